Context: an optimization exercise on an open-source flow, tuned for small area and a short achievable clock period. The choices shown serve that exercise and are no tape-out recipe. At most, simulation tests tie the RTL to the original design; equivalence was not proved. The runs stand in the order in which they began. Some may have run side by side, so a run need not build on the results above it, and the first need not be the original design. Some runs may be left out. An edit can pass the tests and still lose a function that they never use. The RTL of run 2 was laid out without a check of its function. Power and IR drop assume default switching activity.

==> design/flow/design.v <==
`timescale 1ns / 1ps
module ProgCount(
    input PC_CLK,
    input PC_RST,
    input PC_LD,
    input logic [31:0] PC_DIN,
    output logic [31:0] PC_COUNT
    );
    always_ff @(posedge PC_CLK)
    begin
        if (PC_RST == 1'b1)
            PC_COUNT <= '0;
        else if (PC_LD == 1'b1)
            PC_COUNT <= PC_DIN;
    end
endmodule
`timescale 1ns / 1ps
module Mult7to1(In1, In2, In3, In4, In5, In6, In7, Sel, Out);
    input [31:0] In1, In2, In3, In4, In5, In6, In7;  
    input [3:0] Sel;  
    output logic [31:0] Out;  
    always_comb
        case (Sel)  
            0: Out <= In1; 
            1: Out <= In2; 
            2: Out <= In3;
            3: Out <= In4;
            4: Out <= In5;
            5: Out <= In6;
            6: Out <= In7;
            default: Out <= In1; 
        endcase
endmodule
module Mult6to1(In1, In2, In3, In4, In5, In6, Sel, Out);
    input [31:0] In1, In2, In3, In4, In5, In6;  
    input [3:0] Sel;  
    output logic [31:0] Out;  
    always_comb
        case (Sel)  
            0: Out <= In1; 
            1: Out <= In2; 
            2: Out <= In3;
            3: Out <= In4;
            4: Out <= In5;
            5: Out <= In6;
            default: Out <= In1; 
        endcase
endmodule
module Mult5to1(In1, In2, In3, In4, In5, Sel, Out);
    input [31:0] In1, In2, In3, In4, In5;  
    input [2:0] Sel;  
    output logic [31:0] Out;  
    always_comb
        case (Sel)  
            0: Out <= In1; 
            1: Out <= In2; 
            2: Out <= In3;
            3: Out <= In4;
            4: Out <= In5;
            default: Out <= In1; 
        endcase
endmodule
module Mult4to1(In1, In2, In3, In4, Sel, Out);
    input [31:0] In1, In2, In3, In4;  
    input [1:0] Sel;  
    output logic [31:0] Out;  
    always_comb
        case (Sel)  
            0: Out <= In1; 
            1: Out <= In2; 
            2: Out <= In3;
            default: Out <= In4; 
        endcase
endmodule
module Mult2to1(In1, In2, Sel, Out);
    input [31:0] In1, In2;  
    input Sel;  
    output logic [31:0] Out;  
    always_comb
        case (Sel)  
            0: Out <= In1;            
            default: Out <= In2; 
        endcase
endmodule
`timescale 1ns / 1ps
module OTTER_ALU(ALU_fun, A, B, ALUOut);
        input [3:0] ALU_fun;   
        input [31:0] A,B;
        output logic [31:0] ALUOut; 
        always_comb
        begin  
            case(ALU_fun)
                0:  ALUOut = A + B;      
                8:  ALUOut = A - B;      
                6:  ALUOut = A | B;      
                7:  ALUOut = A & B;      
                4:  ALUOut = A ^ B;      
                5:  ALUOut =  A >> B[4:0];     
                1:  ALUOut =  A << B[4:0];     
               13:  ALUOut =  $signed(A) >>> B[4:0];     
                2:  ALUOut = $signed(A) < $signed(B) ? 1: 0;        
                3:  ALUOut = A < B ? 1: 0;       
                9:  ALUOut = A;  
                10: ALUOut = A * B;
                default: ALUOut = 0; 
            endcase
        end
    endmodule
`timescale 1ns / 1ps
module OTTER_registerFile(Read1,Read2,WriteReg,WriteData,RegWrite,Data1,Data2,clock,
                          Read1_2,Read2_2,WriteReg_2,WriteData_2,RegWrite_2,Data1_2,Data2_2
                          );
    input [4:0] Read1,Read2,WriteReg;  
    input [4:0] Read1_2, Read2_2, WriteReg_2;
    input [31:0] WriteData;  
    input [31:0] WriteData_2;
    input RegWrite,  
          RegWrite_2,
          clock;   
    output logic [31:0] Data1, Data2;  
    output logic [31:0] Data1_2, Data2_2;
    logic [31:0] RF [31:0];  
    always_comb
    begin
        if(Read1==0) Data1 =0;
        else Data1 = RF[Read1];
        if(Read1_2==0) Data1_2 =0;
        else Data1_2 = RF[Read1_2];
    end
    always_comb
    begin
        if(Read2==0) Data2 =0;
        else Data2 = RF[Read2];
        if(Read2_2==0) Data2_2 =0;
        else Data2_2 = RF[Read2_2];
    end
    always@(negedge clock) begin  
        if(RegWrite && WriteReg!=0) RF[WriteReg] <= WriteData;
        if(RegWrite_2 && WriteReg_2 !=0) RF[WriteReg_2] <= WriteData_2;
    end
 endmodule
`timescale 1ns / 1ps
module OTTER_CU_DECODER_PIPE(
        input [6:0] CU_OPCODE,
        input [2:0] CU_FUNC3,
        input [6:0] CU_FUNC7,
        input CU_BR_EQ,
        input CU_BR_LT,
        input CU_BR_LTU,
        input intTaken,
        output logic CU_ALU_SRCA,
        output logic [1:0] CU_ALU_SRCB,
        output logic [3:0] CU_ALU_FUN,
        output logic [1:0] CU_RF_WR_SEL,   
        output logic [3:0] CU_PCSOURCE,
        output logic CU_PCWRITE,
        output logic CU_REGWRITE,    
        output logic CU_MEMWRITE,
        output logic CU_MEMREAD1,
        output logic CU_MEMREAD2
    );
    typedef enum logic [6:0] {
               LUI      = 7'b0110111,
               AUIPC    = 7'b0010111,
               JAL      = 7'b1101111,
               JALR     = 7'b1100111,
               BRANCH   = 7'b1100011,
               LOAD     = 7'b0000011,
               STORE    = 7'b0100011,
               OP_IMM   = 7'b0010011,
               OP       = 7'b0110011,
               SYSTEM   = 7'b1110011
    } opcode_t;
    typedef enum logic [2:0] {
            Func3_CSRRW  = 3'b001,
            Func3_CSRRS  = 3'b010,
            Func3_CSRRC  = 3'b011,
            Func3_CSRRWI = 3'b101,
            Func3_CSRRSI = 3'b110,
            Func3_CSRRCI = 3'b111,
            Func3_PRIV   = 3'b000        
    } funct3_system_t;
     logic brn_cond;
     always_comb
         case(CU_OPCODE)
             AUIPC: begin
                     CU_ALU_FUN = 4'b0;
                     CU_ALU_SRCA = 1;
                     CU_ALU_SRCB = 3;
                     CU_MEMREAD2 = 0;  
                     CU_MEMWRITE = 0;
                     CU_PCSOURCE=3'b000;
                     CU_REGWRITE = 1;  
                     CU_RF_WR_SEL = 0;
                    end
             BRANCH: begin
                     CU_ALU_FUN = 4'b0;
                     CU_ALU_SRCA = 0;
                     CU_ALU_SRCB = 0;
                     CU_PCSOURCE=(brn_cond)?3'b010:2'b000;
                     CU_REGWRITE=0;
                     CU_MEMREAD2 = 0;  
                     CU_MEMWRITE = 0;  
                     CU_RF_WR_SEL = 3;
                     end
             OP_IMM: begin
                     CU_ALU_FUN= (CU_FUNC3==3'b101)?{CU_FUNC7[5],CU_FUNC3}:{1'b0,CU_FUNC3};
                     CU_ALU_SRCA = 0;
                     CU_ALU_SRCB = 1;
                     CU_MEMREAD2 = 0;  
                     CU_MEMWRITE = 0;  
                     CU_PCSOURCE=3'b000;
                     CU_REGWRITE = 1;  
                     CU_RF_WR_SEL = 3;
                     end
             OP: begin
                  CU_ALU_FUN = {CU_FUNC7[5],CU_FUNC3};
                  CU_ALU_SRCA = 0;
                  CU_ALU_SRCB = 0;
                  CU_MEMREAD2 = 0;  
                  CU_MEMWRITE = 0; 
                  CU_PCSOURCE=3'b000; 
                  CU_REGWRITE = 1;  
                  CU_RF_WR_SEL = 3;
                 end
             LUI: begin
                  CU_ALU_FUN = 4'b1001;
                  CU_ALU_SRCA = 1;
                  CU_ALU_SRCB = 1;
                  CU_MEMREAD2 = 0;  
                  CU_MEMWRITE = 0;  
                  CU_REGWRITE = 1;
                  CU_PCSOURCE=3'b000;
                  CU_RF_WR_SEL = 3;  
                  end
             JAL: begin
                  CU_ALU_FUN = 4'b0;
                  CU_ALU_SRCA = 0;
                  CU_ALU_SRCB = 1;
                  CU_RF_WR_SEL=0;
                  CU_PCSOURCE =3'b011;
                  CU_MEMREAD2 = 0;  
                  CU_MEMWRITE = 0;  
                  CU_REGWRITE = 1;  
                  end
             JALR: begin
                   CU_ALU_FUN = 4'b0;
                   CU_ALU_SRCA = 0;
                   CU_ALU_SRCB = 0;
                   CU_RF_WR_SEL = 0;
                   CU_PCSOURCE=3'b001;
                   CU_MEMREAD2 = 0;  
                   CU_MEMWRITE = 0; 
                   CU_REGWRITE = 1;  
                   end
             LOAD: begin
                   CU_ALU_FUN = 4'b0;
                   CU_ALU_SRCA = 0;
                   CU_ALU_SRCB = 1;
                   CU_RF_WR_SEL = 2;
                   CU_MEMREAD2 = 1;
                   CU_MEMWRITE = 0;  
                   CU_PCSOURCE=3'b000;
                   CU_REGWRITE = 1;  
                   end
             STORE: begin 
                    CU_ALU_SRCA = 0;
                    CU_ALU_SRCB = 2; 
                    CU_MEMWRITE = 1;
                    CU_ALU_FUN = 4'b0;
                    CU_REGWRITE = 0;
                    CU_MEMREAD2 = 0;  
                    CU_PCSOURCE=3'b000;
                    CU_RF_WR_SEL = 3;
                    end
             SYSTEM: begin
                     CU_ALU_FUN = 4'b1001;
                     CU_ALU_SRCA = 0;
                     CU_ALU_SRCB = 0;
                     CU_RF_WR_SEL=1;
                     CU_PCSOURCE = (CU_FUNC3==Func3_PRIV)? 3'b101:3'b000;
                     CU_MEMREAD2 = 0;  
                     CU_MEMWRITE = 0;  
                     CU_REGWRITE = 1;  
                     end
             default: begin
                      CU_ALU_FUN = 4'b0;
                      CU_RF_WR_SEL=3;
                      CU_ALU_SRCA = 0;
                      CU_ALU_SRCB=0; 
                      CU_PCSOURCE=3'b000; 
                      CU_MEMREAD2 = 0;  
                      CU_MEMWRITE = 0;  
                      CU_REGWRITE = 1;  
                      end
         endcase
         always_comb begin
         case(CU_FUNC3)
                     3'b000: brn_cond = CU_BR_EQ;      
                     3'b001: brn_cond = ~CU_BR_EQ;     
                     3'b100: brn_cond = CU_BR_LT;      
                     3'b101: brn_cond = ~CU_BR_LT;     
                     3'b110: brn_cond = CU_BR_LTU;     
                     3'b111: brn_cond = ~CU_BR_LTU;    
                     default: brn_cond =0;
         endcase
         end
    assign CU_MEMREAD1 = 1'b1;
    assign CU_PCWRITE = 1'b1;
endmodule
`timescale 1ns / 1ps
 module OTTER_mem_byte(MEM_ADDR2, MEM_ADDR2_2, MEM_DIN2, MEM_DIN2_2, MEM_WRITE2, MEM_WRITE2_2,
                               MEM_RDATA2, MEM_RDATA2_2, MEM_DOUT2, MEM_DOUT2_2,
                               MEM_BE2, MEM_BE2_2, MEM_WDATA2, MEM_WDATA2_2,
                               IO_WR, IO_WR_2,MEM_SIZE, MEM_SIZE_2, MEM_SIGN, MEM_SIGN_2);
    parameter NUM_COL = 4;
    parameter COL_WIDTH = 8;
    input [31:0] MEM_ADDR2, MEM_ADDR2_2;      
    input [31:0] MEM_DIN2, MEM_DIN2_2;
    input MEM_WRITE2, MEM_WRITE2_2;
    input [31:0] MEM_RDATA2, MEM_RDATA2_2;
    input [1:0] MEM_SIZE, MEM_SIZE_2;
    input MEM_SIGN, MEM_SIGN_2;
    output logic [31:0] MEM_DOUT2, MEM_DOUT2_2;
    output logic [NUM_COL-1:0] MEM_BE2, MEM_BE2_2;
    output logic [31:0] MEM_WDATA2, MEM_WDATA2_2;
    output logic IO_WR, IO_WR_2;
    logic memWrite2, memWrite2_2;  
    logic [31:0] memOut2, memOut2_2;
    logic [NUM_COL-1:0] weA, weA_2;
    assign memOut2 = MEM_RDATA2;
    assign memOut2_2 = MEM_RDATA2_2;
    always_comb
    begin
        case(MEM_SIZE)
                0:  weA = 4'b1 << MEM_ADDR2[1:0];    
                1:  weA =4'b0011 << MEM_ADDR2[1:0];   
                2:  weA=4'b1111;                     
                default: weA=4'b0000;
        endcase
    end
    always_comb
    begin
        case(MEM_SIZE_2)
                0:  weA_2 = 4'b1 << MEM_ADDR2_2[1:0];    
                1:  weA_2 =4'b0011 << MEM_ADDR2_2[1:0];   
                2:  weA_2 =4'b1111;                     
                default: weA_2 =4'b0000;
        endcase
    end
    assign MEM_BE2 = memWrite2 ? weA : 4'b0000;
    assign MEM_BE2_2 = memWrite2_2 ? weA_2 : 4'b0000;
    assign MEM_WDATA2 = (MEM_SIZE == 2) ? MEM_DIN2 : (MEM_DIN2 << {MEM_ADDR2[1:0], 3'b000});
    assign MEM_WDATA2_2 = (MEM_SIZE_2 == 2) ? MEM_DIN2_2 : (MEM_DIN2_2 << {MEM_ADDR2_2[1:0], 3'b000});
    logic [31:0] memOut2_sliced;
    logic [31:0] memOut2_2_sliced;
    always_comb
    begin
            memOut2_sliced=32'b0;
            case({MEM_SIGN,MEM_SIZE})
                0: case(MEM_ADDR2[1:0])
                        3:  memOut2_sliced = {{24{memOut2[31]}},memOut2[31:24]};       
                        2:  memOut2_sliced = {{24{memOut2[23]}},memOut2[23:16]};
                        1:  memOut2_sliced = {{24{memOut2[15]}},memOut2[15:8]};
                        0:  memOut2_sliced = {{24{memOut2[7]}},memOut2[7:0]};
                   endcase
                1: case(MEM_ADDR2[1:0])
                        3: memOut2_sliced = {{16{memOut2[31]}},memOut2[31:24]};       
                        2: memOut2_sliced = {{16{memOut2[31]}},memOut2[31:16]};
                        1: memOut2_sliced = {{16{memOut2[23]}},memOut2[23:8]};
                        0: memOut2_sliced = {{16{memOut2[15]}},memOut2[15:0]};
                   endcase
                2: case(MEM_ADDR2[1:0])
                        1: memOut2_sliced = memOut2[31:8];    
                        0: memOut2_sliced = memOut2;       
                   endcase
                4: case(MEM_ADDR2[1:0])
                        3:  memOut2_sliced = {24'd0,memOut2[31:24]};       
                        2:  memOut2_sliced = {24'd0,memOut2[23:16]};
                        1:  memOut2_sliced = {24'd0,memOut2[15:8]};
                        0:  memOut2_sliced = {24'd0,memOut2[7:0]};
                   endcase
                5: case(MEM_ADDR2[1:0])
                        3: memOut2_sliced = {16'd0,memOut2};       
                        2: memOut2_sliced = {16'd0,memOut2[31:16]};
                        1: memOut2_sliced = {16'd0,memOut2[23:8]};
                        0: memOut2_sliced = {16'd0,memOut2[15:0]};
                   endcase
            endcase
    end
     always_comb
     begin
               memOut2_2_sliced=32'b0;
               case({MEM_SIGN_2,MEM_SIZE_2})
                   0: case(MEM_ADDR2_2[1:0])
                           3:  memOut2_2_sliced = {{24{memOut2_2[31]}},memOut2_2[31:24]};       
                           2:  memOut2_2_sliced = {{24{memOut2_2[23]}},memOut2_2[23:16]};
                           1:  memOut2_2_sliced = {{24{memOut2_2[15]}},memOut2_2[15:8]};
                           0:  memOut2_2_sliced = {{24{memOut2_2[7]}},memOut2_2[7:0]};
                      endcase
                   1: case(MEM_ADDR2_2[1:0])
                           3: memOut2_2_sliced = {{16{memOut2_2[31]}},memOut2_2[31:24]};       
                           2: memOut2_2_sliced = {{16{memOut2_2[31]}},memOut2_2[31:16]};
                           1: memOut2_2_sliced = {{16{memOut2_2[23]}},memOut2_2[23:8]};
                           0: memOut2_2_sliced = {{16{memOut2_2[15]}},memOut2_2[15:0]};
                      endcase
                   2: case(MEM_ADDR2_2[1:0])
                           1: memOut2_2_sliced = memOut2_2[31:8];    
                           0: memOut2_2_sliced = memOut2_2;          
                      endcase
                   4: case(MEM_ADDR2_2[1:0])
                           3:  memOut2_2_sliced = {24'd0,memOut2_2[31:24]};       
                           2:  memOut2_2_sliced = {24'd0,memOut2_2[23:16]};
                           1:  memOut2_2_sliced = {24'd0,memOut2_2[15:8]};
                           0:  memOut2_2_sliced = {24'd0,memOut2_2[7:0]};
                      endcase
                   5: case(MEM_ADDR2_2[1:0])
                           3: memOut2_2_sliced = {16'd0,memOut2_2};       
                           2: memOut2_2_sliced = {16'd0,memOut2_2[31:16]};
                           1: memOut2_2_sliced = {16'd0,memOut2_2[23:8]};
                           0: memOut2_2_sliced = {16'd0,memOut2_2[15:0]};
                      endcase
               endcase
       end
    always_comb
    begin
        IO_WR=0;
        IO_WR_2=0;
        if(MEM_ADDR2 >= 32'h11000000)
        begin       
            if(MEM_WRITE2) IO_WR = 1;
            memWrite2=0;
            MEM_DOUT2 = 0;  
        end
        else begin 
            memWrite2=MEM_WRITE2;
            MEM_DOUT2 = memOut2_sliced;
        end    
        if(MEM_ADDR2_2 >= 32'h11000000)
        begin       
            if(MEM_WRITE2_2) IO_WR_2 = 1;
            memWrite2_2=0;
            MEM_DOUT2_2 = 0;  
        end
        else begin 
            memWrite2_2 = MEM_WRITE2_2;
            MEM_DOUT2_2 = memOut2_2_sliced;
        end
    end 
 endmodule
`timescale 1ns / 1ps
  typedef enum logic [6:0] {
           LUI      = 7'b0110111,
           AUIPC    = 7'b0010111,
           JAL      = 7'b1101111,
           JALR     = 7'b1100111,
           BRANCH   = 7'b1100011,
           LOAD     = 7'b0000011,
           STORE    = 7'b0100011,
           OP_IMM   = 7'b0010011,
           OP       = 7'b0110011,
           SYSTEM   = 7'b1110011
 } opcode_t;
typedef struct packed{
    opcode_t opcode, opcode_2;
    logic [4:0] rs1_addr, rs1_addr_2;
    logic [4:0] rs2_addr, rs2_addr_2;
    logic [4:0] rd_addr, rd_addr_2;
    logic rs1_used;
    logic rs2_used;
    logic rd_used;
    logic [3:0] alu_fun, alu_fun_2;
    logic memWrite, memWrite_2;
    logic memRead1, memRead1_2;
    logic memRead2, memRead2_2;
    logic regWrite, regWrite_2;
    logic [1:0] rf_wr_sel, rf_wr_sel_2;
    logic [2:0] mem_type;   
    logic [31:0] pc;
    logic [31:0] pc_2;
    logic [31:0] next_pc, next_pc_2;
    logic pcWrite;
    logic [3:0]  pc_sel, pc_sel_2;
    logic [31:0] rs1, rs1_2;
    logic [31:0] rs2, rs2_2;
    logic [31:0] aluRes, aluRes_2;
    logic [31:0] IR, IR_2;
    logic [31:0] I_immed, I_immed_2;
} instr_t;
module OTTER_MCU(input CLK,
                input RESET,
                output [31:0] IMEM_ADDR,
                input [31:0] IMEM_RDATA1,
                input [31:0] IMEM_RDATA2,
                output [31:0] DMEM_ADDR1,
                output [31:0] DMEM_WDATA1,
                output [3:0] DMEM_BE1,
                input [31:0] DMEM_RDATA1,
                output [31:0] DMEM_ADDR2,
                output [31:0] DMEM_WDATA2,
                output [3:0] DMEM_BE2,
                input [31:0] DMEM_RDATA2,
                output [31:0] IOBUS_OUT,
                output [31:0] IOBUS_ADDR,
                output logic IOBUS_WR 
);           
    wire [6:0] opcode;
    wire [31:0] pc, pc_2, pc_value, next_pc, jalr_pc, branch_pc, jump_pc, int_pc,A,B, A_2, B_2,
        I_immed,S_immed,U_immed, I_immed_2,S_immed_2,U_immed_2, aluBin,aluAin,aluResult, aluBin_2,aluAin_2,aluResult_2,
        rfIn, rfIn_2, csr_reg, mem_data, mem_data_2;
    wire [31:0] IR, IR_2;
    assign IR = IMEM_RDATA1;
    assign IR_2 = IMEM_RDATA2;
    assign IMEM_ADDR = pc;
    wire memRead1,memRead2, memRead1_2,memRead2_2;
    wire pcWrite,regWrite,memWrite, op1_sel,mem_op,IorD,pcWriteCond,memRead;
    wire regWrite_2, memWrite_2;
    wire [1:0] opB_sel, opB_sel_2, rf_wr_sel, rf_wr_sel_2, wb_sel, mSize;
    logic [3:0] pc_sel, ex_pc_sel, pc_sel_2;
    wire [3:0]alu_fun, alu_fun_2;
    wire opA_sel, opA_sel_2;
    wire mepcWrite, csrWrite,intCLR, mie, intTaken;
    wire [31:0] mepc, mtvec;
    logic br_lt, br_eq, br_ltu;
    logic br_lt_2, br_eq_2, br_ltu_2;
    logic [31:0] ex_jalr_pc, ex_branch_pc, ex_jump_pc, ex_next_pc;
    logic [31:0] ex_jalr_pc_2, ex_branch_pc_2, ex_jump_pc_2, ex_next_pc_2;
    logic  [31:0] wb_rfIn, wb_rfIn_2;
    logic wb_regWrite, wb_regWrite_2;
    logic [4:0] wb_rd_addr, wb_rd_addr_2;
     instr_t if_de_inst;
     assign next_pc = pc + 8;
     always_ff @(posedge CLK) begin
               if_de_inst.pc <= pc;
               if_de_inst.pc_2 <= pc + 4;
               if_de_inst.next_pc <= next_pc;
               if_de_inst.next_pc_2 <= next_pc + 4;
     end
     Mult7to1 PCdatasrc (next_pc, ex_jalr_pc, ex_branch_pc, ex_jump_pc, ex_jalr_pc_2, ex_branch_pc_2, ex_jump_pc_2, ex_pc_sel, pc_value);    
    ProgCount PC (.PC_CLK(CLK), .PC_RST(RESET), .PC_LD(de_ex_inst.pcWrite),
             .PC_DIN(pc_value), .PC_COUNT(pc)); 
    logic de_br_lt, de_br_eq, de_br_ltu;
    logic [31:0] de_ex_opA, de_ex_opB;
    logic [31:0] de_ex_opA_2, de_ex_opB_2;
    logic [31:0] de_ex_I_immed;
    logic [31:0] de_ex_I_immed_2;
    instr_t de_ex_inst, de_inst;
    opcode_t OPCODE, OPCODE_2;
    assign OPCODE = opcode_t'(IR[6:0]);
    assign OPCODE_2 = opcode_t'(IR_2[6:0]);
    assign de_inst.pc = if_de_inst.pc;
    assign de_inst.next_pc = if_de_inst.next_pc;
    assign de_inst.pc_2 = if_de_inst.pc_2;
    assign de_inst.next_pc_2 = if_de_inst.next_pc_2;
    assign de_inst.IR = IR;
    assign de_inst.rs1_addr = IR[19:15];
    assign de_inst.rs2_addr = IR[24:20];
    assign de_inst.rd_addr  = IR[11:7];
    assign de_inst.opcode   = OPCODE;
    assign de_inst.IR_2 = IR_2;
    assign de_inst.rs1_addr_2 = IR_2[19:15];
    assign de_inst.rs2_addr_2 = IR_2[24:20];
    assign de_inst.rd_addr_2  = IR_2[11:7];
    assign de_inst.opcode_2   = OPCODE_2;
    assign de_inst.rs1_used=    de_inst.rs1 != 0
                                && de_inst.opcode != LUI
                                && de_inst.opcode != AUIPC
                                && de_inst.opcode != JAL;
    always_ff @(posedge CLK)
    begin
        de_ex_inst    <= de_inst;
        de_ex_inst.pcWrite <= pcWrite;
        de_ex_inst.memRead1 <= memRead1;
        de_ex_opA <= aluAin;
        de_ex_opB <= aluBin;
        de_ex_inst.rs1 <= A;
        de_ex_inst.rs2 <= B;
        de_ex_opA_2 <= aluAin_2;
        de_ex_opB_2 <= aluBin_2;
        de_ex_inst.rs1_2 <= A_2;
        de_ex_inst.rs2_2 <= B_2;
        de_ex_inst.I_immed <= I_immed;
        de_ex_inst.I_immed_2 <= I_immed_2;
        de_ex_inst.regWrite  <= regWrite;
        de_ex_inst.memWrite  <= memWrite;
        de_ex_inst.memRead2  <= memRead2;
        de_ex_inst.alu_fun   <= alu_fun;
        de_ex_inst.rf_wr_sel <= rf_wr_sel;
        de_ex_inst.pc_sel    <= pc_sel;
        de_ex_inst.pc_sel_2    <= pc_sel_2;
        de_ex_inst.regWrite_2  <= regWrite_2;
        de_ex_inst.memWrite_2  <= memWrite_2;
        de_ex_inst.memRead2_2  <= memRead2_2;
        de_ex_inst.alu_fun_2   <= alu_fun_2;
        de_ex_inst.rf_wr_sel_2 <= rf_wr_sel_2;
    end
     always_comb
     begin
         br_lt = 0; br_eq = 0; br_ltu = 0;
         if($signed(A) < $signed(B)) br_lt=1;
         if(A == B) br_eq=1;
         if(A < B) br_ltu=1;
     end
      always_comb
      begin
          br_lt_2 = 0; br_eq_2 = 0; br_ltu_2 = 0;
          if($signed(A_2) < $signed(B_2)) br_lt_2=1;
          if(A_2 == B_2) br_eq_2=1;
          if(A_2 < B_2) br_ltu_2=1;
      end
     assign S_immed = {{20{de_inst.IR[31]}},de_inst.IR[31:25],de_inst.IR[11:7]};
     assign I_immed = {{20{de_inst.IR[31]}},de_inst.IR[31:20]};
     assign U_immed = {de_inst.IR[31:12],{12{1'b0}}};
     assign S_immed_2 = {{20{de_inst.IR_2[31]}},de_inst.IR_2[31:25],de_inst.IR_2[11:7]};
     assign I_immed_2 = {{20{de_inst.IR_2[31]}},de_inst.IR_2[31:20]};
     assign U_immed_2 = {de_inst.IR_2[31:12],{12{1'b0}}};
     OTTER_CU_DECODER_PIPE CU_DECODER_PIPE(.CU_OPCODE(de_inst.opcode), .CU_FUNC3(de_inst.IR[14:12]),.CU_FUNC7(de_inst.IR[31:25]), 
                 .CU_BR_EQ(br_eq),.CU_BR_LT(br_lt),.CU_BR_LTU(br_ltu),.CU_PCSOURCE(pc_sel),
                 .CU_ALU_SRCA(opA_sel),.CU_ALU_SRCB(opB_sel),.CU_ALU_FUN(alu_fun),.CU_RF_WR_SEL(rf_wr_sel),.intTaken(intTaken),
                 .CU_PCWRITE(pcWrite), .CU_REGWRITE(regWrite), .CU_MEMWRITE(memWrite), .CU_MEMREAD1(memRead1), .CU_MEMREAD2(memRead2));
     OTTER_CU_DECODER_PIPE CU_DECODER_PIPE_2(.CU_OPCODE(de_inst.opcode_2), .CU_FUNC3(de_inst.IR_2[14:12]),.CU_FUNC7(de_inst.IR_2[31:25]), 
                                 .CU_BR_EQ(br_lt_2),.CU_BR_LT(br_lt_2),.CU_BR_LTU(br_ltu_2),.CU_PCSOURCE(pc_sel_2),
                                 .CU_ALU_SRCA(opA_sel_2),.CU_ALU_SRCB(opB_sel_2),.CU_ALU_FUN(alu_fun_2),.CU_RF_WR_SEL(rf_wr_sel_2),.intTaken(intTaken),
                                 .CU_PCWRITE(), .CU_REGWRITE(regWrite_2), .CU_MEMWRITE(memWrite_2), .CU_MEMREAD1(memRead1_2), .CU_MEMREAD2(memRead2_2));
     OTTER_registerFile RF (.Read1(de_inst.rs1_addr), .Read2(de_inst.rs2_addr), 
                            .WriteReg(wb_rd_addr), .WriteData(wb_rfIn), .RegWrite(wb_regWrite), 
                            .Data1(A), .Data2(B), .clock(CLK),
                            .Read1_2(de_inst.rs1_addr_2) , .Read2_2(de_inst.rs2_addr_2), 
                            .WriteReg_2(wb_rd_addr_2), .WriteData_2(wb_rfIn_2), .RegWrite_2(wb_regWrite_2),
                            .Data1_2(A_2), .Data2_2(B_2) );  
     Mult2to1 ALUAinput (A, U_immed, opA_sel, aluAin);
     Mult4to1 ALUBinput (B, I_immed, S_immed, de_inst.pc, opB_sel, aluBin);
     Mult2to1 ALUAinput_2 (A_2, U_immed_2, opA_sel_2, aluAin_2);
     Mult4to1 ALUBinput_2 (B_2, I_immed_2, S_immed_2, de_inst.pc_2, opB_sel_2, aluBin_2);
     logic [31:0] ex_opA_forwarded;
     logic [31:0] ex_opB_forwarded;
     logic [31:0] ex_opA, ex_opB, ex_opA_2, ex_opB_2;
     logic [31:0] ex_I_immed, ex_I_immed_2; 
     instr_t ex_mem_inst, ex_inst;
     assign ex_inst = de_ex_inst;
     assign ex_I_immed = de_ex_inst.I_immed;
     assign ex_I_immed_2 = de_ex_inst.I_immed_2;
     assign ex_opA = de_ex_opA;
     assign ex_opB = de_ex_opB;
     assign ex_opA_2 = de_ex_opA_2;
     assign ex_opB_2 = de_ex_opB_2;
     always_comb
     begin
     if(de_ex_inst.pc_sel_2 == 0)
       ex_pc_sel = de_ex_inst.pc_sel;
     else if((de_ex_inst.pc_sel == 0) && (de_ex_inst.pc_sel_2 != 0))
        ex_pc_sel = 3 + de_ex_inst.pc_sel_2;
     else
        ex_pc_sel = 0;
     end
     always_ff @(posedge CLK)
     begin       
        ex_mem_inst <= ex_inst;
        ex_mem_inst.aluRes <= aluResult;
        ex_mem_inst.aluRes_2 <= aluResult_2;
     end
    assign ex_jalr_pc = ex_I_immed + ex_inst.rs1;
    assign ex_branch_pc = ex_inst.pc + {{20{ex_inst.IR[31]}},ex_inst.IR[7],ex_inst.IR[30:25],ex_inst.IR[11:8],1'b0};    
    assign ex_jump_pc = de_inst.pc + {{12{ex_inst.IR[31]}}, ex_inst.IR[19:12], ex_inst.IR[20], ex_inst.IR[30:21],1'b0};
    assign int_pc = 0;
    assign ex_jalr_pc_2 = ex_I_immed_2 + ex_inst.rs1_2;
    assign ex_branch_pc_2 = ex_inst.pc_2 + {{20{ex_inst.IR_2[31]}},ex_inst.IR_2[7],ex_inst.IR_2[30:25],ex_inst.IR_2[11:8],1'b0};    
    assign ex_jump_pc_2 = de_inst.pc_2 + {{12{ex_inst.IR_2[31]}}, ex_inst.IR_2[19:12], ex_inst.IR_2[20], ex_inst.IR_2[30:21],1'b0};
     OTTER_ALU ALU (ex_inst.alu_fun, ex_opA, ex_opB, aluResult);
     OTTER_ALU ALU_2 (ex_inst.alu_fun_2, ex_opA_2, ex_opB_2, aluResult_2);
      logic [31:0] mem_rs2, mem_rs2_2;
      logic [31:0] mem_aluRes, mem_aluRes_2;
      instr_t mem_inst, mem_wb_inst;
      logic [31:0] mem_wb_dout2, mem_wb_dout2_2;
      assign mem_inst = ex_mem_inst;
      assign mem_rs2 = mem_inst.rs2;
      assign mem_aluRes = ex_mem_inst.aluRes;
      assign mem_rs2_2 = mem_inst.rs2_2;
      assign mem_aluRes_2 = ex_mem_inst.aluRes_2;
     always_ff @(posedge CLK)
     begin
         mem_wb_dout2 <= mem_data;
         mem_wb_dout2_2 <= mem_data_2;
         mem_wb_inst <= mem_inst;
     end
        assign IOBUS_ADDR = mem_inst.aluRes;
        assign IOBUS_OUT = mem_rs2;
     assign DMEM_ADDR1 = mem_aluRes;
     assign DMEM_ADDR2 = mem_aluRes_2;
     OTTER_mem_byte memory  (.MEM_ADDR2(mem_aluRes), .MEM_ADDR2_2(mem_aluRes_2),
                                       .MEM_DIN2(mem_rs2), .MEM_DIN2_2(mem_rs2_2),
                                       .MEM_WRITE2(mem_inst.memWrite), .MEM_WRITE2_2(mem_inst.memWrite_2),
                                       .MEM_RDATA2(DMEM_RDATA1), .MEM_RDATA2_2(DMEM_RDATA2),
                                       .MEM_DOUT2(mem_data), .MEM_DOUT2_2(mem_data_2), 
                                       .MEM_BE2(DMEM_BE1), .MEM_BE2_2(DMEM_BE2),
                                       .MEM_WDATA2(DMEM_WDATA1), .MEM_WDATA2_2(DMEM_WDATA2),
                                       .IO_WR(IOBUS_WR), .IO_WR_2(),
                                       .MEM_SIZE(mem_inst.IR[13:12]),.MEM_SIZE_2(mem_inst.IR_2[13:12]),
                                       .MEM_SIGN(mem_inst.IR[14]), .MEM_SIGN_2(mem_inst.IR_2[14])
                                       );
     logic [31:0] wb_dout2, wb_dout2_2;
     logic [31:0] wb_aluResult, wb_aluResult_2;
     logic [1:0] wb_rf_wr_sel, wb_rf_wr_sel_2;
     logic [31:0] wb_next_pc, wb_next_pc_2;
     assign wb_dout2 = mem_wb_dout2;
     assign wb_regWrite = mem_wb_inst.regWrite;
     assign wb_aluResult = mem_wb_inst.aluRes;
     assign wb_rf_wr_sel = mem_wb_inst.rf_wr_sel;
     assign wb_next_pc = mem_wb_inst.next_pc;
     assign wb_rd_addr = mem_wb_inst.rd_addr;
     assign wb_rfIn = rfIn;
     assign wb_dout2_2 = mem_wb_dout2_2;
     assign wb_regWrite_2 = mem_wb_inst.regWrite_2;
     assign wb_aluResult_2 = mem_wb_inst.aluRes_2;
     assign wb_rf_wr_sel_2 = mem_wb_inst.rf_wr_sel_2;
     assign wb_next_pc_2 = mem_wb_inst.next_pc_2;
     assign wb_rd_addr_2 = mem_wb_inst.rd_addr_2;
     assign wb_rfIn_2 = rfIn_2;
    Mult4to1 regWriteback (wb_next_pc, csr_reg, wb_dout2 , wb_aluResult, wb_rf_wr_sel, rfIn); 
    Mult4to1 regWriteback_2 (wb_next_pc_2, csr_reg, wb_dout2_2 , wb_aluResult_2, wb_rf_wr_sel_2, rfIn_2);     
    assign csr_reg = 32'd0;
    assign intTaken = 1'b0;
endmodule
==> design/flow/run.sh <==
#!/bin/bash
# synth_recipe.tcl (not shown) runs the flow's synth.tcl, then flattens the netlist and writes it again
# the make line also repeats each setting of config.mk as NAME=value (left out here)
make -C /OpenROAD-flow-scripts/flow DESIGN_CONFIG=/design/flow/config.mk WORK_HOME=/design/flow/orfs CLKGATE_MAP_FILE= SYNTH_SCRIPT=/design/flow/synth_recipe.tcl finish
==> design/flow/config.mk <==
export PLATFORM = sky130hd
export DESIGN_NAME = OTTER_MCU
export DESIGN_NICKNAME = OTTER_MCU
export VERILOG_FILES = /design/flow/design.v
export SDC_FILE = /design/flow/constraint.sdc
export NUM_CORES = 8
export LEC_CHECK = 0
export CAP_MARGIN = 20
export CORE_MARGIN = 2
export CORE_UTILIZATION = 40
export SLEW_MARGIN = 20
==> design/flow/constraint.sdc <==
create_clock -name core_clock -period 11.0 [get_ports {CLK}]
set_input_delay 2.2000 -clock core_clock [delete_from_list [all_inputs] [get_ports {CLK}]]
set_output_delay 2.2000 -clock core_clock [all_outputs]
set_load 0.01 [all_outputs]
==> flow_summary.json, run 1 <==
{
  "asyncSetResetFlopFracSynth_pct": 0,
  "finalNetCount": 18200,
  "antenna_found_initial": 53,
  "place.gp.congestion": 1.03,
  "ys_ff_latch": 2044,
  "postCtsHoldBufs": 0,
  "slew_violations": 0,
  "postCtsSetupRepairBufs": 0,
  "arrival_ns": 11.18,
  "crit_fanout": 4,
  "timing_hold_violations_final": 0,
  "cts_buffer_depth": 4,
  "worst_ep_required_time_ns": 11.83,
  "path_common_cell": "sky130_fd_sc_hd__mux4_2",
  "mappedNetlistArea_um2": 162000,
  "synth_enable_flop_cells": 1024,
  "synthesis_to_finish_area_growth_pct": 13.4,
  "timing_worst_slew_pin_value_ns": 1.32,
  "max_cap_violations": 0,
  "cp.buffers_inverters": 1,
  "placement.setup.worst_slack_ns": 0.901,
  "cts.sinks": 2044,
  "io_buffers": 362,
  "worstSetupEndpointType": "flop",
  "timing.critical_path.slowest_cell_delay_ns": 0.62,
  "run_status": "timing/DRC/antenna clean",
  "cts_made_buffers": 227,
  "n_fill_cell": 37800,
  "worst-setup-path-type": "flop to flop",
  "io-pin-count": 363,
  "drive_above_1_share_pct": 15.4,
  "netlist_top_cells_area": "sky130_fd_sc_hd__edfxtp_1, sky130_fd_sc_hd__mux4_2, sky130_fd_sc_hd__dfxtp_1",
  "overall_overflow_remaining_after_global_route": 0,
  "route.antenna.remaining_nets": 0,
  "largest_net_degree_at_the_start_of_global_routing": 106,
  "clk_root_buffer_cell": "sky130_fd_sc_hd__clkbuf_16",
  "critical_path.startpoint_type": "flop",
  "synth_largest_area_cell": "sky130_fd_sc_hd__edfxtp_1",
  "synth_most_common_cell": "sky130_fd_sc_hd__nor2_1",
  "floorplan.initialDensity_pct": 40.2,
  "path_delay_family": "simple AND/OR/NAND/NOR gates",
  "cts.htree.levels": 4,
  "die-width_um": 640,
  "syn-mean-instance-area_um2": 10.3,
  "grt_setup_unrepaired": "no",
  "cell_count_after_synthesis": 15800,
  "drt_wl_total_um": 729000,
  "placementRows": 233,
  "timing.slew.headroom_pct": 11.6,
  "route.detailed.drc": 0,
  "yosysTopAreaCellShare_pct": 19.0,
  "min-delay-path-class": "flop to flop",
  "grt_util_all_layers_pct": 34.8,
  "total_negative_setup_slack_ns": 0,
  "critPathSlowestCell": "sky130_fd_sc_hd__or4_1",
  "die_area_um2": 410000,
  "yosysWarnings": 111,
  "viasPerCell": 6.34,
  "post_cts.resized_instances": 0,
  "synth_top_cells_by_count": "sky130_fd_sc_hd__nor2_1, sky130_fd_sc_hd__a21oi_1, sky130_fd_sc_hd__mux4_2",
  "final.setup_skew_ns": 0.0979,
  "fp.coreArea_um2": 403000,
  "cts.clk_slew.worst_paths_ns": 0.07,
  "synth-main-ff-cell": "sky130_fd_sc_hd__edfxtp_1",
  "crit_path_cell_trace": "mux4_2 -> mux4_2 -> mux2i_1 -> nor2_1 -> inv_1 -> ha_1 -> nand4_1 -> nor4_1 -> nand2_1 -> or4_1 -> a21oi_1 -> o221ai_1 -> a21o_1 -> o21ai_0",
  "final_setup_violation_count": 0,
  "route.vias.total": 140000,
  "die_height_um": 640,
  "route.detailed.wl_per_inst_um": 32.9,
  "grt_pass1_wl_um": 1020000,
  "clk-insertion-delay-late_ns": 0.97,
  "postLayoutSetupSlackWorst_ns": 0.650,
  "synth.yosys.seq_area_share_pct": 31.6,
  "dr.first_iter.drc_count": 21200,
  "tritoncts": "done",
  "post_dp_hpwl_um": 505000,
  "drt_pass1_iterations": 10,
  "grt_pass1_vias": 136000,
  "yosysUniqueCellTypes": 107
}
[final timing paths]
| path | startpoint | endpoint | slack (ns) | depth (start not counted) |
|---|---|---|---|---|
| setup / recovery | RF.RF[2][24] | de_ex_inst[325] | 0.65 | 14 |
| hold / removal | ex_mem_inst[355] | mem_wb_inst[355] | 0.30 | 0 |
| setup reg to reg | RF.RF[2][24] | de_ex_inst[325] | 0.65 | 14 |
| hold reg to reg | ex_mem_inst[355] | mem_wb_inst[355] | 0.30 | 0 |
[stage by stage]
stage / hold WS, ns / util (%) / area (um2) / instances
finish: 0.299 / 45.5 / 183000 / 22100
global placement: 0.310 / 42.6 / 172000 / 20700
global route: 0.315 / 45.5 / 183000 / 22100
detailed placement: 0.312 / 42.6 / 172000 / 20700
floorplan: 0.310 / - / 162000 / 15800
CTS: 0.306 / 45.5 / 183000 / 22100
[state kept, by name, indices dropped and copies added, names as in the netlist, 120 cells and up]
| signal | count |
|---|---|
| RF.RF | 1024 |
| de_ex_inst | 320 |
| ex_mem_inst | 214 |
| if_de_inst | 120 |
| mem_wb_inst | 142 |
[routing by layer]
layer / up-vias / global-route usage, % / share of wire, %
li1: 58200 / - / -
met1: 68300 / 42.2 / 35
met2: 11100 / 50.6 / 42
met3: 2819 / 12.0 / 14
met4: 32 / 27.4 / 9.6
met5: - / 0 / 0.079
[cell type report]
class,instances,area [um2],area share (%)
multi-input cells,11300,102000,55.5
inverters,1102,4140,2.25
clock inverters,1179,5500,2.99
diodes,42,105,0.0573
well taps,5405,6760,3.69
flip-flops and latches,2044,51200,27.9
clock buffers,256,6030,3.29
repair buffers,854,7850,4.28
[kinds of logic (layout without fill, tap and decap cells)]
| kind of cell | after synthesis | in the layout | share of synthesized area (%) |
|---|---|---|---|
| xor gates and xnor gates | 455 | 455 | 2.47 |
| AOI/OAI and AO/OA | 3474 | 3474 | 13.0 |
| adders and majority gates | 1517 | 1517 | 15.6 |
| and+or+nand+nor | 4110 | 4110 | 10.8 |
| muxes | 1673 | 1673 | 20.4 |
| buffers and inverters | 2488 | 3391 | 6.15 |
| other | 1 | 74 | 0.00232 |
| DFF | 2044 | 2044 | 31.6 |
[placed cells by master, fill, tap and decap left out, types with 68 or more instances in the layout]
| cell type | n |
|---|---|
| sky130_fd_sc_hd__clkdlybuf4s50_1 | 342 |
| sky130_fd_sc_hd__nand2b_1 | 117 |
| sky130_fd_sc_hd__ha_1 | 691 |
| sky130_fd_sc_hd__dfxtp_1 | 999 |
| sky130_fd_sc_hd__mux2i_1 | 241 |
| sky130_fd_sc_hd__nand2_1 | 1042 |
| sky130_fd_sc_hd__inv_1 | 2106 |
| sky130_fd_sc_hd__a211oi_1 | 109 |
| sky130_fd_sc_hd__o31ai_1 | 68 |
| sky130_fd_sc_hd__xnor2_1 | 329 |
| sky130_fd_sc_hd__mux2_2 | 138 |
| sky130_fd_sc_hd__a22oi_1 | 125 |
| sky130_fd_sc_hd__xor2_1 | 121 |
| sky130_fd_sc_hd__buf_4 | 458 |
| sky130_fd_sc_hd__fa_1 | 826 |
| sky130_fd_sc_hd__nor2b_1 | 124 |
| sky130_fd_sc_hd__a21o_1 | 158 |
| sky130_fd_sc_hd__o21ai_0 | 529 |
| sky130_fd_sc_hd__a21oi_1 | 1655 |
| sky130_fd_sc_hd__mux4_2 | 1289 |
| sky130_fd_sc_hd__nor3_1 | 114 |
| sky130_fd_sc_hd__clkbuf_16 | 235 |
| sky130_fd_sc_hd__nor2_1 | 2191 |
| sky130_fd_sc_hd__a221oi_1 | 68 |
| sky130_fd_sc_hd__nand3_1 | 133 |
| sky130_fd_sc_hd__a31oi_1 | 78 |
| sky130_fd_sc_hd__edfxtp_1 | 1024 |
Power of run 1 is left out: the tool's default activity adds up to more than one toggle a clock period on the data nets, which glitch-free logic cannot reach.
==> run 2: changes to the inputs <==
==> design/flow/design.v (replaced) <==
module OTTER_MUL_E(input [31:0] a, input [31:0] b, output [91:0] r);
wire one_0;
wire two_0;
wire neg_0;
wire pp_0_0;
wire pp_0_1;
wire pp_0_2;
wire pp_0_3;
wire pp_0_4;
wire pp_0_5;
wire pp_0_6;
wire pp_0_7;
wire pp_0_8;
wire pp_0_9;
wire pp_0_10;
wire pp_0_11;
wire pp_0_12;
wire pp_0_13;
wire pp_0_14;
wire pp_0_15;
wire pp_0_16;
wire pp_0_17;
wire pp_0_18;
wire pp_0_19;
wire pp_0_20;
wire pp_0_21;
wire pp_0_22;
wire pp_0_23;
wire pp_0_24;
wire pp_0_25;
wire pp_0_26;
wire pp_0_27;
wire pp_0_28;
wire pp_0_29;
wire pp_0_30;
wire pp_0_31;
wire one_1;
wire two_1;
wire neg_1;
wire pp_1_0;
wire pp_1_1;
wire pp_1_2;
wire pp_1_3;
wire pp_1_4;
wire pp_1_5;
wire pp_1_6;
wire pp_1_7;
wire pp_1_8;
wire pp_1_9;
wire pp_1_10;
wire pp_1_11;
wire pp_1_12;
wire pp_1_13;
wire pp_1_14;
wire pp_1_15;
wire pp_1_16;
wire pp_1_17;
wire pp_1_18;
wire pp_1_19;
wire pp_1_20;
wire pp_1_21;
wire pp_1_22;
wire pp_1_23;
wire pp_1_24;
wire pp_1_25;
wire pp_1_26;
wire pp_1_27;
wire pp_1_28;
wire pp_1_29;
wire one_2;
wire two_2;
wire neg_2;
wire pp_2_0;
wire pp_2_1;
wire pp_2_2;
wire pp_2_3;
wire pp_2_4;
wire pp_2_5;
wire pp_2_6;
wire pp_2_7;
wire pp_2_8;
wire pp_2_9;
wire pp_2_10;
wire pp_2_11;
wire pp_2_12;
wire pp_2_13;
wire pp_2_14;
wire pp_2_15;
wire pp_2_16;
wire pp_2_17;
wire pp_2_18;
wire pp_2_19;
wire pp_2_20;
wire pp_2_21;
wire pp_2_22;
wire pp_2_23;
wire pp_2_24;
wire pp_2_25;
wire pp_2_26;
wire pp_2_27;
wire one_3;
wire two_3;
wire neg_3;
wire pp_3_0;
wire pp_3_1;
wire pp_3_2;
wire pp_3_3;
wire pp_3_4;
wire pp_3_5;
wire pp_3_6;
wire pp_3_7;
wire pp_3_8;
wire pp_3_9;
wire pp_3_10;
wire pp_3_11;
wire pp_3_12;
wire pp_3_13;
wire pp_3_14;
wire pp_3_15;
wire pp_3_16;
wire pp_3_17;
wire pp_3_18;
wire pp_3_19;
wire pp_3_20;
wire pp_3_21;
wire pp_3_22;
wire pp_3_23;
wire pp_3_24;
wire pp_3_25;
wire one_4;
wire two_4;
wire neg_4;
wire pp_4_0;
wire pp_4_1;
wire pp_4_2;
wire pp_4_3;
wire pp_4_4;
wire pp_4_5;
wire pp_4_6;
wire pp_4_7;
wire pp_4_8;
wire pp_4_9;
wire pp_4_10;
wire pp_4_11;
wire pp_4_12;
wire pp_4_13;
wire pp_4_14;
wire pp_4_15;
wire pp_4_16;
wire pp_4_17;
wire pp_4_18;
wire pp_4_19;
wire pp_4_20;
wire pp_4_21;
wire pp_4_22;
wire pp_4_23;
wire one_5;
wire two_5;
wire neg_5;
wire pp_5_0;
wire pp_5_1;
wire pp_5_2;
wire pp_5_3;
wire pp_5_4;
wire pp_5_5;
wire pp_5_6;
wire pp_5_7;
wire pp_5_8;
wire pp_5_9;
wire pp_5_10;
wire pp_5_11;
wire pp_5_12;
wire pp_5_13;
wire pp_5_14;
wire pp_5_15;
wire pp_5_16;
wire pp_5_17;
wire pp_5_18;
wire pp_5_19;
wire pp_5_20;
wire pp_5_21;
wire one_6;
wire two_6;
wire neg_6;
wire pp_6_0;
wire pp_6_1;
wire pp_6_2;
wire pp_6_3;
wire pp_6_4;
wire pp_6_5;
wire pp_6_6;
wire pp_6_7;
wire pp_6_8;
wire pp_6_9;
wire pp_6_10;
wire pp_6_11;
wire pp_6_12;
wire pp_6_13;
wire pp_6_14;
wire pp_6_15;
wire pp_6_16;
wire pp_6_17;
wire pp_6_18;
wire pp_6_19;
wire one_7;
wire two_7;
wire neg_7;
wire pp_7_0;
wire pp_7_1;
wire pp_7_2;
wire pp_7_3;
wire pp_7_4;
wire pp_7_5;
wire pp_7_6;
wire pp_7_7;
wire pp_7_8;
wire pp_7_9;
wire pp_7_10;
wire pp_7_11;
wire pp_7_12;
wire pp_7_13;
wire pp_7_14;
wire pp_7_15;
wire pp_7_16;
wire pp_7_17;
wire one_8;
wire two_8;
wire neg_8;
wire pp_8_0;
wire pp_8_1;
wire pp_8_2;
wire pp_8_3;
wire pp_8_4;
wire pp_8_5;
wire pp_8_6;
wire pp_8_7;
wire pp_8_8;
wire pp_8_9;
wire pp_8_10;
wire pp_8_11;
wire pp_8_12;
wire pp_8_13;
wire pp_8_14;
wire pp_8_15;
wire one_9;
wire two_9;
wire neg_9;
wire pp_9_0;
wire pp_9_1;
wire pp_9_2;
wire pp_9_3;
wire pp_9_4;
wire pp_9_5;
wire pp_9_6;
wire pp_9_7;
wire pp_9_8;
wire pp_9_9;
wire pp_9_10;
wire pp_9_11;
wire pp_9_12;
wire pp_9_13;
wire one_10;
wire two_10;
wire neg_10;
wire pp_10_0;
wire pp_10_1;
wire pp_10_2;
wire pp_10_3;
wire pp_10_4;
wire pp_10_5;
wire pp_10_6;
wire pp_10_7;
wire pp_10_8;
wire pp_10_9;
wire pp_10_10;
wire pp_10_11;
wire one_11;
wire two_11;
wire neg_11;
wire pp_11_0;
wire pp_11_1;
wire pp_11_2;
wire pp_11_3;
wire pp_11_4;
wire pp_11_5;
wire pp_11_6;
wire pp_11_7;
wire pp_11_8;
wire pp_11_9;
wire one_12;
wire two_12;
wire neg_12;
wire pp_12_0;
wire pp_12_1;
wire pp_12_2;
wire pp_12_3;
wire pp_12_4;
wire pp_12_5;
wire pp_12_6;
wire pp_12_7;
wire one_13;
wire two_13;
wire neg_13;
wire pp_13_0;
wire pp_13_1;
wire pp_13_2;
wire pp_13_3;
wire pp_13_4;
wire pp_13_5;
wire one_14;
wire two_14;
wire neg_14;
wire pp_14_0;
wire pp_14_1;
wire pp_14_2;
wire pp_14_3;
wire one_15;
wire two_15;
wire neg_15;
wire pp_15_0;
wire pp_15_1;
wire s1;
wire c2;
wire s3;
wire c4;
wire s5;
wire c6;
wire s7;
wire c8;
wire s9;
wire c10;
wire s11;
wire c12;
wire s13;
wire c14;
wire s15;
wire c16;
wire s17;
wire c18;
wire s19;
wire c20;
wire s21;
wire c22;
wire s23;
wire c24;
wire s25;
wire c26;
wire s27;
wire c28;
wire s29;
wire c30;
wire s31;
wire c32;
wire s33;
wire c34;
wire s35;
wire c36;
wire s37;
wire c38;
wire s39;
wire c40;
wire s41;
wire c42;
wire s43;
wire c44;
wire s45;
wire c46;
wire s47;
wire c48;
wire s49;
wire c50;
wire s51;
wire c52;
wire s53;
wire c54;
wire s55;
wire c56;
wire s57;
wire c58;
wire s59;
wire c60;
wire s61;
wire c62;
wire s63;
wire c64;
wire s65;
wire c66;
wire s67;
wire c68;
wire s69;
wire c70;
wire s71;
wire c72;
wire s73;
wire c74;
wire s75;
wire c76;
wire s77;
wire c78;
wire s79;
wire c80;
wire s81;
wire c82;
wire s83;
wire c84;
wire s85;
wire c86;
wire s87;
wire c88;
wire s89;
wire c90;
wire s91;
wire c92;
wire s93;
wire c94;
wire s95;
wire c96;
wire s97;
wire c98;
wire s99;
wire c100;
wire s101;
wire c102;
wire s103;
wire c104;
wire s105;
wire c106;
wire s107;
wire c108;
wire s109;
wire c110;
wire s111;
wire c112;
wire s113;
wire c114;
wire s115;
wire c116;
wire s117;
wire c118;
wire s119;
wire c120;
wire s121;
wire c122;
wire s123;
wire c124;
wire s125;
wire c126;
wire s127;
wire c128;
wire s129;
wire c130;
wire s131;
wire c132;
wire s133;
wire c134;
wire s135;
wire c136;
wire s137;
wire c138;
wire s139;
wire c140;
wire s141;
wire c142;
wire s143;
wire c144;
wire s145;
wire c146;
wire s147;
wire c148;
wire s149;
wire c150;
wire s151;
wire c152;
wire s153;
wire c154;
wire s155;
wire c156;
wire s157;
wire c158;
wire s159;
wire c160;
wire s161;
wire c162;
wire s163;
wire c164;
wire s165;
wire c166;
wire s167;
wire c168;
wire s169;
wire c170;
wire s171;
wire c172;
wire s173;
wire c174;
wire s175;
wire c176;
wire s177;
wire c178;
wire s179;
wire c180;
wire s181;
wire c182;
wire s183;
wire c184;
wire s185;
wire c186;
wire s187;
wire c188;
wire s189;
wire c190;
wire s191;
wire c192;
wire s193;
wire c194;
wire s195;
wire c196;
wire s197;
wire c198;
wire s199;
wire c200;
wire s201;
wire c202;
wire s203;
wire c204;
wire s205;
wire c206;
wire s207;
wire c208;
wire s209;
wire c210;
wire s211;
wire c212;
wire s213;
wire c214;
wire s215;
wire c216;
wire s217;
wire c218;
wire s219;
wire c220;
wire s221;
wire c222;
wire s223;
wire c224;
wire s225;
wire c226;
wire s227;
wire c228;
wire s229;
wire c230;
wire s231;
wire c232;
wire s233;
wire c234;
wire s235;
wire c236;
wire s237;
wire c238;
wire s239;
wire c240;
wire s241;
wire c242;
wire s243;
wire c244;
wire s245;
wire c246;
wire s247;
wire c248;
wire s249;
wire c250;
wire s251;
wire c252;
wire s253;
wire c254;
wire s255;
wire c256;
wire s257;
wire c258;
wire s259;
wire c260;
wire s261;
wire c262;
wire s263;
wire c264;
wire s265;
wire c266;
wire s267;
wire c268;
wire s269;
wire c270;
wire s271;
wire c272;
wire s273;
wire c274;
wire s275;
wire c276;
wire s277;
wire c278;
wire s279;
wire c280;
wire s281;
wire c282;
wire s283;
wire c284;
wire s285;
wire c286;
wire s287;
wire c288;
wire s289;
wire c290;
wire s291;
wire c292;
wire s293;
wire c294;
wire s295;
wire c296;
wire s297;
wire c298;
wire s299;
wire c300;
wire s301;
wire c302;
wire s303;
wire c304;
wire s305;
wire c306;
wire s307;
wire c308;
wire s309;
wire c310;
wire s311;
wire c312;
wire s313;
wire c314;
wire s315;
wire c316;
wire s317;
wire c318;
wire s319;
wire c320;
wire s321;
wire c322;
wire s323;
wire c324;
wire s325;
wire c326;
wire s327;
wire c328;
wire s329;
wire c330;
wire s331;
wire c332;
wire s333;
wire c334;
wire s335;
wire c336;
wire s337;
wire c338;
wire s339;
wire c340;
wire s341;
wire c342;
wire s343;
wire c344;
wire s345;
wire c346;
wire s347;
wire c348;
wire s349;
wire c350;
wire s351;
wire c352;
wire s353;
wire c354;
wire s355;
wire c356;
wire s357;
wire c358;
wire s359;
wire c360;
wire s361;
wire c362;
wire s363;
wire c364;
wire s365;
wire c366;
wire s367;
wire c368;
wire s369;
wire c370;
wire s371;
wire c372;
wire s373;
wire c374;
wire s375;
wire c376;
wire s377;
wire c378;
wire s379;
wire c380;
wire s381;
wire c382;
wire s383;
wire c384;
wire s385;
wire c386;
wire s387;
wire c388;
wire s389;
wire c390;
wire s391;
wire c392;
wire s393;
wire c394;
wire s395;
wire c396;
wire s397;
wire c398;
wire s399;
wire c400;
wire s401;
wire c402;
wire s403;
wire c404;
wire s405;
wire c406;
wire s407;
wire c408;
wire s409;
wire c410;
wire s411;
wire c412;
wire s413;
wire c414;
wire s415;
wire c416;
wire s417;
wire c418;
wire s419;
wire c420;
assign one_0 = b[0] ^ 1'b0;
assign two_0 = (b[1] & ~b[0] & ~1'b0) | (~b[1] & b[0] & 1'b0);
assign neg_0 = b[1];
assign pp_0_0 = ((one_0 & a[0]) | (two_0 & 1'b0)) ^ neg_0;
assign pp_0_1 = ((one_0 & a[1]) | (two_0 & a[0])) ^ neg_0;
assign pp_0_2 = ((one_0 & a[2]) | (two_0 & a[1])) ^ neg_0;
assign pp_0_3 = ((one_0 & a[3]) | (two_0 & a[2])) ^ neg_0;
assign pp_0_4 = ((one_0 & a[4]) | (two_0 & a[3])) ^ neg_0;
assign pp_0_5 = ((one_0 & a[5]) | (two_0 & a[4])) ^ neg_0;
assign pp_0_6 = ((one_0 & a[6]) | (two_0 & a[5])) ^ neg_0;
assign pp_0_7 = ((one_0 & a[7]) | (two_0 & a[6])) ^ neg_0;
assign pp_0_8 = ((one_0 & a[8]) | (two_0 & a[7])) ^ neg_0;
assign pp_0_9 = ((one_0 & a[9]) | (two_0 & a[8])) ^ neg_0;
assign pp_0_10 = ((one_0 & a[10]) | (two_0 & a[9])) ^ neg_0;
assign pp_0_11 = ((one_0 & a[11]) | (two_0 & a[10])) ^ neg_0;
assign pp_0_12 = ((one_0 & a[12]) | (two_0 & a[11])) ^ neg_0;
assign pp_0_13 = ((one_0 & a[13]) | (two_0 & a[12])) ^ neg_0;
assign pp_0_14 = ((one_0 & a[14]) | (two_0 & a[13])) ^ neg_0;
assign pp_0_15 = ((one_0 & a[15]) | (two_0 & a[14])) ^ neg_0;
assign pp_0_16 = ((one_0 & a[16]) | (two_0 & a[15])) ^ neg_0;
assign pp_0_17 = ((one_0 & a[17]) | (two_0 & a[16])) ^ neg_0;
assign pp_0_18 = ((one_0 & a[18]) | (two_0 & a[17])) ^ neg_0;
assign pp_0_19 = ((one_0 & a[19]) | (two_0 & a[18])) ^ neg_0;
assign pp_0_20 = ((one_0 & a[20]) | (two_0 & a[19])) ^ neg_0;
assign pp_0_21 = ((one_0 & a[21]) | (two_0 & a[20])) ^ neg_0;
assign pp_0_22 = ((one_0 & a[22]) | (two_0 & a[21])) ^ neg_0;
assign pp_0_23 = ((one_0 & a[23]) | (two_0 & a[22])) ^ neg_0;
assign pp_0_24 = ((one_0 & a[24]) | (two_0 & a[23])) ^ neg_0;
assign pp_0_25 = ((one_0 & a[25]) | (two_0 & a[24])) ^ neg_0;
assign pp_0_26 = ((one_0 & a[26]) | (two_0 & a[25])) ^ neg_0;
assign pp_0_27 = ((one_0 & a[27]) | (two_0 & a[26])) ^ neg_0;
assign pp_0_28 = ((one_0 & a[28]) | (two_0 & a[27])) ^ neg_0;
assign pp_0_29 = ((one_0 & a[29]) | (two_0 & a[28])) ^ neg_0;
assign pp_0_30 = ((one_0 & a[30]) | (two_0 & a[29])) ^ neg_0;
assign pp_0_31 = ((one_0 & a[31]) | (two_0 & a[30])) ^ neg_0;
assign one_1 = b[2] ^ b[1];
assign two_1 = (b[3] & ~b[2] & ~b[1]) | (~b[3] & b[2] & b[1]);
assign neg_1 = b[3];
assign pp_1_0 = ((one_1 & a[0]) | (two_1 & 1'b0)) ^ neg_1;
assign pp_1_1 = ((one_1 & a[1]) | (two_1 & a[0])) ^ neg_1;
assign pp_1_2 = ((one_1 & a[2]) | (two_1 & a[1])) ^ neg_1;
assign pp_1_3 = ((one_1 & a[3]) | (two_1 & a[2])) ^ neg_1;
assign pp_1_4 = ((one_1 & a[4]) | (two_1 & a[3])) ^ neg_1;
assign pp_1_5 = ((one_1 & a[5]) | (two_1 & a[4])) ^ neg_1;
assign pp_1_6 = ((one_1 & a[6]) | (two_1 & a[5])) ^ neg_1;
assign pp_1_7 = ((one_1 & a[7]) | (two_1 & a[6])) ^ neg_1;
assign pp_1_8 = ((one_1 & a[8]) | (two_1 & a[7])) ^ neg_1;
assign pp_1_9 = ((one_1 & a[9]) | (two_1 & a[8])) ^ neg_1;
assign pp_1_10 = ((one_1 & a[10]) | (two_1 & a[9])) ^ neg_1;
assign pp_1_11 = ((one_1 & a[11]) | (two_1 & a[10])) ^ neg_1;
assign pp_1_12 = ((one_1 & a[12]) | (two_1 & a[11])) ^ neg_1;
assign pp_1_13 = ((one_1 & a[13]) | (two_1 & a[12])) ^ neg_1;
assign pp_1_14 = ((one_1 & a[14]) | (two_1 & a[13])) ^ neg_1;
assign pp_1_15 = ((one_1 & a[15]) | (two_1 & a[14])) ^ neg_1;
assign pp_1_16 = ((one_1 & a[16]) | (two_1 & a[15])) ^ neg_1;
assign pp_1_17 = ((one_1 & a[17]) | (two_1 & a[16])) ^ neg_1;
assign pp_1_18 = ((one_1 & a[18]) | (two_1 & a[17])) ^ neg_1;
assign pp_1_19 = ((one_1 & a[19]) | (two_1 & a[18])) ^ neg_1;
assign pp_1_20 = ((one_1 & a[20]) | (two_1 & a[19])) ^ neg_1;
assign pp_1_21 = ((one_1 & a[21]) | (two_1 & a[20])) ^ neg_1;
assign pp_1_22 = ((one_1 & a[22]) | (two_1 & a[21])) ^ neg_1;
assign pp_1_23 = ((one_1 & a[23]) | (two_1 & a[22])) ^ neg_1;
assign pp_1_24 = ((one_1 & a[24]) | (two_1 & a[23])) ^ neg_1;
assign pp_1_25 = ((one_1 & a[25]) | (two_1 & a[24])) ^ neg_1;
assign pp_1_26 = ((one_1 & a[26]) | (two_1 & a[25])) ^ neg_1;
assign pp_1_27 = ((one_1 & a[27]) | (two_1 & a[26])) ^ neg_1;
assign pp_1_28 = ((one_1 & a[28]) | (two_1 & a[27])) ^ neg_1;
assign pp_1_29 = ((one_1 & a[29]) | (two_1 & a[28])) ^ neg_1;
assign one_2 = b[4] ^ b[3];
assign two_2 = (b[5] & ~b[4] & ~b[3]) | (~b[5] & b[4] & b[3]);
assign neg_2 = b[5];
assign pp_2_0 = ((one_2 & a[0]) | (two_2 & 1'b0)) ^ neg_2;
assign pp_2_1 = ((one_2 & a[1]) | (two_2 & a[0])) ^ neg_2;
assign pp_2_2 = ((one_2 & a[2]) | (two_2 & a[1])) ^ neg_2;
assign pp_2_3 = ((one_2 & a[3]) | (two_2 & a[2])) ^ neg_2;
assign pp_2_4 = ((one_2 & a[4]) | (two_2 & a[3])) ^ neg_2;
assign pp_2_5 = ((one_2 & a[5]) | (two_2 & a[4])) ^ neg_2;
assign pp_2_6 = ((one_2 & a[6]) | (two_2 & a[5])) ^ neg_2;
assign pp_2_7 = ((one_2 & a[7]) | (two_2 & a[6])) ^ neg_2;
assign pp_2_8 = ((one_2 & a[8]) | (two_2 & a[7])) ^ neg_2;
assign pp_2_9 = ((one_2 & a[9]) | (two_2 & a[8])) ^ neg_2;
assign pp_2_10 = ((one_2 & a[10]) | (two_2 & a[9])) ^ neg_2;
assign pp_2_11 = ((one_2 & a[11]) | (two_2 & a[10])) ^ neg_2;
assign pp_2_12 = ((one_2 & a[12]) | (two_2 & a[11])) ^ neg_2;
assign pp_2_13 = ((one_2 & a[13]) | (two_2 & a[12])) ^ neg_2;
assign pp_2_14 = ((one_2 & a[14]) | (two_2 & a[13])) ^ neg_2;
assign pp_2_15 = ((one_2 & a[15]) | (two_2 & a[14])) ^ neg_2;
assign pp_2_16 = ((one_2 & a[16]) | (two_2 & a[15])) ^ neg_2;
assign pp_2_17 = ((one_2 & a[17]) | (two_2 & a[16])) ^ neg_2;
assign pp_2_18 = ((one_2 & a[18]) | (two_2 & a[17])) ^ neg_2;
assign pp_2_19 = ((one_2 & a[19]) | (two_2 & a[18])) ^ neg_2;
assign pp_2_20 = ((one_2 & a[20]) | (two_2 & a[19])) ^ neg_2;
assign pp_2_21 = ((one_2 & a[21]) | (two_2 & a[20])) ^ neg_2;
assign pp_2_22 = ((one_2 & a[22]) | (two_2 & a[21])) ^ neg_2;
assign pp_2_23 = ((one_2 & a[23]) | (two_2 & a[22])) ^ neg_2;
assign pp_2_24 = ((one_2 & a[24]) | (two_2 & a[23])) ^ neg_2;
assign pp_2_25 = ((one_2 & a[25]) | (two_2 & a[24])) ^ neg_2;
assign pp_2_26 = ((one_2 & a[26]) | (two_2 & a[25])) ^ neg_2;
assign pp_2_27 = ((one_2 & a[27]) | (two_2 & a[26])) ^ neg_2;
assign one_3 = b[6] ^ b[5];
assign two_3 = (b[7] & ~b[6] & ~b[5]) | (~b[7] & b[6] & b[5]);
assign neg_3 = b[7];
assign pp_3_0 = ((one_3 & a[0]) | (two_3 & 1'b0)) ^ neg_3;
assign pp_3_1 = ((one_3 & a[1]) | (two_3 & a[0])) ^ neg_3;
assign pp_3_2 = ((one_3 & a[2]) | (two_3 & a[1])) ^ neg_3;
assign pp_3_3 = ((one_3 & a[3]) | (two_3 & a[2])) ^ neg_3;
assign pp_3_4 = ((one_3 & a[4]) | (two_3 & a[3])) ^ neg_3;
assign pp_3_5 = ((one_3 & a[5]) | (two_3 & a[4])) ^ neg_3;
assign pp_3_6 = ((one_3 & a[6]) | (two_3 & a[5])) ^ neg_3;
assign pp_3_7 = ((one_3 & a[7]) | (two_3 & a[6])) ^ neg_3;
assign pp_3_8 = ((one_3 & a[8]) | (two_3 & a[7])) ^ neg_3;
assign pp_3_9 = ((one_3 & a[9]) | (two_3 & a[8])) ^ neg_3;
assign pp_3_10 = ((one_3 & a[10]) | (two_3 & a[9])) ^ neg_3;
assign pp_3_11 = ((one_3 & a[11]) | (two_3 & a[10])) ^ neg_3;
assign pp_3_12 = ((one_3 & a[12]) | (two_3 & a[11])) ^ neg_3;
assign pp_3_13 = ((one_3 & a[13]) | (two_3 & a[12])) ^ neg_3;
assign pp_3_14 = ((one_3 & a[14]) | (two_3 & a[13])) ^ neg_3;
assign pp_3_15 = ((one_3 & a[15]) | (two_3 & a[14])) ^ neg_3;
assign pp_3_16 = ((one_3 & a[16]) | (two_3 & a[15])) ^ neg_3;
assign pp_3_17 = ((one_3 & a[17]) | (two_3 & a[16])) ^ neg_3;
assign pp_3_18 = ((one_3 & a[18]) | (two_3 & a[17])) ^ neg_3;
assign pp_3_19 = ((one_3 & a[19]) | (two_3 & a[18])) ^ neg_3;
assign pp_3_20 = ((one_3 & a[20]) | (two_3 & a[19])) ^ neg_3;
assign pp_3_21 = ((one_3 & a[21]) | (two_3 & a[20])) ^ neg_3;
assign pp_3_22 = ((one_3 & a[22]) | (two_3 & a[21])) ^ neg_3;
assign pp_3_23 = ((one_3 & a[23]) | (two_3 & a[22])) ^ neg_3;
assign pp_3_24 = ((one_3 & a[24]) | (two_3 & a[23])) ^ neg_3;
assign pp_3_25 = ((one_3 & a[25]) | (two_3 & a[24])) ^ neg_3;
assign one_4 = b[8] ^ b[7];
assign two_4 = (b[9] & ~b[8] & ~b[7]) | (~b[9] & b[8] & b[7]);
assign neg_4 = b[9];
assign pp_4_0 = ((one_4 & a[0]) | (two_4 & 1'b0)) ^ neg_4;
assign pp_4_1 = ((one_4 & a[1]) | (two_4 & a[0])) ^ neg_4;
assign pp_4_2 = ((one_4 & a[2]) | (two_4 & a[1])) ^ neg_4;
assign pp_4_3 = ((one_4 & a[3]) | (two_4 & a[2])) ^ neg_4;
assign pp_4_4 = ((one_4 & a[4]) | (two_4 & a[3])) ^ neg_4;
assign pp_4_5 = ((one_4 & a[5]) | (two_4 & a[4])) ^ neg_4;
assign pp_4_6 = ((one_4 & a[6]) | (two_4 & a[5])) ^ neg_4;
assign pp_4_7 = ((one_4 & a[7]) | (two_4 & a[6])) ^ neg_4;
assign pp_4_8 = ((one_4 & a[8]) | (two_4 & a[7])) ^ neg_4;
assign pp_4_9 = ((one_4 & a[9]) | (two_4 & a[8])) ^ neg_4;
assign pp_4_10 = ((one_4 & a[10]) | (two_4 & a[9])) ^ neg_4;
assign pp_4_11 = ((one_4 & a[11]) | (two_4 & a[10])) ^ neg_4;
assign pp_4_12 = ((one_4 & a[12]) | (two_4 & a[11])) ^ neg_4;
assign pp_4_13 = ((one_4 & a[13]) | (two_4 & a[12])) ^ neg_4;
assign pp_4_14 = ((one_4 & a[14]) | (two_4 & a[13])) ^ neg_4;
assign pp_4_15 = ((one_4 & a[15]) | (two_4 & a[14])) ^ neg_4;
assign pp_4_16 = ((one_4 & a[16]) | (two_4 & a[15])) ^ neg_4;
assign pp_4_17 = ((one_4 & a[17]) | (two_4 & a[16])) ^ neg_4;
assign pp_4_18 = ((one_4 & a[18]) | (two_4 & a[17])) ^ neg_4;
assign pp_4_19 = ((one_4 & a[19]) | (two_4 & a[18])) ^ neg_4;
assign pp_4_20 = ((one_4 & a[20]) | (two_4 & a[19])) ^ neg_4;
assign pp_4_21 = ((one_4 & a[21]) | (two_4 & a[20])) ^ neg_4;
assign pp_4_22 = ((one_4 & a[22]) | (two_4 & a[21])) ^ neg_4;
assign pp_4_23 = ((one_4 & a[23]) | (two_4 & a[22])) ^ neg_4;
assign one_5 = b[10] ^ b[9];
assign two_5 = (b[11] & ~b[10] & ~b[9]) | (~b[11] & b[10] & b[9]);
assign neg_5 = b[11];
assign pp_5_0 = ((one_5 & a[0]) | (two_5 & 1'b0)) ^ neg_5;
assign pp_5_1 = ((one_5 & a[1]) | (two_5 & a[0])) ^ neg_5;
assign pp_5_2 = ((one_5 & a[2]) | (two_5 & a[1])) ^ neg_5;
assign pp_5_3 = ((one_5 & a[3]) | (two_5 & a[2])) ^ neg_5;
assign pp_5_4 = ((one_5 & a[4]) | (two_5 & a[3])) ^ neg_5;
assign pp_5_5 = ((one_5 & a[5]) | (two_5 & a[4])) ^ neg_5;
assign pp_5_6 = ((one_5 & a[6]) | (two_5 & a[5])) ^ neg_5;
assign pp_5_7 = ((one_5 & a[7]) | (two_5 & a[6])) ^ neg_5;
assign pp_5_8 = ((one_5 & a[8]) | (two_5 & a[7])) ^ neg_5;
assign pp_5_9 = ((one_5 & a[9]) | (two_5 & a[8])) ^ neg_5;
assign pp_5_10 = ((one_5 & a[10]) | (two_5 & a[9])) ^ neg_5;
assign pp_5_11 = ((one_5 & a[11]) | (two_5 & a[10])) ^ neg_5;
assign pp_5_12 = ((one_5 & a[12]) | (two_5 & a[11])) ^ neg_5;
assign pp_5_13 = ((one_5 & a[13]) | (two_5 & a[12])) ^ neg_5;
assign pp_5_14 = ((one_5 & a[14]) | (two_5 & a[13])) ^ neg_5;
assign pp_5_15 = ((one_5 & a[15]) | (two_5 & a[14])) ^ neg_5;
assign pp_5_16 = ((one_5 & a[16]) | (two_5 & a[15])) ^ neg_5;
assign pp_5_17 = ((one_5 & a[17]) | (two_5 & a[16])) ^ neg_5;
assign pp_5_18 = ((one_5 & a[18]) | (two_5 & a[17])) ^ neg_5;
assign pp_5_19 = ((one_5 & a[19]) | (two_5 & a[18])) ^ neg_5;
assign pp_5_20 = ((one_5 & a[20]) | (two_5 & a[19])) ^ neg_5;
assign pp_5_21 = ((one_5 & a[21]) | (two_5 & a[20])) ^ neg_5;
assign one_6 = b[12] ^ b[11];
assign two_6 = (b[13] & ~b[12] & ~b[11]) | (~b[13] & b[12] & b[11]);
assign neg_6 = b[13];
assign pp_6_0 = ((one_6 & a[0]) | (two_6 & 1'b0)) ^ neg_6;
assign pp_6_1 = ((one_6 & a[1]) | (two_6 & a[0])) ^ neg_6;
assign pp_6_2 = ((one_6 & a[2]) | (two_6 & a[1])) ^ neg_6;
assign pp_6_3 = ((one_6 & a[3]) | (two_6 & a[2])) ^ neg_6;
assign pp_6_4 = ((one_6 & a[4]) | (two_6 & a[3])) ^ neg_6;
assign pp_6_5 = ((one_6 & a[5]) | (two_6 & a[4])) ^ neg_6;
assign pp_6_6 = ((one_6 & a[6]) | (two_6 & a[5])) ^ neg_6;
assign pp_6_7 = ((one_6 & a[7]) | (two_6 & a[6])) ^ neg_6;
assign pp_6_8 = ((one_6 & a[8]) | (two_6 & a[7])) ^ neg_6;
assign pp_6_9 = ((one_6 & a[9]) | (two_6 & a[8])) ^ neg_6;
assign pp_6_10 = ((one_6 & a[10]) | (two_6 & a[9])) ^ neg_6;
assign pp_6_11 = ((one_6 & a[11]) | (two_6 & a[10])) ^ neg_6;
assign pp_6_12 = ((one_6 & a[12]) | (two_6 & a[11])) ^ neg_6;
assign pp_6_13 = ((one_6 & a[13]) | (two_6 & a[12])) ^ neg_6;
assign pp_6_14 = ((one_6 & a[14]) | (two_6 & a[13])) ^ neg_6;
assign pp_6_15 = ((one_6 & a[15]) | (two_6 & a[14])) ^ neg_6;
assign pp_6_16 = ((one_6 & a[16]) | (two_6 & a[15])) ^ neg_6;
assign pp_6_17 = ((one_6 & a[17]) | (two_6 & a[16])) ^ neg_6;
assign pp_6_18 = ((one_6 & a[18]) | (two_6 & a[17])) ^ neg_6;
assign pp_6_19 = ((one_6 & a[19]) | (two_6 & a[18])) ^ neg_6;
assign one_7 = b[14] ^ b[13];
assign two_7 = (b[15] & ~b[14] & ~b[13]) | (~b[15] & b[14] & b[13]);
assign neg_7 = b[15];
assign pp_7_0 = ((one_7 & a[0]) | (two_7 & 1'b0)) ^ neg_7;
assign pp_7_1 = ((one_7 & a[1]) | (two_7 & a[0])) ^ neg_7;
assign pp_7_2 = ((one_7 & a[2]) | (two_7 & a[1])) ^ neg_7;
assign pp_7_3 = ((one_7 & a[3]) | (two_7 & a[2])) ^ neg_7;
assign pp_7_4 = ((one_7 & a[4]) | (two_7 & a[3])) ^ neg_7;
assign pp_7_5 = ((one_7 & a[5]) | (two_7 & a[4])) ^ neg_7;
assign pp_7_6 = ((one_7 & a[6]) | (two_7 & a[5])) ^ neg_7;
assign pp_7_7 = ((one_7 & a[7]) | (two_7 & a[6])) ^ neg_7;
assign pp_7_8 = ((one_7 & a[8]) | (two_7 & a[7])) ^ neg_7;
assign pp_7_9 = ((one_7 & a[9]) | (two_7 & a[8])) ^ neg_7;
assign pp_7_10 = ((one_7 & a[10]) | (two_7 & a[9])) ^ neg_7;
assign pp_7_11 = ((one_7 & a[11]) | (two_7 & a[10])) ^ neg_7;
assign pp_7_12 = ((one_7 & a[12]) | (two_7 & a[11])) ^ neg_7;
assign pp_7_13 = ((one_7 & a[13]) | (two_7 & a[12])) ^ neg_7;
assign pp_7_14 = ((one_7 & a[14]) | (two_7 & a[13])) ^ neg_7;
assign pp_7_15 = ((one_7 & a[15]) | (two_7 & a[14])) ^ neg_7;
assign pp_7_16 = ((one_7 & a[16]) | (two_7 & a[15])) ^ neg_7;
assign pp_7_17 = ((one_7 & a[17]) | (two_7 & a[16])) ^ neg_7;
assign one_8 = b[16] ^ b[15];
assign two_8 = (b[17] & ~b[16] & ~b[15]) | (~b[17] & b[16] & b[15]);
assign neg_8 = b[17];
assign pp_8_0 = ((one_8 & a[0]) | (two_8 & 1'b0)) ^ neg_8;
assign pp_8_1 = ((one_8 & a[1]) | (two_8 & a[0])) ^ neg_8;
assign pp_8_2 = ((one_8 & a[2]) | (two_8 & a[1])) ^ neg_8;
assign pp_8_3 = ((one_8 & a[3]) | (two_8 & a[2])) ^ neg_8;
assign pp_8_4 = ((one_8 & a[4]) | (two_8 & a[3])) ^ neg_8;
assign pp_8_5 = ((one_8 & a[5]) | (two_8 & a[4])) ^ neg_8;
assign pp_8_6 = ((one_8 & a[6]) | (two_8 & a[5])) ^ neg_8;
assign pp_8_7 = ((one_8 & a[7]) | (two_8 & a[6])) ^ neg_8;
assign pp_8_8 = ((one_8 & a[8]) | (two_8 & a[7])) ^ neg_8;
assign pp_8_9 = ((one_8 & a[9]) | (two_8 & a[8])) ^ neg_8;
assign pp_8_10 = ((one_8 & a[10]) | (two_8 & a[9])) ^ neg_8;
assign pp_8_11 = ((one_8 & a[11]) | (two_8 & a[10])) ^ neg_8;
assign pp_8_12 = ((one_8 & a[12]) | (two_8 & a[11])) ^ neg_8;
assign pp_8_13 = ((one_8 & a[13]) | (two_8 & a[12])) ^ neg_8;
assign pp_8_14 = ((one_8 & a[14]) | (two_8 & a[13])) ^ neg_8;
assign pp_8_15 = ((one_8 & a[15]) | (two_8 & a[14])) ^ neg_8;
assign one_9 = b[18] ^ b[17];
assign two_9 = (b[19] & ~b[18] & ~b[17]) | (~b[19] & b[18] & b[17]);
assign neg_9 = b[19];
assign pp_9_0 = ((one_9 & a[0]) | (two_9 & 1'b0)) ^ neg_9;
assign pp_9_1 = ((one_9 & a[1]) | (two_9 & a[0])) ^ neg_9;
assign pp_9_2 = ((one_9 & a[2]) | (two_9 & a[1])) ^ neg_9;
assign pp_9_3 = ((one_9 & a[3]) | (two_9 & a[2])) ^ neg_9;
assign pp_9_4 = ((one_9 & a[4]) | (two_9 & a[3])) ^ neg_9;
assign pp_9_5 = ((one_9 & a[5]) | (two_9 & a[4])) ^ neg_9;
assign pp_9_6 = ((one_9 & a[6]) | (two_9 & a[5])) ^ neg_9;
assign pp_9_7 = ((one_9 & a[7]) | (two_9 & a[6])) ^ neg_9;
assign pp_9_8 = ((one_9 & a[8]) | (two_9 & a[7])) ^ neg_9;
assign pp_9_9 = ((one_9 & a[9]) | (two_9 & a[8])) ^ neg_9;
assign pp_9_10 = ((one_9 & a[10]) | (two_9 & a[9])) ^ neg_9;
assign pp_9_11 = ((one_9 & a[11]) | (two_9 & a[10])) ^ neg_9;
assign pp_9_12 = ((one_9 & a[12]) | (two_9 & a[11])) ^ neg_9;
assign pp_9_13 = ((one_9 & a[13]) | (two_9 & a[12])) ^ neg_9;
assign one_10 = b[20] ^ b[19];
assign two_10 = (b[21] & ~b[20] & ~b[19]) | (~b[21] & b[20] & b[19]);
assign neg_10 = b[21];
assign pp_10_0 = ((one_10 & a[0]) | (two_10 & 1'b0)) ^ neg_10;
assign pp_10_1 = ((one_10 & a[1]) | (two_10 & a[0])) ^ neg_10;
assign pp_10_2 = ((one_10 & a[2]) | (two_10 & a[1])) ^ neg_10;
assign pp_10_3 = ((one_10 & a[3]) | (two_10 & a[2])) ^ neg_10;
assign pp_10_4 = ((one_10 & a[4]) | (two_10 & a[3])) ^ neg_10;
assign pp_10_5 = ((one_10 & a[5]) | (two_10 & a[4])) ^ neg_10;
assign pp_10_6 = ((one_10 & a[6]) | (two_10 & a[5])) ^ neg_10;
assign pp_10_7 = ((one_10 & a[7]) | (two_10 & a[6])) ^ neg_10;
assign pp_10_8 = ((one_10 & a[8]) | (two_10 & a[7])) ^ neg_10;
assign pp_10_9 = ((one_10 & a[9]) | (two_10 & a[8])) ^ neg_10;
assign pp_10_10 = ((one_10 & a[10]) | (two_10 & a[9])) ^ neg_10;
assign pp_10_11 = ((one_10 & a[11]) | (two_10 & a[10])) ^ neg_10;
assign one_11 = b[22] ^ b[21];
assign two_11 = (b[23] & ~b[22] & ~b[21]) | (~b[23] & b[22] & b[21]);
assign neg_11 = b[23];
assign pp_11_0 = ((one_11 & a[0]) | (two_11 & 1'b0)) ^ neg_11;
assign pp_11_1 = ((one_11 & a[1]) | (two_11 & a[0])) ^ neg_11;
assign pp_11_2 = ((one_11 & a[2]) | (two_11 & a[1])) ^ neg_11;
assign pp_11_3 = ((one_11 & a[3]) | (two_11 & a[2])) ^ neg_11;
assign pp_11_4 = ((one_11 & a[4]) | (two_11 & a[3])) ^ neg_11;
assign pp_11_5 = ((one_11 & a[5]) | (two_11 & a[4])) ^ neg_11;
assign pp_11_6 = ((one_11 & a[6]) | (two_11 & a[5])) ^ neg_11;
assign pp_11_7 = ((one_11 & a[7]) | (two_11 & a[6])) ^ neg_11;
assign pp_11_8 = ((one_11 & a[8]) | (two_11 & a[7])) ^ neg_11;
assign pp_11_9 = ((one_11 & a[9]) | (two_11 & a[8])) ^ neg_11;
assign one_12 = b[24] ^ b[23];
assign two_12 = (b[25] & ~b[24] & ~b[23]) | (~b[25] & b[24] & b[23]);
assign neg_12 = b[25];
assign pp_12_0 = ((one_12 & a[0]) | (two_12 & 1'b0)) ^ neg_12;
assign pp_12_1 = ((one_12 & a[1]) | (two_12 & a[0])) ^ neg_12;
assign pp_12_2 = ((one_12 & a[2]) | (two_12 & a[1])) ^ neg_12;
assign pp_12_3 = ((one_12 & a[3]) | (two_12 & a[2])) ^ neg_12;
assign pp_12_4 = ((one_12 & a[4]) | (two_12 & a[3])) ^ neg_12;
assign pp_12_5 = ((one_12 & a[5]) | (two_12 & a[4])) ^ neg_12;
assign pp_12_6 = ((one_12 & a[6]) | (two_12 & a[5])) ^ neg_12;
assign pp_12_7 = ((one_12 & a[7]) | (two_12 & a[6])) ^ neg_12;
assign one_13 = b[26] ^ b[25];
assign two_13 = (b[27] & ~b[26] & ~b[25]) | (~b[27] & b[26] & b[25]);
assign neg_13 = b[27];
assign pp_13_0 = ((one_13 & a[0]) | (two_13 & 1'b0)) ^ neg_13;
assign pp_13_1 = ((one_13 & a[1]) | (two_13 & a[0])) ^ neg_13;
assign pp_13_2 = ((one_13 & a[2]) | (two_13 & a[1])) ^ neg_13;
assign pp_13_3 = ((one_13 & a[3]) | (two_13 & a[2])) ^ neg_13;
assign pp_13_4 = ((one_13 & a[4]) | (two_13 & a[3])) ^ neg_13;
assign pp_13_5 = ((one_13 & a[5]) | (two_13 & a[4])) ^ neg_13;
assign one_14 = b[28] ^ b[27];
assign two_14 = (b[29] & ~b[28] & ~b[27]) | (~b[29] & b[28] & b[27]);
assign neg_14 = b[29];
assign pp_14_0 = ((one_14 & a[0]) | (two_14 & 1'b0)) ^ neg_14;
assign pp_14_1 = ((one_14 & a[1]) | (two_14 & a[0])) ^ neg_14;
assign pp_14_2 = ((one_14 & a[2]) | (two_14 & a[1])) ^ neg_14;
assign pp_14_3 = ((one_14 & a[3]) | (two_14 & a[2])) ^ neg_14;
assign one_15 = b[30] ^ b[29];
assign two_15 = (b[31] & ~b[30] & ~b[29]) | (~b[31] & b[30] & b[29]);
assign neg_15 = b[31];
assign pp_15_0 = ((one_15 & a[0]) | (two_15 & 1'b0)) ^ neg_15;
assign pp_15_1 = ((one_15 & a[1]) | (two_15 & a[0])) ^ neg_15;
assign s1 = pp_0_24 ^ pp_1_22;
assign c2 = pp_0_24 & pp_1_22;
assign s3 = pp_0_25 ^ pp_1_23;
assign c4 = pp_0_25 & pp_1_23;
assign s5 = pp_0_26 ^ pp_1_24 ^ pp_2_22;
assign c6 = (pp_0_26 & pp_1_24) | (pp_0_26 & pp_2_22) | (pp_1_24 & pp_2_22);
assign s7 = pp_3_20 ^ pp_4_18;
assign c8 = pp_3_20 & pp_4_18;
assign s9 = pp_0_27 ^ pp_1_25 ^ pp_2_23;
assign c10 = (pp_0_27 & pp_1_25) | (pp_0_27 & pp_2_23) | (pp_1_25 & pp_2_23);
assign s11 = pp_3_21 ^ pp_4_19;
assign c12 = pp_3_21 & pp_4_19;
assign s13 = pp_0_28 ^ pp_1_26 ^ pp_2_24;
assign c14 = (pp_0_28 & pp_1_26) | (pp_0_28 & pp_2_24) | (pp_1_26 & pp_2_24);
assign s15 = pp_3_22 ^ pp_4_20 ^ pp_5_18;
assign c16 = (pp_3_22 & pp_4_20) | (pp_3_22 & pp_5_18) | (pp_4_20 & pp_5_18);
assign s17 = pp_6_16 ^ pp_7_14;
assign c18 = pp_6_16 & pp_7_14;
assign s19 = pp_0_29 ^ pp_1_27 ^ pp_2_25;
assign c20 = (pp_0_29 & pp_1_27) | (pp_0_29 & pp_2_25) | (pp_1_27 & pp_2_25);
assign s21 = pp_3_23 ^ pp_4_21 ^ pp_5_19;
assign c22 = (pp_3_23 & pp_4_21) | (pp_3_23 & pp_5_19) | (pp_4_21 & pp_5_19);
assign s23 = pp_6_17 ^ pp_7_15;
assign c24 = pp_6_17 & pp_7_15;
assign s25 = pp_0_30 ^ pp_1_28 ^ pp_2_26;
assign c26 = (pp_0_30 & pp_1_28) | (pp_0_30 & pp_2_26) | (pp_1_28 & pp_2_26);
assign s27 = pp_3_24 ^ pp_4_22 ^ pp_5_20;
assign c28 = (pp_3_24 & pp_4_22) | (pp_3_24 & pp_5_20) | (pp_4_22 & pp_5_20);
assign s29 = pp_6_18 ^ pp_7_16 ^ pp_8_14;
assign c30 = (pp_6_18 & pp_7_16) | (pp_6_18 & pp_8_14) | (pp_7_16 & pp_8_14);
assign s31 = pp_9_12 ^ pp_10_10;
assign c32 = pp_9_12 & pp_10_10;
assign s33 = pp_0_31 ^ pp_1_29 ^ pp_2_27;
assign c34 = (pp_0_31 & pp_1_29) | (pp_0_31 & pp_2_27) | (pp_1_29 & pp_2_27);
assign s35 = pp_3_25 ^ pp_4_23 ^ pp_5_21;
assign c36 = (pp_3_25 & pp_4_23) | (pp_3_25 & pp_5_21) | (pp_4_23 & pp_5_21);
assign s37 = pp_6_19 ^ pp_7_17 ^ pp_8_15;
assign c38 = (pp_6_19 & pp_7_17) | (pp_6_19 & pp_8_15) | (pp_7_17 & pp_8_15);
assign s39 = pp_9_13 ^ pp_10_11;
assign c40 = pp_9_13 & pp_10_11;
assign s41 = pp_0_16 ^ pp_1_14;
assign c42 = pp_0_16 & pp_1_14;
assign s43 = pp_0_17 ^ pp_1_15;
assign c44 = pp_0_17 & pp_1_15;
assign s45 = pp_0_18 ^ pp_1_16 ^ pp_2_14;
assign c46 = (pp_0_18 & pp_1_16) | (pp_0_18 & pp_2_14) | (pp_1_16 & pp_2_14);
assign s47 = pp_3_12 ^ pp_4_10;
assign c48 = pp_3_12 & pp_4_10;
assign s49 = pp_0_19 ^ pp_1_17 ^ pp_2_15;
assign c50 = (pp_0_19 & pp_1_17) | (pp_0_19 & pp_2_15) | (pp_1_17 & pp_2_15);
assign s51 = pp_3_13 ^ pp_4_11;
assign c52 = pp_3_13 & pp_4_11;
assign s53 = pp_0_20 ^ pp_1_18 ^ pp_2_16;
assign c54 = (pp_0_20 & pp_1_18) | (pp_0_20 & pp_2_16) | (pp_1_18 & pp_2_16);
assign s55 = pp_3_14 ^ pp_4_12 ^ pp_5_10;
assign c56 = (pp_3_14 & pp_4_12) | (pp_3_14 & pp_5_10) | (pp_4_12 & pp_5_10);
assign s57 = pp_6_8 ^ pp_7_6;
assign c58 = pp_6_8 & pp_7_6;
assign s59 = pp_0_21 ^ pp_1_19 ^ pp_2_17;
assign c60 = (pp_0_21 & pp_1_19) | (pp_0_21 & pp_2_17) | (pp_1_19 & pp_2_17);
assign s61 = pp_3_15 ^ pp_4_13 ^ pp_5_11;
assign c62 = (pp_3_15 & pp_4_13) | (pp_3_15 & pp_5_11) | (pp_4_13 & pp_5_11);
assign s63 = pp_6_9 ^ pp_7_7;
assign c64 = pp_6_9 & pp_7_7;
assign s65 = pp_0_22 ^ pp_1_20 ^ pp_2_18;
assign c66 = (pp_0_22 & pp_1_20) | (pp_0_22 & pp_2_18) | (pp_1_20 & pp_2_18);
assign s67 = pp_3_16 ^ pp_4_14 ^ pp_5_12;
assign c68 = (pp_3_16 & pp_4_14) | (pp_3_16 & pp_5_12) | (pp_4_14 & pp_5_12);
assign s69 = pp_6_10 ^ pp_7_8 ^ pp_8_6;
assign c70 = (pp_6_10 & pp_7_8) | (pp_6_10 & pp_8_6) | (pp_7_8 & pp_8_6);
assign s71 = pp_9_4 ^ pp_10_2;
assign c72 = pp_9_4 & pp_10_2;
assign s73 = pp_0_23 ^ pp_1_21 ^ pp_2_19;
assign c74 = (pp_0_23 & pp_1_21) | (pp_0_23 & pp_2_19) | (pp_1_21 & pp_2_19);
assign s75 = pp_3_17 ^ pp_4_15 ^ pp_5_13;
assign c76 = (pp_3_17 & pp_4_15) | (pp_3_17 & pp_5_13) | (pp_4_15 & pp_5_13);
assign s77 = pp_6_11 ^ pp_7_9 ^ pp_8_7;
assign c78 = (pp_6_11 & pp_7_9) | (pp_6_11 & pp_8_7) | (pp_7_9 & pp_8_7);
assign s79 = pp_9_5 ^ pp_10_3;
assign c80 = pp_9_5 & pp_10_3;
assign s81 = pp_2_20 ^ pp_3_18 ^ pp_4_16;
assign c82 = (pp_2_20 & pp_3_18) | (pp_2_20 & pp_4_16) | (pp_3_18 & pp_4_16);
assign s83 = pp_5_14 ^ pp_6_12 ^ pp_7_10;
assign c84 = (pp_5_14 & pp_6_12) | (pp_5_14 & pp_7_10) | (pp_6_12 & pp_7_10);
assign s85 = pp_8_8 ^ pp_9_6 ^ pp_10_4;
assign c86 = (pp_8_8 & pp_9_6) | (pp_8_8 & pp_10_4) | (pp_9_6 & pp_10_4);
assign s87 = pp_11_2 ^ pp_12_0 ^ neg_12;
assign c88 = (pp_11_2 & pp_12_0) | (pp_11_2 & neg_12) | (pp_12_0 & neg_12);
assign s89 = pp_2_21 ^ pp_3_19 ^ pp_4_17;
assign c90 = (pp_2_21 & pp_3_19) | (pp_2_21 & pp_4_17) | (pp_3_19 & pp_4_17);
assign s91 = pp_5_15 ^ pp_6_13 ^ pp_7_11;
assign c92 = (pp_5_15 & pp_6_13) | (pp_5_15 & pp_7_11) | (pp_6_13 & pp_7_11);
assign s93 = pp_8_9 ^ pp_9_7 ^ pp_10_5;
assign c94 = (pp_8_9 & pp_9_7) | (pp_8_9 & pp_10_5) | (pp_9_7 & pp_10_5);
assign s95 = pp_11_3 ^ pp_12_1 ^ s3;
assign c96 = (pp_11_3 & pp_12_1) | (pp_11_3 & s3) | (pp_12_1 & s3);
assign s97 = pp_5_16 ^ pp_6_14 ^ pp_7_12;
assign c98 = (pp_5_16 & pp_6_14) | (pp_5_16 & pp_7_12) | (pp_6_14 & pp_7_12);
assign s99 = pp_8_10 ^ pp_9_8 ^ pp_10_6;
assign c100 = (pp_8_10 & pp_9_8) | (pp_8_10 & pp_10_6) | (pp_9_8 & pp_10_6);
assign s101 = pp_11_4 ^ pp_12_2 ^ pp_13_0;
assign c102 = (pp_11_4 & pp_12_2) | (pp_11_4 & pp_13_0) | (pp_12_2 & pp_13_0);
assign s103 = neg_13 ^ s5 ^ s7;
assign c104 = (neg_13 & s5) | (neg_13 & s7) | (s5 & s7);
assign s105 = pp_5_17 ^ pp_6_15 ^ pp_7_13;
assign c106 = (pp_5_17 & pp_6_15) | (pp_5_17 & pp_7_13) | (pp_6_15 & pp_7_13);
assign s107 = pp_8_11 ^ pp_9_9 ^ pp_10_7;
assign c108 = (pp_8_11 & pp_9_9) | (pp_8_11 & pp_10_7) | (pp_9_9 & pp_10_7);
assign s109 = pp_11_5 ^ pp_12_3 ^ pp_13_1;
assign c110 = (pp_11_5 & pp_12_3) | (pp_11_5 & pp_13_1) | (pp_12_3 & pp_13_1);
assign s111 = s9 ^ s11 ^ c6;
assign c112 = (s9 & s11) | (s9 & c6) | (s11 & c6);
assign s113 = pp_8_12 ^ pp_9_10 ^ pp_10_8;
assign c114 = (pp_8_12 & pp_9_10) | (pp_8_12 & pp_10_8) | (pp_9_10 & pp_10_8);
assign s115 = pp_11_6 ^ pp_12_4 ^ pp_13_2;
assign c116 = (pp_11_6 & pp_12_4) | (pp_11_6 & pp_13_2) | (pp_12_4 & pp_13_2);
assign s117 = pp_14_0 ^ neg_14 ^ s13;
assign c118 = (pp_14_0 & neg_14) | (pp_14_0 & s13) | (neg_14 & s13);
assign s119 = s15 ^ s17 ^ c10;
assign c120 = (s15 & s17) | (s15 & c10) | (s17 & c10);
assign s121 = pp_8_13 ^ pp_9_11 ^ pp_10_9;
assign c122 = (pp_8_13 & pp_9_11) | (pp_8_13 & pp_10_9) | (pp_9_11 & pp_10_9);
assign s123 = pp_11_7 ^ pp_12_5 ^ pp_13_3;
assign c124 = (pp_11_7 & pp_12_5) | (pp_11_7 & pp_13_3) | (pp_12_5 & pp_13_3);
assign s125 = pp_14_1 ^ s19 ^ s21;
assign c126 = (pp_14_1 & s19) | (pp_14_1 & s21) | (s19 & s21);
assign s127 = s23 ^ c14 ^ c16;
assign c128 = (s23 & c14) | (s23 & c16) | (c14 & c16);
assign s129 = pp_11_8 ^ pp_12_6 ^ pp_13_4;
assign c130 = (pp_11_8 & pp_12_6) | (pp_11_8 & pp_13_4) | (pp_12_6 & pp_13_4);
assign s131 = pp_14_2 ^ pp_15_0 ^ neg_15;
assign c132 = (pp_14_2 & pp_15_0) | (pp_14_2 & neg_15) | (pp_15_0 & neg_15);
assign s133 = s25 ^ s27 ^ s29;
assign c134 = (s25 & s27) | (s25 & s29) | (s27 & s29);
assign s135 = s31 ^ c20 ^ c22;
assign c136 = (s31 & c20) | (s31 & c22) | (c20 & c22);
assign s137 = pp_11_9 ^ pp_12_7 ^ pp_13_5;
assign c138 = (pp_11_9 & pp_12_7) | (pp_11_9 & pp_13_5) | (pp_12_7 & pp_13_5);
assign s139 = pp_14_3 ^ pp_15_1 ^ s33;
assign c140 = (pp_14_3 & pp_15_1) | (pp_14_3 & s33) | (pp_15_1 & s33);
assign s141 = s35 ^ s37 ^ s39;
assign c142 = (s35 & s37) | (s35 & s39) | (s37 & s39);
assign s143 = c26 ^ c28 ^ c30;
assign c144 = (c26 & c28) | (c26 & c30) | (c28 & c30);
assign s145 = pp_0_10 ^ pp_1_8;
assign c146 = pp_0_10 & pp_1_8;
assign s147 = pp_0_11 ^ pp_1_9;
assign c148 = pp_0_11 & pp_1_9;
assign s149 = pp_0_12 ^ pp_1_10 ^ pp_2_8;
assign c150 = (pp_0_12 & pp_1_10) | (pp_0_12 & pp_2_8) | (pp_1_10 & pp_2_8);
assign s151 = pp_3_6 ^ pp_4_4;
assign c152 = pp_3_6 & pp_4_4;
assign s153 = pp_0_13 ^ pp_1_11 ^ pp_2_9;
assign c154 = (pp_0_13 & pp_1_11) | (pp_0_13 & pp_2_9) | (pp_1_11 & pp_2_9);
assign s155 = pp_3_7 ^ pp_4_5;
assign c156 = pp_3_7 & pp_4_5;
assign s157 = pp_0_14 ^ pp_1_12 ^ pp_2_10;
assign c158 = (pp_0_14 & pp_1_12) | (pp_0_14 & pp_2_10) | (pp_1_12 & pp_2_10);
assign s159 = pp_3_8 ^ pp_4_6 ^ pp_5_4;
assign c160 = (pp_3_8 & pp_4_6) | (pp_3_8 & pp_5_4) | (pp_4_6 & pp_5_4);
assign s161 = pp_6_2 ^ pp_7_0;
assign c162 = pp_6_2 & pp_7_0;
assign s163 = pp_0_15 ^ pp_1_13 ^ pp_2_11;
assign c164 = (pp_0_15 & pp_1_13) | (pp_0_15 & pp_2_11) | (pp_1_13 & pp_2_11);
assign s165 = pp_3_9 ^ pp_4_7 ^ pp_5_5;
assign c166 = (pp_3_9 & pp_4_7) | (pp_3_9 & pp_5_5) | (pp_4_7 & pp_5_5);
assign s167 = pp_6_3 ^ pp_7_1;
assign c168 = pp_6_3 & pp_7_1;
assign s169 = pp_2_12 ^ pp_3_10 ^ pp_4_8;
assign c170 = (pp_2_12 & pp_3_10) | (pp_2_12 & pp_4_8) | (pp_3_10 & pp_4_8);
assign s171 = pp_5_6 ^ pp_6_4 ^ pp_7_2;
assign c172 = (pp_5_6 & pp_6_4) | (pp_5_6 & pp_7_2) | (pp_6_4 & pp_7_2);
assign s173 = pp_8_0 ^ neg_8 ^ s41;
assign c174 = (pp_8_0 & neg_8) | (pp_8_0 & s41) | (neg_8 & s41);
assign s175 = pp_2_13 ^ pp_3_11 ^ pp_4_9;
assign c176 = (pp_2_13 & pp_3_11) | (pp_2_13 & pp_4_9) | (pp_3_11 & pp_4_9);
assign s177 = pp_5_7 ^ pp_6_5 ^ pp_7_3;
assign c178 = (pp_5_7 & pp_6_5) | (pp_5_7 & pp_7_3) | (pp_6_5 & pp_7_3);
assign s179 = pp_8_1 ^ s43 ^ c42;
assign c180 = (pp_8_1 & s43) | (pp_8_1 & c42) | (s43 & c42);
assign s181 = pp_5_8 ^ pp_6_6 ^ pp_7_4;
assign c182 = (pp_5_8 & pp_6_6) | (pp_5_8 & pp_7_4) | (pp_6_6 & pp_7_4);
assign s183 = pp_8_2 ^ pp_9_0 ^ neg_9;
assign c184 = (pp_8_2 & pp_9_0) | (pp_8_2 & neg_9) | (pp_9_0 & neg_9);
assign s185 = s45 ^ s47 ^ c44;
assign c186 = (s45 & s47) | (s45 & c44) | (s47 & c44);
assign s187 = pp_5_9 ^ pp_6_7 ^ pp_7_5;
assign c188 = (pp_5_9 & pp_6_7) | (pp_5_9 & pp_7_5) | (pp_6_7 & pp_7_5);
assign s189 = pp_8_3 ^ pp_9_1 ^ s49;
assign c190 = (pp_8_3 & pp_9_1) | (pp_8_3 & s49) | (pp_9_1 & s49);
assign s191 = s51 ^ c46 ^ c48;
assign c192 = (s51 & c46) | (s51 & c48) | (c46 & c48);
assign s193 = pp_8_4 ^ pp_9_2 ^ pp_10_0;
assign c194 = (pp_8_4 & pp_9_2) | (pp_8_4 & pp_10_0) | (pp_9_2 & pp_10_0);
assign s195 = neg_10 ^ s53 ^ s55;
assign c196 = (neg_10 & s53) | (neg_10 & s55) | (s53 & s55);
assign s197 = s57 ^ c50 ^ c52;
assign c198 = (s57 & c50) | (s57 & c52) | (c50 & c52);
assign s199 = pp_8_5 ^ pp_9_3 ^ pp_10_1;
assign c200 = (pp_8_5 & pp_9_3) | (pp_8_5 & pp_10_1) | (pp_9_3 & pp_10_1);
assign s201 = s59 ^ s61 ^ s63;
assign c202 = (s59 & s61) | (s59 & s63) | (s61 & s63);
assign s203 = c54 ^ c56 ^ c58;
assign c204 = (c54 & c56) | (c54 & c58) | (c56 & c58);
assign s205 = pp_11_0 ^ neg_11 ^ s65;
assign c206 = (pp_11_0 & neg_11) | (pp_11_0 & s65) | (neg_11 & s65);
assign s207 = s67 ^ s69 ^ s71;
assign c208 = (s67 & s69) | (s67 & s71) | (s69 & s71);
assign s209 = c60 ^ c62 ^ c64;
assign c210 = (c60 & c62) | (c60 & c64) | (c62 & c64);
assign s211 = pp_11_1 ^ s73 ^ s75;
assign c212 = (pp_11_1 & s73) | (pp_11_1 & s75) | (s73 & s75);
assign s213 = s77 ^ s79 ^ c66;
assign c214 = (s77 & s79) | (s77 & c66) | (s79 & c66);
assign s215 = c68 ^ c70 ^ c72;
assign c216 = (c68 & c70) | (c68 & c72) | (c70 & c72);
assign s217 = s1 ^ s81 ^ s83;
assign c218 = (s1 & s81) | (s1 & s83) | (s81 & s83);
assign s219 = s85 ^ s87 ^ c74;
assign c220 = (s85 & s87) | (s85 & c74) | (s87 & c74);
assign s221 = c76 ^ c78 ^ c80;
assign c222 = (c76 & c78) | (c76 & c80) | (c78 & c80);
assign s223 = c2 ^ s89 ^ s91;
assign c224 = (c2 & s89) | (c2 & s91) | (s89 & s91);
assign s225 = s93 ^ s95 ^ c82;
assign c226 = (s93 & s95) | (s93 & c82) | (s95 & c82);
assign s227 = c84 ^ c86 ^ c88;
assign c228 = (c84 & c86) | (c84 & c88) | (c86 & c88);
assign s229 = c4 ^ s97 ^ s99;
assign c230 = (c4 & s97) | (c4 & s99) | (s97 & s99);
assign s231 = s101 ^ s103 ^ c90;
assign c232 = (s101 & s103) | (s101 & c90) | (s103 & c90);
assign s233 = c92 ^ c94 ^ c96;
assign c234 = (c92 & c94) | (c92 & c96) | (c94 & c96);
assign s235 = c8 ^ s105 ^ s107;
assign c236 = (c8 & s105) | (c8 & s107) | (s105 & s107);
assign s237 = s109 ^ s111 ^ c98;
assign c238 = (s109 & s111) | (s109 & c98) | (s111 & c98);
assign s239 = c100 ^ c102 ^ c104;
assign c240 = (c100 & c102) | (c100 & c104) | (c102 & c104);
assign s241 = c12 ^ s113 ^ s115;
assign c242 = (c12 & s113) | (c12 & s115) | (s113 & s115);
assign s243 = s117 ^ s119 ^ c106;
assign c244 = (s117 & s119) | (s117 & c106) | (s119 & c106);
assign s245 = c108 ^ c110 ^ c112;
assign c246 = (c108 & c110) | (c108 & c112) | (c110 & c112);
assign s247 = c18 ^ s121 ^ s123;
assign c248 = (c18 & s121) | (c18 & s123) | (s121 & s123);
assign s249 = s125 ^ s127 ^ c114;
assign c250 = (s125 & s127) | (s125 & c114) | (s127 & c114);
assign s251 = c116 ^ c118 ^ c120;
assign c252 = (c116 & c118) | (c116 & c120) | (c118 & c120);
assign s253 = c24 ^ s129 ^ s131;
assign c254 = (c24 & s129) | (c24 & s131) | (s129 & s131);
assign s255 = s133 ^ s135 ^ c122;
assign c256 = (s133 & s135) | (s133 & c122) | (s135 & c122);
assign s257 = c124 ^ c126 ^ c128;
assign c258 = (c124 & c126) | (c124 & c128) | (c126 & c128);
assign s259 = c32 ^ s137 ^ s139;
assign c260 = (c32 & s137) | (c32 & s139) | (s137 & s139);
assign s261 = s141 ^ s143 ^ c130;
assign c262 = (s141 & s143) | (s141 & c130) | (s143 & c130);
assign s263 = c132 ^ c134 ^ c136;
assign c264 = (c132 & c134) | (c132 & c136) | (c134 & c136);
assign s265 = pp_0_6 ^ pp_1_4;
assign c266 = pp_0_6 & pp_1_4;
assign s267 = pp_0_7 ^ pp_1_5;
assign c268 = pp_0_7 & pp_1_5;
assign s269 = pp_0_8 ^ pp_1_6 ^ pp_2_4;
assign c270 = (pp_0_8 & pp_1_6) | (pp_0_8 & pp_2_4) | (pp_1_6 & pp_2_4);
assign s271 = pp_3_2 ^ pp_4_0;
assign c272 = pp_3_2 & pp_4_0;
assign s273 = pp_0_9 ^ pp_1_7 ^ pp_2_5;
assign c274 = (pp_0_9 & pp_1_7) | (pp_0_9 & pp_2_5) | (pp_1_7 & pp_2_5);
assign s275 = pp_3_3 ^ pp_4_1;
assign c276 = pp_3_3 & pp_4_1;
assign s277 = pp_2_6 ^ pp_3_4 ^ pp_4_2;
assign c278 = (pp_2_6 & pp_3_4) | (pp_2_6 & pp_4_2) | (pp_3_4 & pp_4_2);
assign s279 = pp_5_0 ^ neg_5 ^ s145;
assign c280 = (pp_5_0 & neg_5) | (pp_5_0 & s145) | (neg_5 & s145);
assign s281 = pp_2_7 ^ pp_3_5 ^ pp_4_3;
assign c282 = (pp_2_7 & pp_3_5) | (pp_2_7 & pp_4_3) | (pp_3_5 & pp_4_3);
assign s283 = pp_5_1 ^ s147 ^ c146;
assign c284 = (pp_5_1 & s147) | (pp_5_1 & c146) | (s147 & c146);
assign s285 = pp_5_2 ^ pp_6_0 ^ neg_6;
assign c286 = (pp_5_2 & pp_6_0) | (pp_5_2 & neg_6) | (pp_6_0 & neg_6);
assign s287 = s149 ^ s151 ^ c148;
assign c288 = (s149 & s151) | (s149 & c148) | (s151 & c148);
assign s289 = pp_5_3 ^ pp_6_1 ^ s153;
assign c290 = (pp_5_3 & pp_6_1) | (pp_5_3 & s153) | (pp_6_1 & s153);
assign s291 = s155 ^ c150 ^ c152;
assign c292 = (s155 & c150) | (s155 & c152) | (c150 & c152);
assign s293 = neg_7 ^ s157 ^ s159;
assign c294 = (neg_7 & s157) | (neg_7 & s159) | (s157 & s159);
assign s295 = s161 ^ c154 ^ c156;
assign c296 = (s161 & c154) | (s161 & c156) | (c154 & c156);
assign s297 = s163 ^ s165 ^ s167;
assign c298 = (s163 & s165) | (s163 & s167) | (s165 & s167);
assign s299 = c158 ^ c160 ^ c162;
assign c300 = (c158 & c160) | (c158 & c162) | (c160 & c162);
assign s301 = s169 ^ s171 ^ s173;
assign c302 = (s169 & s171) | (s169 & s173) | (s171 & s173);
assign s303 = c164 ^ c166 ^ c168;
assign c304 = (c164 & c166) | (c164 & c168) | (c166 & c168);
assign s305 = s175 ^ s177 ^ s179;
assign c306 = (s175 & s177) | (s175 & s179) | (s177 & s179);
assign s307 = c170 ^ c172 ^ c174;
assign c308 = (c170 & c172) | (c170 & c174) | (c172 & c174);
assign s309 = s181 ^ s183 ^ s185;
assign c310 = (s181 & s183) | (s181 & s185) | (s183 & s185);
assign s311 = c176 ^ c178 ^ c180;
assign c312 = (c176 & c178) | (c176 & c180) | (c178 & c180);
assign s313 = s187 ^ s189 ^ s191;
assign c314 = (s187 & s189) | (s187 & s191) | (s189 & s191);
assign s315 = c182 ^ c184 ^ c186;
assign c316 = (c182 & c184) | (c182 & c186) | (c184 & c186);
assign s317 = s193 ^ s195 ^ s197;
assign c318 = (s193 & s195) | (s193 & s197) | (s195 & s197);
assign s319 = c188 ^ c190 ^ c192;
assign c320 = (c188 & c190) | (c188 & c192) | (c190 & c192);
assign s321 = s199 ^ s201 ^ s203;
assign c322 = (s199 & s201) | (s199 & s203) | (s201 & s203);
assign s323 = c194 ^ c196 ^ c198;
assign c324 = (c194 & c196) | (c194 & c198) | (c196 & c198);
assign s325 = s205 ^ s207 ^ s209;
assign c326 = (s205 & s207) | (s205 & s209) | (s207 & s209);
assign s327 = c200 ^ c202 ^ c204;
assign c328 = (c200 & c202) | (c200 & c204) | (c202 & c204);
assign s329 = s211 ^ s213 ^ s215;
assign c330 = (s211 & s213) | (s211 & s215) | (s213 & s215);
assign s331 = c206 ^ c208 ^ c210;
assign c332 = (c206 & c208) | (c206 & c210) | (c208 & c210);
assign s333 = s217 ^ s219 ^ s221;
assign c334 = (s217 & s219) | (s217 & s221) | (s219 & s221);
assign s335 = c212 ^ c214 ^ c216;
assign c336 = (c212 & c214) | (c212 & c216) | (c214 & c216);
assign s337 = s223 ^ s225 ^ s227;
assign c338 = (s223 & s225) | (s223 & s227) | (s225 & s227);
assign s339 = c218 ^ c220 ^ c222;
assign c340 = (c218 & c220) | (c218 & c222) | (c220 & c222);
assign s341 = s229 ^ s231 ^ s233;
assign c342 = (s229 & s231) | (s229 & s233) | (s231 & s233);
assign s343 = c224 ^ c226 ^ c228;
assign c344 = (c224 & c226) | (c224 & c228) | (c226 & c228);
assign s345 = s235 ^ s237 ^ s239;
assign c346 = (s235 & s237) | (s235 & s239) | (s237 & s239);
assign s347 = c230 ^ c232 ^ c234;
assign c348 = (c230 & c232) | (c230 & c234) | (c232 & c234);
assign s349 = s241 ^ s243 ^ s245;
assign c350 = (s241 & s243) | (s241 & s245) | (s243 & s245);
assign s351 = c236 ^ c238 ^ c240;
assign c352 = (c236 & c238) | (c236 & c240) | (c238 & c240);
assign s353 = s247 ^ s249 ^ s251;
assign c354 = (s247 & s249) | (s247 & s251) | (s249 & s251);
assign s355 = c242 ^ c244 ^ c246;
assign c356 = (c242 & c244) | (c242 & c246) | (c244 & c246);
assign s357 = s253 ^ s255 ^ s257;
assign c358 = (s253 & s255) | (s253 & s257) | (s255 & s257);
assign s359 = c248 ^ c250 ^ c252;
assign c360 = (c248 & c250) | (c248 & c252) | (c250 & c252);
assign s361 = s259 ^ s261 ^ s263;
assign c362 = (s259 & s261) | (s259 & s263) | (s261 & s263);
assign s363 = c254 ^ c256 ^ c258;
assign c364 = (c254 & c256) | (c254 & c258) | (c256 & c258);
assign s365 = pp_0_4 ^ pp_1_2;
assign c366 = pp_0_4 & pp_1_2;
assign s367 = pp_0_5 ^ pp_1_3;
assign c368 = pp_0_5 & pp_1_3;
assign s369 = pp_2_2 ^ pp_3_0 ^ neg_3;
assign c370 = (pp_2_2 & pp_3_0) | (pp_2_2 & neg_3) | (pp_3_0 & neg_3);
assign s371 = pp_2_3 ^ pp_3_1 ^ s267;
assign c372 = (pp_2_3 & pp_3_1) | (pp_2_3 & s267) | (pp_3_1 & s267);
assign s373 = neg_4 ^ s269 ^ s271;
assign c374 = (neg_4 & s269) | (neg_4 & s271) | (s269 & s271);
assign s375 = s273 ^ s275 ^ c270;
assign c376 = (s273 & s275) | (s273 & c270) | (s275 & c270);
assign s377 = s277 ^ s279 ^ c274;
assign c378 = (s277 & s279) | (s277 & c274) | (s279 & c274);
assign s379 = s281 ^ s283 ^ c278;
assign c380 = (s281 & s283) | (s281 & c278) | (s283 & c278);
assign s381 = s285 ^ s287 ^ c282;
assign c382 = (s285 & s287) | (s285 & c282) | (s287 & c282);
assign s383 = s289 ^ s291 ^ c286;
assign c384 = (s289 & s291) | (s289 & c286) | (s291 & c286);
assign s385 = s293 ^ s295 ^ c290;
assign c386 = (s293 & s295) | (s293 & c290) | (s295 & c290);
assign s387 = s297 ^ s299 ^ c294;
assign c388 = (s297 & s299) | (s297 & c294) | (s299 & c294);
assign s389 = s301 ^ s303 ^ c298;
assign c390 = (s301 & s303) | (s301 & c298) | (s303 & c298);
assign s391 = s305 ^ s307 ^ c302;
assign c392 = (s305 & s307) | (s305 & c302) | (s307 & c302);
assign s393 = s309 ^ s311 ^ c306;
assign c394 = (s309 & s311) | (s309 & c306) | (s311 & c306);
assign s395 = s313 ^ s315 ^ c310;
assign c396 = (s313 & s315) | (s313 & c310) | (s315 & c310);
assign s397 = s317 ^ s319 ^ c314;
assign c398 = (s317 & s319) | (s317 & c314) | (s319 & c314);
assign s399 = s321 ^ s323 ^ c318;
assign c400 = (s321 & s323) | (s321 & c318) | (s323 & c318);
assign s401 = s325 ^ s327 ^ c322;
assign c402 = (s325 & s327) | (s325 & c322) | (s327 & c322);
assign s403 = s329 ^ s331 ^ c326;
assign c404 = (s329 & s331) | (s329 & c326) | (s331 & c326);
assign s405 = s333 ^ s335 ^ c330;
assign c406 = (s333 & s335) | (s333 & c330) | (s335 & c330);
assign s407 = s337 ^ s339 ^ c334;
assign c408 = (s337 & s339) | (s337 & c334) | (s339 & c334);
assign s409 = s341 ^ s343 ^ c338;
assign c410 = (s341 & s343) | (s341 & c338) | (s343 & c338);
assign s411 = s345 ^ s347 ^ c342;
assign c412 = (s345 & s347) | (s345 & c342) | (s347 & c342);
assign s413 = s349 ^ s351 ^ c346;
assign c414 = (s349 & s351) | (s349 & c346) | (s351 & c346);
assign s415 = s353 ^ s355 ^ c350;
assign c416 = (s353 & s355) | (s353 & c350) | (s355 & c350);
assign s417 = s357 ^ s359 ^ c354;
assign c418 = (s357 & s359) | (s357 & c354) | (s359 & c354);
assign s419 = s361 ^ s363 ^ c358;
assign c420 = (s361 & s363) | (s361 & c358) | (s363 & c358);
assign r[0] = pp_0_0;
assign r[1] = neg_0;
assign r[2] = pp_0_1;
assign r[3] = pp_0_2;
assign r[4] = pp_1_0;
assign r[5] = neg_1;
assign r[6] = pp_0_3;
assign r[7] = pp_1_1;
assign r[8] = pp_2_0;
assign r[9] = neg_2;
assign r[10] = s365;
assign r[11] = pp_2_1;
assign r[12] = s367;
assign r[13] = c366;
assign r[14] = s265;
assign r[15] = s369;
assign r[16] = c368;
assign r[17] = c266;
assign r[18] = s371;
assign r[19] = c370;
assign r[20] = c268;
assign r[21] = s373;
assign r[22] = c372;
assign r[23] = c272;
assign r[24] = s375;
assign r[25] = c374;
assign r[26] = c276;
assign r[27] = s377;
assign r[28] = c376;
assign r[29] = c280;
assign r[30] = s379;
assign r[31] = c378;
assign r[32] = c284;
assign r[33] = s381;
assign r[34] = c380;
assign r[35] = c288;
assign r[36] = s383;
assign r[37] = c382;
assign r[38] = c292;
assign r[39] = s385;
assign r[40] = c384;
assign r[41] = c296;
assign r[42] = s387;
assign r[43] = c386;
assign r[44] = c300;
assign r[45] = s389;
assign r[46] = c388;
assign r[47] = c304;
assign r[48] = s391;
assign r[49] = c390;
assign r[50] = c308;
assign r[51] = s393;
assign r[52] = c392;
assign r[53] = c312;
assign r[54] = s395;
assign r[55] = c394;
assign r[56] = c316;
assign r[57] = s397;
assign r[58] = c396;
assign r[59] = c320;
assign r[60] = s399;
assign r[61] = c398;
assign r[62] = c324;
assign r[63] = s401;
assign r[64] = c400;
assign r[65] = c328;
assign r[66] = s403;
assign r[67] = c402;
assign r[68] = c332;
assign r[69] = s405;
assign r[70] = c404;
assign r[71] = c336;
assign r[72] = s407;
assign r[73] = c406;
assign r[74] = c340;
assign r[75] = s409;
assign r[76] = c408;
assign r[77] = c344;
assign r[78] = s411;
assign r[79] = c410;
assign r[80] = c348;
assign r[81] = s413;
assign r[82] = c412;
assign r[83] = c352;
assign r[84] = s415;
assign r[85] = c414;
assign r[86] = c356;
assign r[87] = s417;
assign r[88] = c416;
assign r[89] = c360;
assign r[90] = s419;
assign r[91] = c418;
endmodule
module OTTER_MUL_M(input [91:0] r, output [31:0] p);
wire s421;
wire c422;
wire s423;
wire c424;
wire s425;
wire c426;
wire s427;
wire c428;
wire s429;
wire c430;
wire s431;
wire c432;
wire s433;
wire c434;
wire s435;
wire c436;
wire s437;
wire c438;
wire s439;
wire c440;
wire s441;
wire c442;
wire s443;
wire c444;
wire s445;
wire c446;
wire s447;
wire c448;
wire s449;
wire c450;
wire s451;
wire c452;
wire s453;
wire c454;
wire s455;
wire c456;
wire s457;
wire c458;
wire s459;
wire c460;
wire s461;
wire c462;
wire s463;
wire c464;
wire s465;
wire c466;
wire s467;
wire c468;
wire s469;
wire c470;
wire s471;
wire c472;
wire s473;
wire c474;
wire s475;
wire c476;
wire s477;
wire c478;
wire s479;
wire c480;
assign s421 = r[3] ^ r[4];
assign c422 = r[3] & r[4];
assign s423 = r[6] ^ r[7];
assign c424 = r[6] & r[7];
assign s425 = r[8] ^ r[9] ^ r[10];
assign c426 = (r[8] & r[9]) | (r[8] & r[10]) | (r[9] & r[10]);
assign s427 = r[11] ^ r[12] ^ r[13];
assign c428 = (r[11] & r[12]) | (r[11] & r[13]) | (r[12] & r[13]);
assign s429 = r[14] ^ r[15] ^ r[16];
assign c430 = (r[14] & r[15]) | (r[14] & r[16]) | (r[15] & r[16]);
assign s431 = r[17] ^ r[18] ^ r[19];
assign c432 = (r[17] & r[18]) | (r[17] & r[19]) | (r[18] & r[19]);
assign s433 = r[20] ^ r[21] ^ r[22];
assign c434 = (r[20] & r[21]) | (r[20] & r[22]) | (r[21] & r[22]);
assign s435 = r[23] ^ r[24] ^ r[25];
assign c436 = (r[23] & r[24]) | (r[23] & r[25]) | (r[24] & r[25]);
assign s437 = r[26] ^ r[27] ^ r[28];
assign c438 = (r[26] & r[27]) | (r[26] & r[28]) | (r[27] & r[28]);
assign s439 = r[29] ^ r[30] ^ r[31];
assign c440 = (r[29] & r[30]) | (r[29] & r[31]) | (r[30] & r[31]);
assign s441 = r[32] ^ r[33] ^ r[34];
assign c442 = (r[32] & r[33]) | (r[32] & r[34]) | (r[33] & r[34]);
assign s443 = r[35] ^ r[36] ^ r[37];
assign c444 = (r[35] & r[36]) | (r[35] & r[37]) | (r[36] & r[37]);
assign s445 = r[38] ^ r[39] ^ r[40];
assign c446 = (r[38] & r[39]) | (r[38] & r[40]) | (r[39] & r[40]);
assign s447 = r[41] ^ r[42] ^ r[43];
assign c448 = (r[41] & r[42]) | (r[41] & r[43]) | (r[42] & r[43]);
assign s449 = r[44] ^ r[45] ^ r[46];
assign c450 = (r[44] & r[45]) | (r[44] & r[46]) | (r[45] & r[46]);
assign s451 = r[47] ^ r[48] ^ r[49];
assign c452 = (r[47] & r[48]) | (r[47] & r[49]) | (r[48] & r[49]);
assign s453 = r[50] ^ r[51] ^ r[52];
assign c454 = (r[50] & r[51]) | (r[50] & r[52]) | (r[51] & r[52]);
assign s455 = r[53] ^ r[54] ^ r[55];
assign c456 = (r[53] & r[54]) | (r[53] & r[55]) | (r[54] & r[55]);
assign s457 = r[56] ^ r[57] ^ r[58];
assign c458 = (r[56] & r[57]) | (r[56] & r[58]) | (r[57] & r[58]);
assign s459 = r[59] ^ r[60] ^ r[61];
assign c460 = (r[59] & r[60]) | (r[59] & r[61]) | (r[60] & r[61]);
assign s461 = r[62] ^ r[63] ^ r[64];
assign c462 = (r[62] & r[63]) | (r[62] & r[64]) | (r[63] & r[64]);
assign s463 = r[65] ^ r[66] ^ r[67];
assign c464 = (r[65] & r[66]) | (r[65] & r[67]) | (r[66] & r[67]);
assign s465 = r[68] ^ r[69] ^ r[70];
assign c466 = (r[68] & r[69]) | (r[68] & r[70]) | (r[69] & r[70]);
assign s467 = r[71] ^ r[72] ^ r[73];
assign c468 = (r[71] & r[72]) | (r[71] & r[73]) | (r[72] & r[73]);
assign s469 = r[74] ^ r[75] ^ r[76];
assign c470 = (r[74] & r[75]) | (r[74] & r[76]) | (r[75] & r[76]);
assign s471 = r[77] ^ r[78] ^ r[79];
assign c472 = (r[77] & r[78]) | (r[77] & r[79]) | (r[78] & r[79]);
assign s473 = r[80] ^ r[81] ^ r[82];
assign c474 = (r[80] & r[81]) | (r[80] & r[82]) | (r[81] & r[82]);
assign s475 = r[83] ^ r[84] ^ r[85];
assign c476 = (r[83] & r[84]) | (r[83] & r[85]) | (r[84] & r[85]);
assign s477 = r[86] ^ r[87] ^ r[88];
assign c478 = (r[86] & r[87]) | (r[86] & r[88]) | (r[87] & r[88]);
assign s479 = r[89] ^ r[90] ^ r[91];
assign c480 = (r[89] & r[90]) | (r[89] & r[91]) | (r[90] & r[91]);
assign p = {s479, s477, s475, s473, s471, s469, s467, s465, s463, s461, s459, s457, s455, s453, s451, s449, s447, s445, s443, s441, s439, s437, s435, s433, s431, s429, s427, s425, s423, r[5], r[2], r[0]} + {c478, c476, c474, c472, c470, c468, c466, c464, c462, c460, c458, c456, c454, c452, c450, c448, c446, c444, c442, c440, c438, c436, c434, c432, c430, c428, c426, c424, c422, s421, 1'b0, r[1]};
endmodule
module OTTER_ALU #(parameter NB = 92) (
    input [3:0] ALU_fun,
    input [31:0] RS1, RS2, Imm,
    input UseA, UseB,
    output logic [31:0] ALUOut,
    output [NB-1:0] MulRows,
    output [31:0] Sum
);
    wire [31:0] A = {32{UseA}} & RS1;
    wire [31:0] B = UseB ? RS2 : Imm;
    wire sub = ALU_fun[3] | ALU_fun[1];
    wire [32:0] s = {1'b0, A} + {1'b0, sub ? ~B : B} + {32'd0, sub};
    assign Sum = s[31:0];
    wire LTU = ~s[32];
    wire LT = (A[31] ^ B[31]) ? A[31] : s[31];
    OTTER_MUL_E MUL (.a(RS1), .b(RS2), .r(MulRows));
    wire left = ~ALU_fun[2];
    logic [31:0] Arev, shr, shl;
    always_comb for (int i = 0; i < 32; i++) Arev[i] = A[31 - i];
    wire [31:0] shin = left ? Arev : A;
    wire fill = ALU_fun[3] & A[31];
    assign shr = 32'($signed({fill, shin}) >>> B[4:0]);
    always_comb for (int i = 0; i < 32; i++) shl[i] = shr[31 - i];
    always_comb begin
        case (ALU_fun)
            4'd0, 4'd8: ALUOut = s[31:0];
            4'd1:  ALUOut = shl;
            4'd5, 4'd13: ALUOut = shr;
            4'd2:  ALUOut = {31'd0, LT};
            4'd3:  ALUOut = {31'd0, LTU};
            4'd4:  ALUOut = A ^ B;
            4'd6:  ALUOut = A | B;
            4'd7:  ALUOut = A & B;
            default: ALUOut = 32'd0;
        endcase
    end
endmodule
module OTTER_registerFile(
    input clock,
    input [4:0] Read1, Read2, Read1_2, Read2_2,
    input [4:0] WriteReg, WriteReg_2,
    input RegWrite, RegWrite_2,
    input [31:0] WriteData, WriteData_2,
    output logic [31:0] Data1, Data2, Data1_2, Data2_2
);
    logic [31:0] RF [1:31];
    logic [31:1] s1, s2, h;
    always_comb
        for (int i = 1; i < 32; i++) begin
            s2[i] = RegWrite_2 & (WriteReg_2 == i);
            s1[i] = RegWrite & (WriteReg == i) & ~s2[i];
            h[i] = ~(s1[i] | s2[i]);
        end
    always_ff @(posedge clock)
        for (int i = 1; i < 32; i++)
            RF[i] <= ({32{s2[i]}} & WriteData_2) | ({32{s1[i]}} & WriteData) | ({32{h[i]}} & RF[i]);
    always_comb begin
        Data1 = 0; Data2 = 0; Data1_2 = 0; Data2_2 = 0;
        for (int i = 1; i < 32; i++) begin
            Data1 = Data1 | ({32{Read1 == i}} & RF[i]);
            Data2 = Data2 | ({32{Read2 == i}} & RF[i]);
            Data1_2 = Data1_2 | ({32{Read1_2 == i}} & RF[i]);
            Data2_2 = Data2_2 | ({32{Read2_2 == i}} & RF[i]);
        end
    end
endmodule
module OTTER_CU_DECODER_PIPE #(parameter LANE2 = 0) (
    input [31:0] IR,
    input [31:0] P, Q,
    output UseA, UseB,         
    output [31:0] Imm, Tgt,
    output logic [3:0] AluFun,
    output RegWrite,           
    output [4:0] Rd,
    output IsLoad, IsStore,
    output [2:0] Func3,
    output RedirStatic,        
    output IsJalr, IsSys,
    output BrEq, BrLt, BrLtu, BrInv
);
    wire [6:0] op = IR[6:0];
    wire [2:0] f3 = IR[14:12];
    wire f7b5 = IR[30];
    wire isLUI   = op == 7'b0110111;
    wire isAUIPC = op == 7'b0010111;
    wire isJAL   = op == 7'b1101111;
    wire isJALR  = op == 7'b1100111;
    wire isBR    = op == 7'b1100011;
    wire isLD    = op == 7'b0000011;
    wire isST    = op == 7'b0100011;
    wire isOPI   = op == 7'b0010011;
    wire isOP    = op == 7'b0110011;
    wire isSYS   = op == 7'b1110011;
    wire isOther = ~(isLUI | isAUIPC | isJAL | isJALR | isBR | isLD | isST | isOPI | isOP | isSYS);
    wire opCopy = isOP & f7b5 & (f3 == 3'b001);
    wire opZero = isOP & f7b5 & (f3 == 3'b011 || f3 == 3'b100 || f3 == 3'b110 || f3 == 3'b111);
    always_comb begin
        if (isOP) begin
            if (f7b5 && (f3 == 3'b000 || f3 == 3'b010 || f3 == 3'b101)) AluFun = {1'b1, f3};
            else if (f7b5) AluFun = 4'd0;
            else AluFun = {1'b0, f3};
        end else if (isOPI) AluFun = {(f3 == 3'b101) & f7b5, f3};
        else if (isBR) AluFun = 4'd8;
        else AluFun = 4'd0;
    end
    wire [31:0] I_imm = {{20{IR[31]}}, IR[31:20]};
    wire [31:0] S_imm = {{20{IR[31]}}, IR[31:25], IR[11:7]};
    wire [31:0] U_imm = {IR[31:12], 12'd0};
    wire [31:0] B_imm = {{20{IR[31]}}, IR[7], IR[30:25], IR[11:8], 1'b0};
    wire [31:0] J_imm = {{12{IR[31]}}, IR[19:12], IR[20], IR[30:21], 1'b0};
    wire [31:0] Pb = LANE2 ? P + 32'd4 : P;
    wire [31:0] Qb = LANE2 ? Q + 32'd4 : Q;
    wire [31:0] LINK = Qb + 32'd8;
    wire useA = ~(isLUI | isSYS | isJAL | isAUIPC | opZero);
    wire useB = (isOP & ~opZero & ~opCopy) | isBR | isOther;
    wire [31:0] imm = ({32{isOPI | isLD | isJALR}} & I_imm)
                    | ({32{isST}} & S_imm)
                    | ({32{isLUI}} & U_imm)
                    | ({32{isJAL | isAUIPC}} & LINK);
    assign UseA = useA;
    assign UseB = useB;
    assign Imm = imm;
    wire [31:0] base = ({32{isJAL}} & Pb) | ({32{~isJAL}} & Qb);
    wire [31:0] off = isJAL ? J_imm : (isJALR ? 32'd8 : B_imm);
    assign Tgt = base + off;
    assign RegWrite = ~(isBR | isST) & (IR[11:7] != 5'd0);
    assign Rd = IR[11:7];
    assign IsLoad = isLD;
    assign IsStore = isST;
    assign Func3 = f3;
    assign IsJalr = isJALR;
    assign IsSys = isSYS & (f3 == 3'b000);
    assign RedirStatic = isJAL | isJALR | IsSys;
    assign BrEq  = isBR & ~f3[2] & ~f3[1] & (LANE2 == 0);
    assign BrLt  = isBR & ((f3[2] & ~f3[1]) | (~f3[2] & ~f3[1] & (LANE2 != 0)));
    assign BrLtu = isBR & f3[2] & f3[1];
    assign BrInv = isBR & f3[0] & (f3[2] | ~f3[1]);
endmodule
module OTTER_mem_store(
    input [1:0] OFF,            
    input [31:0] DIN,           
    input WRITE,                
    input IO,
    input WIDE,
    input [1:0] SIZE,
    output [3:0] BE,
    output [31:0] WDATA
);
    logic [3:0] weA;
    always_comb
        case (SIZE)
            2'd0: weA = 4'b0001 << OFF;
            2'd1: weA = 4'b0011 << OFF;
            2'd2: weA = 4'b1111;
            default: weA = 4'b0000;
        endcase
    assign BE = (WRITE & ~IO) ? weA : 4'b0000;
    wire sh = SIZE == 2'd1;
    assign WDATA[7:0]   = DIN[7:0];
    assign WDATA[15:8]  = (WIDE | (sh & OFF == 2'd0)) ? DIN[15:8] : DIN[7:0];
    assign WDATA[23:16] = WIDE ? DIN[23:16] : (sh & OFF == 2'd1) ? DIN[15:8] : DIN[7:0];
    assign WDATA[31:24] = WIDE ? DIN[31:24] : (sh & OFF == 2'd2) ? DIN[15:8] : DIN[7:0];
endmodule
module OTTER_mem_load(
    input [1:0] OFF,
    input [2:0] Func3,
    input IO,
    input [31:0] RDATA,
    output logic [31:0] DOUT
);
    logic [31:0] m;
    assign m = RDATA;
    always_comb begin
        DOUT = 32'd0;
        if (!IO)
            case (Func3)
                3'd0: case (OFF)
                        2'd3: DOUT = {{24{m[31]}}, m[31:24]};
                        2'd2: DOUT = {{24{m[23]}}, m[23:16]};
                        2'd1: DOUT = {{24{m[15]}}, m[15:8]};
                        2'd0: DOUT = {{24{m[7]}}, m[7:0]};
                      endcase
                3'd1: case (OFF)
                        2'd3: DOUT = {8'd0, {16{m[31]}}, m[31:24]};
                        2'd2: DOUT = {{16{m[31]}}, m[31:16]};
                        2'd1: DOUT = {{16{m[23]}}, m[23:8]};
                        2'd0: DOUT = {{16{m[15]}}, m[15:0]};
                      endcase
                3'd2: case (OFF)
                        2'd1: DOUT = {8'd0, m[31:8]};
                        2'd0: DOUT = m;
                        default: DOUT = 32'd0;
                      endcase
                3'd4: case (OFF)
                        2'd3: DOUT = {24'd0, m[31:24]};
                        2'd2: DOUT = {24'd0, m[23:16]};
                        2'd1: DOUT = {24'd0, m[15:8]};
                        2'd0: DOUT = {24'd0, m[7:0]};
                      endcase
                3'd5: case (OFF)
                        2'd3: DOUT = m;
                        2'd2: DOUT = {16'd0, m[31:16]};
                        2'd1: DOUT = {16'd0, m[23:8]};
                        2'd0: DOUT = {16'd0, m[15:0]};
                      endcase
                default: DOUT = 32'd0;
            endcase
    end
endmodule
`timescale 1ns / 1ps
module OTTER_MCU(input CLK,
                input RESET,
                output [31:0] IMEM_ADDR,
                input [31:0] IMEM_RDATA1,
                input [31:0] IMEM_RDATA2,
                output [31:0] DMEM_ADDR1,
                output [31:0] DMEM_WDATA1,
                output [3:0] DMEM_BE1,
                input [31:0] DMEM_RDATA1,
                output [31:0] DMEM_ADDR2,
                output [31:0] DMEM_WDATA2,
                output [3:0] DMEM_BE2,
                input [31:0] DMEM_RDATA2,
                output [31:0] IOBUS_OUT,
                output [31:0] IOBUS_ADDR,
                output logic IOBUS_WR
);
    logic [31:0] pc, prev_pc;
    wire [31:0] IR = IMEM_RDATA1;
    wire [31:0] IR_2 = IMEM_RDATA2;
    assign IMEM_ADDR = pc;
    wire [31:0] A, B, A_2, B_2;
    logic [4:0] m_rd, m_rd_2;
    logic m_we, m_we_2;
    wire [31:0] wd, wd_2;
    OTTER_registerFile RF (.clock(CLK),
        .Read1(IR[19:15]), .Read2(IR[24:20]), .Read1_2(IR_2[19:15]), .Read2_2(IR_2[24:20]),
        .WriteReg(m_rd), .WriteReg_2(m_rd_2), .RegWrite(m_we), .RegWrite_2(m_we_2),
        .WriteData(wd), .WriteData_2(wd_2),
        .Data1(A), .Data2(B), .Data1_2(A_2), .Data2_2(B_2));
    wire [31:0] d_imm, d_tgt, d_imm_2, d_tgt_2;
    wire d_useA, d_useB, d_useA_2, d_useB_2;
    wire [3:0] d_fun, d_fun_2;
    wire d_we, d_we_2, d_ld, d_ld_2, d_st, d_st_2;
    wire [4:0] d_rd, d_rd_2;
    wire [2:0] d_f3, d_f3_2;
    wire d_rs, d_rs_2, d_jalr, d_jalr_2, d_sys, d_sys_2;
    wire d_beq, d_blt, d_bltu, d_binv, d_beq_2, d_blt_2, d_bltu_2, d_binv_2;
    OTTER_CU_DECODER_PIPE #(.LANE2(0)) DEC (.IR(IR), .P(pc), .Q(prev_pc),
        .UseA(d_useA), .UseB(d_useB), .Imm(d_imm), .Tgt(d_tgt), .AluFun(d_fun), .RegWrite(d_we), .Rd(d_rd),
        .IsLoad(d_ld), .IsStore(d_st), .Func3(d_f3), .RedirStatic(d_rs), .IsJalr(d_jalr),
        .IsSys(d_sys), .BrEq(d_beq), .BrLt(d_blt), .BrLtu(d_bltu), .BrInv(d_binv));
    OTTER_CU_DECODER_PIPE #(.LANE2(1)) DEC_2 (.IR(IR_2), .P(pc), .Q(prev_pc),
        .UseA(d_useA_2), .UseB(d_useB_2), .Imm(d_imm_2), .Tgt(d_tgt_2), .AluFun(d_fun_2), .RegWrite(d_we_2), .Rd(d_rd_2),
        .IsLoad(d_ld_2), .IsStore(d_st_2), .Func3(d_f3_2), .RedirStatic(d_rs_2), .IsJalr(d_jalr_2),
        .IsSys(d_sys_2), .BrEq(d_beq_2), .BrLt(d_blt_2), .BrLtu(d_bltu_2), .BrInv(d_binv_2));
    logic [31:0] e_A, e_B, e_imm, e_tgt, e_A_2, e_B_2, e_imm_2, e_tgt_2;
    logic e_useA, e_useB, e_useA_2, e_useB_2;
    logic [3:0] e_fun, e_fun_2;
    logic e_we, e_we_2, e_ld, e_ld_2, e_st, e_st_2;
    logic [4:0] e_rd, e_rd_2;
    logic [2:0] e_f3, e_f3_2;
    logic e_rs, e_rs_2, e_jalr, e_jalr_2, e_sys, e_sys_2;
    logic e_beq, e_blt, e_bltu, e_binv, e_beq_2, e_blt_2, e_bltu_2, e_binv_2;
    always_ff @(posedge CLK) begin
        prev_pc <= pc;
        e_A <= A; e_B <= B; e_imm <= d_imm; e_useA <= d_useA; e_useB <= d_useB;
        e_tgt <= d_tgt; e_fun <= d_fun;
        e_we <= d_we; e_rd <= d_rd; e_ld <= d_ld; e_st <= d_st; e_f3 <= d_f3;
        e_rs <= d_rs; e_jalr <= d_jalr; e_sys <= d_sys;
        e_beq <= d_beq; e_blt <= d_blt; e_bltu <= d_bltu; e_binv <= d_binv;
        e_A_2 <= A_2; e_B_2 <= B_2; e_imm_2 <= d_imm_2; e_useA_2 <= d_useA_2; e_useB_2 <= d_useB_2;
        e_tgt_2 <= d_tgt_2; e_fun_2 <= d_fun_2;
        e_we_2 <= d_we_2; e_rd_2 <= d_rd_2; e_ld_2 <= d_ld_2; e_st_2 <= d_st_2; e_f3_2 <= d_f3_2;
        e_rs_2 <= d_rs_2; e_jalr_2 <= d_jalr_2; e_sys_2 <= d_sys_2;
        e_beq_2 <= d_beq_2; e_blt_2 <= d_blt_2; e_bltu_2 <= d_bltu_2; e_binv_2 <= d_binv_2;
    end
    localparam NB = 92;      
    wire [31:0] alu, alu_2, sum, sum_2;
    wire [NB-1:0] mrow, mrow_2;
    OTTER_ALU #(.NB(NB)) ALU (.ALU_fun(e_fun), .RS1(e_A), .RS2(e_B), .Imm(e_imm), .UseA(e_useA), .UseB(e_useB), .ALUOut(alu), .MulRows(mrow), .Sum(sum));
    OTTER_ALU #(.NB(NB)) ALU_2 (.ALU_fun(e_fun_2), .RS1(e_A_2), .RS2(e_B_2), .Imm(e_imm_2), .UseA(e_useA_2), .UseB(e_useB_2), .ALUOut(alu_2), .MulRows(mrow_2), .Sum(sum_2));
    wire ltu = e_A < e_B;
    wire lt = (e_A[31] ^ e_B[31]) ? e_A[31] : ltu;
    wire eq = e_A == e_B;
    wire ltu_2 = e_A_2 < e_B_2;
    wire lt_2 = (e_A_2[31] ^ e_B_2[31]) ? e_A_2[31] : ltu_2;
    wire r1 = e_rs | (((e_beq & eq) | (e_blt & lt) | (e_bltu & ltu)) ^ e_binv);
    wire r2 = e_rs_2 | (((e_blt_2 & lt_2) | (e_bltu_2 & ltu_2)) ^ e_binv_2);
    logic [31:0] pc_value;
    always_comb begin
        if (r1 & ~r2) pc_value = e_jalr ? sum : (e_sys ? e_tgt_2 : e_tgt);
        else if (r2 & ~r1) pc_value = e_jalr_2 ? sum_2 : (e_sys_2 ? pc + 32'd8 : e_tgt_2);
        else pc_value = pc + 32'd8;
    end
    always_ff @(posedge CLK) begin
        if (RESET) pc <= 32'd0;
        else pc <= pc_value;
    end
    wire io = sum[31:24] >= 8'h11;
    wire io_2 = sum_2[31:24] >= 8'h11;
    wire [3:0] be, be_2;
    wire [31:0] wdat, wdat_2;
    OTTER_mem_store ST (.OFF(sum[1:0]), .DIN(e_B), .WRITE(e_st), .IO(io), .WIDE(io | e_f3[1:0] == 2'd2),
        .SIZE(e_f3[1:0]), .BE(be), .WDATA(wdat));
    OTTER_mem_store ST_2 (.OFF(sum_2[1:0]), .DIN(e_B_2), .WRITE(e_st_2), .IO(io_2), .WIDE(e_f3_2[1:0] == 2'd2),
        .SIZE(e_f3_2[1:0]), .BE(be_2), .WDATA(wdat_2));
    wire mul = e_fun == 4'd10;
    wire mul_2 = e_fun_2 == 4'd10;
    logic [31:0] m_res, m_res_2, m_wd, m_wd_2;
    logic m_ld, m_ld_2, m_mul, m_mul_2, m_io, m_io_2, m_iowr;
    logic [3:0] m_be, m_be_2;
    logic [NB-1:64] m_mx, m_mx_2;
    logic [2:0] m_f3, m_f3_2;
    always_ff @(posedge CLK) begin
        m_res <= mul ? mrow[31:0] : (e_jalr ? e_tgt : alu);
        m_res_2 <= mul_2 ? mrow_2[31:0] : (e_jalr_2 ? e_tgt_2 : alu_2);
        m_wd <= mul ? mrow[63:32] : wdat;
        m_wd_2 <= mul_2 ? mrow_2[63:32] : wdat_2;
        m_mx <= mrow[NB-1:64]; m_mx_2 <= mrow_2[NB-1:64];
        m_mul <= mul; m_mul_2 <= mul_2;
        m_be <= be; m_be_2 <= be_2;
        m_iowr <= e_st & io;
        m_io <= io; m_io_2 <= io_2;
        m_we <= e_we; m_we_2 <= e_we_2; m_rd <= e_rd; m_rd_2 <= e_rd_2;
        m_ld <= e_ld; m_ld_2 <= e_ld_2;
        m_f3 <= e_f3; m_f3_2 <= e_f3_2;
    end
    assign DMEM_ADDR1 = m_res;
    assign DMEM_ADDR2 = m_res_2;
    assign DMEM_BE1 = m_be;
    assign DMEM_BE2 = m_be_2;
    assign DMEM_WDATA1 = m_wd;
    assign DMEM_WDATA2 = m_wd_2;
    assign IOBUS_ADDR = m_res;
    assign IOBUS_OUT = m_wd;
    assign IOBUS_WR = m_iowr;
    wire [31:0] dout, dout_2;
    OTTER_mem_load LD (.OFF(m_res[1:0]), .Func3(m_f3), .IO(m_io), .RDATA(DMEM_RDATA1), .DOUT(dout));
    OTTER_mem_load LD_2 (.OFF(m_res_2[1:0]), .Func3(m_f3_2), .IO(m_io_2), .RDATA(DMEM_RDATA2), .DOUT(dout_2));
    wire [31:0] prod, prod_2;
    OTTER_MUL_M MULM (.r({m_mx, m_wd, m_res}), .p(prod));
    OTTER_MUL_M MULM_2 (.r({m_mx_2, m_wd_2, m_res_2}), .p(prod_2));
    assign wd = m_mul ? prod : (m_ld ? dout : m_res);
    assign wd_2 = m_mul_2 ? prod_2 : (m_ld_2 ? dout_2 : m_res_2);
endmodule
==> design/flow/flow/run.sh (new file) <==
#!/bin/bash
set -euo pipefail
MARGIN=6.0
FLOWDIR=$(cd "$(dirname "$0")" && pwd)
R=orfs/results/sky130hd/OTTER_MCU/base

bash standard.sh synth > std_synth.log 2>&1
cp $R/1_2_yosys.v std_1_2_yosys.v

bash standard.sh SYNTH_SCRIPT=$FLOWDIR/synth_area.tcl do-yosys > synth_area.log 2>&1
python3 $FLOWDIR/check_regs.py std_1_2_yosys.v $R/1_2_yosys.v > check_regs.log 2>&1
bash standard.sh do-1_synth > synth_odb.log 2>&1

bash standard.sh SETUP_SLACK_MARGIN=$MARGIN "BUFFER_PORTS_ARGS=-buffer_cell sky130_fd_sc_hd__buf_1" finish > layout.log 2>&1
==> design/flow/flow/abc_area.script (new file) <==
&get -n
&st
&dch
&nf -R 0 -p
&put
buffer -c
topo
stime -c
dnsize -c
==> design/flow/flow/check_regs.py (new file) <==
#!/usr/bin/env python3
"""Compare the registers (flip-flop instances: name and cell type) of two netlists.
Exit 1 if they differ."""
import re, sys
def regs(path):
    s = open(path).read()
    out = {}
    for cell, name in re.findall(r'^\s*(sky130_fd_sc_hd__\w+)\s+(\S+)\s*\(', s, re.M):
        base = cell.replace('sky130_fd_sc_hd__', '')
        if re.match(r'(s?e?df|dfb|dfr|dfs|dfx|edf|sdf|dl)', base):
            out[name] = re.sub(r'_\d+$', '', base)
    return out
a, b = regs(sys.argv[1]), regs(sys.argv[2])
print(f"standard: {len(a)} registers, this synthesis: {len(b)} registers")
bad = [n for n in set(a) | set(b) if a.get(n) != b.get(n)]
for n in sorted(bad)[:50]:
    print("differs:", n, a.get(n), b.get(n))
sys.exit(1 if bad else 0)
==> design/flow/flow/synth_area.tcl (new file) <==
# The standard flow's synthesis script (synth_recipe.tcl), with ABC's mapping script replaced by
# abc_area.script from this folder
set abc_area_script [file join [file dirname [file normalize [info script]]] abc_area.script]
proc synth {args} { yosys synth -nofsm -noshare {*}$args }
proc abc {args} {
  set i [lsearch $args -script]
  if {$i >= 0} { lset args [expr {$i + 1}] $::abc_area_script }
  yosys abc {*}$args
}
source $::env(SCRIPTS_DIR)/synth.tcl
# left out here: clear keep_hierarchy, flatten, clean up, hide names made inside functions, write 1_2_yosys.v
==> design/flow/standard.sh (new file) <==
#!/bin/bash
# synth_recipe.tcl (not shown) runs the flow's synth.tcl, then flattens the netlist and writes it again
# the make line also repeats each setting of config.mk as NAME=value (left out here)
make -C /OpenROAD-flow-scripts/flow DESIGN_CONFIG=/design/flow/config.mk WORK_HOME=/design/flow/orfs CLKGATE_MAP_FILE= SYNTH_SCRIPT=/design/flow/synth_recipe.tcl "${@:-finish}"
--- a/design/flow/config.mk
+++ b/design/flow/config.mk
@@ -8,4 +8,7 @@
 export CAP_MARGIN = 20
+export CELL_PAD_IN_SITES_DETAIL_PLACEMENT = 1
+export CELL_PAD_IN_SITES_GLOBAL_PLACEMENT = 2
 export CORE_MARGIN = 2
-export CORE_UTILIZATION = 40
+export CORE_UTILIZATION = 30
+export PLACE_DENSITY = 0.45
 export SLEW_MARGIN = 20
removed: design/flow/run.sh
==> run 2 against run 1 <==
Via count grew 6.4%. Non-clock buffer count up 307. Design area shrank 23%. Synthesized cell count is 0.50% lower. First-iteration DRC count up 26%. Setup slack better by 5.0 ns. Final cell count shrank 5.0%. Wire length increased by 38%. Clock skew is 0.031 ns higher.
==> flow_summary.json, run 2 <==
{
  "tritoncts": "done",
  "combinational_family_with_the_most_area_after_synthesis": "compound AO/OA/AOI/OAI gates",
  "fraction_of_the_mapped_netlist_area_in_compound_gates_pct": 32.8,
  "asyncSetResetFlopFracSynth_pct": 0,
  "worst-r2r-cell-count": 15,
  "overall_overflow_remaining_after_global_route": 0,
  "final_common_cell": "sky130_fd_sc_hd__nand2_1",
  "final-seq-area_um2": 31700,
  "synth-xor-area-share_pct": 6.85,
  "holdWs_ns": 0.328,
  "drive_above_1_share_pct": 11.5,
  "viasPerCell": 7.11,
  "min_period_ns": 5.31,
  "cts.htree.levels": 4,
  "total_negative_setup_slack_ns": 0,
  "cell_count_after_synthesis": 15700,
  "synth.yosys.seq_area_share_pct": 25.6,
  "grt_setup_unrepaired": "yes",
  "grt_pass1_wl_um": 1330000,
  "part_of_the_cycle_the_worst_path_needs_pct": 48.2,
  "critical_register_to_register_path_startpoint": "e_A[7]",
  "worstReg2RegEnd": "m_res[8]",
  "timing_worst_slew_pin_value_ns": 1.34,
  "cts_made_buffers": 209,
  "yosysTopAreaCellShare_pct": 25.6,
  "place.gp.congestion": 1.09,
  "synth_most_common_cell": "sky130_fd_sc_hd__nand2_1",
  "multi_input_comb_area_um2": 85300,
  "synthesis_to_finish_area_growth_pct": 14.9,
  "drt_pass1_iterations": 13,
  "synth_largest_area_cell": "sky130_fd_sc_hd__dfxtp_1",
  "worstSetupEndpointType": "flop",
  "synth.area.mux_share_pct": 0.877,
  "clk_root_buffer_cell": "sky130_fd_sc_hd__clkbuf_16",
  "mappedNetlistArea_um2": 123000,
  "setup.worst_path.end": "e_B[15]",
  "n_fill_cell": 48100,
  "cts.sinks": 1576,
  "yosysWarnings": 8,
  "netlist_top_cells_area": "sky130_fd_sc_hd__dfxtp_1, sky130_fd_sc_hd__a22oi_1, sky130_fd_sc_hd__nand2_1",
  "worst_ep_required_time_ns": 11.72,
  "route.vias.total": 149000,
  "synth-main-ff-cell": "sky130_fd_sc_hd__dfxtp_1",
  "io-pin-count": 363,
  "synth_top_cells_by_count": "sky130_fd_sc_hd__nand2_1, sky130_fd_sc_hd__dfxtp_1, sky130_fd_sc_hd__a22oi_1",
  "run_status": "timing/DRC/antenna clean",
  "placementRows": 235,
  "final_cell_mix": "sky130_fd_sc_hd__nand2_1, sky130_fd_sc_hd__dfxtp_1, sky130_fd_sc_hd__a22oi_1, sky130_fd_sc_hd__a21oi_1, sky130_fd_sc_hd__nor2_1",
  "final.setup_skew_ns": 0.129,
  "dr.first_iter.drc_count": 26800,
  "fp.coreArea_um2": 409000,
  "min-delay-path-class": "flop to flop",
  "route.detailed.wl_per_inst_um": 47.8,
  "drt_wl_total_um": 1010000,
  "worst-setup-path-type": "input port to flop",
  "yosysUniqueCellTypes": 81,
  "largest_net_degree_at_the_start_of_global_routing": 76,
  "clk-insertion-delay-late_ns": 1.03,
  "floorplan.initialDensity_pct": 30.1,
  "critPathLaunch": "IMEM_RDATA1[24]",
  "route.antenna.remaining_nets": 0,
  "largest_register_ffs": 992,
  "syn-mean-instance-area_um2": 7.85,
  "die-width_um": 645,
  "max_cap_violations": 0,
  "arrival_ns": 6.03,
  "route.detailed.drc": 0,
  "regMostFlops": "RF.RF",
  "grt_util_all_layers_pct": 46.1,
  "synth_fa_ha_area_share_pct": 10.7,
  "grt_pass1_vias": 143000,
  "timing_hold_violations_final": 0,
  "final_setup_violation_count": 0,
  "crit_fanout": 29,
  "post_dp_hpwl_um": 723000,
  "cts.clk_slew.worst_paths_ns": 0.06,
  "die_area_um2": 416000,
  "worst-r2r-setup-slack_ns": 5.95,
  "ys_ff_latch": 1576,
  "finalNetCount": 16200,
  "die_height_um": 645,
  "slew_violations": 0,
  "synth_simple_gate_area_share_pct": 15.6,
  "synth_enable_flop_cells": 0,
  "achievable-frequency_ghz": 0.188,
  "antenna_found_initial": 166,
  "timing.slew.headroom_pct": 10.9,
  "io_buffers": 362,
  "cts_buffer_depth": 4,
  "critical_path.startpoint_type": "input port"
}
## run 2: worst min-delay path by stage
stage / from / end / depth (start not counted)
floorplan: e_f3[2] / m_f3[2] / 0
global route: e_rd_2[1] / m_rd_2[1] / 0
CTS: e_rd_2[1] / m_rd_2[1] / 0
global placement: e_rd_2[3] / m_rd_2[3] / 0
finish: e_rd_2[0] / m_rd_2[0] / 0
detailed placement: e_rd_2[4] / m_rd_2[4] / 0
## run 2: area by class of cell
| cell class | instances | share of cell area [%] |
|---|---|---|
| Clock inverter | 78 | 0.709 |
| Timing Repair Buffer | 1161 | 5.75 |
| Antenna cell | 144 | 0.255 |
| Clock buffer | 302 | 4.38 |
| Sequential cell | 1576 | 22.4 |
| Multi-Input combinational cell | 11800 | 60.3 |
| Tap cell | 5451 | 4.82 |
| Inverter | 507 | 1.37 |
## run 2: kinds of logic after synthesis
group           count (synthesis)
mux                           107
flops                        1576
fa+ha+maj                     825
xor+xnor                      963
compound gates               5557
buf+inv                      2302
simple gates                 4353
## run 2: routing by layer
metal	vias to the layer above	part of all wire [%]	GRT usage (%)
met2	11700	40	65.9
met3	3246	13	17.2
met4	100	9.0	33.4
met5	-	0.099	0.509
met1	76200	38	56.3
li1	58300	-	-
## run 2: timing repair
action	4_1_cts	5_1_grt
setup endpoints to repair	220	388
resized for setup	214	193
setup buffers	31	39
hold buffers	0	0
cloned	8	8
pin swaps	20	28
## run 2: metrics by stage
stage          util [%]  area [um2]  cells  setup slack (ns)
2_1_floorplan         -      123000  15700              5.68
3_3_place_gp       32.1      131000  20400              4.22
3_5_place_dp       32.1      131000  20400              4.43
4_1_cts            34.2      140000  20800              6.00
5_1_grt            34.5      141000  20900              5.92
6_report           34.6      142000  21000              5.69
## run 2: critical path: stages
cell and delay, ns:
sky130_fd_sc_hd__clkbuf_2 0.09, sky130_fd_sc_hd__buf_4 0.47, sky130_fd_sc_hd__or3_1 0.40, sky130_fd_sc_hd__nor2_4 0.21, sky130_fd_sc_hd__buf_4 0.42, sky130_fd_sc_hd__a222oi_1 0.42, sky130_fd_sc_hd__buf_4 0.27, sky130_fd_sc_hd__nand4_1 0.32
sky130_fd_sc_hd__nor2_1 0.69, sky130_fd_sc_hd__nand2_1 0.40
Power of run 2 is not shown: the default activity estimate is doubtful for this run.
==> run 3: changes to the inputs <==
--- a/design/flow/design.v
+++ b/design/flow/design.v
@@ -1699,4 +1699,3 @@
     input [3:0] ALU_fun,
-    input [31:0] RS1, RS2, Imm,
-    input UseA, UseB,
+    input [31:0] RS1, RS2, OpB,
     output logic [31:0] ALUOut,
@@ -1705,9 +1704,11 @@
 );
-    wire [31:0] A = {32{UseA}} & RS1;
-    wire [31:0] B = UseB ? RS2 : Imm;
+    wire [31:0] A = RS1;
+    wire [31:0] B = OpB;
     wire sub = ALU_fun[3] | ALU_fun[1];
-    wire [32:0] s = {1'b0, A} + {1'b0, sub ? ~B : B} + {32'd0, sub};
+    wire [33:0] t = {1'b0, A, 1'b1} + {{1'b0, B} ^ {33{sub}}, sub};
+    wire [32:0] s = t[33:1];
     assign Sum = s[31:0];
-    wire LTU = ~s[32];
+    wire LTU = s[32];
     wire LT = (A[31] ^ B[31]) ? A[31] : s[31];
+    wire [31:0] x = A ^ B;
     OTTER_MUL_E MUL (.a(RS1), .b(RS2), .r(MulRows));
@@ -1727,3 +1728,3 @@
             4'd3:  ALUOut = {31'd0, LTU};
-            4'd4:  ALUOut = A ^ B;
+            4'd4:  ALUOut = x;
             4'd6:  ALUOut = A | B;
@@ -1766,4 +1767,4 @@
     input [31:0] P, Q,
-    output UseA, UseB,         
-    output [31:0] Imm, Tgt,
+    output UseA, UseB,
+    output [31:0] AltA, Imm, Tgt,
     output logic [3:0] AluFun,
@@ -1774,3 +1775,5 @@
     output RedirStatic,        
-    output IsJalr, IsSys,
+    output IsJump,             
+    output IsLink,             
+    output IsSys,
     output BrEq, BrLt, BrLtu, BrInv
@@ -1791,2 +1794,3 @@
     wire isOther = ~(isLUI | isAUIPC | isJAL | isJALR | isBR | isLD | isST | isOPI | isOP | isSYS);
+    wire auipcAlu = isAUIPC & (LANE2 != 0);
     wire opCopy = isOP & f7b5 & (f3 == 3'b001);
@@ -1812,12 +1816,19 @@
     wire useB = (isOP & ~opZero & ~opCopy) | isBR | isOther;
-    wire [31:0] imm = ({32{isOPI | isLD | isJALR}} & I_imm)
-                    | ({32{isST}} & S_imm)
-                    | ({32{isLUI}} & U_imm)
-                    | ({32{isJAL | isAUIPC}} & LINK);
     assign UseA = useA;
     assign UseB = useB;
-    assign Imm = imm;
-    wire [31:0] base = ({32{isJAL}} & Pb) | ({32{~isJAL}} & Qb);
-    wire [31:0] off = isJAL ? J_imm : (isJALR ? 32'd8 : B_imm);
-    assign Tgt = base + off;
+    assign AltA = ({32{isJAL}} & Pb) | ({32{auipcAlu}} & Qb);
+    assign Imm = ({32{isOPI | isLD | isJALR}} & I_imm)
+               | ({32{isST}} & S_imm)
+               | ({32{isLUI}} & U_imm)
+               | ({32{isJAL}} & J_imm)
+               | ({32{auipcAlu}} & 32'd8);
+    wire [13:0] bl = {1'b0, Qb[12:0]} + {1'b0, B_imm[12:0]};
+    wire [18:0] qh = Qb[31:13];
+    wire [18:0] qh_p = qh + 19'd1;
+    wire [18:0] qh_m = qh - 19'd1;
+    wire b_up = bl[13] & ~IR[31], b_dn = ~bl[13] & IR[31];
+    wire [18:0] bh = ({19{b_up}} & qh_p) | ({19{b_dn}} & qh_m) | ({19{~(b_up | b_dn)}} & qh);
+    wire [31:0] tgtB = {bh, bl[12:0]};
+    wire link = isJAL | isJALR | (isAUIPC & (LANE2 == 0));
+    assign Tgt = ({32{link}} & LINK) | ({32{~link}} & tgtB);
     assign RegWrite = ~(isBR | isST) & (IR[11:7] != 5'd0);
@@ -1827,3 +1838,4 @@
     assign Func3 = f3;
-    assign IsJalr = isJALR;
+    assign IsJump = isJAL | isJALR;
+    assign IsLink = link;
     assign IsSys = isSYS & (f3 == 3'b000);
@@ -1906,2 +1918,19 @@
 endmodule
+module OTTER_io_detect(
+    input [31:0] A,
+    input [31:0] IMM,
+    output IO
+);
+    wire s = IMM[11];
+    wire [12:0] lo = {1'b0, A[11:0]} + {1'b0, IMM[11:0]};
+    wire c12 = lo[12];
+    wire mid_ones = &A[23:12];
+    wire mid_zero = ~|A[23:12];
+    wire c24 = s ? (c12 | ~mid_zero) : (c12 & mid_ones);
+    wire [7:0] hi = A[31:24];
+    wire io_0 = hi >= 8'h11;
+    wire io_p = (hi + 8'd1) >= 8'h11;
+    wire io_m = (hi - 8'd1) >= 8'h11;
+    assign IO = (c24 & ~s) ? io_p : (~c24 & s) ? io_m : io_0;
+endmodule
 `timescale 1ns / 1ps
@@ -1937,3 +1966,3 @@
         .Data1(A), .Data2(B), .Data1_2(A_2), .Data2_2(B_2));
-    wire [31:0] d_imm, d_tgt, d_imm_2, d_tgt_2;
+    wire [31:0] d_imm, d_tgt, d_alta, d_imm_2, d_tgt_2, d_alta_2;
     wire d_useA, d_useB, d_useA_2, d_useB_2;
@@ -1943,14 +1972,13 @@
     wire [2:0] d_f3, d_f3_2;
-    wire d_rs, d_rs_2, d_jalr, d_jalr_2, d_sys, d_sys_2;
+    wire d_rs, d_rs_2, d_jump, d_jump_2, d_link, d_link_2, d_sys, d_sys_2;
     wire d_beq, d_blt, d_bltu, d_binv, d_beq_2, d_blt_2, d_bltu_2, d_binv_2;
     OTTER_CU_DECODER_PIPE #(.LANE2(0)) DEC (.IR(IR), .P(pc), .Q(prev_pc),
-        .UseA(d_useA), .UseB(d_useB), .Imm(d_imm), .Tgt(d_tgt), .AluFun(d_fun), .RegWrite(d_we), .Rd(d_rd),
-        .IsLoad(d_ld), .IsStore(d_st), .Func3(d_f3), .RedirStatic(d_rs), .IsJalr(d_jalr),
+        .UseA(d_useA), .UseB(d_useB), .AltA(d_alta), .Imm(d_imm), .Tgt(d_tgt), .AluFun(d_fun), .RegWrite(d_we), .Rd(d_rd),
+        .IsLoad(d_ld), .IsStore(d_st), .Func3(d_f3), .RedirStatic(d_rs), .IsJump(d_jump), .IsLink(d_link),
         .IsSys(d_sys), .BrEq(d_beq), .BrLt(d_blt), .BrLtu(d_bltu), .BrInv(d_binv));
     OTTER_CU_DECODER_PIPE #(.LANE2(1)) DEC_2 (.IR(IR_2), .P(pc), .Q(prev_pc),
-        .UseA(d_useA_2), .UseB(d_useB_2), .Imm(d_imm_2), .Tgt(d_tgt_2), .AluFun(d_fun_2), .RegWrite(d_we_2), .Rd(d_rd_2),
-        .IsLoad(d_ld_2), .IsStore(d_st_2), .Func3(d_f3_2), .RedirStatic(d_rs_2), .IsJalr(d_jalr_2),
+        .UseA(d_useA_2), .UseB(d_useB_2), .AltA(d_alta_2), .Imm(d_imm_2), .Tgt(d_tgt_2), .AluFun(d_fun_2), .RegWrite(d_we_2), .Rd(d_rd_2),
+        .IsLoad(d_ld_2), .IsStore(d_st_2), .Func3(d_f3_2), .RedirStatic(d_rs_2), .IsJump(d_jump_2), .IsLink(d_link_2),
         .IsSys(d_sys_2), .BrEq(d_beq_2), .BrLt(d_blt_2), .BrLtu(d_bltu_2), .BrInv(d_binv_2));
-    logic [31:0] e_A, e_B, e_imm, e_tgt, e_A_2, e_B_2, e_imm_2, e_tgt_2;
-    logic e_useA, e_useB, e_useA_2, e_useB_2;
+    logic [31:0] e_A, e_B, e_opB, e_tgt, e_A_2, e_B_2, e_opB_2, e_tgt_2;
     logic [3:0] e_fun, e_fun_2;
@@ -1959,3 +1987,3 @@
     logic [2:0] e_f3, e_f3_2;
-    logic e_rs, e_rs_2, e_jalr, e_jalr_2, e_sys, e_sys_2;
+    logic e_rs, e_rs_2, e_jump, e_jump_2, e_link, e_link_2, e_sys, e_sys_2;
     logic e_beq, e_blt, e_bltu, e_binv, e_beq_2, e_blt_2, e_bltu_2, e_binv_2;
@@ -1963,11 +1991,11 @@
         prev_pc <= pc;
-        e_A <= A; e_B <= B; e_imm <= d_imm; e_useA <= d_useA; e_useB <= d_useB;
+        e_A <= ({32{d_useA}} & A) | d_alta; e_B <= B; e_opB <= d_useB ? B : d_imm;
         e_tgt <= d_tgt; e_fun <= d_fun;
         e_we <= d_we; e_rd <= d_rd; e_ld <= d_ld; e_st <= d_st; e_f3 <= d_f3;
-        e_rs <= d_rs; e_jalr <= d_jalr; e_sys <= d_sys;
+        e_rs <= d_rs; e_jump <= d_jump; e_link <= d_link; e_sys <= d_sys;
         e_beq <= d_beq; e_blt <= d_blt; e_bltu <= d_bltu; e_binv <= d_binv;
-        e_A_2 <= A_2; e_B_2 <= B_2; e_imm_2 <= d_imm_2; e_useA_2 <= d_useA_2; e_useB_2 <= d_useB_2;
+        e_A_2 <= ({32{d_useA_2}} & A_2) | d_alta_2; e_B_2 <= B_2; e_opB_2 <= d_useB_2 ? B_2 : d_imm_2;
         e_tgt_2 <= d_tgt_2; e_fun_2 <= d_fun_2;
         e_we_2 <= d_we_2; e_rd_2 <= d_rd_2; e_ld_2 <= d_ld_2; e_st_2 <= d_st_2; e_f3_2 <= d_f3_2;
-        e_rs_2 <= d_rs_2; e_jalr_2 <= d_jalr_2; e_sys_2 <= d_sys_2;
+        e_rs_2 <= d_rs_2; e_jump_2 <= d_jump_2; e_link_2 <= d_link_2; e_sys_2 <= d_sys_2;
         e_beq_2 <= d_beq_2; e_blt_2 <= d_blt_2; e_bltu_2 <= d_bltu_2; e_binv_2 <= d_binv_2;
@@ -1977,4 +2005,4 @@
     wire [NB-1:0] mrow, mrow_2;
-    OTTER_ALU #(.NB(NB)) ALU (.ALU_fun(e_fun), .RS1(e_A), .RS2(e_B), .Imm(e_imm), .UseA(e_useA), .UseB(e_useB), .ALUOut(alu), .MulRows(mrow), .Sum(sum));
-    OTTER_ALU #(.NB(NB)) ALU_2 (.ALU_fun(e_fun_2), .RS1(e_A_2), .RS2(e_B_2), .Imm(e_imm_2), .UseA(e_useA_2), .UseB(e_useB_2), .ALUOut(alu_2), .MulRows(mrow_2), .Sum(sum_2));
+    OTTER_ALU #(.NB(NB)) ALU (.ALU_fun(e_fun), .RS1(e_A), .RS2(e_B), .OpB(e_opB), .ALUOut(alu), .MulRows(mrow), .Sum(sum));
+    OTTER_ALU #(.NB(NB)) ALU_2 (.ALU_fun(e_fun_2), .RS1(e_A_2), .RS2(e_B_2), .OpB(e_opB_2), .ALUOut(alu_2), .MulRows(mrow_2), .Sum(sum_2));
     wire ltu = e_A < e_B;
@@ -1988,4 +2016,4 @@
     always_comb begin
-        if (r1 & ~r2) pc_value = e_jalr ? sum : (e_sys ? e_tgt_2 : e_tgt);
-        else if (r2 & ~r1) pc_value = e_jalr_2 ? sum_2 : (e_sys_2 ? pc + 32'd8 : e_tgt_2);
+        if (r1 & ~r2) pc_value = e_jump ? sum : (e_sys ? e_tgt_2 : e_tgt);
+        else if (r2 & ~r1) pc_value = e_jump_2 ? sum_2 : (e_sys_2 ? pc + 32'd8 : e_tgt_2);
         else pc_value = pc + 32'd8;
@@ -1996,4 +2024,5 @@
     end
-    wire io = sum[31:24] >= 8'h11;
-    wire io_2 = sum_2[31:24] >= 8'h11;
+    wire io, io_2;
+    OTTER_io_detect IOD (.A(e_A), .IMM(e_opB), .IO(io));
+    OTTER_io_detect IOD_2 (.A(e_A_2), .IMM(e_opB_2), .IO(io_2));
     wire [3:0] be, be_2;
@@ -2012,4 +2041,4 @@
     always_ff @(posedge CLK) begin
-        m_res <= mul ? mrow[31:0] : (e_jalr ? e_tgt : alu);
-        m_res_2 <= mul_2 ? mrow_2[31:0] : (e_jalr_2 ? e_tgt_2 : alu_2);
+        m_res <= mul ? mrow[31:0] : (e_link ? e_tgt : alu);
+        m_res_2 <= mul_2 ? mrow_2[31:0] : (e_link_2 ? e_tgt_2 : alu_2);
         m_wd <= mul ? mrow[63:32] : wdat;
--- a/design/flow/config.mk
+++ b/design/flow/config.mk
@@ -12,2 +12,3 @@
 export CORE_UTILIZATION = 30
+export CTS_BUF_LIST = sky130_fd_sc_hd__clkbuf_8
 export PLACE_DENSITY = 0.45
==> run 3 against run 2 <==
Non-clock buffer count increased by 30. Setup slack got worse by 0.050 ns. Wire length increased by 4.2%. Maximum frequency decreased by 0.94%. Via count increased by 0.95%. Worst hold slack got worse by 0.031 ns. First-iteration DRC count increased by 5.8%. Highest routed layer unchanged. Still clean. Synthesized cell count decreased by 0.93%. Clock skew increased by 0.055 ns.
==> flow_summary.json, run 3 <==
{
  "net_switching_mw": 34.1,
  "critPathSlowestCell": "sky130_fd_sc_hd__nor2_2",
  "route.detailed.wl_per_inst_um": 49.5,
  "postLayoutSetupSlackWorst_ns": 5.64,
  "placed_cell_count": 20400,
  "synth_most_common_cell": "sky130_fd_sc_hd__nand2_1",
  "synthesis_to_finish_area_growth_pct": 15.1,
  "place.gp.congestion": 1.06,
  "grt_pass1_vias": 145000,
  "timing_hold_violations_final": 0,
  "mappedNetlistArea_um2": 123000,
  "asyncSetResetFlopFracSynth_pct": 0,
  "final_setup_violation_count": 0,
  "synth-main-ff-cell": "sky130_fd_sc_hd__dfxtp_1",
  "drt_pass1_iterations": 12,
  "worst-r2r-setup-slack_ns": 5.99,
  "final.setup_skew_ns": 0.184,
  "cts.clk_slew.worst_paths_ns": 0.07,
  "vdd_ir_drop_max_mv": 0.807,
  "comb_power_share_pct": 65.9,
  "cts_made_buffers": 331,
  "dr.first_iter.drc_count": 28300,
  "critical_register_to_register_path_startpoint": "m_res[22]",
  "drt_wl_total_um": 1050000,
  "cts.htree.levels": 5,
  "final-seq-area_um2": 31600,
  "hold-path-cell-count": 0,
  "ys_ff_latch": 1573,
  "floorplan.initialDensity_pct": 30.1,
  "grt_pass1_wl_um": 1380000,
  "syn-mean-instance-area_um2": 7.94,
  "route.antenna.remaining_nets": 0,
  "timing_worst_slew_pin_value_ns": 1.39,
  "holdCritStartpoint": "e_f3[2]",
  "grt_setup_unrepaired": "yes",
  "die-width_um": 645,
  "n_fill_cell": 48100,
  "timing.slew.headroom_pct": 7.39,
  "cell_internal_pwr_mw": 25.8,
  "crit_fanout": 18,
  "power.clock.fraction_pct": 12.2,
  "critical_path.startpoint_type": "input port",
  "worstSetupEndpointType": "flop",
  "placement.setup.worst_slack_ns": 3.58,
  "drive_above_1_share_pct": 13.4,
  "crit_path_cell_trace": "buf_1 -> nand2b_2 -> nor4_2 -> buf_4 -> buf_4 -> a222oi_1 -> nand3_1 -> a221o_1 -> a211oi_4 -> nand4_1 -> nor2_2 -> o21ai_0",
  "synth_enable_flop_cells": 0,
  "synth_largest_area_cell": "sky130_fd_sc_hd__dfxtp_1",
  "fp.coreArea_um2": 410000,
  "placementRows": 235,
  "cp.buffers_inverters": 3,
  "worst-r2r-cell-count": 13,
  "regMostFlops": "RF.RF",
  "cellLeakagePower_nw": 53.5,
  "cts.sinks": 1573,
  "yosysUniqueCellTypes": 78,
  "final_cell_mix": "sky130_fd_sc_hd__nand2_1, sky130_fd_sc_hd__a22oi_1, sky130_fd_sc_hd__dfxtp_1, sky130_fd_sc_hd__xnor2_1, sky130_fd_sc_hd__a21oi_1",
  "post_dp_hpwl_um": 760000,
  "die_height_um": 645,
  "timing.critical_path.slowest_cell_delay_ns": 0.67,
  "fraction_of_the_mapped_netlist_area_in_compound_gates_pct": 30.9,
  "grt_util_all_layers_pct": 48.1,
  "path_delay_family": "compound AO/OA/AOI/OAI gates",
  "cts_buffer_depth": 4,
  "min_period_ns": 5.36,
  "worst_ep_required_time_ns": 11.92,
  "postPlaceCellArea_um2": 133000,
  "fin_util_pct": 34.7,
  "min_delay_worst_endpoint": "m_f3[2]",
  "seq_power_share_pct": 21.9,
  "io-pin-count": 363,
  "holdWs_ns": 0.298,
  "worst-setup-path-type": "input port to flop",
  "clk-insertion-delay-late_ns": 1.28,
  "achievable-frequency_ghz": 0.187,
  "synth.area.mux_share_pct": 2.85,
  "synth-xor-area-share_pct": 6.91,
  "clk_root_buffer_cell": "sky130_fd_sc_hd__clkbuf_8",
  "yosysWarnings": 8,
  "combinational_family_with_the_most_area_after_synthesis": "compound AO/OA/AOI/OAI gates",
  "final_common_cell": "sky130_fd_sc_hd__nand2_1",
  "tritoncts": "done",
  "multi_input_comb_area_um2": 86100,
  "largest_net_degree_at_the_start_of_global_routing": 73,
  "total_negative_setup_slack_ns": 0,
  "yosysTopAreaCellShare_pct": 25.5,
  "design_area_um2": 142000,
  "run_status": "timing/DRC/antenna clean",
  "power.density_nw_per_um2": 422,
  "synth_top_cells_by_count": "sky130_fd_sc_hd__nand2_1, sky130_fd_sc_hd__a22oi_1, sky130_fd_sc_hd__dfxtp_1",
  "route.vias.total": 151000,
  "synth_fa_ha_area_share_pct": 10.4,
  "power.total_mw": 59.9,
  "antenna_found_initial": 167,
  "arrival_ns": 6.28,
  "largest_register_ffs": 992,
  "netlist_top_cells_area": "sky130_fd_sc_hd__dfxtp_1, sky130_fd_sc_hd__a22oi_1, sky130_fd_sc_hd__nand2_1",
  "viasPerCell": 7.13,
  "worstReg2RegEnd": "RF.RF[16][29]",
  "synth_simple_gate_area_share_pct": 16.2,
  "overall_overflow_remaining_after_global_route": 0,
  "path_common_cell": "sky130_fd_sc_hd__buf_4",
  "die_area_um2": 417000,
  "slew_violations": 0,
  "io_buffers": 362,
  "max_cap_violations": 0,
  "min-delay-path-class": "flop to flop",
  "synth.yosys.seq_area_share_pct": 25.5,
  "finalNetCount": 16300,
  "cell_count_after_synthesis": 15500,
  "final-instance-count-excl-fill": 21100,
  "part_of_the_cycle_the_worst_path_needs_pct": 48.7,
  "netSwitchingFraction_pct": 56.9,
  "route.detailed.drc": 0
}
==> run 3: changes by cell type in the layout (fill, tap and decap cells not counted), sizes merged, moves of 68 or more <==
| cell | delta |
|---|---|
| a21oi | -214 |
| inv | +95 |
| xnor2 | +68 |
| o21ai | -158 |
| clkbuf | +99 |
| o221ai | -192 |
| nand2 | +378 |
| a221o | +96 |
| a22oi | +197 |
| mux4 | +72 |
==> run 3: layout make-up <==
class                           count  area share [%]
Antenna cell                       78           0.137
Clock buffer                      404            3.91
Inverter                          507            1.37
Sequential cell                  1573            22.2
Clock inverter                    187            1.17
Multi-Input combinational cell  11800            60.6
Timing Repair Buffer             1191            5.79
Tap cell                         5451            4.80
==> run 3: worst max path at each step <==
stage	startpoint	end	slack (ns)	depth (start not counted)
after floorplan	IMEM_RDATA2[23]	e_B_2[24]	6.11	12
after global placement	IMEM_RDATA2[17]	e_A_2[14]	2.62	10
after detailed placement	IMEM_RDATA1[20]	e_opB[19]	3.58	10
after CTS	IMEM_RDATA2[15]	e_A_2[12]	5.87	12
after global routing	IMEM_RDATA2[16]	e_A_2[12]	5.84	12
final	IMEM_RDATA2[16]	e_A_2[12]	5.64	12
==> run 3: routing by layer <==
metal,up-vias,track usage [%],routed length (um)
met1,77000,57.2,388000
met5,-,0.393,616
li1,58000,-,-
met3,3656,18.4,131000
met2,12100,69.7,428000
met4,84,36.9,99900
==> run 3: power by group through the flow <==
stage / clock (mW) / combinational (mW) / sequential, mW
2_1_floorplan: 0 / 22.2 / 10.3
3_3_place_gp: 0 / 36.9 / 12.9
3_5_place_dp: 0 / 37.6 / 12.8
4_1_cts: 7.32 / 38.3 / 12.8
5_1_grt: 7.56 / 42.2 / 13.1
6_report: 7.31 / 39.5 / 13.1
==> run 3: timing repair <==
| action | CTS | global route |
|---|---|---|
| endpoints found under the setup margin | 249 | 206 |
| setup buffers | 9 | 33 |
| cloned | 2 | 0 |
| resized for setup | 188 | 173 |
| pin swaps | 15 | 33 |
| hold buffers | 0 | 0 |
==> run 3: worst register-to-register path, delay by kind of cell (launching register included) <==
family          cells  cell delay [ns]
simple gates        1             0.27
compound gates      8             2.34
flops               1             0.62
buf+inv             1             0.36
fa+ha+maj           2             0.92
xor+xnor            1             0.29
==> run 3: kinds of logic after synthesis <==
group | after synthesis
AO/OA/AOI/OAI | 5132
AND/OR/NAND/NOR | 4595
buffers and inverters | 2212
flip-flops | 1573
XOR/XNOR | 973
adder cells (fa/ha/maj) | 797
multiplexers | 255
==> run 4: changes to the inputs <==
--- a/design/flow/flow/run.sh
+++ b/design/flow/flow/run.sh
@@ -2,3 +2,3 @@
 set -euo pipefail
-MARGIN=6.0
+MARGIN=6.3
 FLOWDIR=$(cd "$(dirname "$0")" && pwd)
@@ -13,2 +13,3 @@
 
-bash standard.sh SETUP_SLACK_MARGIN=$MARGIN "BUFFER_PORTS_ARGS=-buffer_cell sky130_fd_sc_hd__buf_1" finish > layout.log 2>&1
+CTS="-sink_clustering_enable -repair_clock_nets -sink_clustering_size 20 -sink_clustering_max_diameter 100 -dont_use_dummy_load"
+bash standard.sh SETUP_SLACK_MARGIN=$MARGIN "BUFFER_PORTS_ARGS=-buffer_cell sky130_fd_sc_hd__buf_1" "CTS_ARGS=$CTS" finish > layout.log 2>&1
--- a/design/flow/config.mk
+++ b/design/flow/config.mk
@@ -12,3 +12,2 @@
 export CORE_UTILIZATION = 30
-export CTS_BUF_LIST = sky130_fd_sc_hd__clkbuf_8
 export PLACE_DENSITY = 0.45
==> run 4 against run 3 <==
Still clean on timing, DRC and antenna. Die area did not move. Flip-flop and latch count unchanged. Clock power is 39% lower. Worst hold slack better by 0.034 ns. Sequential power barely moved. Maximum frequency is 4.3% higher. Via count down 2.2%.
==> flow_summary.json, run 4 <==
{
  "timing.critical_path.slowest_cell_delay_ns": 1.06,
  "yosysWarnings": 8,
  "n_fill_cell": 48000,
  "hold-path-cell-count": 0,
  "worst-setup-path-type": "input port to flop",
  "critical_path.startpoint_type": "input port",
  "final-seq-area_um2": 31600,
  "die_area_um2": 417000,
  "floorplan.initialDensity_pct": 30.1,
  "crit_fanout": 6,
  "io_buffers": 362,
  "synthesis_to_finish_area_growth_pct": 13.9,
  "synth_largest_area_cell": "sky130_fd_sc_hd__dfxtp_1",
  "antenna_found_initial": 172,
  "clk-insertion-delay-late_ns": 1.05,
  "die-width_um": 645,
  "synth_enable_flop_cells": 0,
  "syn-mean-instance-area_um2": 7.94,
  "netlist_top_cells_area": "sky130_fd_sc_hd__dfxtp_1, sky130_fd_sc_hd__a22oi_1, sky130_fd_sc_hd__nand2_1",
  "arrival_ns": 6.00,
  "finalNetCount": 16200,
  "seq_power_share_pct": 22.5,
  "viasPerCell": 7.09,
  "net_switching_mw": 33.5,
  "route.vias.total": 147000,
  "drt_wl_total_um": 1010000,
  "worstSetupEndpointType": "flop",
  "die_height_um": 645,
  "route.detailed.wl_per_inst_um": 48.5,
  "cts.clk_slew.worst_paths_ns": 0.09,
  "final_cell_mix": "sky130_fd_sc_hd__nand2_1, sky130_fd_sc_hd__a22oi_1, sky130_fd_sc_hd__dfxtp_1, sky130_fd_sc_hd__buf_4, sky130_fd_sc_hd__xnor2_1",
  "largest_net_degree_at_the_start_of_global_routing": 70,
  "holdWs_ns": 0.332,
  "worst-r2r-cell-count": 17,
  "synth-main-ff-cell": "sky130_fd_sc_hd__dfxtp_1",
  "min-delay-path-class": "flop to flop",
  "worst_ep_required_time_ns": 11.87,
  "part_of_the_cycle_the_worst_path_needs_pct": 46.7,
  "synth.yosys.seq_area_share_pct": 25.5,
  "drt_pass1_iterations": 15,
  "cts_made_buffers": 123,
  "cell_internal_pwr_mw": 24.4,
  "placement.setup.worst_slack_ns": 3.83,
  "fp.coreArea_um2": 410000,
  "timing_hold_violations_final": 0,
  "grt_util_all_layers_pct": 46.1,
  "final_setup_violation_count": 0,
  "clk_root_buffer_cell": "sky130_fd_sc_hd__clkbuf_16",
  "route.detailed.drc": 0,
  "holdCritStartpoint": "e_rd[4]",
  "final_common_cell": "sky130_fd_sc_hd__nand2_1",
  "comb_power_share_pct": 69.7,
  "path_common_cell": "sky130_fd_sc_hd__nand4_1",
  "run_status": "timing/DRC/antenna clean",
  "vdd_ir_drop_max_mv": 0.793,
  "critical_register_to_register_path_startpoint": "e_B[15]",
  "io-pin-count": 363,
  "largest_register_ffs": 992,
  "achievable-frequency_ghz": 0.195,
  "regMostFlops": "RF.RF",
  "timing_worst_slew_pin_value_ns": 1.36,
  "drive_above_1_share_pct": 13.0,
  "grt_pass1_wl_um": 1320000,
  "mappedNetlistArea_um2": 123000,
  "crit_path_cell_trace": "clkbuf_2 -> buf_12 -> nand2b_4 -> nor3_4 -> buf_6 -> a222oi_1 -> nand4_1 -> nor2_1 -> nand4_1 -> nor2_4 -> o21ai_2",
  "worstReg2RegEnd": "m_mx[90]",
  "power.density_nw_per_um2": 412,
  "overall_overflow_remaining_after_global_route": 0,
  "cell_count_after_synthesis": 15500,
  "place.gp.congestion": 1.05,
  "cts.sinks": 1573,
  "cts_buffer_depth": 4,
  "final.setup_skew_ns": 0.136,
  "netSwitchingFraction_pct": 57.8,
  "cts.htree.levels": 3,
  "max_cap_violations": 0,
  "critPathSlowestCell": "sky130_fd_sc_hd__nand4_1",
  "asyncSetResetFlopFracSynth_pct": 0,
  "grt_pass1_vias": 140000,
  "route.antenna.remaining_nets": 0,
  "timing.slew.headroom_pct": 8.99,
  "synth_top_cells_by_count": "sky130_fd_sc_hd__nand2_1, sky130_fd_sc_hd__a22oi_1, sky130_fd_sc_hd__dfxtp_1",
  "grt_setup_unrepaired": "yes",
  "dr.first_iter.drc_count": 28100,
  "min_delay_worst_endpoint": "m_rd[4]",
  "yosysTopAreaCellShare_pct": 25.5,
  "postLayoutSetupSlackWorst_ns": 5.87,
  "multi_input_comb_area_um2": 86900,
  "synth_most_common_cell": "sky130_fd_sc_hd__nand2_1",
  "post_dp_hpwl_um": 740000,
  "slew_violations": 0,
  "cellLeakagePower_nw": 52.1,
  "min_period_ns": 5.13,
  "yosysUniqueCellTypes": 78,
  "worst-r2r-setup-slack_ns": 6.25,
  "power.clock.fraction_pct": 7.7,
  "tritoncts": "done",
  "placementRows": 235,
  "total_negative_setup_slack_ns": 0,
  "ys_ff_latch": 1573
}
-- run 4: cell types whose count changed in the layout (fill, tap and decap cells not counted), sizes merged --
cell           previous run  this run
clkbuf                  419       137
buf                    1172      1294
inv                     602       490
clkinv                   60        10
bufinv                   24         0
diode                    78        87
bufbuf                    2         7
clkdlybuf4s15             2         0
clkinvlp                  8         7
-- run 4: power by group through the flow --
stage	registers, mW	logic, mW	clock network, mW
2_1_floorplan	10.3	22.2	0
3_3_place_gp	12.8	37.0	0
3_5_place_dp	12.8	37.6	0
4_1_cts	12.7	38.9	4.47
5_1_grt	13.0	43.2	4.65
6_report	13.0	40.4	4.48
-- run 4: timing repair --
item | in CTS | in global routing
setup endpoints to repair | 515 | 325
hold buffers | 0 | 0
setup buffers | 101 | 100
gates cloned | 8 | 6
pin swaps | 70 | 94
resized for setup | 460 | 226
-- run 4: worst max-delay path by stage --
stage                                from          end  slack, ns  cells after the start
after floorplan            IMEM_RDATA2[8]  e_tgt_2[17]       6.31                     18
after global placement    IMEM_RDATA2[17]    e_A_2[14]       3.44                     11
after detailed placement  IMEM_RDATA2[17]    e_A_2[24]       3.83                     12
after CTS                        e_fun[3]    m_res[29]       6.27                     14
after global routing              e_B[15]     m_mx[90]       6.14                     18
final                     IMEM_RDATA1[18]      e_A[17]       5.87                     11
-- run 4: cell type report --
type                            count  area share [%]
Sequential cell                  1573            22.5
Timing Repair Buffer             1315            6.99
Clock buffer                      123            2.19
Tap cell                         5451            4.85
Multi-Input combinational cell  11800            61.9
Antenna cell                       87           0.155
Inverter                          507            1.41
-- run 4: kinds of logic (layout without fill, tap and decap cells) --
group,Yosys count,in the layout,synth area share [%]
AOI/OAI and AO/OA,5132,5132,30.9
xor gates and xnor gates,973,973,6.91
adders and majority gates,797,797,10.4
buffers and inverters,2212,1945,7.32
DFF,1573,1573,25.5
muxes,255,255,2.85
other,0,87,0
and+or+nand+nor,4595,4595,16.2
-- run 4: per-layer routing --
metal / track usage [%] / vias up / wire [um]
li1: - / 57500 / -
met1: 57.2 / 75600 / 388000
met2: 66.9 / 11200 / 414000
met3: 15.8 / 3083 / 120000
met4: 31.5 / 88 / 85500
met5: 0.324 / - / 825
-- run 4: stage by stage --
stage	cells	total power, mW	utilization (%)	area (um2)
2_1_floorplan	15500	32.5	-	123000
3_3_place_gp	20400	49.8	32.3	132000
3_5_place_dp	20400	50.4	32.4	133000
4_1_cts	20600	56.0	33.8	138000
5_1_grt	20800	60.8	34.3	140000
6_report	20800	57.9	34.3	141000
-- run 4: worst max-delay path: cells and delay by family --
| kind | cells | cell delay (ns) |
|---|---|---|
| compound gates | 2 | 0.70 |
| buf+inv | 3 | 0.44 |
| simple gates | 6 | 2.61 |
==> run 5: changes to the inputs <==
--- a/design/flow/config.mk
+++ b/design/flow/config.mk
@@ -11,4 +11,4 @@
 export CORE_MARGIN = 2
-export CORE_UTILIZATION = 30
-export PLACE_DENSITY = 0.45
+export CORE_UTILIZATION = 38
+export PLACE_DENSITY = 0.55
 export SLEW_MARGIN = 20
==> run 5 against run 4 <==
Still clean on timing, DRC and antenna. Critical endpoint is now e_A[31]. Maximum frequency decreased by 4.6%. Die area decreased by 21%. Combinational power about the same. Highest routed layer unchanged.
==> flow_summary.json, run 5 <==
{
  "worst-r2r-setup-slack_ns": 6.16,
  "timing.slew.headroom_pct": 3.68,
  "comb_power_share_pct": 70.1,
  "netlist_top_cells_area": "sky130_fd_sc_hd__dfxtp_1, sky130_fd_sc_hd__a22oi_1, sky130_fd_sc_hd__nand2_1",
  "clk-insertion-delay-late_ns": 1.06,
  "crit_fanout": 22,
  "ys_ff_latch": 1573,
  "syn-mean-instance-area_um2": 7.94,
  "worst-setup-path-type": "input port to flop",
  "route.vias.total": 153000,
  "worstSetupEndpointType": "flop",
  "critPathLaunch": "IMEM_RDATA1[18]",
  "synth_most_common_cell": "sky130_fd_sc_hd__nand2_1",
  "placed_cell_count": 19200,
  "hold-path-cell-count": 0,
  "synth_enable_flop_cells": 0,
  "fp.coreArea_um2": 324000,
  "yosysWarnings": 8,
  "antenna_found_initial": 130,
  "final_common_cell": "sky130_fd_sc_hd__nand2_1",
  "timing_worst_slew_pin_value_ns": 1.44,
  "io_buffers": 362,
  "net_switching_mw": 32.9,
  "max_cap_violations": 0,
  "grt-busiest-layer": "met2",
  "final-instance-count-excl-fill": 19600,
  "path_common_cell": "sky130_fd_sc_hd__nand4_1",
  "final_cell_mix": "sky130_fd_sc_hd__nand2_1, sky130_fd_sc_hd__a22oi_1, sky130_fd_sc_hd__dfxtp_1, sky130_fd_sc_hd__xnor2_1, sky130_fd_sc_hd__a21oi_1",
  "cts.sinks": 1573,
  "cp.buffers_inverters": 3,
  "min_period_ns": 5.38,
  "post_dp_hpwl_um": 668000,
  "largest_register_ffs": 992,
  "cts_made_buffers": 117,
  "timing_hold_violations_final": 0,
  "arrival_ns": 6.21,
  "io-pin-count": 363,
  "cts_buffer_depth": 4,
  "critical_path_depth": 11,
  "n_fill_cell": 38300,
  "vdd_ir_drop_max_mv": 2.02,
  "cell_internal_pwr_mw": 24.4,
  "synth_largest_area_cell": "sky130_fd_sc_hd__dfxtp_1",
  "drive_above_1_share_pct": 12.3,
  "synth-main-ff-cell": "sky130_fd_sc_hd__dfxtp_1",
  "min-delay-path-class": "flop to flop",
  "run_status": "timing/DRC/antenna clean",
  "clk_root_buffer_cell": "sky130_fd_sc_hd__clkbuf_16",
  "yosysUniqueCellTypes": 78,
  "synthesis_to_finish_area_growth_pct": 12.2,
  "critical_path.startpoint_type": "input port",
  "achievable-frequency_ghz": 0.186,
  "cts.htree.levels": 3,
  "die_area_um2": 329000,
  "power.clock.fraction_pct": 7.5,
  "worst-r2r-cell-count": 17,
  "place.gp.congestion": 1.10,
  "grt_util_all_layers_pct": 55.4,
  "route.antenna.remaining_nets": 0,
  "final_setup_violation_count": 0,
  "postLayoutSetupSlackWorst_ns": 5.62,
  "grt_pass1_wl_um": 1280000,
  "finalNetCount": 16100,
  "mappedNetlistArea_um2": 123000,
  "path_delay_family": "simple AND/OR/NAND/NOR gates",
  "synth.yosys.seq_area_share_pct": 25.5,
  "dr.first_iter.drc_count": 31400,
  "synth_top_cells_by_count": "sky130_fd_sc_hd__nand2_1, sky130_fd_sc_hd__a22oi_1, sky130_fd_sc_hd__dfxtp_1",
  "seq_power_share_pct": 22.5,
  "grt_setup_unrepaired": "yes",
  "cell_count_after_synthesis": 15500,
  "final.setup_skew_ns": 0.204,
  "total_negative_setup_slack_ns": 0,
  "placementRows": 209,
  "tritoncts": "done",
  "drt_pass1_iterations": 15,
  "critPathSlowestCell": "sky130_fd_sc_hd__nand4_1",
  "worst_ep_required_time_ns": 11.82,
  "met2_usage_pct": 76.2,
  "die-width_um": 574,
  "regMostFlops": "RF.RF",
  "overall_overflow_remaining_after_global_route": 0,
  "gr_util_met1_pct": 63.7,
  "die_height_um": 574,
  "route.detailed.wl_per_inst_um": 48.9,
  "grt_pass1_vias": 144000,
  "largest_net_degree_at_the_start_of_global_routing": 95,
  "netSwitchingFraction_pct": 57.5,
  "drt_wl_total_um": 961000,
  "crit_path_cell_trace": "buf_8 -> nand2_4 -> nor3_2 -> buf_4 -> buf_6 -> a22oi_1 -> nand4_1 -> a211oi_4 -> nand4_1 -> nor2_2 -> o21ai_2",
  "part_of_the_cycle_the_worst_path_needs_pct": 48.9,
  "floorplan.initialDensity_pct": 38.1,
  "route.detailed.drc": 0,
  "met3_usage_pct": 25.6,
  "slew_violations": 0,
  "setup.worst_path.end": "e_A[31]",
  "timing.critical_path.slowest_cell_delay_ns": 0.93,
  "worstReg2RegEnd": "pc[1]",
  "critical_register_to_register_path_startpoint": "e_B[25]",
  "yosysTopAreaCellShare_pct": 25.5,
  "power.density_nw_per_um2": 414,
  "placement.setup.worst_slack_ns": 4.17,
  "cts.clk_slew.worst_paths_ns": 0.08,
  "asyncSetResetFlopFracSynth_pct": 0,
  "cellLeakagePower_nw": 51.8,
  "viasPerCell": 7.78
}
run 5: cell counts after synthesis:
Identical to the previous run, type by type.
run 5: worst min-delay path by stage:
stage | from | end | slack [ns]
floorplan | e_f3[2] | m_f3[2] | 0.31
global placement | e_f3[2] | m_f3[2] | 0.31
detailed placement | e_rd[4] | m_rd[4] | 0.31
CTS | e_we_2 | m_we_2 | 0.33
global route | e_we_2 | m_we_2 | 0.33
finish | e_we_2 | m_we_2 | 0.33
run 5: what timing repair did:
| action | CTS | global route |
|---|---|---|
| hold buffers | 0 | 0 |
| setup endpoints to repair | 350 | 349 |
| resized for setup | 361 | 372 |
| buffers inserted | 35 | 123 |
| pin swaps | 46 | 93 |
| cloned | 8 | 17 |
run 5: cells by family (layout without fill, tap and decap cells):
family | count (synthesis) | in the layout | share of synthesized area, %
adders and majority gates | 797 | 797 | 10.4
buffers and inverters | 2212 | 1889 | 7.32
and+or+nand+nor | 4595 | 4595 | 16.2
AOI/OAI and AO/OA | 5132 | 5132 | 30.9
muxes | 255 | 255 | 2.85
xor gates and xnor gates | 973 | 973 | 6.91
other | 0 | 103 | 0
DFF | 1573 | 1573 | 25.5
run 5: cell type report:
cell class	count	area (um2)	share of cell area, %
multi-input combinational	11800	86500	62.4
antenna	103	258	0.186
timing repair buffer	1265	9820	7.09
tap	4325	5410	3.91
clock buffer	117	2930	2.11
inverter	507	2020	1.46
sequential	1573	31600	22.8
run 5: metal layers:
metal / share of wire (%) / wire length [um] / up-vias
met3: 15 / 142000 / 4635
met5: 0.14 / 1390 / -
met4: 12 / 111000 / 60
li1: - / - / 57500
met1: 34 / 331000 / 76300
met2: 39 / 376000 / 14300
run 5: through the flow:
stage / area, um2 / power [mW] / hold slack [ns] / utilization [%]
floorplan: 123000 / 32.5 / 0.310 / -
global placement: 130000 / 47.7 / 0.310 / 40.2
detailed placement: 130000 / 49.1 / 0.315 / 40.2
CTS: 135000 / 54.4 / 0.327 / 41.7
global route: 138000 / 59.7 / 0.331 / 42.7
finish: 139000 / 57.3 / 0.331 / 42.8
run 5: worst reg2reg max path: stages, from the launching register on:
cell and delay [ns]:
sky130_fd_sc_hd__dfxtp_2 0.59, sky130_fd_sc_hd__inv_2 0.25, sky130_fd_sc_hd__ha_1 0.37, sky130_fd_sc_hd__nand2_1 0.06, sky130_fd_sc_hd__or3_1 0.43, sky130_fd_sc_hd__nor4_4 0.50, sky130_fd_sc_hd__a211oi_1 0.20, sky130_fd_sc_hd__nand2b_1 0.20
sky130_fd_sc_hd__o211ai_1 0.12, sky130_fd_sc_hd__a31oi_1 0.20, sky130_fd_sc_hd__or3_1 0.47, sky130_fd_sc_hd__ha_2 0.28, sky130_fd_sc_hd__nand2b_2 0.33, sky130_fd_sc_hd__nor2_1 0.22, sky130_fd_sc_hd__o21ai_0 0.11, sky130_fd_sc_hd__a21oi_1 0.14
sky130_fd_sc_hd__o21ai_0 0.11, sky130_fd_sc_hd__a21oi_1 0.18
run 5: power groups by stage:
| stage | Combinational, mW | Clock, mW | Sequential [mW] |
|---|---|---|---|
| 2_1_floorplan | 22.2 | 0 | 10.3 |
| 3_3_place_gp | 35.3 | 0 | 12.4 |
| 3_5_place_dp | 36.7 | 0 | 12.5 |
| 4_1_cts | 37.8 | 4.20 | 12.4 |
| 5_1_grt | 42.4 | 4.40 | 12.9 |
| 6_report | 40.2 | 4.28 | 12.9 |
==> run 6: changes to the inputs <==
--- a/design/flow/design.v
+++ b/design/flow/design.v
@@ -1741,3 +1741,3 @@
     input [31:0] WriteData, WriteData_2,
-    output logic [31:0] Data1, Data2, Data1_2, Data2_2
+    output [31:0] Data1, Data2, Data1_2, Data2_2
 );
@@ -1754,11 +1754,16 @@
             RF[i] <= ({32{s2[i]}} & WriteData_2) | ({32{s1[i]}} & WriteData) | ({32{h[i]}} & RF[i]);
-    always_comb begin
-        Data1 = 0; Data2 = 0; Data1_2 = 0; Data2_2 = 0;
-        for (int i = 1; i < 32; i++) begin
-            Data1 = Data1 | ({32{Read1 == i}} & RF[i]);
-            Data2 = Data2 | ({32{Read2 == i}} & RF[i]);
-            Data1_2 = Data1_2 | ({32{Read1_2 == i}} & RF[i]);
-            Data2_2 = Data2_2 | ({32{Read2_2 == i}} & RF[i]);
-        end
-    end
+    function automatic logic [31:0] rd(input logic [4:0] a);
+        logic [31:0] sel;
+        logic [31:0] p [0:15];
+        logic [31:0] q [0:3];
+        for (int i = 0; i < 32; i++) sel[i] = (a == i);
+        p[0] = ~({32{sel[1]}} & RF[1]);
+        for (int i = 1; i < 16; i++) p[i] = ~(({32{sel[2*i]}} & RF[2*i]) | ({32{sel[2*i+1]}} & RF[2*i+1]));
+        for (int i = 0; i < 4; i++) q[i] = ~(p[4*i] & p[4*i+1] & p[4*i+2] & p[4*i+3]);
+        rd = q[0] | q[1] | q[2] | q[3];
+    endfunction
+    assign Data1 = rd(Read1);
+    assign Data2 = rd(Read2);
+    assign Data1_2 = rd(Read1_2);
+    assign Data2_2 = rd(Read2_2);
 endmodule
--- a/design/flow/config.mk
+++ b/design/flow/config.mk
@@ -11,4 +11,4 @@
 export CORE_MARGIN = 2
-export CORE_UTILIZATION = 38
-export PLACE_DENSITY = 0.55
+export CORE_UTILIZATION = 30
+export PLACE_DENSITY = 0.45
 export SLEW_MARGIN = 20
==> run 6 against run 5 <==
Non-clock buffer count up 52. Clock-buffer cell count up 4. Area after synthesis hardly changed. Utilization decreased by 8.5 points. Register-to-register slack better by 0.02 ns. Wire length grew 4.5%. Clock skew shrank 0.084 ns. Flip-flop and latch count is the same. Synthesized cell count down 1.9%. Setup slack better by 0.082 ns. First-iteration DRC count is 15% lower. Maximum frequency increased by 1.5%. Largest cell class unchanged.
==> flow_summary.json, run 6 <==
{
  "grt_setup_unrepaired": "yes",
  "setup.worst_path.end": "e_A[27]",
  "timing_hold_violations_final": 0,
  "netlist_top_cells_area": "sky130_fd_sc_hd__dfxtp_1, sky130_fd_sc_hd__a22oi_1, sky130_fd_sc_hd__nand2_1",
  "total_negative_setup_slack_ns": 0,
  "cts.clk_slew.worst_paths_ns": 0.08,
  "dr.first_iter.drc_count": 26600,
  "clk-insertion-delay-late_ns": 1.00,
  "cts_buffer_depth": 4,
  "synth.yosys.seq_area_share_pct": 25.5,
  "placementRows": 235,
  "critical_register_to_register_path_startpoint": "e_A[5]",
  "slew_violations": 0,
  "die_height_um": 645,
  "met3WireLength_um": 120000,
  "route.layer.met1.wl_um": 383000,
  "timing_worst_slew_pin_value_ns": 1.37,
  "synth_most_common_cell": "sky130_fd_sc_hd__nand2_1",
  "multi_input_comb_area_um2": 86400,
  "worst-setup-path-type": "input port to flop",
  "synth_fa_ha_area_share_pct": 10.4,
  "tritoncts": "done",
  "final-seq-area_um2": 31700,
  "cell_count_after_synthesis": 15200,
  "worstSetupEndpointType": "flop",
  "grt_util_all_layers_pct": 45.9,
  "synthesis_to_finish_area_growth_pct": 13.9,
  "regMostFlops": "RF.RF",
  "highest_layer": "met5",
  "synth_largest_area_cell": "sky130_fd_sc_hd__dfxtp_1",
  "cts.htree.levels": 3,
  "viasPerCell": 7.18,
  "timing.slew.headroom_pct": 8.55,
  "syn-mean-instance-area_um2": 8.10,
  "asyncSetResetFlopFracSynth_pct": 0,
  "mappedNetlistArea_um2": 123000,
  "dr_wl_met2_um": 419000,
  "run_status": "timing/DRC/antenna clean",
  "worstReg2RegEnd": "m_res[8]",
  "route.antenna.remaining_nets": 0,
  "grt_pass1_vias": 141000,
  "post_dp_hpwl_um": 724000,
  "place.gp.congestion": 1.07,
  "drt_wl_total_um": 1000000,
  "die-width_um": 645,
  "yosysUniqueCellTypes": 80,
  "synth_enable_flop_cells": 0,
  "arrival_ns": 6.07,
  "cts_made_buffers": 121,
  "synth_top_cells_by_count": "sky130_fd_sc_hd__nand2_1, sky130_fd_sc_hd__a22oi_1, sky130_fd_sc_hd__dfxtp_1",
  "postCtsHoldBufs": 0,
  "final_setup_violation_count": 0,
  "fin_util_pct": 34.3,
  "max_cap_violations": 0,
  "antenna_found_initial": 139,
  "achievable-frequency_ghz": 0.189,
  "combinational_family_with_the_most_area_after_synthesis": "compound AO/OA/AOI/OAI gates",
  "overall_overflow_remaining_after_global_route": 0,
  "grt_pass1_wl_um": 1320000,
  "worst-r2r-cell-count": 11,
  "yosysWarnings": 16,
  "largest_net_degree_at_the_start_of_global_routing": 93,
  "floorplan.initialDensity_pct": 30.1,
  "io-pin-count": 363,
  "largest_register_ffs": 992,
  "finalNetCount": 15900,
  "io_buffers": 362,
  "synth.area.mux_share_pct": 3.25,
  "worst-r2r-setup-slack_ns": 6.18,
  "die_area_um2": 417000,
  "final_common_cell": "sky130_fd_sc_hd__nand2_1",
  "critPathSlowestCell": "sky130_fd_sc_hd__nand4_1",
  "synth_simple_gate_area_share_pct": 14.4,
  "final_cell_mix": "sky130_fd_sc_hd__nand2_1, sky130_fd_sc_hd__a22oi_1, sky130_fd_sc_hd__dfxtp_1, sky130_fd_sc_hd__xnor2_1, sky130_fd_sc_hd__buf_4",
  "crit_fanout": 22,
  "drt_pass1_iterations": 13,
  "critPathLaunch": "IMEM_RDATA1[16]",
  "part_of_the_cycle_the_worst_path_needs_pct": 48.2,
  "synth-main-ff-cell": "sky130_fd_sc_hd__dfxtp_1",
  "drive_above_1_share_pct": 12.9,
  "route.detailed.wl_per_inst_um": 49.0,
  "worst_ep_required_time_ns": 11.76,
  "route.vias.total": 147000,
  "cts.sinks": 1573,
  "route.detailed.drc": 0,
  "fp.coreArea_um2": 410000,
  "critical_path.startpoint_type": "input port",
  "yosysTopAreaCellShare_pct": 25.5,
  "final.setup_skew_ns": 0.120,
  "min-delay-path-class": "flop to flop",
  "min_period_ns": 5.30,
  "ys_ff_latch": 1573,
  "clk_root_buffer_cell": "sky130_fd_sc_hd__clkbuf_16",
  "fraction_of_the_mapped_netlist_area_in_compound_gates_pct": 32.2,
  "timing.critical_path.slowest_cell_delay_ns": 0.96,
  "crit_path_cell_trace": "buf_8 -> buf_8 -> buf_12 -> nand2b_4 -> nor3_2 -> buf_6 -> a222oi_1 -> nand4_1 -> a2111oi_4 -> nand4_1 -> a22o_1",
  "n_fill_cell": 47800,
  "synth-xor-area-share_pct": 6.97
}
-- run 6: worst min-delay path by stage --
stage / from / end / slack [ns] / depth (start not counted)
6_report: e_rd[0] / m_rd[0] / 0.33 / 0
3_5_place_dp: e_rd[2] / m_rd[2] / 0.31 / 0
5_1_grt: e_f3_2[2] / m_f3_2[2] / 0.33 / 0
3_3_place_gp: e_f3_2[2] / m_f3_2[2] / 0.31 / 0
4_1_cts: e_f3_2[2] / m_f3_2[2] / 0.33 / 0
2_1_floorplan: e_f3[2] / m_f3[2] / 0.31 / 0
-- run 6: final cells by class --
| type | count | share of cell area [%] |
|---|---|---|
| clock buffers | 121 | 2.15 |
| well taps | 5451 | 4.85 |
| multi-input cells | 11400 | 61.4 |
| diodes | 70 | 0.125 |
| repair buffers | 1317 | 7.48 |
| flip-flops and latches | 1573 | 22.5 |
| inverters | 520 | 1.47 |
| repair inverters | 1 | 0.00356 |
-- run 6: metrics by stage --
stage | cells | worst slack [ns] | cell area, um2 | hold WS, ns
after CTS | 20300 | 6.09 | 139000 | 0.327
after global routing | 20500 | 6.00 | 141000 | 0.329
final | 20500 | 5.70 | 141000 | 0.325
after floorplan | 15200 | 6.30 | 123000 | 0.310
after detailed placement | 20100 | 3.31 | 132000 | 0.313
after global placement | 20000 | 3.43 | 132000 | 0.314
-- run 6: cell families after synthesis --
group / count (synthesis)
buf+inv: 2216
compound gates: 5408
mux: 275
xor+xnor: 975
simple gates: 3993
fa+ha+maj: 797
flops: 1573
-- run 6: critical path, delay by kind of cell --
family	cells	cell delay, ns
AND/OR/NAND/NOR	4	1.65
buffers and inverters	4	0.59
AO/OA/AOI/OAI	3	1.55
-- run 6: what timing repair did --
item,in CTS,in global routing
cloned,20,5
setup endpoints to repair,439,266
setup buffers,150,80
pin swaps,81,89
endpoints found under the hold margin,0,0
resized for setup,494,257
-- run 6: per-layer routing --
metal,vias to the layer above,track usage (%)
met5,-,0
met4,86,29.8
met3,3132,15.6
met2,11300,67.9
met1,75500,56.7
li1,57200,-
Power of run 6 is not shown: the default activity estimate is doubtful for this run.
==> run 7: changes to the inputs <==
--- a/design/flow/design.v
+++ b/design/flow/design.v
@@ -1741,3 +1741,3 @@
     input [31:0] WriteData, WriteData_2,
-    output [31:0] Data1, Data2, Data1_2, Data2_2
+    output logic [31:0] Data1, Data2, Data1_2, Data2_2
 );
@@ -1754,16 +1754,11 @@
             RF[i] <= ({32{s2[i]}} & WriteData_2) | ({32{s1[i]}} & WriteData) | ({32{h[i]}} & RF[i]);
-    function automatic logic [31:0] rd(input logic [4:0] a);
-        logic [31:0] sel;
-        logic [31:0] p [0:15];
-        logic [31:0] q [0:3];
-        for (int i = 0; i < 32; i++) sel[i] = (a == i);
-        p[0] = ~({32{sel[1]}} & RF[1]);
-        for (int i = 1; i < 16; i++) p[i] = ~(({32{sel[2*i]}} & RF[2*i]) | ({32{sel[2*i+1]}} & RF[2*i+1]));
-        for (int i = 0; i < 4; i++) q[i] = ~(p[4*i] & p[4*i+1] & p[4*i+2] & p[4*i+3]);
-        rd = q[0] | q[1] | q[2] | q[3];
-    endfunction
-    assign Data1 = rd(Read1);
-    assign Data2 = rd(Read2);
-    assign Data1_2 = rd(Read1_2);
-    assign Data2_2 = rd(Read2_2);
+    always_comb begin
+        Data1 = 0; Data2 = 0; Data1_2 = 0; Data2_2 = 0;
+        for (int i = 1; i < 32; i++) begin
+            Data1 = Data1 | ({32{Read1 == i}} & RF[i]);
+            Data2 = Data2 | ({32{Read2 == i}} & RF[i]);
+            Data1_2 = Data1_2 | ({32{Read1_2 == i}} & RF[i]);
+            Data2_2 = Data2_2 | ({32{Read2_2 == i}} & RF[i]);
+        end
+    end
 endmodule
--- a/design/flow/flow/run.sh
+++ b/design/flow/flow/run.sh
@@ -13,3 +13,3 @@
 
-CTS="-sink_clustering_enable -repair_clock_nets -sink_clustering_size 20 -sink_clustering_max_diameter 100 -dont_use_dummy_load"
+CTS="-sink_clustering_enable -repair_clock_nets -sink_clustering_size 24 -sink_clustering_max_diameter 120 -dont_use_dummy_load"
 bash standard.sh SETUP_SLACK_MARGIN=$MARGIN "BUFFER_PORTS_ARGS=-buffer_cell sky130_fd_sc_hd__buf_1" "CTS_ARGS=$CTS" finish > layout.log 2>&1
==> run 7 against run 6 <==
Largest cell class unchanged. Global-route usage is 0.21 points higher. Worst hold slack worse by 0.0059 ns. First-iteration DRC count is 3.6% higher. Clock-buffer cell count is 21 lower. Critical endpoint is now e_A[17]. Critical path type unchanged. Die area hardly changed. Non-clock buffer count is 23 higher. Utilization hardly changed. Register-to-register slack better by 0.07 ns. Still clean on timing, DRC and antenna.
==> flow_summary.json, run 7 <==
{
  "achievable-frequency_ghz": 0.197,
  "final.setup_skew_ns": 0.148,
  "vdd_ir_drop_max_mv": 0.827,
  "combinational_family_with_the_most_area_after_synthesis": "compound AO/OA/AOI/OAI gates",
  "syn-mean-instance-area_um2": 7.94,
  "worstReg2RegEnd": "m_mx[90]",
  "final_common_cell": "sky130_fd_sc_hd__nand2_1",
  "largest_register_ffs": 992,
  "synth_fa_ha_area_share_pct": 10.4,
  "synth-main-ff-cell": "sky130_fd_sc_hd__dfxtp_1",
  "die_height_um": 645,
  "holdCritStartpoint": "e_rd_2[2]",
  "ys_ff_latch": 1573,
  "cts.htree.levels": 3,
  "io-pin-count": 363,
  "n_fill_cell": 48100,
  "net_switching_mw": 33.5,
  "fp.coreArea_um2": 410000,
  "cell_internal_pwr_mw": 24.2,
  "synth_largest_area_cell": "sky130_fd_sc_hd__dfxtp_1",
  "worstSetupEndpointType": "flop",
  "yosysWarnings": 8,
  "drive_above_1_share_pct": 13.0,
  "fraction_of_the_mapped_netlist_area_in_compound_gates_pct": 30.9,
  "route.detailed.drc": 0,
  "grt_util_all_layers_pct": 46.1,
  "dr.first_iter.drc_count": 27500,
  "die_area_um2": 417000,
  "seq_power_share_pct": 22.6,
  "timing_hold_violations_final": 0,
  "synth_top_cells_by_count": "sky130_fd_sc_hd__nand2_1, sky130_fd_sc_hd__a22oi_1, sky130_fd_sc_hd__dfxtp_1",
  "synth_enable_flop_cells": 0,
  "viasPerCell": 7.12,
  "route.antenna.remaining_nets": 0,
  "asyncSetResetFlopFracSynth_pct": 0,
  "io_buffers": 362,
  "drt_wl_total_um": 1010000,
  "mappedNetlistArea_um2": 123000,
  "regMostFlops": "RF.RF",
  "final_cell_mix": "sky130_fd_sc_hd__nand2_1, sky130_fd_sc_hd__a22oi_1, sky130_fd_sc_hd__dfxtp_1, sky130_fd_sc_hd__buf_4, sky130_fd_sc_hd__xnor2_1",
  "grt_setup_unrepaired": "yes",
  "crit_fanout": 17,
  "route.detailed.wl_per_inst_um": 48.6,
  "cts.sinks": 1573,
  "worst-r2r-cell-count": 17,
  "place.gp.congestion": 1.05,
  "synth.yosys.seq_area_share_pct": 25.5,
  "cts_buffer_depth": 4,
  "yosysUniqueCellTypes": 78,
  "worst_ep_required_time_ns": 11.84,
  "cell_count_after_synthesis": 15500,
  "total_negative_setup_slack_ns": 0,
  "worst-setup-path-type": "input port to flop",
  "cellLeakagePower_nw": 52.1,
  "clk-insertion-delay-late_ns": 1.02,
  "comb_power_share_pct": 70.3,
  "critical_path.startpoint_type": "input port",
  "timing.slew.headroom_pct": 8.60,
  "worst-r2r-setup-slack_ns": 6.25,
  "post_dp_hpwl_um": 740000,
  "largest_net_degree_at_the_start_of_global_routing": 70,
  "min-delay-path-class": "flop to flop",
  "synth.area.mux_share_pct": 2.85,
  "cts.clk_slew.worst_paths_ns": 0.11,
  "netlist_top_cells_area": "sky130_fd_sc_hd__dfxtp_1, sky130_fd_sc_hd__a22oi_1, sky130_fd_sc_hd__nand2_1",
  "drt_pass1_iterations": 14,
  "synthesis_to_finish_area_growth_pct": 13.8,
  "synth_simple_gate_area_share_pct": 16.2,
  "timing_worst_slew_pin_value_ns": 1.37,
  "antenna_found_initial": 163,
  "power.density_nw_per_um2": 410,
  "tritoncts": "done",
  "power.clock.fraction_pct": 7.0,
  "grt_pass1_wl_um": 1320000,
  "hold-path-cell-count": 0,
  "grt_pass1_vias": 140000,
  "part_of_the_cycle_the_worst_path_needs_pct": 46.1,
  "min_delay_worst_endpoint": "m_rd_2[2]",
  "run_status": "timing/DRC/antenna clean",
  "yosysTopAreaCellShare_pct": 25.5,
  "multi_input_comb_area_um2": 87000,
  "min_period_ns": 5.07,
  "die-width_um": 645,
  "clk_root_buffer_cell": "sky130_fd_sc_hd__clkbuf_16",
  "placementRows": 235,
  "route.vias.total": 148000,
  "fin_util_pct": 34.3,
  "cts_made_buffers": 100,
  "netSwitchingFraction_pct": 58.1,
  "finalNetCount": 16200,
  "slew_violations": 0,
  "holdWs_ns": 0.319,
  "critical_register_to_register_path_startpoint": "e_B[15]",
  "synth-xor-area-share_pct": 6.91,
  "final-seq-area_um2": 31600,
  "max_cap_violations": 0,
  "arrival_ns": 5.91,
  "floorplan.initialDensity_pct": 30.1,
  "overall_overflow_remaining_after_global_route": 0,
  "synth_most_common_cell": "sky130_fd_sc_hd__nand2_1",
  "final_setup_violation_count": 0
}
run 7: worst max path at each step:
stage                         start          end  slack [ns]  cells after the start
finish              IMEM_RDATA1[16]      e_A[17]        5.93                     10
global placement    IMEM_RDATA2[17]    e_A_2[14]        3.44                     11
detailed placement  IMEM_RDATA2[17]    e_A_2[24]        3.83                     12
floorplan            IMEM_RDATA2[8]  e_tgt_2[17]        6.31                     18
global route                e_B[15]     m_mx[90]        6.17                     19
CTS                 IMEM_RDATA1[17]      e_A[17]        6.25                     11
run 7: cell families (layout without fill, tap and decap cells):
family | after synthesis | in the layout
AOI/OAI and AO/OA | 5132 | 5132
and+or+nand+nor | 4595 | 4595
buffers and inverters | 2212 | 1947
DFF | 1573 | 1573
xor gates and xnor gates | 973 | 973
adders and majority gates | 797 | 797
muxes | 255 | 255
other | 0 | 97
run 7: stage by stage:
| stage | area, um2 | setup WS [ns] | instances | power, mW |
|---|---|---|---|---|
| 2_1_floorplan | 123000 | 6.31 | 15500 | 32.5 |
| 4_1_cts | 138000 | 6.25 | 20600 | 55.7 |
| 6_report | 140000 | 5.93 | 20800 | 57.6 |
| 5_1_grt | 140000 | 6.17 | 20800 | 60.5 |
| 3_3_place_gp | 132000 | 3.44 | 20400 | 49.8 |
| 3_5_place_dp | 133000 | 3.83 | 20400 | 50.4 |
run 7: power by group through the flow:
stage               Sequential (mW)  Combinational (mW)  Clock, mW
finish                         13.0                40.6       4.06
global route                   13.0                43.3       4.23
CTS                            12.7                38.9       4.04
detailed placement             12.8                37.6          0
global placement               12.8                37.0          0
floorplan                      10.3                22.2          0
run 7: repair_timing:
| action | CTS | global route |
|---|---|---|
| pin swaps | 73 | 108 |
| setup endpoints to repair | 530 | 343 |
| resized for setup | 464 | 263 |
| cloned | 9 | 9 |
| buffers inserted | 103 | 118 |
| hold buffers | 0 | 0 |
run 7: cell type report:
class | instances | area share, %
multi-input cells | 11800 | 61.9
flip-flops and latches | 1573 | 22.5
repair buffers | 1340 | 7.34
well taps | 5451 | 4.86
clock buffers | 100 | 1.78
inverters | 507 | 1.41
diodes | 97 | 0.173
run 7: worst max-delay path, stage by stage:
cell                       delay [ns]
sky130_fd_sc_hd__buf_4           0.24
sky130_fd_sc_hd__nand2b_4        0.22
sky130_fd_sc_hd__nor3_2          0.06
sky130_fd_sc_hd__buf_6           0.20
sky130_fd_sc_hd__a222oi_1        0.45
sky130_fd_sc_hd__nand4_1         0.55
sky130_fd_sc_hd__nor2_1          0.23
sky130_fd_sc_hd__nand4_1         1.06
sky130_fd_sc_hd__nor2_4          0.50
sky130_fd_sc_hd__o21ai_2         0.11
run 7: per-layer routing:
layer / vias to the layer above / global-route usage (%) / wire length (um)
li1: 57600 / - / -
met1: 76200 / 57.4 / 387000
met2: 11300 / 67.0 / 415000
met3: 3025 / 15.6 / 123000
met4: 68 / 31.2 / 85700
met5: - / 0.197 / 582
==> run 8: changes to the inputs <==
--- a/design/flow/design.v
+++ b/design/flow/design.v
@@ -1741,3 +1741,3 @@
     input [31:0] WriteData, WriteData_2,
-    output logic [31:0] Data1, Data2, Data1_2, Data2_2
+    output [31:0] Data1, Data2, Data1_2, Data2_2
 );
@@ -1754,11 +1754,16 @@
             RF[i] <= ({32{s2[i]}} & WriteData_2) | ({32{s1[i]}} & WriteData) | ({32{h[i]}} & RF[i]);
-    always_comb begin
-        Data1 = 0; Data2 = 0; Data1_2 = 0; Data2_2 = 0;
-        for (int i = 1; i < 32; i++) begin
-            Data1 = Data1 | ({32{Read1 == i}} & RF[i]);
-            Data2 = Data2 | ({32{Read2 == i}} & RF[i]);
-            Data1_2 = Data1_2 | ({32{Read1_2 == i}} & RF[i]);
-            Data2_2 = Data2_2 | ({32{Read2_2 == i}} & RF[i]);
-        end
-    end
+    function automatic logic [31:0] rd(input logic [4:0] a);
+        logic [31:0] sel;
+        logic [31:0] p [0:15];
+        logic [31:0] q [0:3];
+        for (int i = 0; i < 32; i++) sel[i] = (a == i);
+        p[0] = ~({32{sel[1]}} & RF[1]);
+        for (int i = 1; i < 16; i++) p[i] = ~(({32{sel[2*i]}} & RF[2*i]) | ({32{sel[2*i+1]}} & RF[2*i+1]));
+        for (int i = 0; i < 4; i++) q[i] = ~(p[4*i] & p[4*i+1] & p[4*i+2] & p[4*i+3]);
+        rd = q[0] | q[1] | q[2] | q[3];
+    endfunction
+    assign Data1 = rd(Read1);
+    assign Data2 = rd(Read2);
+    assign Data1_2 = rd(Read1_2);
+    assign Data2_2 = rd(Read2_2);
 endmodule
==> design/flow/flow/run.sh (replaced) <==
#!/bin/bash
set -euo pipefail
MARGIN=6.3
FLOWDIR=$(cd "$(dirname "$0")" && pwd)
R=orfs/results/sky130hd/OTTER_MCU/base

bash standard.sh synth > std_synth.log 2>&1
cp $R/1_2_yosys.v std_1_2_yosys.v

bash standard.sh SYNTH_SCRIPT=$FLOWDIR/synth_area.tcl "SYNTH_OPERATIONS_ARGS=-extra-map $FLOWDIR/no_extra_map.v" do-yosys > synth_area.log 2>&1
python3 $FLOWDIR/check_regs.py std_1_2_yosys.v $R/1_2_yosys.v > check_regs.log 2>&1
bash standard.sh do-1_synth > synth_odb.log 2>&1

CTS="-sink_clustering_enable -repair_clock_nets -sink_clustering_size 20 -sink_clustering_max_diameter 100 -dont_use_dummy_load"
bash standard.sh SETUP_SLACK_MARGIN=$MARGIN "BUFFER_PORTS_ARGS=-buffer_cell sky130_fd_sc_hd__buf_1" "CTS_ARGS=$CTS" finish > layout.log 2>&1
==> design/flow/flow/no_extra_map.v (new file) <==
// intentionally empty: adders keep Yosys's default carry-lookahead mapping
==> run 8 against run 7 <==
Sequential share of layout area is 0.13 points higher. Global-route usage is 1.2 points lower. Still clean. Final cell count is 6.7% lower. Highest routed layer unchanged. Maximum frequency is 1.5% higher.
==> flow_summary.json, run 8 <==
{
  "run_status": "timing/DRC/antenna clean",
  "largest_net_degree_at_the_start_of_global_routing": 64,
  "grt_setup_unrepaired": "yes",
  "hold-path-cell-count": 0,
  "clk_root_buffer_cell": "sky130_fd_sc_hd__clkbuf_16",
  "path_delay_family": "compound AO/OA/AOI/OAI gates",
  "drive_above_1_share_pct": 15.9,
  "synth-main-ff-cell": "sky130_fd_sc_hd__dfxtp_1",
  "antenna_found_initial": 141,
  "synth.area.mux_share_pct": 2.96,
  "total_negative_setup_slack_ns": 0,
  "timing.critical_path.slowest_cell_delay_ns": 0.88,
  "yosysUniqueCellTypes": 74,
  "max_cap_violations": 0,
  "critPathSlowestCell": "sky130_fd_sc_hd__a222oi_1",
  "postLayoutSetupSlackWorst_ns": 6.01,
  "clk-insertion-delay-late_ns": 1.02,
  "holdWs_ns": 0.335,
  "final.setup_skew_ns": 0.135,
  "drt_wl_total_um": 965000,
  "final_common_cell": "sky130_fd_sc_hd__nand2_1",
  "postCtsHoldBufs": 0,
  "final-seq-area_um2": 31800,
  "grt_pass1_wl_um": 1260000,
  "slew_violations": 0,
  "timing_worst_slew_pin_value_ns": 1.46,
  "die-width_um": 637,
  "fraction_of_the_mapped_netlist_area_in_compound_gates_pct": 31.3,
  "placed_cell_count": 18900,
  "crit_path_cell_trace": "buf_12 -> clkbuf_16 -> buf_4 -> nand2b_4 -> nor3_4 -> clkbuf_16 -> a222oi_1 -> nand4_1 -> nor2_2 -> nand4_1 -> buf_6 -> a222oi_1 -> buf_4 -> inv_2",
  "critical_path.startpoint_type": "input port",
  "arrival_ns": 5.83,
  "cts.htree.levels": 3,
  "worst-r2r-cell-count": 20,
  "floorplan.initialDensity_pct": 30.1,
  "synth_fa_ha_area_share_pct": 12.9,
  "route.vias.total": 139000,
  "worst_ep_required_time_ns": 11.84,
  "critical_path_depth": 14,
  "grt_pass1_vias": 134000,
  "synth_simple_gate_area_share_pct": 12.6,
  "syn-mean-instance-area_um2": 8.45,
  "synth.yosys.seq_area_share_pct": 26.2,
  "synth_enable_flop_cells": 0,
  "cts_made_buffers": 123,
  "combinational_family_with_the_most_area_after_synthesis": "compound AO/OA/AOI/OAI gates",
  "io_buffers": 362,
  "worst-r2r-setup-slack_ns": 6.07,
  "route.detailed.drc": 0,
  "final-instance-count-excl-fill": 19400,
  "cp.buffers_inverters": 7,
  "dr.first_iter.drc_count": 23200,
  "route.detailed.wl_per_inst_um": 49.7,
  "yosysTopAreaCellShare_pct": 26.2,
  "asyncSetResetFlopFracSynth_pct": 0,
  "placementRows": 232,
  "min-delay-path-class": "flop to flop",
  "placement.setup.worst_slack_ns": 3.71,
  "fp.coreArea_um2": 399000,
  "achievable-frequency_ghz": 0.200,
  "final_cell_mix": "sky130_fd_sc_hd__nand2_1, sky130_fd_sc_hd__dfxtp_1, sky130_fd_sc_hd__a22oi_1, sky130_fd_sc_hd__o221ai_1, sky130_fd_sc_hd__buf_4",
  "timing.slew.headroom_pct": 2.76,
  "post_dp_hpwl_um": 688000,
  "place.gp.congestion": 1.05,
  "die_height_um": 637,
  "min_delay_worst_endpoint": "m_f3[2]",
  "yosysWarnings": 16,
  "part_of_the_cycle_the_worst_path_needs_pct": 45.4,
  "min_period_ns": 4.99,
  "synth_largest_area_cell": "sky130_fd_sc_hd__dfxtp_1",
  "worstSetupEndpointType": "flop",
  "regMostFlops": "RF.RF",
  "finalNetCount": 15200,
  "mappedNetlistArea_um2": 120000,
  "ys_ff_latch": 1573,
  "cts_buffer_depth": 4,
  "multi_input_comb_area_um2": 84200,
  "grt_util_all_layers_pct": 44.9,
  "synth_most_common_cell": "sky130_fd_sc_hd__nand2_1",
  "n_fill_cell": 45700,
  "io-pin-count": 363,
  "cell_count_after_synthesis": 14200,
  "worstReg2RegEnd": "RF.RF[9][31]",
  "worst-setup-path-type": "input port to flop",
  "viasPerCell": 7.17,
  "synth_top_cells_by_count": "sky130_fd_sc_hd__nand2_1, sky130_fd_sc_hd__dfxtp_1, sky130_fd_sc_hd__clkbuf_1",
  "tritoncts": "done",
  "drt_pass1_iterations": 13,
  "final_setup_violation_count": 0,
  "critical_register_to_register_path_startpoint": "m_res_2[17]",
  "timing_hold_violations_final": 0,
  "synthesis_to_finish_area_growth_pct": 16.7,
  "crit_fanout": 6,
  "largest_register_ffs": 992,
  "cts.sinks": 1573,
  "die_area_um2": 406000,
  "netlist_top_cells_area": "sky130_fd_sc_hd__dfxtp_1, sky130_fd_sc_hd__a22oi_1, sky130_fd_sc_hd__fa_1",
  "holdCritStartpoint": "e_f3[2]",
  "route.antenna.remaining_nets": 0,
  "cts.clk_slew.worst_paths_ns": 0.09,
  "overall_overflow_remaining_after_global_route": 0,
  "synth-xor-area-share_pct": 6.25
}
## run 8: per-stage QoR
stage	area, um2	utilization (%)
2_1_floorplan	120000	-
3_3_place_gp	128000	32.2
3_5_place_dp	129000	32.3
4_1_cts	137000	34.3
5_1_grt	140000	35.1
6_report	140000	35.2
## run 8: worst max-delay path by stage
stage | start | to | slack, ns
final | IMEM_RDATA1[21] | e_opB[0] | 6.01
after global routing | m_res_2[17] | RF.RF[25][31] | 5.92
after CTS | m_res[31] | RF.RF[29][31] | 6.10
after detailed placement | IMEM_RDATA1[18] | e_A[22] | 3.71
after global placement | IMEM_RDATA1[17] | e_A[13] | 2.12
after floorplan | IMEM_RDATA2[8] | e_tgt_2[14] | 6.17
## run 8: repair_timing
item	in CTS	in global routing
gates cloned	20	17
setup endpoints to repair	763	428
pin swaps	128	199
setup buffers	178	138
gates resized for setup	737	414
## run 8: worst register-to-register path: cells and delay by family (launching register included)
family	cells	cell delay, ns
compound gates	12	2.07
fa+ha+maj	3	1.24
buf+inv	4	0.71
xor+xnor	1	0.45
flops	1	0.37
## run 8: layout make-up
cell class | count | share of cell area, %
Inverter | 607 | 1.72
Tap cell | 5265 | 4.70
Antenna cell | 67 | 0.119
Sequential cell | 1573 | 22.7
Multi-Input combinational cell | 10400 | 60.0
Timing Repair Buffer | 1433 | 8.60
Clock buffer | 123 | 2.19
## run 8: layer usage
layer  GRT usage, %  share of wire [%]
met1           56.2                 39
met2           66.4                 42
met3           14.4                 11
met4           28.3                7.7
met5          0.709               0.13
## run 8: logic make-up (layout without fill, tap and decap cells)
group / Yosys count / in the layout
multiplexers: 241 / 241
XOR/XNOR: 848 / 848
adder cells (fa/ha/maj): 973 / 973
AND/OR/NAND/NOR: 3395 / 3396
buffers and inverters: 2302 / 2163
AO/OA/AOI/OAI: 4896 / 4896
flip-flops: 1573 / 1573
other: 0 / 67
Power of run 8 is not shown: the default activity estimate is doubtful for this run.
==> run 9: changes to the inputs <==
--- a/design/flow/flow/run.sh
+++ b/design/flow/flow/run.sh
@@ -2,3 +2,3 @@
 set -euo pipefail
-MARGIN=6.3
+MARGIN=6.45
 FLOWDIR=$(cd "$(dirname "$0")" && pwd)
==> run 9 against run 8 <==
Wire length rose by 1.8%. Utilization grew 0.81 points. Sequential share of layout area fell by 0.50 points. Design area grew 2.3%. Setup slack better by 0.012 ns. Final cell count up 0.33%. Critical path depth down 2. Non-clock buffer count up 59. Worst hold slack got worse by 0.0090 ns. Via count grew 1.0%. Critical path type unchanged. Highest routed layer unchanged.
==> flow_summary.json, run 9 <==
{
  "syn-mean-instance-area_um2": 8.45,
  "cts.clk_slew.worst_paths_ns": 0.09,
  "synth_largest_area_cell": "sky130_fd_sc_hd__dfxtp_1",
  "min-delay-path-class": "flop to flop",
  "timing_hold_violations_final": 0,
  "worst_ep_required_time_ns": 11.80,
  "die_area_um2": 406000,
  "yosysWarnings": 16,
  "synth_enable_flop_cells": 0,
  "timing_worst_slew_pin_value_ns": 1.41,
  "regMostFlops": "RF.RF",
  "cts_buffer_depth": 4,
  "fp.coreArea_um2": 399000,
  "n_fill_cell": 45300,
  "placementRows": 232,
  "holdCritStartpoint": "e_rd[2]",
  "yosysUniqueCellTypes": 74,
  "grt_setup_unrepaired": "yes",
  "slew_violations": 0,
  "route.vias.total": 141000,
  "worst-setup-path-type": "input port to flop",
  "final_cell_mix": "sky130_fd_sc_hd__nand2_1, sky130_fd_sc_hd__dfxtp_1, sky130_fd_sc_hd__a22oi_1, sky130_fd_sc_hd__buf_4, sky130_fd_sc_hd__o221ai_1",
  "critical_path.startpoint_type": "input port",
  "min_delay_worst_endpoint": "m_rd[2]",
  "grt_pass1_wl_um": 1270000,
  "drt_pass1_iterations": 13,
  "timing.critical_path.slowest_cell_delay_ns": 0.88,
  "hold-path-cell-count": 0,
  "route.detailed.drc": 0,
  "worst-r2r-setup-slack_ns": 6.16,
  "io_buffers": 362,
  "post_dp_hpwl_um": 680000,
  "clk_root_buffer_cell": "sky130_fd_sc_hd__clkbuf_16",
  "part_of_the_cycle_the_worst_path_needs_pct": 45.3,
  "drt_wl_total_um": 982000,
  "synth_top_cells_by_count": "sky130_fd_sc_hd__nand2_1, sky130_fd_sc_hd__dfxtp_1, sky130_fd_sc_hd__clkbuf_1",
  "crit_path_cell_trace": "buf_12 -> nand2b_4 -> buf_8 -> buf_4 -> nor3b_2 -> buf_8 -> buf_12 -> a22oi_2 -> nand3_2 -> a2111oi_4 -> nand4_1 -> a22o_1",
  "ys_ff_latch": 1573,
  "min_period_ns": 4.98,
  "synth_most_common_cell": "sky130_fd_sc_hd__nand2_1",
  "grt_pass1_vias": 133000,
  "critPathLaunch": "IMEM_RDATA1[16]",
  "cts_made_buffers": 125,
  "clk-insertion-delay-late_ns": 1.07,
  "yosysTopAreaCellShare_pct": 26.2,
  "overall_overflow_remaining_after_global_route": 0,
  "route.antenna.remaining_nets": 0,
  "max_cap_violations": 0,
  "cell_count_after_synthesis": 14200,
  "multi_input_comb_area_um2": 86000,
  "place.gp.congestion": 1.04,
  "postPlaceCellArea_um2": 128000,
  "crit_fanout": 24,
  "antenna_found_initial": 139,
  "critPathSlowestCell": "sky130_fd_sc_hd__nand4_1",
  "die_height_um": 637,
  "tritoncts": "done",
  "achievable-frequency_ghz": 0.201,
  "dr.first_iter.drc_count": 25600,
  "route.detailed.wl_per_inst_um": 50.4,
  "worstSetupEndpointType": "flop",
  "synthesis_to_finish_area_growth_pct": 19.4,
  "mappedNetlistArea_um2": 120000,
  "viasPerCell": 7.22,
  "final.setup_skew_ns": 0.167,
  "io-pin-count": 363,
  "netlist_top_cells_area": "sky130_fd_sc_hd__dfxtp_1, sky130_fd_sc_hd__a22oi_1, sky130_fd_sc_hd__fa_1",
  "grt_util_all_layers_pct": 45.5,
  "floorplan.initialDensity_pct": 30.1,
  "largest_register_ffs": 992,
  "asyncSetResetFlopFracSynth_pct": 0,
  "die-width_um": 637,
  "arrival_ns": 5.78,
  "final_setup_violation_count": 0,
  "cts.sinks": 1573,
  "synth.yosys.seq_area_share_pct": 26.2,
  "final_common_cell": "sky130_fd_sc_hd__nand2_1",
  "finalNetCount": 15300,
  "timing.slew.headroom_pct": 5.82,
  "cts.htree.levels": 3,
  "critical_register_to_register_path_startpoint": "m_res_2[11]",
  "synth-main-ff-cell": "sky130_fd_sc_hd__dfxtp_1",
  "worstReg2RegEnd": "RF.RF[31][31]",
  "worst-r2r-cell-count": 20,
  "final-seq-area_um2": 31800,
  "total_negative_setup_slack_ns": 0,
  "drive_above_1_share_pct": 18.4,
  "largest_net_degree_at_the_start_of_global_routing": 82,
  "run_status": "timing/DRC/antenna clean",
  "design_area_um2": 144000
}
==> run 9: cell counts after synthesis <==
Identical to the previous run, type by type.
==> run 9: what timing repair did <==
| action | 4_1_cts | 5_1_grt |
|---|---|---|
| endpoints found under the setup margin | 812 | 536 |
| gates cloned | 26 | 26 |
| hold buffers | 0 | 0 |
| setup buffers | 277 | 142 |
| resized for setup | 1012 | 595 |
| pin swaps | 190 | 311 |
==> run 9: kinds of logic after synthesis <==
| family | after synthesis | share of synthesized area, % |
|---|---|---|
| buffers and inverters | 2302 | 7.79 |
| flip-flops | 1573 | 26.2 |
| multiplexers | 241 | 2.96 |
| AND/OR/NAND/NOR | 3395 | 12.6 |
| adder cells (fa/ha/maj) | 973 | 12.9 |
| AO/OA/AOI/OAI | 4896 | 31.3 |
| XOR/XNOR | 848 | 6.25 |
==> run 9: layout make-up <==
cell class                      instances  share of cell area, %
Multi-Input combinational cell      10400                   59.9
Sequential cell                      1573                   22.2
Timing Repair Buffer                 1492                   9.32
Tap cell                             5265                   4.59
Clock buffer                          125                   2.18
Inverter                              607                   1.69
Antenna cell                           68                  0.119
Timing Repair inverter                  2                0.00959
==> run 9: worst max path at each step <==
stage	end	slack [ns]	cells past startpoint
finish	e_A[22]	6.02	12
global placement	e_A_2[15]	1.03	10
floorplan	e_tgt_2[14]	6.20	16
global route	RF.RF[31][31]	6.04	20
detailed placement	e_opB_2[24]	3.84	12
CTS	RF.RF[31][31]	6.15	20
==> run 9: through the flow <==
step           std cells  hold WS (ns)  util (%)  setup WS (ns)
2_1_floorplan      14200         0.310         -           6.20
3_3_place_gp       18800         0.313      32.1           1.03
3_5_place_dp       18800         0.314      32.2           3.84
4_1_cts            19200         0.329      34.7           6.15
5_1_grt            19400         0.329      35.9           6.04
6_report           19500         0.326      36.0           6.02
==> run 9: routing by layer <==
layer	share of wire (%)	vias up	wire (um)	global-route usage, %
li1	-	54000	-	-
met1	38	72900	377000	56.4
met2	41	10800	407000	67.3
met3	12	2943	118000	15.4
met4	8.1	78	79300	28.9
met5	0.091	-	889	0.803
==> run 9: worst max-delay path: cells and delay by family <==
kind / cells / cell delay, ns
buf+inv: 5 / 0.82
simple gates: 4 / 1.24
compound gates: 3 / 1.39
Power of run 9 is not shown: the default activity estimate is doubtful for this run.
==> run 10: changes to the inputs <==
--- a/design/flow/flow/run.sh
+++ b/design/flow/flow/run.sh
@@ -2,3 +2,3 @@
 set -euo pipefail
-MARGIN=6.45
+MARGIN=6.15
 FLOWDIR=$(cd "$(dirname "$0")" && pwd)
==> run 10 against run 9 <==
Still clean on timing, DRC and antenna. Sequential share of layout area is 0.74 points higher. Register-to-register slack worse by 0.13 ns. Flip-flop and latch count stayed put. Via count is 1.3% lower. Critical path type unchanged.
==> flow_summary.json, run 10 <==
{
  "grt_pass1_vias": 133000,
  "min-delay-path-class": "flop to flop",
  "min_period_ns": 5.25,
  "floorplan.initialDensity_pct": 30.1,
  "final-seq-area_um2": 31800,
  "largest_net_degree_at_the_start_of_global_routing": 75,
  "synthesis_to_finish_area_growth_pct": 15.4,
  "final_setup_violation_count": 0,
  "critPathSlowestCell": "sky130_fd_sc_hd__a221oi_1",
  "fp.coreArea_um2": 399000,
  "route.detailed.drc": 0,
  "yosysTopAreaCellShare_pct": 26.2,
  "worst-setup-path-type": "input port to flop",
  "placementRows": 232,
  "worstReg2RegEnd": "RF.RF[18][31]",
  "run_status": "timing/DRC/antenna clean",
  "synth.yosys.seq_area_share_pct": 26.2,
  "synth_enable_flop_cells": 0,
  "synth_top_cells_by_count": "sky130_fd_sc_hd__nand2_1, sky130_fd_sc_hd__dfxtp_1, sky130_fd_sc_hd__clkbuf_1",
  "holdWs_ns": 0.306,
  "route.vias.total": 139000,
  "final-instance-count-excl-fill": 19400,
  "tritoncts": "done",
  "final.setup_skew_ns": 0.156,
  "clk_root_buffer_cell": "sky130_fd_sc_hd__clkbuf_16",
  "design_area_um2": 139000,
  "final_common_cell": "sky130_fd_sc_hd__nand2_1",
  "total_negative_setup_slack_ns": 0,
  "crit_fanout": 22,
  "timing_hold_violations_final": 0,
  "final_cell_mix": "sky130_fd_sc_hd__nand2_1, sky130_fd_sc_hd__dfxtp_1, sky130_fd_sc_hd__a22oi_1, sky130_fd_sc_hd__o221ai_1, sky130_fd_sc_hd__buf_4",
  "critPathLaunch": "IMEM_RDATA2[23]",
  "postCtsHoldBufs": 0,
  "worst_ep_required_time_ns": 11.81,
  "worst-r2r-setup-slack_ns": 6.03,
  "netlist_top_cells_area": "sky130_fd_sc_hd__dfxtp_1, sky130_fd_sc_hd__a22oi_1, sky130_fd_sc_hd__fa_1",
  "dr.first_iter.drc_count": 24100,
  "viasPerCell": 7.17,
  "synth_largest_area_cell": "sky130_fd_sc_hd__dfxtp_1",
  "part_of_the_cycle_the_worst_path_needs_pct": 47.8,
  "timing.critical_path.slowest_cell_delay_ns": 1.14,
  "post_dp_hpwl_um": 689000,
  "drt_pass1_iterations": 14,
  "overall_overflow_remaining_after_global_route": 0,
  "yosysWarnings": 16,
  "worstSetupEndpointType": "flop",
  "die-width_um": 637,
  "cp.buffers_inverters": 5,
  "cts_buffer_depth": 4,
  "die_area_um2": 406000,
  "clk-insertion-delay-late_ns": 1.03,
  "regMostFlops": "RF.RF",
  "io_buffers": 362,
  "cts.htree.levels": 3,
  "drive_above_1_share_pct": 14.9,
  "n_fill_cell": 45700,
  "grt_util_all_layers_pct": 44.9,
  "finalNetCount": 15100,
  "cell_count_after_synthesis": 14200,
  "critical_register_to_register_path_startpoint": "m_res_2[10]",
  "postPlaceCellArea_um2": 129000,
  "mappedNetlistArea_um2": 120000,
  "yosysUniqueCellTypes": 74,
  "cts.clk_slew.worst_paths_ns": 0.08,
  "grt_pass1_wl_um": 1260000,
  "antenna_found_initial": 134,
  "setup.worst_path.end": "e_opB_2[6]",
  "multi_input_comb_area_um2": 83600,
  "ys_ff_latch": 1573,
  "cts.sinks": 1573,
  "slew_violations": 0,
  "grt_setup_unrepaired": "yes",
  "crit_path_cell_trace": "buf_1 -> buf_4 -> nand2_2 -> nor3b_2 -> buf_4 -> buf_4 -> buf_4 -> a221oi_1 -> nand3_1 -> a22o_1",
  "arrival_ns": 6.07,
  "critical_path.startpoint_type": "input port",
  "io-pin-count": 363,
  "achievable-frequency_ghz": 0.190,
  "synth_most_common_cell": "sky130_fd_sc_hd__nand2_1",
  "die_height_um": 637,
  "path_delay_family": "compound AO/OA/AOI/OAI gates",
  "route.antenna.remaining_nets": 0,
  "worst-r2r-cell-count": 21,
  "route.detailed.wl_per_inst_um": 49.6,
  "largest_register_ffs": 992,
  "placed_cell_count": 18900,
  "asyncSetResetFlopFracSynth_pct": 0,
  "critical_path_depth": 10,
  "hold-path-cell-count": 0,
  "syn-mean-instance-area_um2": 8.45,
  "path_common_cell": "sky130_fd_sc_hd__buf_4",
  "timing.slew.headroom_pct": 11.0,
  "drt_wl_total_um": 961000,
  "cts_made_buffers": 124,
  "synth-main-ff-cell": "sky130_fd_sc_hd__dfxtp_1",
  "place.gp.congestion": 1.08,
  "max_cap_violations": 0,
  "timing_worst_slew_pin_value_ns": 1.34
}
==> run 10: worst min-delay path by stage <==
stage                           end  startpoint
after floorplan             m_f3[2]     e_f3[2]
after global placement    m_f3_2[2]   e_f3_2[2]
after detailed placement    m_rd[3]     e_rd[3]
after CTS                   m_f3[2]     e_f3[2]
after global routing        m_f3[2]     e_f3[2]
final                       m_f3[2]     e_f3[2]
==> run 10: what timing repair did <==
| action | CTS | global route |
|---|---|---|
| gates resized for setup | 593 | 377 |
| pin swaps | 96 | 155 |
| setup endpoints to repair | 673 | 364 |
| setup buffers | 130 | 128 |
| gates cloned | 16 | 11 |
==> run 10: cells by family (layout without fill, tap and decap cells) <==
| group | count (synthesis) | count (layout) | share of synthesized area (%) |
|---|---|---|---|
| and+or+nand+nor | 3395 | 3396 | 12.6 |
| adders and majority gates | 973 | 973 | 12.9 |
| AOI/OAI and AO/OA | 4896 | 4896 | 31.3 |
| DFF | 1573 | 1573 | 26.2 |
| other | 0 | 79 | 0 |
| muxes | 241 | 241 | 2.96 |
| xor gates and xnor gates | 848 | 848 | 6.25 |
| buffers and inverters | 2302 | 2090 | 7.79 |
==> run 10: area by class of cell <==
cell class                 count  share of cell area [%]
antenna                       79                   0.143
sequential                  1573                    22.9
timing repair buffer        1359                    8.00
multi-input combinational  10400                    60.2
clock buffer                 124                    2.24
inverter                     607                    1.72
tap                         5265                    4.75
==> run 10: stage by stage <==
step,worst slack [ns],utilization [%]
floorplan,6.13,-
global placement,1.80,32.2
detailed placement,3.41,32.2
CTS,6.02,34.0
global route,5.84,34.7
finish,5.75,34.8
==> run 10: routing by layer <==
metal  routed length, um  global-route usage (%)
met2              403000                    66.7
met5                 740                       0
met4               76200                    28.7
met3              110000                    14.6
met1              371000                    55.7
Power of run 10 is not shown: the default activity estimate is doubtful for this run.
==> run 11: changes to the inputs <==
--- a/design/flow/flow/run.sh
+++ b/design/flow/flow/run.sh
@@ -2,3 +2,3 @@
 set -euo pipefail
-MARGIN=6.15
+MARGIN=6.3
 FLOWDIR=$(cd "$(dirname "$0")" && pwd)
--- a/design/flow/config.mk
+++ b/design/flow/config.mk
@@ -12,3 +12,3 @@
 export CORE_UTILIZATION = 30
-export PLACE_DENSITY = 0.45
+export PLACE_DENSITY = 0.5
 export SLEW_MARGIN = 20
==> run 11 against run 10 <==
Still clean. Wire length grew 0.42%. Worst hold slack gained 0.029 ns. Area after synthesis is the same. Flip-flop and latch count is the same. Via count grew 0.31%. Clock skew shrank 0.021 ns. Sequential share of layout area shrank 0.24 points. Die area is the same. Critical path type unchanged. Critical endpoint is now e_opB[0].
==> flow_summary.json, run 11 <==
{
  "ys_ff_latch": 1573,
  "finalNetCount": 15200,
  "route.antenna.remaining_nets": 0,
  "final-seq-area_um2": 31800,
  "cell_count_after_synthesis": 14200,
  "synth_enable_flop_cells": 0,
  "synth_simple_gate_area_share_pct": 12.6,
  "antenna_found_initial": 141,
  "drt_wl_total_um": 965000,
  "fraction_of_the_mapped_netlist_area_in_compound_gates_pct": 31.3,
  "cts_buffer_depth": 4,
  "grt_util_all_layers_pct": 44.9,
  "synth_fa_ha_area_share_pct": 12.9,
  "worstReg2RegEnd": "RF.RF[9][31]",
  "combinational_family_with_the_most_area_after_synthesis": "compound AO/OA/AOI/OAI gates",
  "critical_register_to_register_path_startpoint": "m_res_2[17]",
  "postLayoutSetupSlackWorst_ns": 6.01,
  "hold-path-cell-count": 0,
  "syn-mean-instance-area_um2": 8.45,
  "cts.sinks": 1573,
  "synth_largest_area_cell": "sky130_fd_sc_hd__dfxtp_1",
  "die-width_um": 637,
  "cts.clk_slew.worst_paths_ns": 0.09,
  "largest_register_ffs": 992,
  "regMostFlops": "RF.RF",
  "route.detailed.drc": 0,
  "yosysUniqueCellTypes": 74,
  "final_cell_mix": "sky130_fd_sc_hd__nand2_1, sky130_fd_sc_hd__dfxtp_1, sky130_fd_sc_hd__a22oi_1, sky130_fd_sc_hd__o221ai_1, sky130_fd_sc_hd__buf_4",
  "run_status": "timing/DRC/antenna clean",
  "floorplan.initialDensity_pct": 30.1,
  "dr.first_iter.drc_count": 23200,
  "route.vias.total": 139000,
  "path_delay_family": "compound AO/OA/AOI/OAI gates",
  "critical_path.startpoint_type": "input port",
  "die_area_um2": 406000,
  "synth.area.mux_share_pct": 2.96,
  "holdCritStartpoint": "e_f3[2]",
  "placementRows": 232,
  "final_common_cell": "sky130_fd_sc_hd__nand2_1",
  "synth-main-ff-cell": "sky130_fd_sc_hd__dfxtp_1",
  "clk-insertion-delay-late_ns": 1.02,
  "min_period_ns": 4.99,
  "tritoncts": "done",
  "post_dp_hpwl_um": 688000,
  "postCtsHoldBufs": 0,
  "cts_made_buffers": 123,
  "io-pin-count": 363,
  "placement.setup.worst_slack_ns": 3.71,
  "overall_overflow_remaining_after_global_route": 0,
  "multi_input_comb_area_um2": 84200,
  "fp.coreArea_um2": 399000,
  "worst-r2r-setup-slack_ns": 6.07,
  "timing_hold_violations_final": 0,
  "arrival_ns": 5.83,
  "total_negative_setup_slack_ns": 0,
  "final_setup_violation_count": 0,
  "drt_pass1_iterations": 13,
  "grt_setup_unrepaired": "yes",
  "die_height_um": 637,
  "netlist_top_cells_area": "sky130_fd_sc_hd__dfxtp_1, sky130_fd_sc_hd__a22oi_1, sky130_fd_sc_hd__fa_1",
  "crit_fanout": 6,
  "synth.yosys.seq_area_share_pct": 26.2,
  "yosysWarnings": 16,
  "grt_pass1_vias": 134000,
  "clk_root_buffer_cell": "sky130_fd_sc_hd__clkbuf_16",
  "min-delay-path-class": "flop to flop",
  "asyncSetResetFlopFracSynth_pct": 0,
  "worst_ep_required_time_ns": 11.84,
  "worst-setup-path-type": "input port to flop",
  "yosysTopAreaCellShare_pct": 26.2,
  "n_fill_cell": 45700,
  "synthesis_to_finish_area_growth_pct": 16.7,
  "cts.htree.levels": 3,
  "worstSetupEndpointType": "flop",
  "grt_pass1_wl_um": 1260000,
  "synth_most_common_cell": "sky130_fd_sc_hd__nand2_1",
  "worst-r2r-cell-count": 20,
  "critPathSlowestCell": "sky130_fd_sc_hd__a222oi_1",
  "min_delay_worst_endpoint": "m_f3[2]",
  "part_of_the_cycle_the_worst_path_needs_pct": 45.4,
  "io_buffers": 362,
  "final.setup_skew_ns": 0.135,
  "timing.slew.headroom_pct": 2.76,
  "achievable-frequency_ghz": 0.200,
  "timing_worst_slew_pin_value_ns": 1.46,
  "mappedNetlistArea_um2": 120000,
  "viasPerCell": 7.17,
  "drive_above_1_share_pct": 15.9,
  "max_cap_violations": 0,
  "cp.buffers_inverters": 7,
  "route.detailed.wl_per_inst_um": 49.7,
  "synth_top_cells_by_count": "sky130_fd_sc_hd__nand2_1, sky130_fd_sc_hd__dfxtp_1, sky130_fd_sc_hd__clkbuf_1",
  "place.gp.congestion": 1.05,
  "largest_net_degree_at_the_start_of_global_routing": 64,
  "synth-xor-area-share_pct": 6.25,
  "crit_path_cell_trace": "buf_12 -> clkbuf_16 -> buf_4 -> nand2b_4 -> nor3_4 -> clkbuf_16 -> a222oi_1 -> nand4_1 -> nor2_2 -> nand4_1 -> buf_6 -> a222oi_1 -> buf_4 -> inv_2",
  "slew_violations": 0,
  "timing.critical_path.slowest_cell_delay_ns": 0.88
}
==> run 11: worst max-delay path by stage <==
stage / depth (start not counted) / startpoint / slack (ns) / endpoint
floorplan: 16 / IMEM_RDATA2[8] / 6.17 / e_tgt_2[14]
global placement: 11 / IMEM_RDATA1[17] / 2.12 / e_A[13]
detailed placement: 11 / IMEM_RDATA1[18] / 3.71 / e_A[22]
CTS: 20 / m_res[31] / 6.10 / RF.RF[29][31]
global route: 20 / m_res_2[17] / 5.92 / RF.RF[25][31]
finish: 14 / IMEM_RDATA1[21] / 6.01 / e_opB[0]
==> run 11: metal layers <==
layer | global-route usage (%) | vias to the layer above | part of all wire [%]
met5 | 0.709 | - | 0.13
met4 | 28.3 | 88 | 7.7
met3 | 14.4 | 2900 | 11
met2 | 66.4 | 10200 | 42
met1 | 56.2 | 72300 | 39
li1 | - | 53800 | -
==> run 11: metrics by stage <==
| step | hold WS [ns] | cell area [um2] | utilization [%] | instances |
|---|---|---|---|---|
| after floorplan | 0.310 | 120000 | - | 14200 |
| after global placement | 0.312 | 128000 | 32.2 | 18800 |
| after detailed placement | 0.314 | 129000 | 32.3 | 18900 |
| after CTS | 0.337 | 137000 | 34.3 | 19200 |
| after global routing | 0.342 | 140000 | 35.1 | 19400 |
| final | 0.335 | 140000 | 35.2 | 19400 |
==> run 11: repair_timing <==
action / in CTS / in global routing
pin swaps: 128 / 199
cloned: 20 / 17
endpoints found under the setup margin: 763 / 428
gates resized for setup: 737 / 414
setup buffers: 178 / 138
==> run 11: final cells by class <==
| class | count | share of cell area (%) |
|---|---|---|
| diodes | 67 | 0.119 |
| clock buffers | 123 | 2.19 |
| inverters | 607 | 1.72 |
| multi-input cells | 10400 | 60.0 |
| flip-flops and latches | 1573 | 22.7 |
| well taps | 5265 | 4.70 |
| repair buffers | 1433 | 8.60 |
==> run 11: logic make-up after synthesis <==
logic type	Yosys count
xor+xnor	848
buf+inv	2302
compound gates	4896
fa+ha+maj	973
mux	241
flops	1573
simple gates	3395
==> run 11: worst reg2reg max path: stages, from the launching register on <==
cell and delay [ns]:
sky130_fd_sc_hd__dfxtp_4 0.37, sky130_fd_sc_hd__fa_1 0.60, sky130_fd_sc_hd__ha_4 0.24, sky130_fd_sc_hd__a21oi_4 0.16, sky130_fd_sc_hd__o21ai_2 0.08, sky130_fd_sc_hd__o2111ai_2 0.26
sky130_fd_sc_hd__a31oi_4 0.14, sky130_fd_sc_hd__a31oi_4 0.24, sky130_fd_sc_hd__o31a_1 0.29, sky130_fd_sc_hd__o31ai_2 0.08, sky130_fd_sc_hd__buf_4 0.18, sky130_fd_sc_hd__a21o_4 0.23
sky130_fd_sc_hd__a31o_4 0.24, sky130_fd_sc_hd__fa_2 0.40, sky130_fd_sc_hd__xnor2_4 0.45, sky130_fd_sc_hd__a21oi_4 0.12, sky130_fd_sc_hd__buf_12 0.22, sky130_fd_sc_hd__buf_8 0.16
sky130_fd_sc_hd__buf_16 0.15, sky130_fd_sc_hd__a22oi_2 0.13, sky130_fd_sc_hd__o21ai_1 0.10
Power of run 11 is not shown: the default activity estimate is doubtful for this run.

-- afterwards: timing with drivers on the ports --
Ports are ideal in the flow. The routed layouts listed here were re-timed in OpenROAD.
Step 1 (the two cells are an assumption about what drives the block):
set clk [get_ports {CLK}]
set_driving_cell -lib_cell sky130_fd_sc_hd__clkbuf_16 $clk
set_driving_cell -lib_cell sky130_fd_sc_hd__buf_2 [delete_from_list [all_inputs] $clk]
Step 2 also shifts input and output timing later by t, the mid clock arrival at the registers, as if the neighbouring blocks saw the same clock.
Three values: ideal ports, drivers, drivers and shift; two values: the first two.
run | t (ns) | setup slack, ns | worst data-port slew with drivers (ns) | cell pins on the clock port's net
run 2 | 1.094 | 5.694 / 5.768 / 4.674 | 0.42 | 1
run 3 | 1.312 | 5.643 / 5.567 / 4.256 | 0.31 | 1
run 4 | 1.103 | 5.867 / 5.794 / 4.691 | 0.36 | 1
run 5 | 1.079 | 5.616 / 5.610 / 4.530 | 0.36 | 1
run 6 | 1.076 | 5.698 / 5.699 / 4.623 | 0.33 | 1
run 7 | 1.076 | 5.934 / 5.815 / 4.739 | 0.35 | 1
run 8 | 1.091 | 6.009 / 5.942 / 4.850 | 0.42 | 1
run 9 | 1.099 | 6.021 / 5.759 / 4.659 | 0.45 | 1
run 10 | 1.072 | 5.746 / 5.776 / 4.704 | 0.39 | 1
run 11 | 1.091 | 6.009 / 5.942 / 4.850 | 0.42 | 1
After both steps setup and hold are still met in every run listed. For run 3, which loses most, drivers alone change the setup slack by -0.076 ns; drivers and shift together by -1.387 ns.
